Background: an optimization exercise with open tools, aiming at small area. Do not read the settings as production practice. RTL that was checked went through simulation tests only; none was proved equivalent to the original. Runs are listed by start time; runs that overlapped did not see each other's results, and the first one shown may already differ from the original design. Not every run is shown, and edits may drop behaviour that the tests do not exercise. For run 3, only the layout was checked, not whether the RTL still works. Power is estimated from default activity; no workload was simulated.

<file path="design/flow/run.sh">
#!/bin/bash
# synth_recipe.tcl (not shown) runs the flow's synth.tcl, then flattens the netlist and writes it again
# the make line also repeats each setting of config.mk as NAME=value (left out here)
make -C /OpenROAD-flow-scripts/flow DESIGN_CONFIG=/design/flow/config.mk WORK_HOME=/design/flow/orfs CLKGATE_MAP_FILE= SYNTH_SCRIPT=/design/flow/synth_recipe.tcl finish
</file>
<file path="design/flow/config.mk">
export PLATFORM = sky130hd
export DESIGN_NAME = golife
export DESIGN_NICKNAME = golife
export VERILOG_FILES = /design/flow/design.v
export SDC_FILE = /design/flow/constraint.sdc
export NUM_CORES = 4
export LEC_CHECK = 0
export CAP_MARGIN = 20
export CORE_MARGIN = 2
export CORE_UTILIZATION = 40
export SLEW_MARGIN = 20
</file>
<file path="design/flow/constraint.sdc">
create_clock -name core_clock -period 5.0 [get_ports {clk}]
set_input_delay 1.0000 -clock core_clock [delete_from_list [all_inputs] [get_ports {clk}]]
set_output_delay 1.0000 -clock core_clock [all_outputs]
set_load 0.01 [all_outputs]
</file>
<file path="design/flow/design.v">
module golife #(
	parameter SIDEWIDTH = 16
)(
	clk,
	rst,
	load,
	run,
	ingrid,
	grid
);
    input	wire	clk;
    input	wire	rst;
    input	wire	load;
    input	wire	run;
    input	wire	[SIDEWIDTH-1:0][SIDEWIDTH-1:0]	ingrid;
    output	wire	[SIDEWIDTH-1:0][SIDEWIDTH-1:0]	grid;
    genvar i, j;
    generate
        for (i = 0; i < SIDEWIDTH; i = i + 1) begin: row
            for (j = 0; j < SIDEWIDTH; j = j + 1) begin: column
                game_cell game_cell_inst(
                    .clk(clk),
                    .rst(rst),
                    .load(load),
                    .run(run),
                    .right_upper(grid[(SIDEWIDTH+(i+1))%SIDEWIDTH][(SIDEWIDTH+(j+1))%SIDEWIDTH]),
                    .right      (grid[(SIDEWIDTH+(i  ))%SIDEWIDTH][(SIDEWIDTH+(j+1))%SIDEWIDTH]),
                    .right_lower(grid[(SIDEWIDTH+(i-1))%SIDEWIDTH][(SIDEWIDTH+(j+1))%SIDEWIDTH]),
                    .lower      (grid[(SIDEWIDTH+(i-1))%SIDEWIDTH][(SIDEWIDTH+(j  ))%SIDEWIDTH]),
                    .left_lower (grid[(SIDEWIDTH+(i-1))%SIDEWIDTH][(SIDEWIDTH+(j-1))%SIDEWIDTH]),
                    .left       (grid[(SIDEWIDTH+(i  ))%SIDEWIDTH][(SIDEWIDTH+(j-1))%SIDEWIDTH]),
                    .left_upper (grid[(SIDEWIDTH+(i+1))%SIDEWIDTH][(SIDEWIDTH+(j-1))%SIDEWIDTH]),
                    .upper      (grid[(SIDEWIDTH+(i+1))%SIDEWIDTH][(SIDEWIDTH+(j  ))%SIDEWIDTH]),
                    .self       (grid[(SIDEWIDTH+(i  ))%SIDEWIDTH][(SIDEWIDTH+(j  ))%SIDEWIDTH]),
                    .inself     (ingrid[i][j]));
            end
        end
    endgenerate
endmodule    
module game_cell(
    clk,
    rst,
    load,
    run,
    right_upper,
    right,
    right_lower,
    lower,
    left_lower,
    left,
    left_upper,
    upper,
    self,
    inself
);
    input wire clk;
    input wire rst;
    input wire load;
    input wire run;
    input wire right_upper;
    input wire right;
    input wire right_lower;
    input wire lower;
    input wire left_lower;
    input wire left;
    input wire left_upper;
    input wire upper;
    output reg self;
    input wire inself;
    parameter LIVE = 1'b1;
    parameter DEAD = 1'b0;
    reg state;
    wire [3:0] liveCells;
    assign liveCells = right_upper + right + right_lower + lower + left_lower + left + left_upper + upper;
    always @(posedge clk) begin
        if (rst) begin
            self <= DEAD;
        end
        else begin
            if (load) begin
                self <= inself;
            end
            else if (run) begin
                if (liveCells < 2) begin
                    self <= DEAD;
                end
                else if (liveCells > 3) begin
                    self <= DEAD;
                end
                else if (liveCells == 3) begin
                    self <= LIVE;
                end
            end
        end
    end
endmodule
</file>
==> summary.txt, run 1 <==
The setup skew after layout is 0.0166 ns. The largest registers in the layout are row.column.game_cell_inst.self x256. Wires add up to 188000 um.

After detailed routing, the average wire length per cell comes to 23.1 um. The number of CTS-inserted buffers is 44. After clock tree synthesis, the setup repair step added 0 buffers. The cell sitting at the root of the clock tree is a sky130_fd_sc_hd__clkbuf_16. The maximum number of pins on one net before global-route repair is 173.

The floorplan die area is 0.146 mm2. The share of the yosys chip area belonging to registers is 8.96%. The first-pass GRT wire length is 289000 um. The final weighted congestion in routability-driven placement is 0.894. TritonCTS built the clock tree. The worst hold path belongs to the class reg -> reg. The final count of pins violating max slew came out at 0. The synthesized netlist occupies a cell area of 0.0572 mm2.

The leftover overflow at the end of global routing came out at 0. The fmax is 251 MHz. The count of routing violations after the opening detailed-route iteration is 2723. For the worst-skew pair, the clock arrives at the later sink with an insertion delay of 0.62 ns. The max capacitance violation total is 0. The effective utilization at floorplan is 40.4%. In this run, post-CTS hold repair placed 0 buffers. The number of global-route vias before repair is 46400. Detailed routing inserted a total of 43900 vias. In the layout the commonest cells are 1546 x sky130_fd_sc_hd__inv_1, 1024 x sky130_fd_sc_hd__fa_1, 768 x sky130_fd_sc_hd__ha_1, 512 x sky130_fd_sc_hd__clkdlybuf4s50_1, 348 x sky130_fd_sc_hd__nor2_1. The net count reported at finish came out at 8279. The normalized max-slew margin came out at 33.7%. The antenna cell count came out at 0. The clock tree buffer depth is 3. The count of different cell masters after synthesis is 26. The H-tree was split into 2 levels. Leaving out fill and tap cells, the most frequent cell in the layout is sky130_fd_sc_hd__inv_1. STA classifies the critical path endpoint as a flip-flop. The number of buffers inserted by port buffering is 515.

The filler cell count is 13400. The clock-pin slew on the worst setup and hold paths came out at 0.05 ns. The total setup violations reported at the end of the flow came out at 0. The setup TNS came out at 0 ns.

The mean cell area of the mapped netlist came out at 9.43 um2. The largest fanout on the critical path is 6. In the routed layout, each cell is associated on average with a via count of 5.40. The count of unresolved DRC violations after routing came out at 0.

The placed cell area is 0.0625 mm2. The number of sinks handled by clock tree synthesis came out at 256. The number of gates resized after CTS was 0. The worst setup path is launched from a flip-flop. The region available for standard cell placement spans 0.142 mm2. Data on the critical path is required at its endpoint by 5.53 ns. The HPWL reported at the end of detailed placement is 152000 um. The floorplan has 138 rows.

The cell count after synthesis is 6070. The slew at the pin closest to its max-slew limit is 0.994 ns. Global routing used 26.2% of the available tracks.

The warning count from the yosys run came out at 1. The number of hold violations in the final report came out at 0. The total of flip-flops plus latches after synthesis came out at 256.

The flow ran to the end and the layout has no timing, DRC or antenna violations. The top-level port count is 516. The critical path is of the reg -> reg type.

The clock period minus final worst setup slack came out at 3.98 ns. Setup repair after global routing left no endpoint under its margin. The floorplan die width is 382 um. The post-layout instance area is 0.0638 mm2. The number of antenna-violating nets in the routed design is 0. Ranked by flip-flop count, first place goes to row.column.game_cell_inst.self. The first-pass detailed-route iteration total is 7. The total nets after synthesis is 8122.

The layout overhead on the synthesized area is 11.5%. The flip-flop count of the largest register after layout came out at 256. Data on the critical path arrives at its endpoint at 4.51 ns. The die is 382 um tall. The share of the clock period used by the worst path after layout came out at 79.6%.

The share of cells above drive strength 1 is 2.27%. The number of antenna violations at the first check in global routing came out at 2.
==> stage by stage <==
step	hold WS [ns]	util (%)	instances	worst slack (ns)
final	0.693	45.0	8139	1.02
after global routing	0.739	45.0	8139	0.962
after CTS	0.694	45.0	8139	1.05
after detailed placement	0.685	44.1	8071	1.06
after global placement	0.687	44.1	8071	1.09
after floorplan	0.604	-	6070	1.58
==> path summary, 6_finish.rpt <==
kind / start / endpoint / slack (ns) / cells after the start
worst max-delay path: row[3].column[5].game_cell_inst.self / row[4].column[6].game_cell_inst.self / 1.02 / 8
worst min-delay path: row[4].column[14].game_cell_inst.self / row[4].column[14].game_cell_inst.self / 0.69 / 2
worst max register to register: row[3].column[5].game_cell_inst.self / row[4].column[6].game_cell_inst.self / 1.02 / 8
worst min register to register: row[4].column[14].game_cell_inst.self / row[4].column[14].game_cell_inst.self / 0.69 / 2
==> cell families after synthesis <==
kind of cell,after synthesis,synth area share [%]
DFF,256,8.96
adders and majority gates,1792,52.6
buffers and inverters,2001,15.0
AOI/OAI and AO/OA,777,9.65
and+or+nand+nor,1244,13.8
==> final cells by class <==
| cell class | count | area (um2) | share of cell area [%] |
|---|---|---|---|
| multi-input cells | 3813 | 43500 | 68.2 |
| repair buffers | 566 | 5700 | 8.94 |
| well taps | 1890 | 2360 | 3.71 |
| inverters | 1546 | 5800 | 9.10 |
| flip-flops and latches | 256 | 5120 | 8.03 |
| clock buffers | 63 | 1220 | 1.92 |
| clock inverters | 5 | 50.0 | 0.0784 |
==> worst max-delay path: stages (launching register included) <==
cell and delay (ns):
sky130_fd_sc_hd__dfxtp_1 0.59, sky130_fd_sc_hd__inv_1 0.38, sky130_fd_sc_hd__fa_1 0.65, sky130_fd_sc_hd__fa_1 0.42
sky130_fd_sc_hd__fa_1 0.42, sky130_fd_sc_hd__fa_1 0.47, sky130_fd_sc_hd__or4b_1 0.52, sky130_fd_sc_hd__a211o_1 0.25
sky130_fd_sc_hd__a311oi_1 0.20
==> synthesized netlist by cell type, drive strengths merged <==
cell / count / area, um2
dfxtp: 256 / 5120
ha: 768 / 9610
nand4: 111 / 694
nor3b: 126 / 946
nand2b: 247 / 1550
inv: 1546 / 5800
nand3: 135 / 676
buf: 313 / 2230
nor4: 8 / 50.1
or4b: 264 / 2640
fa: 1024 / 20500
a311oi: 256 / 2240
nor3: 1 / 5.00
nor2: 349 / 1310
a211oi: 256 / 1920
a211o: 9 / 78.8
or4: 1 / 7.51
nor4b: 1 / 8.76
a21oi: 256 / 1280
nand4b: 1 / 8.76
clkbuf: 142 / 534
==> routing by layer <==
metal	up-vias	wire, um	GRT usage [%]
met5	-	25	0
met4	4	7950	9.87
met3	267	11500	4.84
met2	1207	88600	43.2
met1	22400	80000	34.0
li1	20100	-	-
Power of run 1 is not shown: the default activity estimate is doubtful for this run.
==> run 2: changes to the inputs <==
==> design/flow/design.v (replaced) <==
module golife #(
	parameter SIDEWIDTH = 16
)(
	input  wire clk,
	input  wire rst,
	input  wire load,
	input  wire run,
	input  wire [SIDEWIDTH-1:0][SIDEWIDTH-1:0] ingrid,
	output reg  [SIDEWIDTH-1:0][SIDEWIDTH-1:0] grid
);
    localparam N = SIDEWIDTH;
    wire [N-1:0][N-1:0] h0, h1;
    wire [N/2-1:0][N-1:0] t0, t1, t2, ty;
    genvar i, j;
    generate
        for (i = 0; i < N; i = i + 1) begin: row
            for (j = 0; j < N; j = j + 1) begin: col
                gl_fa u_h3(.a(grid[i][(j+N-1)%N]), .b(grid[i][j]), .c(grid[i][(j+1)%N]),
                           .s(h0[i][j]), .co(h1[i][j]));
            end
        end
        for (i = 0; i < N/2; i = i + 1) begin: prow
            for (j = 0; j < N; j = j + 1) begin: pcol
                gl_pair u_t(.a0(h0[2*i][j]), .a1(h1[2*i][j]), .b0(h0[2*i+1][j]), .b1(h1[2*i+1][j]),
                            .t0(t0[i][j]), .t1(t1[i][j]), .t2(t2[i][j]), .y(ty[i][j]));
            end
        end
        for (i = 0; i < N; i = i + 1) begin: crow
            for (j = 0; j < N; j = j + 1) begin: ccol
                localparam P = i / 2;
                localparam O = (i % 2 == 0) ? (i + N - 1) % N : (i + 1) % N;
                wire d;
                gl_next u_n(.t0(t0[P][j]), .t1(t1[P][j]), .t2(t2[P][j]), .y(ty[P][j]),
                            .h0(h0[O][j]), .h1(h1[O][j]), .g(grid[i][j]), .in(ingrid[i][j]),
                            .rst(rst), .load(load), .run(run), .d(d));
                always @(posedge clk) grid[i][j] <= d;
            end
        end
    endgenerate
endmodule
module gl_fa(input wire a, input wire b, input wire c, output wire s, output wire co);
    assign s = a ^ b ^ c;
    assign co = (a & b) | (a & c) | (b & c);
endmodule
module gl_pair(input wire a0, input wire a1, input wire b0, input wire b1,
               output wire t0, output wire t1, output wire t2, output wire y);
    wire cy = a0 & b0;
    assign t0 = a0 ^ b0;
    gl_fa u_fa(.a(a1), .b(b1), .c(cy), .s(t1), .co(t2));
    assign y = t1 ^ t2;
endmodule
module gl_next(input wire t0, input wire t1, input wire t2, input wire y,
               input wire h0, input wire h1, input wire g, input wire in,
               input wire rst, input wire load, input wire run, output wire d);
    wire x1 = t1 ^ h1;
    wire A  = ~t2 & x1;
    wire nxt = h0 ? (A & (~t0 | g)) : (t0 ? A : (g & ~x1 & y));
    assign d = rst ? 1'b0 : load ? in : run ? nxt : g;
endmodule
--- a/design/flow/config.mk
+++ b/design/flow/config.mk
@@ -7,5 +7,6 @@
 export LEC_CHECK = 0
 export CAP_MARGIN = 20
 export CORE_MARGIN = 2
-export CORE_UTILIZATION = 40
+export CORE_UTILIZATION = 60
 export SLEW_MARGIN = 20
+export SYNTH_HIERARCHICAL = 1
==> run 2 against run 1 <==
Against the previous run: non-clock buffer count down 33; count of clock-buffer cells in the layout down 8; area after synthesis down 39%; critical path depth down 7; register-to-register slack better by 1.2 ns; first-iteration DRC count down 6.7%; via count down 26%; sequential share of layout area up 4.1 points; critical endpoint is now grid[128].
==> summary.txt, run 2 <==
For the final database, setup skew stands at 0.0155 ns. Leaving out fill and tap cells, the most frequent cells in the layout are 512 x sky130_fd_sc_hd__a21oi_1, 512 x sky130_fd_sc_hd__clkdlybuf4s50_1, 384 x sky130_fd_sc_hd__fa_1. After synthesis, the cell types taking the most area are sky130_fd_sc_hd__fa_1 22%, sky130_fd_sc_hd__dfxtp_1 15%, sky130_fd_sc_hd__and4bb_1 9.2%. The largest fanout on the critical path is 7. The mean cell area of the mapped netlist came out at 9.36 um2. The chip height came out at 245 um. The HPWL reported at the end of detailed placement came out at 86800 um. The clock reaches the later pin of the worst-skew pair after 0.56 ns. The critical path in this run is classified as reg -> out. The first-pass GRT wire length is 175000 um.

For this run, the top clock speed supported by timing is 346 MHz. The kind of cell with the highest combined delay on the critical path is buffers and inverters. Cells with a size suffix above 1 make up 1.53% of the layout.

The total setup violations reported at the end of the flow is 0. The placement row count is 88. The post-layout instance area came out at 0.0422 mm2.

The final weighted congestion in routability-driven placement is 0.939. The count of different cell masters after synthesis is 14. grid holds more flip-flops than any other register. The share of the yosys chip area belonging to registers came out at 14.7%.

The number of antenna-violating nets in the routed design is 0. The total nets after synthesis came out at 4484. The final count of pins violating max slew was 0. In this run, post-CTS repair resized a total of 0 instances.

The worst hold path begins at grid[168]. The worst hold path cell count is 3. For this design, the sink count on the clock tree is 256. The number of buffers added for setup after CTS came out at 0. The filler cell count is 4497. The number of global-route vias before repair is 30800.

The path class of the lowest-slack min-delay path is reg -> reg. The warning count from the yosys run came out at 7. In this run the cell area of the synthesized design comes to 0.0348 mm2. Port buffering added 515 buffers. Dividing the final minimum period by the clock period gives 57.9%. The final layout contains routed wiring with a total length of 112000 um. The worst setup slack before clock tree synthesis came out at 2.22 ns. The first routing iteration left 2541 violations.

In this run the register-to-register setup slack is 2.17 ns. STA classifies the critical path startpoint as a flip-flop. Relative to the synthesized area, the layout overhead comes to 21.4%. The flow ran to the end and the layout has no timing, DRC or antenna violations.

The cell count after synthesis is 3712. The flip-flop count of the largest register after layout came out at 256. STA classifies the critical path endpoint as a primary output. The top cell type's share of synthesized area came out at 22.1%. The signal arrival time at the worst endpoint came out at 1.89 ns.

Sorting the synthesized cells by how often they occur yields 512 x sky130_fd_sc_hd__a21oi_1, 384 x sky130_fd_sc_hd__fa_1. The most common flop cell mapped by yosys is sky130_fd_sc_hd__dfxtp_1. The most instantiated library cell after synthesis is sky130_fd_sc_hd__a21oi_1. The leftover overflow at the end of global routing is 0.

In this run the critical register-to-register path is captured at grid[80]. The slew at the pin closest to its max-slew limit is 0.892 ns. The count of flip-flops with a built-in enable after synthesis is 0.

Setup repair after global routing left no endpoint under its margin. For this design the ratio of total power to cell area is 489 mW/mm2. The number of cell instances on the worst register-to-register path is 7. Detailed routing inserted a total of 32400 vias. The floorplan die width is 245 um. The net count reported at finish came out at 5055.

The normalized max-slew margin is 40.5%. The fraction of synthesis flops using an asynchronous set or reset pin is 0%. The maximum cell stage delay along the critical path is 0.74 ns. The max capacitance violation total came out at 0.

After detailed routing, the number of remaining DRC violations is 0. The setup TNS is 0 ns. The number of hold violations in the final report came out at 0.

For this design, the CTS-stage hold fixing added 0 buffers. The clock tree buffer depth came out at 3. The maximum number of pins on one net before global-route repair is 134. The number of buffer and inverter instances along the worst setup path came out at 1. Setup slack on the critical path of the routed design comes to 2.11 ns.

In the final layout, the registers with the most flip-flops are grid x256. The average detailed-routed wire length per instance came out at 22.1 um. The clock-pin slew on the worst setup and hold paths came out at 0.06 ns. sky130_fd_sc_hd__fa_1 takes more of the synthesized area than any other cell. Global routing used 37.0% of the available tracks across all layers. After synthesis the netlist holds a flip-flop and latch count of 256.

Once the floorplan was initialized, standard cells occupied 60.5% of the core. For this design the top-level I/O count stands at 516. The data required time at the worst endpoint came out at 4.00 ns. The first-pass detailed-route iteration total is 5. In this run the number of H-tree levels came out at 2. The floorplan step defined a die boundary enclosing 0.0599 mm2. The detailed-route vias per instance is 6.39. Counting I/O delays and the setup requirement, the final critical path takes 2.89 ns. The worst-case IR drop observed on VDD is 0.311 mV.

TritonCTS built the clock tree. The static power due to leakage came out at 0.0195 uW. The standard cell with the maximum stage delay on the critical path is sky130_fd_sc_hd__clkdlybuf4s50_1.

The signal on the critical path passes through clkdlybuf4s50_1. The number of CTS-inserted buffers came out at 36. The root buffer cell is sky130_fd_sc_hd__clkbuf_16. The worst hold path terminates at grid[168].

The worst register-to-register path begins at grid[64]. The area of the core region is 0.0575 mm2. The number of antenna violations at the first check in global routing came out at 1.

The placed cell area is 0.0411 mm2.
[run 2: cell families (layout without fill, tap and decap cells)]
group	Yosys count	in the layout	synth area share, %
AND/OR/NAND/NOR	1536	1536	32.3
other	0	1	0
buffers and inverters	256	846	2.76
flip-flops	256	256	14.7
AO/OA/AOI/OAI	768	768	13.8
adder cells (fa/ha/maj)	512	512	26.7
XOR/XNOR	384	384	9.68
[run 2: modules after synthesis, one instance, submodules excluded]
module	copies in the design	cells
gl_pair	128	2
golife	1	256
gl_next	256	11
gl_fa	384	1
[run 2: worst max-delay path by stage]
stage	startpoint	end	slack [ns]	cells past startpoint
2_1_floorplan	grid[97]	grid[112]	2.56	6
3_3_place_gp	grid[64]	grid[64]	2.26	7
3_5_place_dp	grid[235]	grid[250]	2.22	7
4_1_cts	grid[128]	grid[128]	2.09	1
5_1_grt	grid[215]	grid[215]	2.06	1
6_report	grid[128]	grid[128]	2.11	1
[run 2: metrics by stage]
| stage | total power, uW | utilization, % | cells | hold slack [ns] |
|---|---|---|---|---|
| after floorplan | 14100 | - | 3712 | 0.779 |
| after global placement | 17500 | 71.6 | 5010 | 0.779 |
| after detailed placement | 17900 | 71.6 | 5010 | 0.798 |
| after CTS | 20500 | 73.4 | 5067 | 0.807 |
| after global routing | 22400 | 73.4 | 5067 | 0.852 |
| final | 20600 | 73.4 | 5068 | 0.803 |
[run 2: final cells by class]
type	instances	area (um2)	area share, %
sequential	256	5120	12.1
inverter	256	961	2.28
clock inverter	2	10.0	0.0237
antenna	1	2.50	0.00593
multi-input combinational	3200	28700	67.9
clock buffer	55	1050	2.50
tap	765	957	2.27
timing repair buffer	533	5430	12.9
[run 2: where the power goes]
group	switching (uW)	internal (uW)	leakage (uW)
registers	1130	2360	0.00213
clock network	1070	1440	0.000521
logic	7170	7450	0.0169
[run 2: layer usage]
metal | routed length (um) | GRT usage [%]
met4 | 4710 | 15.1
met3 | 9640 | 5.87
met5 | 10 | 0
met2 | 51800 | 59.0
met1 | 45800 | 50.3
==> run 3: changes to the inputs <==
==> design/flow/design.v (replaced) <==
module golife #(
	parameter SIDEWIDTH = 16
)(
	input  wire clk,
	input  wire rst,
	input  wire load,
	input  wire run,
	input  wire [SIDEWIDTH-1:0][SIDEWIDTH-1:0] ingrid,
	output reg  [SIDEWIDTH-1:0][SIDEWIDTH-1:0] grid
);
    localparam N = SIDEWIDTH;
    wire ld = ~rst & load;
    wire rn = ~rst & ~load & run;
    wire hd = ~rst & ~load & ~run;
    wire [N-1:0][N-1:0] h0, h1;
    wire [N/2-1:0][N-1:0] t0, t1, be, de;
    genvar i, j;
    generate
        for (i = 0; i < N; i = i + 1) begin: row
            for (j = 0; j < N; j = j + 1) begin: col
                gl_fa u_h3(.a(grid[i][(j+N-1)%N]), .b(grid[i][j]), .c(grid[i][(j+1)%N]),
                           .s(h0[i][j]), .co(h1[i][j]));
            end
        end
        for (i = 0; i < N/2; i = i + 1) begin: prow
            for (j = 0; j < N; j = j + 1) begin: pcol
                gl_pair u_t(.a0(h0[2*i][j]), .a1(h1[2*i][j]), .b0(h0[2*i+1][j]), .b1(h1[2*i+1][j]),
                            .rn(rn), .t0(t0[i][j]), .t1(t1[i][j]), .be(be[i][j]), .de(de[i][j]));
            end
        end
        for (i = 0; i < N; i = i + 1) begin: crow
            for (j = 0; j < N; j = j + 1) begin: ccol
                localparam P = i / 2;
                localparam O = (i % 2 == 0) ? (i + N - 1) % N : (i + 1) % N;
                wire d;
                gl_next u_n(.t0(t0[P][j]), .t1(t1[P][j]), .be(be[P][j]), .de(de[P][j]),
                            .h0(h0[O][j]), .h1(h1[O][j]), .g(grid[i][j]), .in(ingrid[i][j]),
                            .ld(ld), .hd(hd), .d(d));
                always @(posedge clk) grid[i][j] <= d;
            end
        end
    endgenerate
endmodule
module gl_fa(input wire a, input wire b, input wire c, output wire s, output wire co);
    assign s = a ^ b ^ c;
    assign co = (a & b) | (a & c) | (b & c);
endmodule
module gl_pair(input wire a0, input wire a1, input wire b0, input wire b1, input wire rn,
               output wire t0, output wire t1, output wire be, output wire de);
    wire cy = a0 & b0;
    wire t2;
    assign t0 = a0 ^ b0;
    gl_fa u_fa(.a(a1), .b(b1), .c(cy), .s(t1), .co(t2));
    assign be = rn & ~t2;
    assign de = rn & ~t0 & (t1 ^ t2);
endmodule
module gl_next(input wire t0, input wire t1, input wire be, input wire de,
               input wire h0, input wire h1, input wire g, input wire in,
               input wire ld, input wire hd, output wire d);
    wire x1 = t1 ^ h1;
    wire x0 = t0 ^ h0;
    assign d = (ld & in) | (hd & g) | (be & x1 & x0) | (g & (h0 ? (x1 & be) : (~x1 & de)));
endmodule
==> design/flow/flow/run.sh (new file) <==
#!/bin/bash
# Own layout flow: the standard ORFS flow, with the port buffers made with the
# smallest buffer cell (buf_1) instead of the one buffer_ports picks by default.
set -euo pipefail
export BUFFER_PORTS_ARGS="-buffer_cell sky130_fd_sc_hd__buf_1"
bash standard.sh > standard_flow.log 2>&1
==> design/flow/standard.sh (new file) <==
#!/bin/bash
# synth_recipe.tcl (not shown) runs the flow's synth.tcl, then flattens the netlist and writes it again
# the make line also repeats each setting of config.mk as NAME=value (left out here)
make -C /OpenROAD-flow-scripts/flow DESIGN_CONFIG=/design/flow/config.mk WORK_HOME=/design/flow/orfs CLKGATE_MAP_FILE= SYNTH_SCRIPT=/design/flow/synth_recipe.tcl "${@:-finish}"
removed: design/flow/run.sh
==> run 3 against run 2 <==
Against the previous run: still clean; clock power increased by 14%; final area down 8.1%; area after synthesis down 1.3%; flip-flop and latch count did not move; critical path depth is 7 higher; first-iteration DRC count down 36%; routed wire length shrank 3.2%.
==> summary.txt, run 3 <==
The static power due to leakage is 0.0191 uW. The critical path start-end classification is reg -> reg. For the pin with the worst max-slew slack, the measured transition is 1.02 ns. The detailed-route via count is 28300.

The most area-hungry cell type in the Yosys netlist is sky130_fd_sc_hd__fa_1. In this run the post-CTS setup repair buffer count came out at 0. The most common library cell in the layout ignoring fill and taps is sky130_fd_sc_hd__buf_1. The number of placed instances, taps included, is 4491. STA classifies the critical path startpoint as a flip-flop. The cell count after synthesis is 3203. The number of global-route vias before repair is 29100.

The sequential cell area came out at 0.00512 mm2. The path class of the lowest-slack min-delay path is reg -> reg. sky130_fd_sc_hd__xor2_1 is the most common cell in the netlist. The depth of the CTS H-tree came out at 2. The area of the core region came out at 0.0565 mm2. The endpoint kind of the worst setup timing path is a flip-flop. The start point of the worst min-delay path is grid[172]. The hold buffer count at CTS came out at 0. The number of CTS-inserted buffers came out at 38. The count of different cell masters after synthesis came out at 15. The warning count from the yosys run came out at 7. The maximum number of pins on one net before global-route repair came out at 71.

The placement row count came out at 87. TritonCTS built the clock tree. The chip height is 243 um. The number of antenna-violating nets in the routed design came out at 0. Once the floorplan was initialized, standard cells occupied 60.7% of the core. The floorplan die area came out at 0.0591 mm2. The first-pass detailed-route iteration total came out at 7. The wire length after detailed routing came out at 108000 um. The clock period minus final worst setup slack is 2.94 ns. The average detailed-routed wire length per instance is 23.7 um. The worst path uses 58.8% of the clock period.

The signal arrival time at the worst endpoint came out at 3.39 ns. The count of flip-flops with a built-in enable after synthesis is 0. The aggregate global-route resource usage is 36.4%. The share of cells above drive strength 1 came out at 15.5%. The total standard cell area after synthesis came out at 0.0343 mm2.

For this run the aggregate overflow at the end of global routing stands at 0. The flip-flop count of the largest register after layout came out at 256. The final count of pins violating max slew is 0. The count of routing violations after the opening detailed-route iteration came out at 1619. After routing, the total negative slack on setup checks comes to 0 ns.

The first global-routing pass estimated 168000 um of wire. Max-cap violations in this run came to 0. The number of instances resized during post-cts repair came out at 0. After synthesis, the largest area contributor takes up 22.4% of total cell area. Leaving out fill and tap cells, the most frequent cells in the layout are 515 x sky130_fd_sc_hd__buf_1, 512 x sky130_fd_sc_hd__xor2_1, 384 x sky130_fd_sc_hd__fa_1. Setup repair after global routing left no endpoint under its margin.

The launch point of the worst reg-to-reg path is grid[226]. The flow ran to the end and the layout has no timing, DRC or antenna violations. The normalized max-slew margin is 31.5%. The layout overhead on the synthesized area is 13.1%. The number of cell instances on the worst register-to-register path is 8. The count of cells in the finished layout, fillers not included, comes to 4578. The clock network latency to the later pin of the worst-skew pair came out at 0.58 ns.

The endpoint of the worst hold-timing path is grid[172]. The clock tree buffer depth came out at 3. The share of the yosys chip area belonging to registers is 14.9%. Port buffering added 515 buffers.

Routability-driven placement finished with a final weighted congestion of 0.958. In the post-synthesis netlist, the biggest area contributors are sky130_fd_sc_hd__fa_1 22%, sky130_fd_sc_hd__dfxtp_1 15%, sky130_fd_sc_hd__xor2_1 13%. For the worst setup path, the data required time is 5.45 ns.

The core occupancy in the finished layout came out at 68.6%. The total nets after synthesis is 3975. In this run the worst path has a maximum fanout of 6. The HPWL reported at the end of detailed placement is 88200 um. The number of sinks handled by clock tree synthesis is 256. In the final layout, the registers with the most flip-flops are grid x256. Measured along the x axis, the die boundary spans 243 um. The top-level port count is 516. In this run the critical register-to-register path is captured at grid[225]. The root buffer cell chosen for the clock tree is sky130_fd_sc_hd__clkbuf_16. The clock-pin slew on the worst setup and hold paths is 0.06 ns. In the final design database the tool counted 4547 nets. The number of hold violations in the final report came out at 0.

The mean cell area of the mapped netlist is 10.7 um2. Of all flip-flops after synthesis, the portion carrying an async set or reset was 0%. The count of unresolved DRC violations after routing is 0.

The detailed-route vias per instance is 6.18. Summing all multi-input logic gate instances after layout gives 0.0292 mm2. The setup skew after layout is 0.0214 ns. In the synthesized netlist the dominant register cell turns out to be sky130_fd_sc_hd__dfxtp_1.

The total of flip-flops plus latches after synthesis came out at 256. The worst supply voltage drop on vdd came out at 0.305 mV. For this design the ratio of total power to cell area is 443 mW/mm2. The layout has 4514 filler cells. The fmax is 340 MHz.

The register-to-register path setup slack came out at 2.06 ns. The number of antenna violations at the first check in global routing is 28. The total setup violations reported at the end of the flow came out at 0. The register with the most flip-flops is grid. Counting instances, the worst hold path has a depth of 1. The commonest cells after synthesis are 512 x sky130_fd_sc_hd__xor2_1, 384 x sky130_fd_sc_hd__fa_1.
## run 3: cell types whose count changed after synthesis, moves of 129 or more
cell                       previous run  this run
sky130_fd_sc_hd__and3b_1            256         0
sky130_fd_sc_hd__and4bb_1           256         0
sky130_fd_sc_hd__nor3_1             256         1
sky130_fd_sc_hd__nand2_1              0       256
sky130_fd_sc_hd__mux2i_1              0       256
sky130_fd_sc_hd__xor2_1             128       512
sky130_fd_sc_hd__a21oi_1            512         0
sky130_fd_sc_hd__and3_2               0       256
sky130_fd_sc_hd__inv_1              256         0
sky130_fd_sc_hd__a22o_1               0       256
sky130_fd_sc_hd__or4_1              256         0
sky130_fd_sc_hd__nor2_1             256         0
sky130_fd_sc_hd__nor3b_2              0       129
## run 3: cells by family (layout without fill, tap and decap cells)
kind of cell | after synthesis | after routing | synth area share (%)
and+or+nand+nor | 1027 | 1027 | 21.1
xor gates and xnor gates | 640 | 640 | 16.3
adders and majority gates | 512 | 512 | 27.1
AOI/OAI and AO/OA | 512 | 512 | 13.1
muxes | 256 | 256 | 7.47
DFF | 256 | 256 | 14.9
other | 0 | 18 | 0
buffers and inverters | 0 | 601 | 0
## run 3: final cells by class
cell class | count | area share, %
timing repair buffer | 532 | 5.60
sequential | 256 | 13.2
tap | 756 | 2.44
antenna | 18 | 0.116
clock inverter | 4 | 0.116
clock buffer | 65 | 3.21
multi-input combinational | 2947 | 75.3
## run 3: worst max-delay path by stage
| stage | to | cells after the start | from |
|---|---|---|---|
| floorplan | grid[0] | 3 | run |
| global placement | grid[196] | 7 | rst |
| detailed placement | grid[244] | 7 | rst |
| CTS | grid[225] | 8 | grid[226] |
| global route | grid[225] | 8 | grid[226] |
| finish | grid[225] | 8 | grid[226] |
## run 3: metrics by stage
stage          area, um2  total power [uW]  worst slack [ns]  hold slack [ns]
2_1_floorplan      34300             11700            -0.971            0.677
3_3_place_gp       37400             13600              1.87            0.687
3_5_place_dp       37400             14200              1.79            0.694
4_1_cts            38700             17100              2.07            0.701
5_1_grt            38800             18400              1.93            0.726
6_report           38800             17200              2.06            0.699
## run 3: critical path: stages, from the launching register on
cell                       delay (ns)
sky130_fd_sc_hd__dfxtp_1         0.67
sky130_fd_sc_hd__fa_1            0.59
sky130_fd_sc_hd__ha_1            0.25
sky130_fd_sc_hd__fa_1            0.53
sky130_fd_sc_hd__xnor2_1         0.27
sky130_fd_sc_hd__nor3b_2         0.08
sky130_fd_sc_hd__nand2b_1        0.07
sky130_fd_sc_hd__mux2i_1         0.06
sky130_fd_sc_hd__a211o_1         0.29
## run 3: per-module statistics from Yosys, one instance, submodules excluded
module   flops+latches  area, um2  times used  cells
gl_fa                0       20.0         384      1
gl_next              0       62.6         256      8
gl_pair              0       42.5         128      4
golife             256       5150           1    259
## run 3: layer usage
layer / GRT usage [%] / part of all wire, % / vias up
li1: - / - / 12800
met1: 47.0 / 42 / 14300
met2: 59.5 / 47 / 905
met3: 8.54 / 7.5 / 231
met4: 13.7 / 4.1 / 18
met5: 0 / 0.11 / -
## run 3: power breakdown
| group | internal, uW | switching, uW |
|---|---|---|
| Combinational | 5110 | 5870 |
| Sequential | 2340 | 990 |
| Clock | 1740 | 1130 |
| Total | 9190 | 7990 |
==> run 4: changes to the inputs <==
--- a/design/flow/design.v
+++ b/design/flow/design.v
@@ -9,9 +9,9 @@
 	output reg  [SIDEWIDTH-1:0][SIDEWIDTH-1:0] grid
 );
     localparam N = SIDEWIDTH;
-    wire ld = ~rst & load;
-    wire rn = ~rst & ~load & run;
-    wire hd = ~rst & ~load & ~run;
+    wire ld  = ~rst & load;
+    wire hd  = ~rst & ~load & ~run;
+    wire rnn = rst | load | ~run;
     wire [N-1:0][N-1:0] h0, h1;
     wire [N/2-1:0][N-1:0] t0, t1, be, de;
     genvar i, j;
@@ -25,7 +25,7 @@
         for (i = 0; i < N/2; i = i + 1) begin: prow
             for (j = 0; j < N; j = j + 1) begin: pcol
                 gl_pair u_t(.a0(h0[2*i][j]), .a1(h1[2*i][j]), .b0(h0[2*i+1][j]), .b1(h1[2*i+1][j]),
-                            .rn(rn), .t0(t0[i][j]), .t1(t1[i][j]), .be(be[i][j]), .de(de[i][j]));
+                            .rnn(rnn), .t0(t0[i][j]), .t1(t1[i][j]), .be(be[i][j]), .de(de[i][j]));
             end
         end
         for (i = 0; i < N; i = i + 1) begin: crow
@@ -45,19 +45,48 @@
     assign s = a ^ b ^ c;
     assign co = (a & b) | (a & c) | (b & c);
 endmodule
-module gl_pair(input wire a0, input wire a1, input wire b0, input wire b1, input wire rn,
+module gl_ha(input wire a, input wire b, output wire s, output wire co);
+    assign s = a ^ b;
+    assign co = a & b;
+endmodule
+module gl_pair(input wire a0, input wire a1, input wire b0, input wire b1, input wire rnn,
                output wire t0, output wire t1, output wire be, output wire de);
-    wire cy = a0 & b0;
-    wire t2;
-    assign t0 = a0 ^ b0;
+    wire cy, t2;
+    gl_ha u_ha(.a(a0), .b(b0), .s(t0), .co(cy));
     gl_fa u_fa(.a(a1), .b(b1), .c(cy), .s(t1), .co(t2));
-    assign be = rn & ~t2;
-    assign de = rn & ~t0 & (t1 ^ t2);
+    assign be = ~(rnn | t2);
+    assign de = ~(rnn | t0 | ~(t1 ^ t2));
 endmodule
 module gl_next(input wire t0, input wire t1, input wire be, input wire de,
                input wire h0, input wire h1, input wire g, input wire in,
                input wire ld, input wire hd, output wire d);
-    wire x1 = t1 ^ h1;
-    wire x0 = t0 ^ h0;
-    assign d = (ld & in) | (hd & g) | (be & x1 & x0) | (g & (h0 ? (x1 & be) : (~x1 & de)));
+    wire new_n12, new_n13, new_n14, new_n15, new_n16, new_n17;
+    gl_g_xor2 g0(.A(t1), .B(h1), .X(new_n12));
+    gl_g_nor3b g1(.A(h0), .B(new_n12), .C_N(de), .Y(new_n13));
+    gl_g_o21ai g2(.A1(hd), .A2(new_n13), .B1(g), .Y(new_n14));
+    gl_g_nand2 g3(.A(in), .B(ld), .Y(new_n15));
+    gl_g_nand3b g4(.A_N(g), .B(h0), .C(t0), .Y(new_n16));
+    gl_g_o2111ai g5(.A1(t0), .A2(h0), .B1(new_n12), .C1(new_n16), .D1(be), .Y(new_n17));
+    gl_g_nand3 g6(.A(new_n14), .B(new_n15), .C(new_n17), .Y(d));
 endmodule
+module gl_g_nand2(input wire A, input wire B, output wire Y);
+    assign Y = (~A) | (~B);
+endmodule
+module gl_g_nand3(input wire A, input wire B, input wire C, output wire Y);
+    assign Y = (~A) | (~B) | (~C);
+endmodule
+module gl_g_nand3b(input wire A_N, input wire B, input wire C, output wire Y);
+    assign Y = (A_N) | (~B) | (~C);
+endmodule
+module gl_g_nor3b(input wire A, input wire B, input wire C_N, output wire Y);
+    assign Y = (~A&~B&C_N);
+endmodule
+module gl_g_o2111ai(input wire A1, input wire A2, input wire B1, input wire C1, input wire D1, output wire Y);
+    assign Y = (~A1&~A2) | (~B1) | (~C1) | (~D1);
+endmodule
+module gl_g_o21ai(input wire A1, input wire A2, input wire B1, output wire Y);
+    assign Y = (~A1&~A2) | (~B1);
+endmodule
+module gl_g_xor2(input wire A, input wire B, output wire X);
+    assign X = (A&~B) | (~A&B);
+endmodule
==> design/flow/flow/run.sh (replaced) <==
#!/bin/bash
# Own layout flow: the standard ORFS flow (standard.sh) with two changes:
#  - after synthesis, every combinational cell is set to the smallest drive strength of its
#    function (flow/downsize.sed; same cell function and pins), leaving the registers alone;
#    the resizer later upsizes wherever slew, capacitance or timing need it;
#  - the port buffers are made with sky130_fd_sc_hd__buf_1.
set -euo pipefail
export BUFFER_PORTS_ARGS="-buffer_cell sky130_fd_sc_hd__buf_1"
R=orfs/results/sky130hd/golife/base
bash standard.sh synth > make_synth.log 2>&1
cp $R/1_2_yosys.v $R/1_2_yosys.orig.v
sed -f flow/downsize.sed $R/1_2_yosys.orig.v > $R/1_2_yosys.v
diff $R/1_2_yosys.orig.v $R/1_2_yosys.v | grep -c '^>' > downsize.log || true
bash standard.sh > make_layout.log 2>&1
==> design/flow/flow/downsize.sed (new file) <==
s/\<sky130_fd_sc_hd__a2111o_2\>/sky130_fd_sc_hd__a2111o_1/g
s/\<sky130_fd_sc_hd__a2111o_4\>/sky130_fd_sc_hd__a2111o_1/g
s/\<sky130_fd_sc_hd__a2111oi_1\>/sky130_fd_sc_hd__a2111oi_0/g
s/\<sky130_fd_sc_hd__a2111oi_2\>/sky130_fd_sc_hd__a2111oi_0/g
s/\<sky130_fd_sc_hd__a2111oi_4\>/sky130_fd_sc_hd__a2111oi_0/g
s/\<sky130_fd_sc_hd__a211o_2\>/sky130_fd_sc_hd__a211o_1/g
s/\<sky130_fd_sc_hd__a211o_4\>/sky130_fd_sc_hd__a211o_1/g
s/\<sky130_fd_sc_hd__a211oi_2\>/sky130_fd_sc_hd__a211oi_1/g
s/\<sky130_fd_sc_hd__a211oi_4\>/sky130_fd_sc_hd__a211oi_1/g
s/\<sky130_fd_sc_hd__a21bo_4\>/sky130_fd_sc_hd__a21bo_2/g
s/\<sky130_fd_sc_hd__a21boi_2\>/sky130_fd_sc_hd__a21boi_1/g
s/\<sky130_fd_sc_hd__a21boi_4\>/sky130_fd_sc_hd__a21boi_1/g
s/\<sky130_fd_sc_hd__a21o_2\>/sky130_fd_sc_hd__a21o_1/g
s/\<sky130_fd_sc_hd__a21o_4\>/sky130_fd_sc_hd__a21o_1/g
s/\<sky130_fd_sc_hd__a21oi_2\>/sky130_fd_sc_hd__a21oi_1/g
s/\<sky130_fd_sc_hd__a21oi_4\>/sky130_fd_sc_hd__a21oi_1/g
s/\<sky130_fd_sc_hd__a221o_2\>/sky130_fd_sc_hd__a221o_1/g
s/\<sky130_fd_sc_hd__a221o_4\>/sky130_fd_sc_hd__a221o_1/g
s/\<sky130_fd_sc_hd__a221oi_2\>/sky130_fd_sc_hd__a221oi_1/g
s/\<sky130_fd_sc_hd__a221oi_4\>/sky130_fd_sc_hd__a221oi_1/g
s/\<sky130_fd_sc_hd__a22o_2\>/sky130_fd_sc_hd__a22o_1/g
s/\<sky130_fd_sc_hd__a22o_4\>/sky130_fd_sc_hd__a22o_1/g
s/\<sky130_fd_sc_hd__a22oi_2\>/sky130_fd_sc_hd__a22oi_1/g
s/\<sky130_fd_sc_hd__a22oi_4\>/sky130_fd_sc_hd__a22oi_1/g
s/\<sky130_fd_sc_hd__a2bb2o_2\>/sky130_fd_sc_hd__a2bb2o_1/g
s/\<sky130_fd_sc_hd__a2bb2o_4\>/sky130_fd_sc_hd__a2bb2o_1/g
s/\<sky130_fd_sc_hd__a2bb2oi_2\>/sky130_fd_sc_hd__a2bb2oi_1/g
s/\<sky130_fd_sc_hd__a2bb2oi_4\>/sky130_fd_sc_hd__a2bb2oi_1/g
s/\<sky130_fd_sc_hd__a311o_2\>/sky130_fd_sc_hd__a311o_1/g
s/\<sky130_fd_sc_hd__a311o_4\>/sky130_fd_sc_hd__a311o_1/g
s/\<sky130_fd_sc_hd__a311oi_2\>/sky130_fd_sc_hd__a311oi_1/g
s/\<sky130_fd_sc_hd__a311oi_4\>/sky130_fd_sc_hd__a311oi_1/g
s/\<sky130_fd_sc_hd__a31o_4\>/sky130_fd_sc_hd__a31o_2/g
s/\<sky130_fd_sc_hd__a31oi_2\>/sky130_fd_sc_hd__a31oi_1/g
s/\<sky130_fd_sc_hd__a31oi_4\>/sky130_fd_sc_hd__a31oi_1/g
s/\<sky130_fd_sc_hd__a32o_2\>/sky130_fd_sc_hd__a32o_1/g
s/\<sky130_fd_sc_hd__a32o_4\>/sky130_fd_sc_hd__a32o_1/g
s/\<sky130_fd_sc_hd__a32oi_2\>/sky130_fd_sc_hd__a32oi_1/g
s/\<sky130_fd_sc_hd__a32oi_4\>/sky130_fd_sc_hd__a32oi_1/g
s/\<sky130_fd_sc_hd__a41o_2\>/sky130_fd_sc_hd__a41o_1/g
s/\<sky130_fd_sc_hd__a41o_4\>/sky130_fd_sc_hd__a41o_1/g
s/\<sky130_fd_sc_hd__a41oi_2\>/sky130_fd_sc_hd__a41oi_1/g
s/\<sky130_fd_sc_hd__a41oi_4\>/sky130_fd_sc_hd__a41oi_1/g
s/\<sky130_fd_sc_hd__and2_2\>/sky130_fd_sc_hd__and2_1/g
s/\<sky130_fd_sc_hd__and2_4\>/sky130_fd_sc_hd__and2_1/g
s/\<sky130_fd_sc_hd__and2b_2\>/sky130_fd_sc_hd__and2b_1/g
s/\<sky130_fd_sc_hd__and2b_4\>/sky130_fd_sc_hd__and2b_1/g
s/\<sky130_fd_sc_hd__and3_2\>/sky130_fd_sc_hd__and3_1/g
s/\<sky130_fd_sc_hd__and3_4\>/sky130_fd_sc_hd__and3_1/g
s/\<sky130_fd_sc_hd__and3b_2\>/sky130_fd_sc_hd__and3b_1/g
s/\<sky130_fd_sc_hd__and3b_4\>/sky130_fd_sc_hd__and3b_1/g
s/\<sky130_fd_sc_hd__and4_2\>/sky130_fd_sc_hd__and4_1/g
s/\<sky130_fd_sc_hd__and4_4\>/sky130_fd_sc_hd__and4_1/g
s/\<sky130_fd_sc_hd__and4b_2\>/sky130_fd_sc_hd__and4b_1/g
s/\<sky130_fd_sc_hd__and4b_4\>/sky130_fd_sc_hd__and4b_1/g
s/\<sky130_fd_sc_hd__and4bb_4\>/sky130_fd_sc_hd__and4bb_2/g
s/\<sky130_fd_sc_hd__fa_2\>/sky130_fd_sc_hd__fa_1/g
s/\<sky130_fd_sc_hd__fa_4\>/sky130_fd_sc_hd__fa_1/g
s/\<sky130_fd_sc_hd__ha_2\>/sky130_fd_sc_hd__ha_1/g
s/\<sky130_fd_sc_hd__ha_4\>/sky130_fd_sc_hd__ha_1/g
s/\<sky130_fd_sc_hd__inv_12\>/sky130_fd_sc_hd__inv_2/g
s/\<sky130_fd_sc_hd__inv_16\>/sky130_fd_sc_hd__inv_2/g
s/\<sky130_fd_sc_hd__inv_4\>/sky130_fd_sc_hd__inv_2/g
s/\<sky130_fd_sc_hd__inv_6\>/sky130_fd_sc_hd__inv_2/g
s/\<sky130_fd_sc_hd__inv_8\>/sky130_fd_sc_hd__inv_2/g
s/\<sky130_fd_sc_hd__maj3_2\>/sky130_fd_sc_hd__maj3_1/g
s/\<sky130_fd_sc_hd__maj3_4\>/sky130_fd_sc_hd__maj3_1/g
s/\<sky130_fd_sc_hd__mux2_4\>/sky130_fd_sc_hd__mux2_2/g
s/\<sky130_fd_sc_hd__mux2_8\>/sky130_fd_sc_hd__mux2_2/g
s/\<sky130_fd_sc_hd__mux2i_2\>/sky130_fd_sc_hd__mux2i_1/g
s/\<sky130_fd_sc_hd__mux2i_4\>/sky130_fd_sc_hd__mux2i_1/g
s/\<sky130_fd_sc_hd__mux4_1\>/sky130_fd_sc_hd__mux4_2/g
s/\<sky130_fd_sc_hd__mux4_4\>/sky130_fd_sc_hd__mux4_2/g
s/\<sky130_fd_sc_hd__nand2_2\>/sky130_fd_sc_hd__nand2_1/g
s/\<sky130_fd_sc_hd__nand2_4\>/sky130_fd_sc_hd__nand2_1/g
s/\<sky130_fd_sc_hd__nand2_8\>/sky130_fd_sc_hd__nand2_1/g
s/\<sky130_fd_sc_hd__nand2b_2\>/sky130_fd_sc_hd__nand2b_1/g
s/\<sky130_fd_sc_hd__nand2b_4\>/sky130_fd_sc_hd__nand2b_1/g
s/\<sky130_fd_sc_hd__nand3_2\>/sky130_fd_sc_hd__nand3_1/g
s/\<sky130_fd_sc_hd__nand3_4\>/sky130_fd_sc_hd__nand3_1/g
s/\<sky130_fd_sc_hd__nand3b_2\>/sky130_fd_sc_hd__nand3b_1/g
s/\<sky130_fd_sc_hd__nand3b_4\>/sky130_fd_sc_hd__nand3b_1/g
s/\<sky130_fd_sc_hd__nand4_2\>/sky130_fd_sc_hd__nand4_1/g
s/\<sky130_fd_sc_hd__nand4_4\>/sky130_fd_sc_hd__nand4_1/g
s/\<sky130_fd_sc_hd__nand4b_2\>/sky130_fd_sc_hd__nand4b_1/g
s/\<sky130_fd_sc_hd__nand4b_4\>/sky130_fd_sc_hd__nand4b_1/g
s/\<sky130_fd_sc_hd__nand4bb_2\>/sky130_fd_sc_hd__nand4bb_1/g
s/\<sky130_fd_sc_hd__nand4bb_4\>/sky130_fd_sc_hd__nand4bb_1/g
s/\<sky130_fd_sc_hd__nor2_2\>/sky130_fd_sc_hd__nor2_1/g
s/\<sky130_fd_sc_hd__nor2_4\>/sky130_fd_sc_hd__nor2_1/g
s/\<sky130_fd_sc_hd__nor2_8\>/sky130_fd_sc_hd__nor2_1/g
s/\<sky130_fd_sc_hd__nor2b_2\>/sky130_fd_sc_hd__nor2b_1/g
s/\<sky130_fd_sc_hd__nor2b_4\>/sky130_fd_sc_hd__nor2b_1/g
s/\<sky130_fd_sc_hd__nor3_2\>/sky130_fd_sc_hd__nor3_1/g
s/\<sky130_fd_sc_hd__nor3_4\>/sky130_fd_sc_hd__nor3_1/g
s/\<sky130_fd_sc_hd__nor3b_2\>/sky130_fd_sc_hd__nor3b_1/g
s/\<sky130_fd_sc_hd__nor3b_4\>/sky130_fd_sc_hd__nor3b_1/g
s/\<sky130_fd_sc_hd__nor4_2\>/sky130_fd_sc_hd__nor4_1/g
s/\<sky130_fd_sc_hd__nor4_4\>/sky130_fd_sc_hd__nor4_1/g
s/\<sky130_fd_sc_hd__nor4b_2\>/sky130_fd_sc_hd__nor4b_1/g
s/\<sky130_fd_sc_hd__nor4b_4\>/sky130_fd_sc_hd__nor4b_1/g
s/\<sky130_fd_sc_hd__nor4bb_2\>/sky130_fd_sc_hd__nor4bb_1/g
s/\<sky130_fd_sc_hd__nor4bb_4\>/sky130_fd_sc_hd__nor4bb_1/g
s/\<sky130_fd_sc_hd__o2111a_2\>/sky130_fd_sc_hd__o2111a_1/g
s/\<sky130_fd_sc_hd__o2111a_4\>/sky130_fd_sc_hd__o2111a_1/g
s/\<sky130_fd_sc_hd__o2111ai_2\>/sky130_fd_sc_hd__o2111ai_1/g
s/\<sky130_fd_sc_hd__o2111ai_4\>/sky130_fd_sc_hd__o2111ai_1/g
s/\<sky130_fd_sc_hd__o211a_4\>/sky130_fd_sc_hd__o211a_2/g
s/\<sky130_fd_sc_hd__o211ai_2\>/sky130_fd_sc_hd__o211ai_1/g
s/\<sky130_fd_sc_hd__o211ai_4\>/sky130_fd_sc_hd__o211ai_1/g
s/\<sky130_fd_sc_hd__o21a_2\>/sky130_fd_sc_hd__o21a_1/g
s/\<sky130_fd_sc_hd__o21a_4\>/sky130_fd_sc_hd__o21a_1/g
s/\<sky130_fd_sc_hd__o21ai_2\>/sky130_fd_sc_hd__o21ai_1/g
s/\<sky130_fd_sc_hd__o21ai_4\>/sky130_fd_sc_hd__o21ai_1/g
s/\<sky130_fd_sc_hd__o21ba_4\>/sky130_fd_sc_hd__o21ba_2/g
s/\<sky130_fd_sc_hd__o21bai_2\>/sky130_fd_sc_hd__o21bai_1/g
s/\<sky130_fd_sc_hd__o21bai_4\>/sky130_fd_sc_hd__o21bai_1/g
s/\<sky130_fd_sc_hd__o221a_4\>/sky130_fd_sc_hd__o221a_2/g
s/\<sky130_fd_sc_hd__o221ai_2\>/sky130_fd_sc_hd__o221ai_1/g
s/\<sky130_fd_sc_hd__o221ai_4\>/sky130_fd_sc_hd__o221ai_1/g
s/\<sky130_fd_sc_hd__o22a_2\>/sky130_fd_sc_hd__o22a_1/g
s/\<sky130_fd_sc_hd__o22a_4\>/sky130_fd_sc_hd__o22a_1/g
s/\<sky130_fd_sc_hd__o22ai_2\>/sky130_fd_sc_hd__o22ai_1/g
s/\<sky130_fd_sc_hd__o22ai_4\>/sky130_fd_sc_hd__o22ai_1/g
s/\<sky130_fd_sc_hd__o2bb2a_2\>/sky130_fd_sc_hd__o2bb2a_1/g
s/\<sky130_fd_sc_hd__o2bb2a_4\>/sky130_fd_sc_hd__o2bb2a_1/g
s/\<sky130_fd_sc_hd__o2bb2ai_2\>/sky130_fd_sc_hd__o2bb2ai_1/g
s/\<sky130_fd_sc_hd__o2bb2ai_4\>/sky130_fd_sc_hd__o2bb2ai_1/g
s/\<sky130_fd_sc_hd__o311a_2\>/sky130_fd_sc_hd__o311a_1/g
s/\<sky130_fd_sc_hd__o311a_4\>/sky130_fd_sc_hd__o311a_1/g
s/\<sky130_fd_sc_hd__o311ai_2\>/sky130_fd_sc_hd__o311ai_1/g
s/\<sky130_fd_sc_hd__o311ai_4\>/sky130_fd_sc_hd__o311ai_1/g
s/\<sky130_fd_sc_hd__o31a_2\>/sky130_fd_sc_hd__o31a_1/g
s/\<sky130_fd_sc_hd__o31a_4\>/sky130_fd_sc_hd__o31a_1/g
s/\<sky130_fd_sc_hd__o31ai_2\>/sky130_fd_sc_hd__o31ai_1/g
s/\<sky130_fd_sc_hd__o31ai_4\>/sky130_fd_sc_hd__o31ai_1/g
s/\<sky130_fd_sc_hd__o32a_2\>/sky130_fd_sc_hd__o32a_1/g
s/\<sky130_fd_sc_hd__o32a_4\>/sky130_fd_sc_hd__o32a_1/g
s/\<sky130_fd_sc_hd__o32ai_2\>/sky130_fd_sc_hd__o32ai_1/g
s/\<sky130_fd_sc_hd__o32ai_4\>/sky130_fd_sc_hd__o32ai_1/g
s/\<sky130_fd_sc_hd__o41a_2\>/sky130_fd_sc_hd__o41a_1/g
s/\<sky130_fd_sc_hd__o41a_4\>/sky130_fd_sc_hd__o41a_1/g
s/\<sky130_fd_sc_hd__o41ai_2\>/sky130_fd_sc_hd__o41ai_1/g
s/\<sky130_fd_sc_hd__o41ai_4\>/sky130_fd_sc_hd__o41ai_1/g
s/\<sky130_fd_sc_hd__or2_4\>/sky130_fd_sc_hd__or2_2/g
s/\<sky130_fd_sc_hd__or2b_2\>/sky130_fd_sc_hd__or2b_1/g
s/\<sky130_fd_sc_hd__or2b_4\>/sky130_fd_sc_hd__or2b_1/g
s/\<sky130_fd_sc_hd__or3_2\>/sky130_fd_sc_hd__or3_1/g
s/\<sky130_fd_sc_hd__or3_4\>/sky130_fd_sc_hd__or3_1/g
s/\<sky130_fd_sc_hd__or3b_4\>/sky130_fd_sc_hd__or3b_2/g
s/\<sky130_fd_sc_hd__or4_2\>/sky130_fd_sc_hd__or4_1/g
s/\<sky130_fd_sc_hd__or4_4\>/sky130_fd_sc_hd__or4_1/g
s/\<sky130_fd_sc_hd__or4b_4\>/sky130_fd_sc_hd__or4b_2/g
s/\<sky130_fd_sc_hd__or4bb_2\>/sky130_fd_sc_hd__or4bb_1/g
s/\<sky130_fd_sc_hd__or4bb_4\>/sky130_fd_sc_hd__or4bb_1/g
s/\<sky130_fd_sc_hd__xnor2_2\>/sky130_fd_sc_hd__xnor2_1/g
s/\<sky130_fd_sc_hd__xnor2_4\>/sky130_fd_sc_hd__xnor2_1/g
s/\<sky130_fd_sc_hd__xnor3_2\>/sky130_fd_sc_hd__xnor3_1/g
s/\<sky130_fd_sc_hd__xnor3_4\>/sky130_fd_sc_hd__xnor3_1/g
s/\<sky130_fd_sc_hd__xor2_2\>/sky130_fd_sc_hd__xor2_1/g
s/\<sky130_fd_sc_hd__xor2_4\>/sky130_fd_sc_hd__xor2_1/g
s/\<sky130_fd_sc_hd__xor3_2\>/sky130_fd_sc_hd__xor3_1/g
s/\<sky130_fd_sc_hd__xor3_4\>/sky130_fd_sc_hd__xor3_1/g
==> run 4 against run 3 <==
Against the previous run: still clean on timing, DRC and antenna; via count shrank 0.74%; area after synthesis shrank 17%; power shrank 24%.
==> summary.txt, run 4 <==
The average detailed-routed wire length per instance came out at 24.6 um. Setup repair after global routing left no endpoint under its margin. The floorplan step set the die height to 222 um. The setup TNS came out at 0 ns.

The power per cell area came out at 399 mW/mm2. The aggregate global-route resource usage is 41.0%. In this design, the critical path's most frequently occurring cell is sky130_fd_sc_hd__fa_1. On the worst path, the slowest cell contributes a delay of 0.65 ns. The number of antenna-violating nets in the routed design is 0.

The number of buffer and inverter instances along the worst setup path is 0. The detailed-route via count came out at 28100. After legalization and detailed placement, the total HPWL measured 81100 um. The number of antenna violations at the first check in global routing is 6. The normalized max-slew margin is 23.3%. In this run the horizontal extent of the chip is 222 um.

The clock-pin slew on the worst setup and hold paths came out at 0.07 ns. The library cell used most frequently in the layout, excluding fill and tap cells, is sky130_fd_sc_hd__buf_1. The total nets after synthesis came out at 3719. The max capacitance violation total is 0. Of the available clock period, the critical path in the final layout requires 60.0%.

The final count of pins violating max slew came out at 0. The cell count after synthesis came out at 2947. The run finished with no timing, DRC or antenna violations.

The longest clock path from root to sink contains 3 buffers. The flip-flop count of the largest register after layout is 256. The mean cell area of the mapped netlist came out at 9.68 um2. The final weighted congestion in routability-driven placement came out at 0.970.

The final layout contains routed wiring with a total length of 102000 um. The clock arrives with 0.0301 ns of skew. The root buffer cell chosen for the clock tree is sky130_fd_sc_hd__clkbuf_16. The effective utilization at floorplan is 61.0%.

The hold buffer count at CTS came out at 0. The placement row count came out at 79. The count of routing violations after the opening detailed-route iteration came out at 3109. The largest registers in the layout are grid x256. The number of sinks handled by clock tree synthesis came out at 256. Summing internal, switching and leakage power gives 13000 uW. The worst setup slack before clock tree synthesis is 1.98 ns. TritonCTS built the clock tree. The number of buffers added for setup after CTS is 0. In this run the cell area of the synthesized design comes to 0.0285 mm2.

The Yosys step of the flow raised 7 warnings. The number of instances resized during post-cts repair is 0. For the pin with the worst max-slew slack, the measured transition is 1.15 ns. Dividing the detail-routed via count by the number of cells gives 6.77. Based on the critical path, the design can be clocked at up to 333 MHz.

Across the VDD grid, the largest voltage drop is 0.242 mV. The total setup violations reported at the end of the flow is 0. In the post-route analysis, the smallest setup slack over all paths is 2.00 ns. The area of the core region is 0.0468 mm2. The number of hold violations in the final report came out at 0. grid holds more flip-flops than any other register. The count of unresolved DRC violations after routing is 0. The path class of the tightest hold or removal check is in -> reg. The first-pass GRT wire length came out at 159000 um. The first-pass detailed-route iteration total is 8. Traced cell by cell, the critical path runs through fa_1, ha_1, fa_1, xnor2_1, nor3_1, nor3b_1, o21ai_1, nand3_1. The clock period minus final worst setup slack came out at 3.00 ns. The slowest stage of the critical path is the sky130_fd_sc_hd__dfxtp_1 cell. Counting the buffers created by CTS gives 35. The filler cell count came out at 3738. For the worst setup path, the data required time is 5.49 ns. The depth of the CTS H-tree came out at 2. The worst setup path is of the reg -> reg kind. Registers take 0.00512 mm2. The maximum number of pins on one net before global-route repair is 153. The net count reported at finish came out at 4283.

In the layout the commonest cells are 515 x sky130_fd_sc_hd__buf_1, 384 x sky130_fd_sc_hd__fa_1. STA classifies the critical path startpoint as a flip-flop. The floorplan die area is 0.0493 mm2. The top-level port count came out at 516. The number of global-route vias before repair came out at 27800. For the worst setup path, the data arrival time is 3.49 ns.

The kind of cell with the highest combined delay on the critical path is adder cells. The static power due to leakage came out at 0.0139 uW. The layout overhead on the synthesized area came out at 14.1%. Of all nets on the critical path, the largest fanout is 6.

The leftover overflow at the end of global routing came out at 0. The multi-input combinational cells in the finished layout cover a total of 0.0234 mm2. Buffers placed on the I/O ports in this run total 515. The later pin in the worst-skew pair is clocked with a latency of 0.58 ns. The worst setup path is captured at a flip-flop.

Cells with a size suffix above 1 make up 1.95% of the layout.
==> run 4: final timing paths <==
kind / start / end / slack [ns] / cells past startpoint
max reg2reg: grid[144] / grid[159] / 2.00 / 8
min reg2reg: grid[54] / grid[54] / 0.63 / 2
min: ingrid[194] / grid[194] / 0.62 / 3
max: grid[144] / grid[159] / 2.00 / 8
==> run 4: power breakdown <==
| part | total [uW] | leakage [uW] | internal [uW] | switching [uW] |
|---|---|---|---|---|
| combinational | 7410 | 0.0112 | 2980 | 4430 |
| sequential | 3050 | 0.00211 | 2290 | 761 |
| clock | 2550 | 0.000549 | 1450 | 1100 |
==> run 4: worst register-to-register path: stages (launching register included) <==
cell,delay (ns)
sky130_fd_sc_hd__dfxtp_1,0.65
sky130_fd_sc_hd__fa_1,0.57
sky130_fd_sc_hd__ha_1,0.22
sky130_fd_sc_hd__fa_1,0.52
sky130_fd_sc_hd__xnor2_1,0.16
sky130_fd_sc_hd__nor3_1,0.22
sky130_fd_sc_hd__nor3b_1,0.32
sky130_fd_sc_hd__o21ai_1,0.14
sky130_fd_sc_hd__nand3_1,0.13
==> run 4: final cells by class <==
type / instances / area share (%)
tap: 607 / 2.33
clock buffer: 48 / 3.06
clock inverter: 13 / 0.330
sequential: 256 / 15.7
timing repair buffer: 527 / 6.56
multi-input combinational: 2691 / 71.9
antenna: 7 / 0.0538
==> run 4: metrics by stage <==
step                      cells  cell area, um2  hold WS (ns)  util, %
final                      4149           32600         0.617     69.6
after global routing       4148           32600         0.628     69.6
after CTS                  4142           32500         0.603     69.6
after detailed placement   4081           31400         0.627     67.2
after global placement     4081           31400         0.616     67.2
after floorplan            2947           28500         0.612        -
==> run 4: metal layers <==
metal	GRT usage [%]	vias up	share of wire [%]
li1	-	12300	-
met1	56.2	13900	40
met4	17.0	0	4.2
met3	8.31	271	11
met2	63.7	1643	45
met5	0	-	0
==> run 5: changes to the inputs <==
--- a/design/flow/flow/run.sh
+++ b/design/flow/flow/run.sh
@@ -3,9 +3,12 @@
 #  - after synthesis, every combinational cell is set to the smallest drive strength of its
 #    function (flow/downsize.sed; same cell function and pins), leaving the registers alone;
 #    the resizer later upsizes wherever slew, capacitance or timing need it;
-#  - the port buffers are made with sky130_fd_sc_hd__buf_1.
+#  - the port buffers are made with sky130_fd_sc_hd__buf_1;
+#  - the clock tree is built from clkbuf_4/clkbuf_8 in clusters of up to 16 registers,
+#    without dummy loads.
 set -euo pipefail
 export BUFFER_PORTS_ARGS="-buffer_cell sky130_fd_sc_hd__buf_1"
+export CTS_ARGS="-sink_clustering_enable -repair_clock_nets -buf_list {sky130_fd_sc_hd__clkbuf_4 sky130_fd_sc_hd__clkbuf_8} -sink_clustering_size 16 -sink_clustering_max_diameter 60 -dont_use_dummy_load"
 R=orfs/results/sky130hd/golife/base
 bash standard.sh synth > make_synth.log 2>&1
 cp $R/1_2_yosys.v $R/1_2_yosys.orig.v
==> run 5 against run 4 <==
Against the previous run: largest power group unchanged; global-route usage fell by 0.18 points; count of clock-buffer cells in the layout fell by 8; still clean; final area fell by 1.7%.
==> summary.txt, run 5 <==
The library cell used most frequently in the layout, excluding fill and tap cells, is sky130_fd_sc_hd__buf_1. The wire length after detailed routing came out at 102000 um. The largest registers in the layout are grid x256. The die covers 0.0493 mm2. The clock network latency to the later pin of the worst-skew pair is 0.65 ns. The first-pass GRT wire length is 158000 um. The detailed-route via count came out at 28000. Summed over all nets, the switching power comes to 6110 uW.

The final count of pins violating max slew came out at 0. At the placement stage, the worst setup path has a slack of 1.98 ns. The number of antenna-violating nets in the routed design is 0. The share of the clock period used by the worst path after layout came out at 58.5%. The first-pass detailed-route iteration total is 5. The register with the most flip-flops in the layout has 256 of them. The number of buffers inserted by port buffering came out at 515. The worst supply voltage drop on vdd is 0.284 mV. The number of CTS-inserted buffers is 40.

The flow ran to the end and the layout has no timing, DRC or antenna violations. The chip height is 222 um. The filler cell count came out at 3839. The post-route worst setup slack came out at 2.08 ns. The number of buffer and inverter instances along the worst setup path is 0. The post-layout instance count excluding filler cells came out at 4126.

Including well taps, the total number of placed cells is 4081. The sequential cell area is 0.00512 mm2. The count of routing violations after the opening detailed-route iteration is 2897.

Global routing consumed, on the met1 layer, 55.4% of the routing resources. Relative to the synthesized area, the layout overhead comes to 12.2%. Setup repair after global routing left no endpoint under its margin. The aggregate global-route resource usage came out at 40.9%. The fmax is 342 MHz. In the final design database the tool counted 4288 nets. The type of element launching the critical path is a flip-flop. The slew at the pin closest to its max-slew limit came out at 0.957 ns. The mapped netlist covers 0.0285 mm2. The worst hold path belongs to the class in -> reg.

In the global route stage, met3 resource usage came out at 9.71%. The power per cell area is 378 mW/mm2. The part of the total power dissipated in sequential elements is 25.2%. The final weighted congestion in routability-driven placement came out at 0.970. The CTS tree is yes. The share of cells above drive strength 1 is 1.57%. The net switching fraction of the power is 50.6%. In the layout the commonest cells are 515 x sky130_fd_sc_hd__buf_1, 384 x sky130_fd_sc_hd__fa_1. After clock tree synthesis, the clock-pin slew on the worst setup and hold paths is 0.07 ns. The area of the core region came out at 0.0468 mm2.

The placement row count is 79. The setup TNS came out at 0 ns. The internal power of the cells totals 5970 uW. The signal arrival time at the worst endpoint came out at 3.50 ns. On the critical path, the stage with the largest delay is an instance of sky130_fd_sc_hd__dfxtp_1. Setup violations remaining at the end of the flow were counted as 0. The maximum number of pins on one net before global-route repair came out at 153. The mean cell area of the mapped netlist is 9.68 um2. Dividing the detail-routed wire length by the instance count gives 24.7 um. The H-tree generated during clock tree synthesis spans 2 levels.

The largest fanout on the critical path came out at 6. The leftover overflow at the end of global routing came out at 0. In this run the most used layer during global routing was met2. The detailed-route vias per instance came out at 6.78. The most prevalent standard cell on the critical path is sky130_fd_sc_hd__fa_1. The HPWL reported at the end of detailed placement is 81100 um.

The effective utilization at floorplan is 61.0%. The final hold slack came out at 0.546 ns. The multi-input logic area is 0.0234 mm2.

The root buffer cell is sky130_fd_sc_hd__clkbuf_8. The number of buffers added for setup after CTS came out at 0. The cell count after synthesis is 2947. Summed over all cells, the static leakage comes to 0.0136 uW. The warning count from the yosys run came out at 7. The number of nets handed over by synthesis was 3719. The clock period minus final worst setup slack is 2.92 ns. The max capacitance violation total is 0. The worst setup path is captured at a flip-flop. Traced cell by cell, the critical path runs through fa_1, ha_1, fa_1, xnor2_1, nor3_1, nor3b_1, o21ai_1, nand3_1.

The count of unresolved DRC violations after routing came out at 0. The setup skew after layout came out at 0.0390 ns. The maximum cell stage delay along the critical path is 0.65 ns. The number of antenna violations at the first check in global routing was 5.

The number of sinks handled by clock tree synthesis is 256. For the worst setup path, the data required time is 5.57 ns. The fraction of met2 tracks used by global routing came out at 63.3%. The share of total power in the clock network came out at 13.6%. Hold repair after CTS inserted 0 buffers. The worst setup path is of the reg -> reg kind.

The number of global-route vias before repair came out at 27700. The floorplan die width is 222 um. The normalized max-slew margin came out at 36.2%. The number of hold violations in the final report came to 0. The cell family contributing the most delay on the critical path is adder cells. The number of gates resized after CTS was 0. The part of the power in combinational logic is 61.2%. More flip-flops sit in one register than any other, and that register is grid. The clock tree buffer depth came out at 3.

The top-level port count is 516.
[run 5: metrics by stage]
stage	instance area (um2)	power (uW)	util, %
2_1_floorplan	28500	8320	-
3_3_place_gp	31400	9810	67.2
3_5_place_dp	31400	10200	67.2
4_1_cts	32000	11900	68.4
5_1_grt	32000	12900	68.5
6_report	32000	12100	68.5
[run 5: tightest hold or removal path, stage by stage]
cell and delay, ns:
sky130_fd_sc_hd__buf_1 0.06, sky130_fd_sc_hd__nand2_1 0.05, sky130_fd_sc_hd__nand3_1 0.05
[run 5: worst paths after layout]
path,startpoint,end,slack [ns],cells after the start
setup / recovery,grid[168],grid[183],2.08,8
hold / removal,ingrid[194],grid[194],0.55,3
setup reg to reg,grid[168],grid[183],2.08,8
hold reg to reg,grid[55],grid[55],0.64,2
[run 5: final cells by class]
type	instances	area share (%)
multi-input combinational	2691	73.2
sequential	256	16.0
timing repair buffer	527	6.67
tap	607	2.37
clock buffer	40	1.72
antenna	5	0.0391
[run 5: per-layer routing]
| layer | vias up | routed length (um) |
|---|---|---|
| li1 | 12300 | - |
| met1 | 13800 | 40900 |
| met2 | 1594 | 46500 |
| met3 | 241 | 10700 |
| met4 | 0 | 3880 |
| met5 | - | 0 |
[run 5: power by group through the flow]
stage / Combinational, uW / Sequential, uW / Clock [uW]
detailed placement: 7160 / 3080 / 0
global placement: 6750 / 3070 / 0
global route: 8090 / 3100 / 1720
floorplan: 5410 / 2900 / 0
CTS: 7200 / 3030 / 1660
finish: 7400 / 3050 / 1640
==> run 6: changes to the inputs <==
--- a/design/flow/flow/run.sh
+++ b/design/flow/flow/run.sh
@@ -8,7 +8,7 @@
 #    without dummy loads.
 set -euo pipefail
 export BUFFER_PORTS_ARGS="-buffer_cell sky130_fd_sc_hd__buf_1"
-export CTS_ARGS="-sink_clustering_enable -repair_clock_nets -buf_list {sky130_fd_sc_hd__clkbuf_4 sky130_fd_sc_hd__clkbuf_8} -sink_clustering_size 16 -sink_clustering_max_diameter 60 -dont_use_dummy_load"
+export CTS_ARGS="-sink_clustering_enable -repair_clock_nets -buf_list {sky130_fd_sc_hd__clkbuf_8} -sink_clustering_size 12 -sink_clustering_max_diameter 80 -dont_use_dummy_load"
 R=orfs/results/sky130hd/golife/base
 bash standard.sh synth > make_synth.log 2>&1
 cp $R/1_2_yosys.v $R/1_2_yosys.orig.v
==> run 6 against run 5 <==
Against the previous run: power is 2.4% lower; register-to-register slack worse by 0.02 ns; critical path type unchanged; via count shrank 0.12%; utilization fell by 0.34 points; cell count down 0.24%; non-clock buffer count stayed put; fmax down 0.69%; largest cell class unchanged; synthesized cell count is the same; global-route usage shrank 0.42 points; sequential share of layout area up 0.081 points; clock power is 16% lower; still clean on timing, DRC and antenna; clock skew shrank 0.0023 ns.
==> summary.txt, run 6 <==
The run finished with no timing, DRC or antenna violations. The signal arrival time at the worst endpoint is 3.54 ns. Leaving out fill and tap cells, the most frequent cell in the layout is sky130_fd_sc_hd__buf_1. The filler cell count is 3869. The count of unresolved DRC violations after routing came out at 0. For this run, the number of Yosys warnings is 7.

The final count of pins violating max slew came out at 0. After the first detailed-routing iteration, the DRC count stood at 3104. The CTS tree is yes. The clock network latency to the later pin of the worst-skew pair came out at 0.66 ns.

The max capacitance violation total came out at 0. The first-pass detailed-route iteration total came out at 5. The share of cells above drive strength 1 came out at 1.23%.

The clock tree buffer depth is 3. The number of instances in the placed design came out at 4081. STA classifies the critical path startpoint as a flip-flop. The number of antenna-violating nets in the routed design came out at 0. The wire length after detailed routing is 101000 um. Using the TritonRoute via totals, the vias-per-cell ratio works out to 6.78. Setup repair after global routing left no endpoint under its margin. The floorplan has 79 rows. Leaving out fill and tap cells, the most frequent cells in the layout are 515 x sky130_fd_sc_hd__buf_1, 384 x sky130_fd_sc_hd__fa_1. The worst register-to-register path begins at grid[145].

The largest fanout on the critical path is 6. The floorplan die area is 0.0493 mm2. In the final timing run, aggregate negative setup slack is 0 ns. The root buffer cell is sky130_fd_sc_hd__clkbuf_8. The area of the core region came out at 0.0468 mm2.

For the final database, setup skew stands at 0.0367 ns. The total nets after synthesis is 3719. The placed cell area is 0.0314 mm2. In this run the number of H-tree levels came out at 1.

In this run the critical register-to-register path is captured at grid[130]. Once routing completed, OpenROAD measured the worst setup slack at 2.06 ns. The number of buffers inserted by port buffering came out at 515. The register with the most flip-flops in the layout has 256 of them.

After detailed routing, the average wire length per cell comes to 24.6 um. In this run the mean area of a mapped cell was 9.68 um2. The total chip power is 11800 uW. The share of total power in the clock network came out at 11.6%. The normalized max-slew margin is 34.1%.

The total standard cell area after synthesis is 0.0285 mm2. The net switching fraction of the power is 51.3%. Ranked by flip-flop count, first place goes to grid. 516 I/O pins were placed. The total setup violations reported at the end of the flow came out at 0. After legalization and detailed placement, the total HPWL measured 81100 um. The detailed-route via count is 27900.

STA classifies the critical path endpoint as a flip-flop. The register-to-register path setup slack came out at 2.06 ns. The critical path is of the reg -> reg type. The critical path startpoint is grid[145]. The min-delay analysis places its worst path in the category in -> reg.

The power per cell area is 370 mW/mm2. Following the worst setup path forward leads to its endpoint at grid[130]. For this run, the number of standard cells in the final layout without fillers is 4116. Combinational logic is responsible for 62.6% of the overall power. Summed over all cells, the static leakage comes to 0.0135 uW.

The first-pass GRT wire length came out at 157000 um. The number of global-route vias before repair came to 27600. After clock tree synthesis, the clock-pin slew on the worst setup and hold paths is 0.10 ns. For this run, the post-layout net count is 4276. The internal portion of the total power is 5750 uW. The largest registers in the layout are grid x256. Synthesis handed over a netlist of 2947 instances.

The slew at the pin closest to its max-slew limit came out at 0.988 ns. The number of antenna violations at the first check in global routing came out at 6. The effective utilization at floorplan is 61.0%. The number of hold violations in the final report was 0. The aggregate global-route resource usage is 40.4%. The fmax came out at 340 MHz. The part of the total power dissipated in sequential elements is 25.8%. The layout overhead on the synthesized area came out at 11.6%. The leftover overflow at the end of global routing is 0. The switching power summed over all nets came out at 6050 uW. The worst setup slack before clock tree synthesis is 1.98 ns. The number of sinks handled by clock tree synthesis is 256. The die is 222 um tall. Buffers inserted during clock tree synthesis total 28. The die is 222 um wide. The data required time at the worst endpoint is 5.60 ns. The clock period minus final worst setup slack is 2.94 ns. The worst supply voltage drop on vdd is 0.229 mV. The congestion estimate from routability-driven global placement came to 0.970. The share of the clock period used by the worst path after layout is 58.9%. After clock tree synthesis, the repair step resized 0 gates.

The maximum number of pins on one net before global-route repair is 153. The post-layout instance area came out at 0.0318 mm2. The hold buffer count at CTS is 0. The number of cell instances on the worst register-to-register path came out at 8. The number of buffers added for setup after CTS is 0.
run 6: changes by cell type in the layout (fill, tap and decap cells not counted), sizes merged:
cell	previous run	this run
clkbuf	40	28
diode	5	7
run 6: worst min-delay path by stage:
stage | slack (ns) | startpoint | cells after the start | endpoint
floorplan | 0.61 | grid[100] | 2 | grid[100]
global placement | 0.62 | grid[20] | 2 | grid[20]
detailed placement | 0.63 | grid[21] | 2 | grid[21]
CTS | 0.49 | ingrid[30] | 3 | grid[30]
global route | 0.54 | ingrid[140] | 3 | grid[140]
finish | 0.53 | ingrid[185] | 3 | grid[185]
run 6: cell type report:
| class | count | area (um2) | area share [%] |
|---|---|---|---|
| clock buffers | 28 | 385 | 1.21 |
| multi-input cells | 2691 | 23400 | 73.5 |
| flip-flops and latches | 256 | 5120 | 16.1 |
| diodes | 7 | 17.5 | 0.0550 |
| well taps | 607 | 759 | 2.39 |
| repair buffers | 527 | 2140 | 6.71 |
run 6: power by group through the flow:
stage	combinational [uW]	clock, uW	sequential [uW]
floorplan	5410	0	2900
global placement	6750	0	3070
detailed placement	7160	0	3080
CTS	7200	1380	3030
global route	8090	1430	3090
finish	7390	1370	3040
run 6: per-layer routing:
metal	up-vias	routed length [um]	GRT usage, %
met3	247	10400	8.38
met1	13800	40700	55.4
met4	0	4090	15.1
li1	12300	-	-
met2	1646	46300	63.4
met5	-	0	0
run 6: worst max-delay path, cell delays in order (launching register included):
cell and delay, ns:
sky130_fd_sc_hd__dfxtp_1 0.67, sky130_fd_sc_hd__fa_1 0.57, sky130_fd_sc_hd__ha_1 0.24, sky130_fd_sc_hd__fa_1 0.52, sky130_fd_sc_hd__xnor2_1 0.16, sky130_fd_sc_hd__nor3_1 0.20
sky130_fd_sc_hd__nor3b_1 0.31, sky130_fd_sc_hd__o21ai_1 0.11, sky130_fd_sc_hd__nand3_1 0.11
run 6: per-stage QoR:
step	hold slack, ns	utilization, %
after floorplan	0.612	-
after detailed placement	0.627	67.2
after CTS	0.491	68.1
after global routing	0.545	68.1
after global placement	0.616	67.2
final	0.531	68.1
==> run 7: changes to the inputs <==
--- a/design/flow/flow/run.sh
+++ b/design/flow/flow/run.sh
@@ -8,7 +8,7 @@
 #    without dummy loads.
 set -euo pipefail
 export BUFFER_PORTS_ARGS="-buffer_cell sky130_fd_sc_hd__buf_1"
-export CTS_ARGS="-sink_clustering_enable -repair_clock_nets -buf_list {sky130_fd_sc_hd__clkbuf_8} -sink_clustering_size 12 -sink_clustering_max_diameter 80 -dont_use_dummy_load"
+export CTS_ARGS="-sink_clustering_enable -repair_clock_nets -buf_list {sky130_fd_sc_hd__clkbuf_16} -sink_clustering_size 24 -sink_clustering_max_diameter 80 -dont_use_dummy_load"
 R=orfs/results/sky130hd/golife/base
 bash standard.sh synth > make_synth.log 2>&1
 cp $R/1_2_yosys.v $R/1_2_yosys.orig.v
==> run 7 against run 6 <==
Against the previous run: still clean; cell count about the same; clock power grew 34%; fmax grew 1.1%; sequential share of layout area down 0.13 points; sequential power about the same; via count hardly changed; global-route usage increased by 0.19 points; die area stayed put; flip-flop and latch count stayed put; critical path type unchanged; critical endpoint unchanged; highest routed layer unchanged.
==> summary.txt, run 7 <==
The run finished with no timing, DRC or antenna violations. The total setup violations reported at the end of the flow is 0. In this run the worst hold path is classified as in -> reg. The number of antenna-violating nets in the routed design came out at 0. The core occupancy in the finished layout is 68.7%. For this block, the via count after detailed routing is 27900. The post-route worst setup slack came out at 2.09 ns. Once the floorplan was initialized, standard cells occupied 61.0% of the core. The worst setup path is captured at a flip-flop. CTS placed an instance of sky130_fd_sc_hd__clkbuf_16 at the clock tree root. TritonCTS built the clock tree. In the final layout, the registers with the most flip-flops are grid x256. The HPWL reported at the end of detailed placement came out at 81100 um. The detailed-route vias per instance came out at 6.78. The worst supply voltage drop on vdd came out at 0.312 mV. The max capacitance violation total is 0. The mean cell area of the mapped netlist came out at 9.68 um2. After detailed routing, the total wire length is 101000 um. The register with the most flip-flops in the layout has 256 of them. The number of buffers inserted by port buffering is 515.

The leftover overflow at the end of global routing came out at 0. Routability-driven placement finished with a final weighted congestion of 0.970. The maximum number of pins on one net before global-route repair came out at 153. The clock-pin slew on the worst setup and hold paths is 0.08 ns. The setup skew after layout is 0.0378 ns. The first-pass detailed-route iteration total is 5. The total standard cell area after synthesis came out at 0.0285 mm2.

Once the clock tree was built, the resizer swapped 0 gates to a different size. At the pin with the least slew margin, the transition time is 1.04 ns. The setup TNS came out at 0 ns. The number of global-route vias before repair is 27600. Measured along the y axis, the die boundary spans 222 um. Setup repair after global routing left no endpoint under its margin.

After detailed routing, the number of remaining DRC violations is 0. For hold timing, the worst endpoint is grid[194]. Along the worst path, the maximum fanout reaches 6. The signal arrival time at the worst endpoint came out at 3.45 ns. The critical path is of the reg -> reg type. The worst hold path cell count came out at 3. The worst register-to-register path begins at grid[145]. The average detailed-routed wire length per instance came out at 24.7 um.

The net switching fraction of the power came out at 49.7%. The net count of the finished layout is 4274. For the worst-skew pair, the clock arrives at the later sink with an insertion delay of 0.59 ns. The number of sinks handled by clock tree synthesis came out at 256. The share of cells above drive strength 1 is 1.17%. The share of the clock period used by the worst path after layout came out at 58.2%. The power per cell area came out at 382 mW/mm2.

The worst setup slack before clock tree synthesis is 1.98 ns. The register-to-register path setup slack is 2.09 ns. The number of hold violations in the final report came out at 0.

The static power due to leakage came out at 0.0137 uW. The normalized max-slew margin is 31.0%. The cell count after synthesis is 2947. The depth of the CTS H-tree came out at 1. The library cell used most frequently in the layout, excluding fill and tap cells, is sky130_fd_sc_hd__buf_1. The count of routing violations after the opening detailed-route iteration is 2965.

Of the total power, combinational logic draws 60.3%. The number of antenna violations at the first check in global routing came out at 7. The switching power summed over all nets came out at 6100 uW. Sequential cells burn 24.8% of the power.

STA classifies the critical path startpoint as a flip-flop. The clock tree buffer depth is 3. In this run the standard cell core region covers 0.0468 mm2. The number of instances in the placed design came out at 4081. For this design the top-level I/O count stands at 516. The clock period minus final worst setup slack is 2.91 ns. The final count of pins violating max slew was 0. The placement row count is 79. The number of cell instances on the worst register-to-register path came out at 8.

The share of total power in the clock network is 14.9%. In the global route stage, overall resource usage came out at 40.6%. Relative to the synthesized area, the layout overhead comes to 12.5%.

The first-pass GRT wire length is 158000 um. The floorplan die area came out at 0.0493 mm2. Based on the critical path, the design can be clocked at up to 343 MHz.

Counting the buffers created by CTS gives 26. The warning count from the yosys run came out at 7. In the layout the commonest cells are 515 x sky130_fd_sc_hd__buf_1, 384 x sky130_fd_sc_hd__fa_1. The hold buffer count at CTS came out at 0. The post-layout instance count excluding filler cells is 4114. The register with the most flip-flops is grid.

Synthesis produced a netlist with a net count of 3719. The internal portion of total power came out at 6170 uW. The startpoint identified for the worst hold timing path is ingrid[194]. The data required time at the worst endpoint is 5.54 ns.

The final hold slack came out at 0.593 ns. The die is 222 um wide. The endpoint of the most critical register-to-register path is grid[130]. The number of buffers added for setup after CTS came out at 0.
run 7: worst max path at each step:
stage	startpoint	endpoint	slack (ns)	cells past startpoint
2_1_floorplan	load	grid[100]	-0.89	3
3_3_place_gp	run	grid[178]	2.10	7
3_5_place_dp	run	grid[81]	1.98	7
4_1_cts	grid[224]	grid[239]	2.14	8
5_1_grt	grid[208]	grid[223]	1.88	8
6_report	grid[145]	grid[130]	2.09	8
run 7: cell type report:
type	instances	area (um2)
Tap cell	607	759
Timing Repair Buffer	527	2140
Multi-Input combinational cell	2691	23400
Sequential cell	256	5120
Fill cell	3820	14600
Antenna cell	7	17.5
Clock buffer	26	651
run 7: power groups by stage:
| stage | logic (uW) | clock network [uW] | registers, uW |
|---|---|---|---|
| 6_report | 7390 | 1830 | 3040 |
| 3_5_place_dp | 7160 | 0 | 3080 |
| 5_1_grt | 8100 | 1900 | 3100 |
| 2_1_floorplan | 5410 | 0 | 2900 |
| 4_1_cts | 7220 | 1840 | 3030 |
| 3_3_place_gp | 6750 | 0 | 3070 |
run 7: per-stage QoR:
step | power (uW) | cell area [um2]
4_1_cts | 12100 | 32100
6_report | 12300 | 32100
3_3_place_gp | 9810 | 31400
3_5_place_dp | 10200 | 31400
5_1_grt | 13100 | 32100
2_1_floorplan | 8320 | 28500
run 7: layer usage:
metal  GRT usage, %  share of wire (%)  vias up
met3           7.91                 10      243
met4           16.3                4.2        0
met5              0                  0        -
met2           63.5                 46     1588
li1               -                  -    12200
met1           55.7                 40    13800
run 7: critical path, stage by stage, from the launching register on:
cell and delay, ns:
sky130_fd_sc_hd__dfxtp_1 0.64, sky130_fd_sc_hd__fa_1 0.57, sky130_fd_sc_hd__ha_1 0.25, sky130_fd_sc_hd__fa_1 0.51, sky130_fd_sc_hd__xnor2_1 0.16, sky130_fd_sc_hd__nor3_1 0.20, sky130_fd_sc_hd__nor3b_1 0.32, sky130_fd_sc_hd__o21ai_1 0.11
sky130_fd_sc_hd__nand3_1 0.11
==> run 8: changes to the inputs <==
==> design/flow/design.v (replaced) <==
module golife #(
	parameter SIDEWIDTH = 16
)(
	input  wire clk,
	input  wire rst,
	input  wire load,
	input  wire run,
	input  wire [SIDEWIDTH-1:0][SIDEWIDTH-1:0] ingrid,
	output reg  [SIDEWIDTH-1:0][SIDEWIDTH-1:0] grid
);
    localparam N = SIDEWIDTH;
    wire ld  = ~rst & load;
    wire hd  = ~rst & ~load & ~run;
    wire rnn = rst | load | ~run;
    wire [N-1:0][N-1:0] h0, h1;
    wire [N/2-1:0][N-1:0] t0, t1, t2, q;
    genvar i, j;
    generate
        for (i = 0; i < N; i = i + 1) begin: row
            for (j = 0; j < N; j = j + 1) begin: col
                gl_fa u_h3(.a(grid[i][(j+N-1)%N]), .b(grid[i][j]), .c(grid[i][(j+1)%N]),
                           .s(h0[i][j]), .co(h1[i][j]));
            end
        end
        for (i = 0; i < N/2; i = i + 1) begin: prow
            for (j = 0; j < N; j = j + 1) begin: pcol
                gl_pair u_t(.a0(h0[2*i][j]), .a1(h1[2*i][j]), .b0(h0[2*i+1][j]), .b1(h1[2*i+1][j]),
                            .rnn(rnn), .t0(t0[i][j]), .t1(t1[i][j]), .t2(t2[i][j]), .q(q[i][j]));
            end
        end
        for (i = 0; i < N; i = i + 1) begin: crow
            for (j = 0; j < N; j = j + 1) begin: ccol
                localparam P = i / 2;
                localparam O = (i % 2 == 0) ? (i + N - 1) % N : (i + 1) % N;
                wire d;
                gl_next u_n(.t0(t0[P][j]), .t1(t1[P][j]), .t2(t2[P][j]), .rnn(rnn), .q(q[P][j]),
                            .h0(h0[O][j]), .h1(h1[O][j]), .g(grid[i][j]), .in(ingrid[i][j]),
                            .ld(ld), .hd(hd), .d(d));
                always @(posedge clk) grid[i][j] <= d;
            end
        end
    endgenerate
endmodule
module gl_fa(input wire a, input wire b, input wire c, output wire s, output wire co);
    assign s = a ^ b ^ c;
    assign co = (a & b) | (a & c) | (b & c);
endmodule
module gl_ha(input wire a, input wire b, output wire s, output wire co);
    assign s = a ^ b;
    assign co = a & b;
endmodule
module gl_pair(input wire a0, input wire a1, input wire b0, input wire b1, input wire rnn,
               output wire t0, output wire t1, output wire t2, output wire q);
    wire cy;
    gl_ha u_ha(.a(a0), .b(b0), .s(t0), .co(cy));
    gl_fa u_fa(.a(a1), .b(b1), .c(cy), .s(t1), .co(t2));
    gl_pairq u_q(.t1(t1), .t2(t2), .rnn(rnn), .q(q));
endmodule
module gl_next(input wire t0, input wire t1, input wire t2, input wire rnn, input wire q, input wire h0, input wire h1, input wire g, input wire in, input wire ld, input wire hd, output wire d);
    wire new_n29, new_n30, new_n31, new_n32, new_n33, new_n34, new_n35, new_n36;
    gl_g_nor2 g12(.A(t0), .B(h0), .Y(new_n29));
    gl_g_xor2 g13(.A(t1), .B(h1), .X(new_n30));
    gl_g_nor4 g14(.A(t0), .B(h0), .C(q), .D(new_n30), .Y(new_n31));
    gl_g_o21ai g15(.A1(hd), .A2(new_n31), .B1(g), .Y(new_n32));
    gl_g_nand2 g16(.A(t0), .B(h0), .Y(new_n33));
    gl_g_o21ai g17(.A1(g), .A2(new_n33), .B1(new_n30), .Y(new_n34));
    gl_g_nor4 g18(.A(t2), .B(rnn), .C(new_n29), .D(new_n34), .Y(new_n35));
    gl_g_a21oi g19(.A1(ld), .A2(in), .B1(new_n35), .Y(new_n36));
    gl_g_nand2 g20(.A(new_n32), .B(new_n36), .Y(d));
endmodule
module gl_pairq(input wire t1, input wire t2, input wire rnn, output wire q);
    wire new_n17;
    gl_g_a21oi g00(.A1(t1), .A2(t2), .B1(rnn), .Y(new_n17));
    gl_g_o21ai g01(.A1(t1), .A2(t2), .B1(new_n17), .Y(q));
endmodule
module gl_g_a21oi(input wire A1, input wire A2, input wire B1, output wire Y);
    assign Y = (~A1&~B1) | (~A2&~B1);
endmodule
module gl_g_nand2(input wire A, input wire B, output wire Y);
    assign Y = (~A) | (~B);
endmodule
module gl_g_nor2(input wire A, input wire B, output wire Y);
    assign Y = (~A&~B);
endmodule
module gl_g_nor4(input wire A, input wire B, input wire C, input wire D, output wire Y);
    assign Y = (~A&~B&~C&~D);
endmodule
module gl_g_o21ai(input wire A1, input wire A2, input wire B1, output wire Y);
    assign Y = (~A1&~A2) | (~B1);
endmodule
module gl_g_xor2(input wire A, input wire B, output wire X);
    assign X = (A&~B) | (~A&B);
endmodule
==> design/flow/flow/run.sh (replaced) <==
#!/bin/bash
# Own layout flow: the standard ORFS flow (standard.sh) with these changes:
#  - after synthesis, every combinational cell is set to the smallest drive strength of its
#    function (flow/downsize.sed; same cell function and pins), leaving the registers alone;
#    the resizer later upsizes wherever slew, capacitance or timing need it;
#  - the port buffers are made with sky130_fd_sc_hd__buf_1;
#  - the clock tree is built from clkbuf_8 in clusters of up to 12 registers,
#    without dummy loads.
set -euo pipefail
export BUFFER_PORTS_ARGS="-buffer_cell sky130_fd_sc_hd__buf_1"
export CTS_ARGS="-sink_clustering_enable -repair_clock_nets -buf_list {sky130_fd_sc_hd__clkbuf_8} -sink_clustering_size 12 -sink_clustering_max_diameter 80 -dont_use_dummy_load"
R=orfs/results/sky130hd/golife/base
bash standard.sh synth > make_synth.log 2>&1
cp $R/1_2_yosys.v $R/1_2_yosys.orig.v
sed -f flow/downsize.sed $R/1_2_yosys.orig.v > $R/1_2_yosys.v
diff $R/1_2_yosys.orig.v $R/1_2_yosys.v | grep -c '^>' > downsize.log || true
bash standard.sh > make_layout.log 2>&1
==> run 8 against run 7 <==
Against the previous run: still clean on timing, DRC and antenna; clock power is 25% lower; non-clock buffer count up 2; hold slack got worse by 0.074 ns; worst setup slack worse by 0.15 ns; via count rose by 11%; utilization shrank 0.27 points; sequential share of layout area up 0.44 points; power grew 6.6%; flip-flop and latch count did not move; fmax is 4.8% lower; final area decreased by 2.7%; first-iteration DRC count up 45%; largest cell class unchanged; largest power group unchanged.
==> summary.txt, run 8 <==
The wire length after detailed routing is 107000 um. Based on the critical path, the design can be clocked at up to 327 MHz. The final hold slack came out at 0.520 ns. The maximum cell stage delay along the critical path came out at 0.63 ns. Setup violations remaining at the end of the flow were counted as 0.

The root buffer cell is sky130_fd_sc_hd__clkbuf_8. The count of unresolved DRC violations after routing is 0. TritonCTS built the clock tree. The number of CTS-inserted buffers is 29. The number of instances resized during post-cts repair is 0. The number of global-route vias before repair is 29000. The layout overhead on the synthesized area came out at 12.0%.

The HPWL reported at the end of detailed placement came out at 83400 um. The clock period minus final worst setup slack came out at 3.06 ns. The final count of pins violating max slew is 0.

The worst hold path belongs to the class in -> reg. The number of antenna violations at the first check in global routing is 24. After layout, the worst path uses 61.2% of the clock period.

The hold buffer count at CTS came out at 0. The clock-pin slew on the worst setup and hold paths is 0.11 ns. The cell count after synthesis is 3331. The longest clock path from root to sink contains 3 buffers. The multi-input combinational cells in the finished layout cover a total of 0.0228 mm2.

The aggregate global-route resource usage is 43.1%. The area of the core region is 0.0457 mm2. The placement row count is 78. The share of cells above drive strength 1 came out at 1.18%. The signal on the critical path passes through fa_1, ha_1, fa_1, xor2_1, o21ai_1, nor4_1, a21oi_1, nand2_1.

The first-pass detailed-route iteration total is 6. The number of hold violations in the final report came out at 0. The chip height is 220 um. For this design, the slowest cell found on the critical path is sky130_fd_sc_hd__dfxtp_1.

The average detailed-routed wire length per instance is 23.7 um. The signal arrival time at the worst endpoint is 3.65 ns. In this run the number of H-tree levels came out at 1. The largest fanout on the critical path is 6. The cell area that synthesis handed to floorplanning was 0.0279 mm2. The number of buffers inserted by port buffering came out at 515. In this run the tightest slew margin relative to its limit is 30.9%.

The data required time at the worst endpoint came out at 5.59 ns. The count of routing violations after the opening detailed-route iteration is 4302. The largest registers in the layout are grid x256. In this run the cell area measured after placement is 0.0308 mm2. The filler cell count came out at 3779. Counting both buffers and inverters, the worst setup path holds a total of 0.

The worst setup path is launched from a flip-flop. The detailed-route vias per instance is 6.85. Across the run, the number of max-cap violations was 0. The critical path start-end classification is reg -> reg.

The sequential cell area came out at 0.00512 mm2. Setup repair after global routing left no endpoint under its margin. After the last flow step, the layout net total stands at 4663. Ranked by flip-flop count, first place goes to grid. The maximum number of pins on one net before global-route repair came out at 115. The number of antenna-violating nets in the routed design is 0. The flow ran to the end and the layout has no timing, DRC or antenna violations. VDD sags by at most 0.248 mV.

The warning count from the yosys run came out at 7. The first global-routing pass estimated 162000 um of wire. In this design, the critical path's most frequently occurring cell is sky130_fd_sc_hd__fa_1. The clock drives 256 sinks.

The clock arrives with 0.0421 ns of skew. Pin placement for this block handled 516 I/O pins. At the later pin of the worst-skew pair, clock insertion delay measures 0.68 ns.

The post-layout instance area came out at 0.0312 mm2. The effective utilization at floorplan is 61.1%. STA classifies the critical path endpoint as a flip-flop. The die is 220 um wide.

The library cell used most frequently in the layout, excluding fill and tap cells, is sky130_fd_sc_hd__o21ai_1. For this design the static power due to leakage is 0.0139 uW. The detailed-route via count is 30900.

The cell family contributing the most delay on the critical path is adder cells. Leaving out fill and tap cells, the most frequent cells in the layout are 640 x sky130_fd_sc_hd__o21ai_1, 515 x sky130_fd_sc_hd__buf_1, 512 x sky130_fd_sc_hd__nor4_1, 512 x sky130_fd_sc_hd__nand2_1. The total nets after synthesis came out at 4103.

The mean cell area of the mapped netlist came out at 8.37 um2. The number of buffers added for setup after CTS came out at 0. The final weighted congestion in routability-driven placement is 1.01.

The die covers 0.0482 mm2. The flip-flop count of the largest register after layout is 256. The slew at the pin closest to its max-slew limit is 1.03 ns. The leftover overflow at the end of global routing came out at 0. The power per cell area is 418 mW/mm2.
## run 8: metal layers
| metal | global-route usage [%] | vias to the layer above | routed length, um | share of wire (%) |
|---|---|---|---|---|
| li1 | - | 13600 | - | - |
| met4 | 19.2 | 14 | 5690 | 5.3 |
| met1 | 57.1 | 14700 | 40000 | 37 |
| met3 | 10.9 | 397 | 13600 | 13 |
| met2 | 67.1 | 2218 | 47500 | 44 |
| met5 | 0 | - | 90 | 0.084 |
## run 8: power breakdown
part | internal, uW | switching (uW) | leakage, uW
sequential | 2290 | 809 | 0.00211
combinational | 3230 | 5360 | 0.0116
clock | 512 | 872 | 0.000209
total | 6030 | 7040 | 0.0139
## run 8: layout make-up
| cell class | count | area share (%) |
|---|---|---|
| clock buffer | 29 | 1.28 |
| timing repair buffer | 529 | 6.84 |
| tap | 600 | 2.40 |
| sequential | 256 | 16.4 |
| multi-input combinational | 3075 | 72.9 |
| antenna | 21 | 0.168 |
## run 8: stage by stage
| stage | setup slack [ns] | TNS (ns) | total power (uW) | cells | utilization (%) |
|---|---|---|---|---|---|
| floorplan | -0.834 | -208.48 | 9250 | 3331 | - |
| global placement | 2.02 | 0 | 10800 | 4460 | 67.4 |
| detailed placement | 1.91 | 0 | 11400 | 4460 | 67.4 |
| CTS | 2.06 | 0 | 12800 | 4489 | 68.3 |
| global route | 1.91 | 0 | 14100 | 4503 | 68.4 |
| finish | 1.94 | 0 | 13100 | 4510 | 68.4 |
## run 8: worst reg2reg max path, stage by stage, from the launching register on
cell                      delay [ns]
sky130_fd_sc_hd__dfxtp_1        0.63
sky130_fd_sc_hd__fa_1           0.59
sky130_fd_sc_hd__ha_1           0.25
sky130_fd_sc_hd__fa_1           0.59
sky130_fd_sc_hd__xor2_1         0.24
sky130_fd_sc_hd__o21ai_1        0.13
sky130_fd_sc_hd__nor4_1         0.37
sky130_fd_sc_hd__a21oi_1        0.08
sky130_fd_sc_hd__nand2_1        0.09
## run 8: path summary, 6_finish.rpt
kind                    start   endpoint  slack [ns]  depth (start not counted)
setup / recovery    grid[202]  grid[201]        1.94                          8
hold / removal    ingrid[176]  grid[176]        0.52                          3
setup reg to reg    grid[202]  grid[201]        1.94                          8
hold reg to reg      grid[54]   grid[54]        0.62                          2
==> run 9: changes to the inputs <==
--- a/design/flow/config.mk
+++ b/design/flow/config.mk
@@ -5,8 +5,8 @@
 export SDC_FILE = /design/flow/constraint.sdc
 export NUM_CORES = 4
 export LEC_CHECK = 0
-export CAP_MARGIN = 20
+export CAP_MARGIN = 0
 export CORE_MARGIN = 2
 export CORE_UTILIZATION = 60
-export SLEW_MARGIN = 20
+export SLEW_MARGIN = 0
 export SYNTH_HIERARCHICAL = 1
==> run 9 against run 8 <==
Against the previous run: clock power is essentially flat; power unchanged; sequential power hardly changed; hold slack unchanged; first-iteration DRC count is the same; utilization unchanged; synthesized cell count is the same; via count unchanged; fmax is the same.
==> summary.txt, run 9 <==
The run finished with no timing, DRC or antenna violations. The share of cells above drive strength 1 came out at 1.18%. TritonCTS built the clock tree. The first global-routing pass estimated 162000 um of wire. The post-route worst setup slack is 1.94 ns. The wire length after detailed routing came out at 107000 um.

Setup repair after global routing left no endpoint under its margin. The HPWL reported at the end of detailed placement came out at 83400 um. In the final layout, the registers with the most flip-flops are grid x256. STA classifies the critical path endpoint as a flip-flop.

In the final layout, the multi-input gates occupy 0.0228 mm2. Clock tree synthesis selected as its root buffer the cell sky130_fd_sc_hd__clkbuf_8. The floorplan step defined a core boundary enclosing 0.0457 mm2. The leftover overflow at the end of global routing came out at 0. The worst setup path is of the reg -> reg kind. The warning count from the yosys run is 7. The layout overhead on the synthesized area is 12.0%.

The clock period minus final worst setup slack is 3.06 ns. The number of buffers inserted by port buffering is 515. Counting along the longest clock path gives a buffer depth of 3.

The fmax is 327 MHz. The number of hold violations in the final report is 0. Global routing consumed, over all layers together, 43.1% of the routing resources. The maximum number of pins on one net before global-route repair is 115. Before CTS, the worst setup slack after placement is 1.91 ns. The sequential cell area is 0.00512 mm2.

The number of instances in the placed design came out at 4460. The depth of the CTS H-tree came out at 1. Across all layers, the routed design uses 30900 vias. The signal arrival time at the worst endpoint is 3.65 ns.

The chip height is 220 um. The worst supply voltage drop on vdd is 0.248 mV. For this configuration, the core starts out at a cell density of 61.1%.

The flip-flop count of the largest register after layout came out at 256. Pin placement for this block handled 516 I/O pins. The total setup violations reported at the end of the flow is 0. The slew at the pin closest to its max-slew limit is 1.03 ns.

The core occupancy in the finished layout came out at 68.4%. The number of CTS-inserted buffers came out at 29. The synthesized netlist occupies a cell area of 0.0279 mm2. The count of routing violations after the opening detailed-route iteration is 4302. The final hold slack came out at 0.520 ns. The count of unresolved DRC violations after routing came out at 0. The average detailed-routed wire length per instance is 23.7 um.

Before antenna repair, the detailed router went through 6 iterations. In this run the horizontal extent of the chip is 220 um. The number of antenna violations at the first check in global routing is 24. The share of the clock period used by the worst path after layout is 61.2%. When the netlist entered floorplanning its net count stood at 4103. The net count reported at finish came out at 4663.

The setup TNS came out at 0 ns. The max capacitance violation total is 0. The final count of pins violating max slew is 0.

Post-CTS timing repair inserted 0 buffers for setup. The largest fanout on the critical path came out at 6. The setup skew after layout came out at 0.0421 ns. The top cell types in the final layout, fill and taps aside, are 640 x sky130_fd_sc_hd__o21ai_1, 515 x sky130_fd_sc_hd__buf_1, 512 x sky130_fd_sc_hd__nor4_1, 512 x sky130_fd_sc_hd__nand2_1. The clock-pin slew on the worst setup and hold paths came out at 0.11 ns. The cell count after synthesis is 3331. Using the TritonRoute via totals, the vias-per-cell ratio works out to 6.85. The final weighted congestion in routability-driven placement is 1.01. The placement row count came out at 78.

The clock network latency to the later pin of the worst-skew pair came out at 0.68 ns. A synthesized cell averages 8.37 um2. Post-CTS repair changed the size of 0 cells. The floorplan die area is 0.0482 mm2. The post-layout instance count excluding filler cells came out at 4510. The static power due to leakage is 0.0139 uW. The type of element launching the critical path is a flip-flop. grid holds more flip-flops than any other register. The normalized max-slew margin came out at 30.9%. The data required time at the worst endpoint came out at 5.59 ns. The hold buffer count at CTS came out at 0. The number of sinks handled by clock tree synthesis came out at 256.

The number of antenna-violating nets in the routed design came out at 0. The min-delay analysis places its worst path in the category in -> reg. The library cell used most frequently in the layout, excluding fill and tap cells, is sky130_fd_sc_hd__o21ai_1. The number of global-route vias before repair came out at 29000. The power per cell area came out at 418 mW/mm2. The filler cell count is 3779.
run 9: worst paths after layout:
path | start | endpoint | slack, ns | depth (start not counted)
min | ingrid[176] | grid[176] | 0.52 | 3
min reg2reg | grid[54] | grid[54] | 0.62 | 2
max | grid[202] | grid[201] | 1.94 | 8
max reg2reg | grid[202] | grid[201] | 1.94 | 8
run 9: layout make-up:
class | instances | share of cell area, %
Sequential cell | 256 | 16.4
Tap cell | 600 | 2.40
Clock buffer | 29 | 1.28
Antenna cell | 21 | 0.168
Timing Repair Buffer | 529 | 6.84
Multi-Input combinational cell | 3075 | 72.9
run 9: power by group:
group,total [uW],internal (uW),switching [uW]
Clock,1380,512,872
Sequential,3100,2290,809
Combinational,8590,3230,5360
run 9: metrics by stage:
stage	power [uW]	instance area (um2)
finish	13100	31200
global route	14100	31200
CTS	12800	31200
detailed placement	11400	30800
global placement	10800	30800
floorplan	9250	27900
run 9: metal layers:
metal / track usage (%) / wire length, um
met4: 19.2 / 5690
met1: 57.1 / 40000
met2: 67.1 / 47500
met3: 10.9 / 13600
met5: 0 / 90
run 9: critical path: stages, from the launching register on:
cell	delay, ns
sky130_fd_sc_hd__dfxtp_1	0.63
sky130_fd_sc_hd__fa_1	0.58
sky130_fd_sc_hd__ha_1	0.25
sky130_fd_sc_hd__fa_1	0.59
sky130_fd_sc_hd__xor2_1	0.24
sky130_fd_sc_hd__o21ai_1	0.13
sky130_fd_sc_hd__nor4_1	0.37
sky130_fd_sc_hd__a21oi_1	0.08
sky130_fd_sc_hd__nand2_1	0.09
==> run 10: changes to the inputs <==
--- a/design/flow/flow/run.sh
+++ b/design/flow/flow/run.sh
@@ -8,7 +8,7 @@
 #    without dummy loads.
 set -euo pipefail
 export BUFFER_PORTS_ARGS="-buffer_cell sky130_fd_sc_hd__buf_1"
-export CTS_ARGS="-sink_clustering_enable -repair_clock_nets -buf_list {sky130_fd_sc_hd__clkbuf_8} -sink_clustering_size 12 -sink_clustering_max_diameter 80 -dont_use_dummy_load"
+export CTS_ARGS="-sink_clustering_enable -repair_clock_nets -buf_list {sky130_fd_sc_hd__clkbuf_4} -sink_clustering_size 7 -sink_clustering_max_diameter 50 -dont_use_dummy_load"
 R=orfs/results/sky130hd/golife/base
 bash standard.sh synth > make_synth.log 2>&1
 cp $R/1_2_yosys.v $R/1_2_yosys.orig.v
--- a/design/flow/config.mk
+++ b/design/flow/config.mk
@@ -5,8 +5,8 @@
 export SDC_FILE = /design/flow/constraint.sdc
 export NUM_CORES = 4
 export LEC_CHECK = 0
-export CAP_MARGIN = 0
+export CAP_MARGIN = 20
 export CORE_MARGIN = 2
 export CORE_UTILIZATION = 60
-export SLEW_MARGIN = 0
+export SLEW_MARGIN = 20
 export SYNTH_HIERARCHICAL = 1
==> run 10 against run 9 <==
Against the previous run: count of clock-buffer cells in the layout increased by 21; die area unchanged; first-iteration DRC count decreased by 2.7%; area after synthesis unchanged; global-route usage increased by 0.30 points.
==> summary.txt, run 10 <==
The data required time at the worst endpoint is 5.82 ns. The setup skew after layout came out at 0.0734 ns. The top-level port count came out at 516. The root buffer cell is sky130_fd_sc_hd__clkbuf_4. The routed layout has 30900 vias.

The static power due to leakage is 0.0139 uW. The total nets after synthesis is 4103. In this design, the critical path's most frequently occurring cell is sky130_fd_sc_hd__fa_1. The number of buffer and inverter instances along the worst setup path came out at 0. The clock period minus final worst setup slack came out at 3.00 ns. The hold buffer count at CTS is 0. The depth of the CTS H-tree is 2. The floorplan die width is 220 um. The net count of the finished layout is 4684. The number of cell instances on the worst register-to-register path is 8. The maximum number of pins on one net before global-route repair came out at 115. The count of routing violations after the opening detailed-route iteration came out at 4187.

In this run the critical register-to-register path is launched from grid[36]. The wire length after detailed routing came out at 107000 um. At the end of routability-driven placement, the weighted congestion stood at 1.01. The uppermost layer routed is met5.

The total setup violations reported at the end of the flow came out at 0. The final count of pins violating max slew came out at 0. The maximum cell stage delay along the critical path is 0.61 ns. The chip height came out at 220 um. After synthesis, the mean cell area works out to 8.37 um2. The worst supply voltage drop on vdd came out at 0.232 mV.

Wire segments on met3 add up to 14300 um in the final route. The placed cell area came out at 0.0308 mm2. The first-pass detailed-route iteration total came out at 8. The number of buffers added for setup after CTS came out at 0. The setup TNS came out at 0 ns. In this run the worst path has a maximum fanout of 6. The min-delay analysis places its worst path in the category in -> reg. The max capacitance violation total is 0.

The first-pass GRT wire length is 162000 um. The area of the core region came out at 0.0457 mm2. The effective utilization at floorplan is 61.1%. Clock tree synthesis found a total of 256 sinks.

The leftover overflow at the end of global routing came out at 0. The power per cell area came out at 417 mW/mm2. For hold timing, the worst endpoint is grid[142].

The startpoint identified for the worst hold timing path is ingrid[142]. The total standard cell area after synthesis came out at 0.0279 mm2. The number of global-route vias before repair was 29200. The largest individual stage delay along the critical path comes from the cell sky130_fd_sc_hd__dfxtp_1. Summing all non-filler instances in the final layout gives an area of 0.0312 mm2. Detailed routing placed a total of 47800 um of wire on met2. The cell family contributing the most delay on the critical path is adder cells. TritonCTS built the clock tree. The endpoint identified for the worst register-to-register timing path is grid[37]. For this block, wires on met1 add up to 39500 um. The normalized max-slew margin is 27.6%. The number of antenna violations at the first check in global routing is 24. The wire-length estimate of the detail-placed layout is 83400 um. Ranked by flip-flop count, first place goes to grid. The fmax is 333 MHz.

In the layout the commonest cells are 640 x sky130_fd_sc_hd__o21ai_1, 515 x sky130_fd_sc_hd__buf_1, 512 x sky130_fd_sc_hd__nor4_1, 512 x sky130_fd_sc_hd__nand2_1. The placement row count is 78. Buffers inserted during clock tree synthesis total 50.

The number of antenna-violating nets in the routed design came out at 0. The slew at the pin closest to its max-slew limit is 1.08 ns. Clock-pin slew was measured on the worst setup and hold paths at 0.09 ns. Setup repair after global routing left no endpoint under its margin. The clock network latency to the later pin of the worst-skew pair came out at 0.89 ns. The share of the clock period used by the worst path after layout is 60.0%. The flow ran to the end and the layout has no timing, DRC or antenna violations. The flip-flop count of the largest register after layout came out at 256.

The aggregate global-route resource usage came out at 43.5%. The completed layout was analyzed and its total power is 13000 uW. The critical path start-end classification is reg -> reg. The worst hold path was traced through 3 stages. The filler cell count is 3777. The number of hold violations in the final report came to 0. The signal arrival time at the worst endpoint is 3.82 ns. The largest registers in the layout are grid x256. The number of buffers inserted by port buffering came out at 515. The number of instances resized during post-cts repair came out at 0. Using the TritonRoute via totals, the vias-per-cell ratio works out to 6.81. The worst setup path is captured at a flip-flop.

The warning count from the yosys run came out at 7. Relative to the synthesized area, the layout overhead comes to 12.0%. After detailed routing, the number of remaining DRC violations is 0. The register-to-register path setup slack came out at 2.00 ns. The library cell used most frequently in the layout, excluding fill and tap cells, is sky130_fd_sc_hd__o21ai_1. The share of cells above drive strength 1 is 1.71%. The clock tree buffer depth is 3. The average detailed-routed wire length per instance is 23.6 um. After technology mapping, the gate count stands at 3331. The type of element launching the critical path is a flip-flop. Traced cell by cell, the critical path runs through fa_1, ha_1, fa_1, xor2_1, o21ai_1, nor4_1, a21oi_1, nand2_1.

The floorplan die area came out at 0.0482 mm2. The core occupancy in the finished layout came out at 68.4%.
-- run 10: cell count changes in the layout (fill, tap and decap cells not counted), sizes merged --
cell,before,now
clkbuf,29,50
diode,21,27
-- run 10: worst register-to-register path, delay by kind of cell (launching register included) --
family	cells	cell delay [ns]
xor+xnor	1	0.31
compound gates	2	0.21
flops	1	0.61
simple gates	2	0.44
fa+ha+maj	3	1.40
-- run 10: through the flow --
stage / setup WS [ns] / instances / hold WS, ns
3_5_place_dp: 1.91 / 4460 / 0.598
2_1_floorplan: -0.834 / 3331 / 0.589
3_3_place_gp: 2.02 / 4460 / 0.592
6_report: 2.00 / 4537 / 0.309
5_1_grt: 1.90 / 4526 / 0.315
4_1_cts: 2.12 / 4510 / 0.278
-- run 10: worst max path at each step --
stage,from,endpoint,slack (ns),cells after the start
after detailed placement,load,grid[37],1.91,8
after global placement,run,grid[168],2.02,8
after floorplan,load,grid[100],-0.83,3
after global routing,grid[1],grid[0],1.90,8
after CTS,grid[201],grid[201],2.12,8
final,grid[36],grid[37],2.00,8
-- run 10: power by group --
group / leakage, uW / internal (uW) / total [uW] / switching, uW
Clock: 0.000230 / 452 / 1370 / 919
Combinational: 0.0116 / 3230 / 8560 / 5330
Sequential: 0.00211 / 2290 / 3100 / 810
-- run 10: layout make-up --
cell class,count,area [um2],area share [%]
Tap cell,600,751,2.40
Multi-Input combinational cell,3075,22800,72.9
Clock buffer,50,375,1.20
Antenna cell,27,67.6,0.216
Timing Repair Buffer,529,2140,6.85
Sequential cell,256,5120,16.4
-- run 10: metal layers --
metal | global-route usage (%) | up-vias
li1 | - | 13700
met1 | 57.1 | 14600
met2 | 67.2 | 2252
met3 | 12.3 | 371
met4 | 18.9 | 12
met5 | 0 | -
==> run 11: changes to the inputs <==
--- a/design/flow/config.mk
+++ b/design/flow/config.mk
@@ -7,6 +7,6 @@
 export LEC_CHECK = 0
 export CAP_MARGIN = 20
 export CORE_MARGIN = 2
-export CORE_UTILIZATION = 60
+export CORE_UTILIZATION = 75
 export SLEW_MARGIN = 20
 export SYNTH_HIERARCHICAL = 1
==> run 11 against run 10 <==
Against the previous run: register-to-register slack lost 0.04 ns; largest power group unchanged; utilization rose by 16 points; area after synthesis is the same; power about the same; cell count shrank 3.1%; still clean on timing, DRC and antenna; synthesized cell count unchanged; critical path depth stayed put; combinational power is 1% higher.
==> summary.txt, run 11 <==
The run finished with no timing, DRC or antenna violations. The slew at the pin closest to its max-slew limit is 1.05 ns. The internal portion of total power came out at 5940 uW. Setup repair after global routing left no endpoint under its margin.

The setup TNS came out at 0 ns. The setup skew after layout is 0.0778 ns. The normalized max-slew margin came out at 30.2%. The top cell types in the final layout, fill and taps aside, are 640 x sky130_fd_sc_hd__o21ai_1, 515 x sky130_fd_sc_hd__buf_1, 512 x sky130_fd_sc_hd__nor4_1, 512 x sky130_fd_sc_hd__nand2_1. Registers are responsible for 23.5% of the overall power. The number of instances resized during post-cts repair is 0. The depth of the CTS H-tree is 2. In the final layout, the registers with the most flip-flops are grid x256. In this run the power spent charging and discharging nets is 7100 uW. The tool flagged a number of max-cap violations equal to 0. The total setup violations reported at the end of the flow is 0. The clock network latency to the later pin of the worst-skew pair came out at 0.85 ns. The fmax came out at 329 MHz. The post-layout instance area came out at 0.0310 mm2. The net count reported at finish is 4676.

The cell count after synthesis came out at 3331. The congestion estimate from routability-driven global placement came to 1.09. TritonCTS built the clock tree. The worst path uses 60.8% of the clock period. The floorplan die width came out at 197 um. The number of instances in the placed design came out at 4324. The total standard cell area after synthesis is 0.0279 mm2. Entering global routing, the biggest net connects 167 pins. The final count of pins violating max slew is 0. The HPWL reported at the end of detailed placement came out at 76800 um. The register-to-register path setup slack came out at 1.96 ns. The static power due to leakage is 0.0139 uW. The data required time at the worst endpoint is 5.78 ns. Counting every net in the synthesized netlist gives 4103. The clock tree buffer depth is 3. The area growth from synthesis to layout is 11.2%. STA classifies the critical path startpoint as a flip-flop.

The placed cell area is 0.0306 mm2. The post-route netlist has 1.51% of its cells at a drive strength greater than 1. The power per cell area is 420 mW/mm2. The largest fanout on the critical path came out at 6.

STA classifies the critical path endpoint as a flip-flop. The leftover overflow at the end of global routing came out at 0. The net switching fraction of the power came out at 54.5%.

The register with the most flip-flops in the layout has 256 of them. The number of global-route vias before repair came out at 30000. CTS saw 256 sinks. The number of antenna violations at the first check in global routing came to 28. Global routing consumed, over all layers together, 51.6% of the routing resources. Once layout is complete, the cells apart from fillers number 4398. The floorplan step set the die height to 197 um. The number of buffers added for setup after CTS is 0. The top-level port count came out at 516. The warning count from the yosys run came out at 7. The die covers 0.0387 mm2. After detailed routing, the total wire length is 101000 um. The average detailed-routed wire length per instance came out at 23.0 um. The signal arrival time at the worst endpoint is 3.82 ns. The hold buffer count at CTS came out at 0. The total chip power came out at 13000 uW. The effective utilization at floorplan is 76.2%. For this run, design rule violations remaining after detail routing come to 0.

The part of the power in combinational logic came out at 66.4%. The detailed-route via count is 31600. The count of routing violations after the opening detailed-route iteration came out at 4507. The register with the most flip-flops is grid.

The library cell used most frequently in the layout, excluding fill and tap cells, is sky130_fd_sc_hd__o21ai_1. The filler cell count came out at 2322. The worst setup path is of the reg -> reg kind.

The worst supply voltage drop on vdd is 0.288 mV. The clock network is responsible for 10.1% of the overall power. The first global-routing pass estimated 158000 um of wire. The area of the core region is 0.0366 mm2.

The floorplan has 70 rows. The detailed-route vias per instance is 7.18. The number of buffers inserted by port buffering came out at 515. The number of CTS-inserted buffers is 46. The number of hold violations in the final report is 0. The final hold slack is 0.341 ns. The first-pass detailed-route iteration total is 9.

The root buffer cell chosen for the clock tree is sky130_fd_sc_hd__clkbuf_4. For the finished layout, the period the worst path requires is 3.04 ns. A synthesized cell averages 8.37 um2. The path class of the lowest-slack min-delay path is in -> reg. The number of antenna-violating nets in the routed design came out at 0. The clock-pin slew on the worst setup and hold paths came out at 0.11 ns.
[run 11: layout make-up]
cell class	instances	area (um2)	share of cell area, %
diodes	28	70.1	0.226
flip-flops and latches	256	5120	16.5
repair buffers	525	2110	6.80
multi-input cells	3075	22800	73.4
well taps	468	586	1.89
clock buffers	46	345	1.11
[run 11: final timing paths]
check                            startpoint         to  cells past startpoint
worst max-delay path              grid[140]  grid[156]                      8
worst min-delay path            ingrid[159]  grid[159]                      3
worst max register to register    grid[140]  grid[156]                      8
worst min register to register     grid[70]   grid[70]                      2
[run 11: routing by layer]
metal	up-vias	track usage, %	wire, um
li1	13700	-	-
met1	14500	64.4	34600
met2	2832	77.6	43600
met3	606	17.4	15600
met4	12	31.7	7240
met5	-	0	80
[run 11: power groups by stage]
stage / clock, uW / combinational, uW / sequential (uW)
CTS: 1290 / 8310 / 3040
global route: 1370 / 9470 / 3120
floorplan: 0 / 6310 / 2940
global placement: 0 / 7590 / 3070
detailed placement: 0 / 8240 / 3090
finish: 1320 / 8660 / 3070
[run 11: critical path, cell delays in order, from the launching register on]
cell                      delay [ns]
sky130_fd_sc_hd__dfxtp_1        0.67
sky130_fd_sc_hd__fa_1           0.58
sky130_fd_sc_hd__ha_1           0.26
sky130_fd_sc_hd__fa_1           0.59
sky130_fd_sc_hd__xor2_1         0.24
sky130_fd_sc_hd__o21ai_1        0.11
sky130_fd_sc_hd__nor4_1         0.34
sky130_fd_sc_hd__a21oi_1        0.11
sky130_fd_sc_hd__nand2_1        0.10
[run 11: metrics by stage]
| step | util, % | setup slack (ns) |
|---|---|---|
| final | 84.7 | 1.96 |
| after global placement | 83.6 | 1.79 |
| after global routing | 84.6 | 1.86 |
| after floorplan | - | -0.834 |
| after CTS | 84.5 | 2.11 |
| after detailed placement | 83.6 | 1.64 |
==> run 12: changes to the inputs <==
--- a/design/flow/flow/run.sh
+++ b/design/flow/flow/run.sh
@@ -5,10 +5,12 @@
 #    the resizer later upsizes wherever slew, capacitance or timing need it;
 #  - the port buffers are made with sky130_fd_sc_hd__buf_1;
 #  - the clock tree is built from clkbuf_8 in clusters of up to 12 registers,
-#    without dummy loads.
+#    without dummy loads;
+#  - after global routing, repair_timing -recover_power 100 downsizes gates off the critical paths.
 set -euo pipefail
 export BUFFER_PORTS_ARGS="-buffer_cell sky130_fd_sc_hd__buf_1"
 export CTS_ARGS="-sink_clustering_enable -repair_clock_nets -buf_list {sky130_fd_sc_hd__clkbuf_4} -sink_clustering_size 7 -sink_clustering_max_diameter 50 -dont_use_dummy_load"
+export RECOVER_POWER=100
 R=orfs/results/sky130hd/golife/base
 bash standard.sh synth > make_synth.log 2>&1
 cp $R/1_2_yosys.v $R/1_2_yosys.orig.v
--- a/design/flow/config.mk
+++ b/design/flow/config.mk
@@ -7,6 +7,6 @@
 export LEC_CHECK = 0
 export CAP_MARGIN = 20
 export CORE_MARGIN = 2
-export CORE_UTILIZATION = 75
+export CORE_UTILIZATION = 60
 export SLEW_MARGIN = 20
 export SYNTH_HIERARCHICAL = 1
==> run 12 against run 11 <==
Against the previous run: critical path depth unchanged; sequential share of layout area decreased by 0.12 points; fmax rose by 1.3%; worst setup slack better by 0.039 ns; global-route usage decreased by 8.1 points; area after synthesis unchanged; non-clock buffer count grew 4; count of clock-buffer cells in the layout grew 4; routed wire length up 5.7%; critical endpoint is now grid[37]; largest power group unchanged.
==> summary.txt, run 12 <==
The number of sinks handled by clock tree synthesis is 256. Setup repair after global routing left no endpoint under its margin. The top-level port count is 516.

No sink is reached through more buffers than the 3 on the longest clock path. The chip height came out at 220 um. The number of antenna violations at the first check in global routing came out at 24. The number of antenna-violating nets in the routed design came out at 0. The share of cells above drive strength 1 is 1.71%.

The placed cell area came out at 0.0308 mm2. Measured along the x axis, the die boundary spans 220 um. In this run the post-CTS setup repair buffer count came out at 0. The total chip power came out at 12900 uW. The hold buffer count at CTS came out at 0. The setup skew after layout is 0.0831 ns. The maximum number of pins on one net before global-route repair came out at 115.

The count of routing violations after the opening detailed-route iteration is 4140. The average detailed-routed wire length per instance is 23.6 um. Among cell families on the critical path, the largest total delay comes from adder cells. The total setup violations reported at the end of the flow came out at 0.

The detailed-route vias per instance is 6.80. The aggregate global-route resource usage is 43.5%. The register with the most flip-flops is grid. The static power due to leakage came out at 0.0139 uW. The depth of the CTS H-tree is 2. The effective utilization at floorplan came out at 61.1%. The largest registers in the layout are grid x256. The net count reported at finish came out at 4684. The leftover overflow at the end of global routing is 0. The endpoint kind of the worst setup timing path is a flip-flop.

The fmax is 333 MHz. The filler cell count is 3777. TritonCTS built the clock tree. In the finished design, the share of the clock period the worst path needs comes to 60.1%. The final weighted congestion in routability-driven placement is 1.01. The number of CTS-inserted buffers is 50.

Gates resized during post-CTS repair numbered 0. The final count of pins violating max slew came out at 0. After clock tree synthesis, the clock-pin slew on the worst setup and hold paths is 0.10 ns. Walking the worst path, the cells encountered are fa_1, ha_1, fa_1, xor2_1, o21ai_0, nor4_1, a21oi_1, nand2_1. The die covers 0.0482 mm2.

The type of element launching the critical path is a flip-flop. The worst supply voltage drop on vdd is 0.230 mV. The critical path start-end classification is reg -> reg.

Once detailed placement completed, the half-perimeter wirelength came to 83400 um. The number of buffer and inverter instances along the worst setup path came out at 0. The first-pass detailed-route iteration total came out at 8. The maximum cell stage delay along the critical path is 0.60 ns. The first-pass GRT wire length came out at 162000 um. Of all nets on the critical path, the largest fanout is 6.

By instance count, the cell type seen most on the critical path is sky130_fd_sc_hd__fa_1. The total standard cell area after synthesis is 0.0279 mm2. The area of the core region came out at 0.0457 mm2. The total nets after synthesis came out at 4103. The max capacitance violation total is 0.

In this run the power density over the cells is 412 mW/mm2. Clock latency on the worst-skew pair, taken at its later pin, is 0.91 ns. The standard cell with the maximum stage delay on the critical path is sky130_fd_sc_hd__fa_1. The detailed-route via count is 30900.

The worst hold path belongs to the class in -> reg. The tree is rooted in a sky130_fd_sc_hd__clkbuf_4. The flow ran to the end and the layout has no timing, DRC or antenna violations. In the layout the commonest cells are 512 x sky130_fd_sc_hd__nor4_1, 512 x sky130_fd_sc_hd__nand2_1, 505 x sky130_fd_sc_hd__buf_1. The cell count after synthesis came out at 3331. The wire length after detailed routing is 107000 um. The worst setup slack before clock tree synthesis came out at 1.91 ns.

The final hold slack came out at 0.290 ns. The number of buffers inserted by port buffering is 515. The signal arrival time at the worst endpoint came out at 3.84 ns.

The post-route worst setup slack is 2.00 ns. The warning count from the yosys run came out at 7. After detailed routing, the number of remaining DRC violations is 0. The flip-flop count of the largest register after layout is 256.

With fillers left out, the area of the finished cells amounts to 0.0312 mm2. The normalized max-slew margin came out at 27.9%. The number of hold violations in the final report came out at 0. The data required time at the worst endpoint is 5.83 ns.

The placement row count is 78. A synthesized cell averages 8.37 um2. The layout overhead on the synthesized area is 12.0%. The clock period could shrink to 3.00 ns.

The number of global-route vias before repair came out at 29200. The slew at the pin closest to its max-slew limit came out at 1.08 ns.
==> run 12: changes by cell type in the layout (fill, tap and decap cells not counted) <==
cell,before,now
sky130_fd_sc_hd__buf_1,515,505
sky130_fd_sc_hd__buf_4,2,6
sky130_fd_sc_hd__clkbuf_1,0,10
sky130_fd_sc_hd__clkbuf_4,46,50
sky130_fd_sc_hd__diode_2,28,27
sky130_fd_sc_hd__o21ai_0,0,256
sky130_fd_sc_hd__o21ai_1,640,384
==> run 12: where the power goes <==
group	total [uW]	leakage (uW)	internal, uW	switching [uW]
combinational	8420	0.0116	3150	5280
sequential	3080	0.00211	2290	796
clock	1380	0.000230	452	923
==> run 12: path summary, 6_finish.rpt <==
kind / startpoint / end / slack (ns) / cells after the start
max: grid[36] / grid[37] / 2.00 / 8
max reg2reg: grid[36] / grid[37] / 2.00 / 8
min reg2reg: grid[54] / grid[54] / 0.60 / 2
min: ingrid[142] / grid[142] / 0.29 / 3
==> run 12: per-layer routing <==
| metal | wire, um | part of all wire (%) | vias up | global-route usage (%) |
|---|---|---|---|---|
| li1 | - | - | 13700 | - |
| met1 | 39400 | 37 | 14600 | 57.1 |
| met2 | 47900 | 45 | 2243 | 67.2 |
| met3 | 14400 | 13 | 388 | 12.3 |
| met4 | 5120 | 4.8 | 12 | 18.9 |
| met5 | 70 | 0.065 | - | 0 |
==> run 12: through the flow <==
| stage | TNS [ns] | utilization [%] | instances |
|---|---|---|---|
| 2_1_floorplan | -208.48 | - | 3331 |
| 3_3_place_gp | 0 | 67.4 | 4460 |
| 3_5_place_dp | 0 | 67.4 | 4460 |
| 4_1_cts | 0 | 68.2 | 4510 |
| 5_1_grt | 0 | 68.3 | 4526 |
| 6_report | 0 | 68.4 | 4537 |
==> run 12: layout make-up <==
cell class	instances	area (um2)	share of cell area (%)
Antenna cell	27	67.6	0.216
Clock buffer	50	375	1.20
Multi-Input combinational cell	3075	22800	72.9
Sequential cell	256	5120	16.4
Tap cell	600	751	2.40
Timing Repair Buffer	529	2140	6.85
==> run 12: worst reg2reg max path, cell delays in order (launching register included) <==
cell	delay [ns]
sky130_fd_sc_hd__dfxtp_1	0.59
sky130_fd_sc_hd__fa_1	0.55
sky130_fd_sc_hd__ha_1	0.25
sky130_fd_sc_hd__fa_1	0.60
sky130_fd_sc_hd__xor2_1	0.30
sky130_fd_sc_hd__o21ai_0	0.15
sky130_fd_sc_hd__nor4_1	0.36
sky130_fd_sc_hd__a21oi_1	0.09
sky130_fd_sc_hd__nand2_1	0.08
==> run 13: changes to the inputs <==
--- a/design/flow/flow/run.sh
+++ b/design/flow/flow/run.sh
@@ -4,13 +4,11 @@
 #    function (flow/downsize.sed; same cell function and pins), leaving the registers alone;
 #    the resizer later upsizes wherever slew, capacitance or timing need it;
 #  - the port buffers are made with sky130_fd_sc_hd__buf_1;
-#  - the clock tree is built from clkbuf_8 in clusters of up to 12 registers,
-#    without dummy loads;
-#  - after global routing, repair_timing -recover_power 100 downsizes gates off the critical paths.
+#  - the clock tree is built from clkbuf_4 in clusters of up to 7 registers,
+#    without dummy loads.
 set -euo pipefail
 export BUFFER_PORTS_ARGS="-buffer_cell sky130_fd_sc_hd__buf_1"
 export CTS_ARGS="-sink_clustering_enable -repair_clock_nets -buf_list {sky130_fd_sc_hd__clkbuf_4} -sink_clustering_size 7 -sink_clustering_max_diameter 50 -dont_use_dummy_load"
-export RECOVER_POWER=100
 R=orfs/results/sky130hd/golife/base
 bash standard.sh synth > make_synth.log 2>&1
 cp $R/1_2_yosys.v $R/1_2_yosys.orig.v
==> run 13 against run 12 <==
Against the previous run: highest routed layer unchanged; clock power is essentially flat; final area unchanged; still clean; fmax about the same; sequential share of layout area did not move; area after synthesis unchanged; clock skew down 0.0097 ns; count of clock-buffer cells in the layout unchanged; hold slack improved by 0.020 ns; utilization is the same; cell count unchanged; power rose by 1.1%.
==> summary.txt, run 13 <==
The flow ran to the end and the layout has no timing, DRC or antenna violations. The clock network accounts for 10.5% of the total power. The clock tree synthesis step divided the H-tree into 2 levels. The final count of pins violating max slew is 0. The floorplan has 78 rows. The detailed-route vias per instance came out at 6.81.

The part of the total power dissipated in sequential elements is 23.8%. The count of unresolved DRC violations after routing is 0. The hold buffer count at CTS is 0. Wires add up to 107000 um. The clock-pin slew on the worst setup and hold paths came out at 0.09 ns. In this run the power density over the cells is 417 mW/mm2. The fmax came out at 333 MHz. The area of the core region came out at 0.0457 mm2.

TritonCTS created 50 clock buffers. The slew at the pin closest to its max-slew limit came out at 1.08 ns. Of all nets on the critical path, the largest fanout is 6. The layout overhead on the synthesized area is 12.0%.

The first global-routing pass estimated 162000 um of wire. Summed over all nets, the switching power comes to 7060 uW. The clock period minus final worst setup slack is 3.00 ns. The aggregate global-route resource usage is 43.5%. The total chip power is 13000 uW. The static power due to leakage is 0.0139 uW.

The number of antenna violations at the first check in global routing is 24. The tree is rooted in a sky130_fd_sc_hd__clkbuf_4. At the placement stage, the worst setup path has a slack of 1.91 ns. Data on the critical path arrives at its endpoint at 3.82 ns. The number of cell instances on the worst register-to-register path is 8. The number of global-route vias before repair came out at 29200.

The flip-flop count of the largest register after layout came out at 256. The setup skew after layout is 0.0734 ns. The critical path is of the reg -> reg type. The worst hold path cell count came out at 3. The maximum number of pins on one net before global-route repair is 115.

The net count reported at finish is 4684. For this configuration, the core starts out at a cell density of 61.1%. The tightest min-delay check is of the in -> reg type. The internal power of the cells totals 5970 uW. The number of sinks handled by clock tree synthesis is 256. The maximum cell stage delay along the critical path is 0.61 ns. The first-pass detailed-route iteration total is 8. After clock tree synthesis, the setup repair step added 0 buffers. The mapped netlist covers 0.0279 mm2. Detailed placement finished with a half-perimeter wire length of 83400 um. The net switching fraction of the power came out at 54.2%. After global routing the overflow that remains totals 0. The floorplan die area is 0.0482 mm2. The count of routing violations after the opening detailed-route iteration is 4187. The total nets after synthesis is 4103. The cell count after synthesis came out at 3331. The Yosys step of the flow raised 7 warnings. After layout, the worst setup slack is 2.00 ns. The top-level port count came out at 516. The number of buffers inserted by port buffering is 515. The normalized max-slew margin came out at 27.6%. The detailed-route via count is 30900. The largest individual stage delay along the critical path comes from the cell sky130_fd_sc_hd__dfxtp_1. The share of total power dissipated in combinational logic is 65.7%. At the worst endpoint, the required time is 5.82 ns. Leaving out fill and tap cells, the most frequent cell in the layout is sky130_fd_sc_hd__o21ai_1.

In the final layout, the registers with the most flip-flops are grid x256. The most prevalent standard cell on the critical path is sky130_fd_sc_hd__fa_1. The top cell types in the final layout, fill and taps aside, are 640 x sky130_fd_sc_hd__o21ai_1, 515 x sky130_fd_sc_hd__buf_1, 512 x sky130_fd_sc_hd__nor4_1, 512 x sky130_fd_sc_hd__nand2_1. The average detailed-routed wire length per instance is 23.6 um.

In the final layout, the share of cells above drive strength 1 is 1.71%. The detail route stage leaves a number of antenna-violating nets equal to 0. Setup violations remaining at the end of the flow were counted as 0. Post-CTS repair changed the size of 0 cells. The max capacitance violation total came out at 0. The share of the clock period used by the worst path after layout came out at 60.0%.

The critical path goes through fa_1, ha_1, fa_1, xor2_1, o21ai_1, nor4_1, a21oi_1, nand2_1. TritonCTS built the clock tree. The worst setup path is launched from a flip-flop. The endpoint kind of the worst setup timing path is a flip-flop. The clock tree buffer depth is 3. At the end of routability-driven placement, the weighted congestion stood at 1.01.

The mean cell area of the mapped netlist is 8.37 um2. The floorplan die width came out at 220 um. The die is 220 um tall.

The number of hold violations in the final report came out at 0. The worst supply voltage drop on vdd came out at 0.232 mV. The register with the most flip-flops is grid. Setup repair after global routing left no endpoint under its margin. The clock network latency to the later pin of the worst-skew pair is 0.89 ns.
-- run 13: cell types whose count changed in the layout (fill, tap and decap cells not counted), sizes merged --
cell    previous run  this run
clkbuf            60        50
buf              519       529
-- run 13: worst paths after layout --
check | startpoint | end | slack, ns
worst min register to register | grid[54] | grid[54] | 0.61
worst max register to register | grid[36] | grid[37] | 2.00
worst min-delay path | ingrid[142] | grid[142] | 0.31
worst max-delay path | grid[36] | grid[37] | 2.00
-- run 13: area by class of cell --
type,count,area (um2)
antenna,27,67.6
clock buffer,50,375
fill,3777,14400
multi-input combinational,3075,22800
sequential,256,5120
tap,600,751
timing repair buffer,529,2140
-- run 13: power groups by stage --
stage	Combinational [uW]	Sequential, uW	Clock [uW]
final	8560	3100	1370
after global routing	9440	3150	1460
after CTS	8300	3080	1370
after detailed placement	8250	3130	0
after global placement	7740	3110	0
after floorplan	6310	2940	0
-- run 13: metrics by stage --
| stage | util [%] | hold WS, ns | setup TNS (ns) | cells | instance area, um2 |
|---|---|---|---|---|---|
| CTS | 68.2 | 0.278 | 0 | 4510 | 31200 |
| floorplan | - | 0.589 | -208.48 | 3331 | 27900 |
| finish | 68.4 | 0.309 | 0 | 4537 | 31200 |
| global route | 68.3 | 0.315 | 0 | 4526 | 31200 |
| global placement | 67.4 | 0.592 | 0 | 4460 | 30800 |
| detailed placement | 67.4 | 0.598 | 0 | 4460 | 30800 |
-- run 13: worst max-delay path: cells and delay by family, from the launching register on --
kind	cells	cell delay (ns)
compound gates	2	0.21
xor+xnor	1	0.31
fa+ha+maj	3	1.39
flops	1	0.61
simple gates	2	0.44
-- run 13: routing by layer --
metal	GRT usage, %	share of wire (%)
met1	57.1	37
met2	67.2	45
met3	12.3	13
met4	18.9	4.9
met5	0	0.070
==> run 14: changes to the inputs <==
--- a/design/flow/config.mk
+++ b/design/flow/config.mk
@@ -7,6 +7,6 @@
 export LEC_CHECK = 0
 export CAP_MARGIN = 20
 export CORE_MARGIN = 2
-export CORE_UTILIZATION = 60
+export CORE_UTILIZATION = 75
 export SLEW_MARGIN = 20
 export SYNTH_HIERARCHICAL = 1
==> run 14 against run 13 <==
Against the previous run: fmax decreased by 1.4%; register-to-register slack got worse by 0.04 ns; flip-flop and latch count unchanged; largest power group unchanged; sequential power about the same; die area decreased by 20%; still clean on timing, DRC and antenna; critical path depth unchanged; clock skew increased by 0.0045 ns.
==> summary.txt, run 14 <==
The count of routing violations after the opening detailed-route iteration came out at 4507. The number of buffers added for setup after CTS came out at 0. The power per cell area is 420 mW/mm2.

The number of antenna-violating nets in the routed design came out at 0. The initial utilization of the core area, before any placement, comes to 76.2%. In this run the critical register-to-register path is launched from grid[140]. The flow ran to the end and the layout has no timing, DRC or antenna violations. The total overflow left after global routing is 0. The multi-input combinational cells in the finished layout cover a total of 0.0228 mm2. By startpoint and endpoint, the worst setup path is classified as reg -> reg. The die covers 0.0387 mm2. The number of hold violations in the final report is 0. TritonCTS built the clock tree. The detailed-route vias per instance came out at 7.18. Setup repair after global routing left no endpoint under its margin. The hold buffer count at CTS is 0. In this run the clock root is driven by a sky130_fd_sc_hd__clkbuf_4. Registers take 0.00512 mm2. With fillers left out, the area of the finished cells amounts to 0.0310 mm2. The library cells used most frequently in the layout, excluding fill and tap cells, are 640 x sky130_fd_sc_hd__o21ai_1, 515 x sky130_fd_sc_hd__buf_1, 512 x sky130_fd_sc_hd__nor4_1, 512 x sky130_fd_sc_hd__nand2_1.

The endpoint of the worst hold-timing path is grid[159]. The total nets after synthesis came out at 4103. For the worst setup path, the data arrival time is 3.82 ns.

The filler cell count is 2322. From bottom edge to top edge, the die measures 197 um. The path class of the tightest hold or removal check is in -> reg.

The met3 wirelength from detailed routing is 15600 um. The core region is 0.0366 mm2. The largest registers in the layout are grid x256. The worst supply voltage drop on vdd is 0.288 mV. The depth of the CTS H-tree came out at 2. The number of instances resized during post-cts repair came out at 0. The worst setup path is launched from a flip-flop. The first-pass GRT wire length is 158000 um. The net count reported at finish came out at 4676. The static power due to leakage is 0.0139 uW. The worst hold path was traced through 3 stages. By instance count, the cell type seen most on the critical path is sky130_fd_sc_hd__fa_1. The largest fanout on the critical path is 6. The uppermost layer routed is met5. The clock-pin slew on the worst setup and hold paths is 0.11 ns.

For this run, the number of Yosys warnings is 7. The share of cells above drive strength 1 came out at 1.51%. Clock tree synthesis found a total of 256 sinks. The wire length after detailed routing is 101000 um. The number of global-route vias before repair came out at 30000.

The worst hold path begins at ingrid[159]. The setup TNS came out at 0 ns. In the routed design, unresolved DRC markers number 0. The cell count after synthesis is 3331. The max capacitance violation total came out at 0.

The critical path startpoint is grid[140]. In the final routed layout, each cell accounts on average for 23.0 um. At the pin with the least slew margin, the transition time is 1.05 ns. The worst setup path is captured at a flip-flop.

For this run, the top clock speed supported by timing is 329 MHz. The clock arrives with 0.0778 ns of skew. The first-pass detailed-route iteration total came out at 9.

The endpoint identified for the worst register-to-register timing path is grid[156]. The maximum cell stage delay along the critical path is 0.67 ns. The number of buffers inserted by port buffering came out at 515.

The signal on the critical path passes through fa_1, ha_1, fa_1, xor2_1, o21ai_1, nor4_1, a21oi_1, nand2_1. The most common library cell in the layout ignoring fill and taps is sky130_fd_sc_hd__o21ai_1. For this design, the slowest cell found on the critical path is sky130_fd_sc_hd__dfxtp_1. The average instance in the mapped netlist occupies 8.37 um2. The layout overhead on the synthesized area came out at 11.2%.

Across every metal layer, demand over resource in global routing totals 51.6%. The final weighted congestion in routability-driven placement came out at 1.09. The detailed-route wire length on metal 1 is 34600 um. Across all register-to-register paths, the minimum setup slack is 1.96 ns.

The floorplan die width came out at 197 um. The kind of cell with the highest combined delay on the critical path is adder cells. The floorplan has 70 rows.

The flip-flop count of the largest register after layout is 256. The maximum number of pins on one net before global-route repair came out at 167. Once placement finished, the instance area stood at 0.0306 mm2. Summed over all nets, wire length on met2 after detailed routing comes to 43600 um. The number of cell instances on the worst register-to-register path came out at 8.

Measured against its own limit, the worst slew margin works out to 30.2%. The detailed-route via count is 31600. The clock network latency to the later pin of the worst-skew pair came out at 0.85 ns. The number of buffer and inverter instances along the worst setup path came out at 0. The clock period minus final worst setup slack came out at 3.04 ns. The total standard cell area after synthesis is 0.0279 mm2. After layout, the worst path uses 60.8% of the clock period. Once detailed placement completed, the half-perimeter wirelength came to 76800 um. The data required time at the worst endpoint came out at 5.78 ns. The register with the most flip-flops is grid. The clock passes through at most 3 buffers. The top-level port count is 516. The number of antenna violations at the first check in global routing came out at 28.

The final count of pins violating max slew came to 0. Setup violations remaining at the end of the flow were counted as 0. In this run, CTS created clock tree buffers numbering 46.
run 14: worst reg2reg max path: cells and delay by family (launching register included):
kind	cells	cell delay [ns]
AND/OR/NAND/NOR	2	0.44
adder cells (fa/ha/maj)	3	1.43
AO/OA/AOI/OAI	2	0.22
flip-flops	1	0.67
XOR/XNOR	1	0.24
run 14: stage by stage:
step	power, uW	util (%)	cells	hold WS, ns	setup slack (ns)
3_3_place_gp	10700	83.6	4324	0.586	1.79
5_1_grt	14000	84.6	4385	0.366	1.86
6_report	13000	84.7	4398	0.341	1.96
2_1_floorplan	9250	-	3331	0.589	-0.834
4_1_cts	12600	84.5	4370	0.326	2.11
3_5_place_dp	11300	83.6	4324	0.594	1.64
run 14: worst max-delay path by stage:
| stage | end | slack, ns | cells past startpoint |
|---|---|---|---|
| floorplan | grid[100] | -0.83 | 3 |
| global placement | grid[167] | 1.79 | 9 |
| detailed placement | grid[23] | 1.64 | 9 |
| CTS | grid[156] | 2.11 | 8 |
| global route | grid[144] | 1.86 | 8 |
| finish | grid[156] | 1.96 | 8 |
run 14: metal layers:
layer / vias up / global-route usage, %
met3: 606 / 17.4
met4: 12 / 31.7
met1: 14500 / 64.4
li1: 13700 / -
met5: - / 0
met2: 2832 / 77.6
run 14: layout make-up:
class,count,area share (%)
Timing Repair Buffer,525,6.80
Tap cell,468,1.89
Clock buffer,46,1.11
Sequential cell,256,16.5
Multi-Input combinational cell,3075,73.4
Antenna cell,28,0.226
run 14: power breakdown:
| part | total, uW | leakage (uW) | internal (uW) | switching [uW] |
|---|---|---|---|---|
| Combinational | 8660 | 0.0116 | 3230 | 5420 |
| Sequential | 3070 | 0.00211 | 2290 | 778 |
| Clock | 1320 | 0.000212 | 418 | 897 |
| Total | 13000 | 0.0139 | 5940 | 7100 |

static timing again, ports no longer ideal:
Ports are ideal in the flow. The routed layouts listed here were re-timed in OpenROAD. Step 1 sets driving cells, clkbuf_16 on the clock port and buf_2 on the other inputs (assumed; they add their load-dependent delay and slew). Step 2 adds t to the input delays and takes it off the output delays; t is the mean of the earliest and latest rising clock arrival at the registers after step 1. Input paths then give back, and output paths get back, about the clock's delay inside the block. Three values: no drivers, after step 1, after step 2; two values: the first two.
run	shift t [ns]	slack for setup (ns)	worst slew at a driven data input, ns
run 1	0.688	1.020 / 1.020 / 1.020	0.09
run 2	0.619	2.106 / 2.042 / 2.142	0.14
run 3	0.633	2.059 / 2.059 / 1.756	0.12
run 4	0.623	2.001 / 2.001 / 1.810	0.10
run 5	0.685	2.075 / 2.075 / 1.840	0.11
run 6	0.697	2.055 / 2.055 / 1.892	0.10
run 7	0.642	2.088 / 2.088 / 1.870	0.10
run 8	0.716	1.942 / 1.942 / 1.766	0.14
run 9	0.716	1.942 / 1.942 / 1.766	0.14
run 10	0.909	1.999 / 1.999 / 1.757	0.12
run 11	0.879	1.958 / 1.958 / 1.474	0.13
run 12	0.922	1.997 / 1.997 / 1.809	0.14
run 13	0.909	1.999 / 1.999 / 1.757	0.12
run 14	0.879	1.958 / 1.958 / 1.474	0.13
After both steps setup and hold are still met in every run listed.
